This design comes from an exercise in tuning for small area and a short achievable clock period on the open sky130 flow, not from production work. The RTL was checked by simulation tests, not by an equivalence proof against the original design. Order is by start time. A run may have started before the one above it ended, and the first run may already hold edits. Not every run is shown, and edits may drop behaviour that the tests do not exercise. In runs 6 to 19 the design's own scripts or RTL, not TritonCTS, make the clock network. No driver is modelled on the clock port, so clock power and skew are understated where the tree is cut down; a real chip needs a root buffer or a tree. Power is estimated from default activity; no workload was simulated.

==> flow/design.v <==
module HW(clk, rst, din, do0, do1, do2, count, di0, mo);
    input clk ;
    input rst ;
    localparam  dSize = 10;
    input [dSize*5-1:0] din ;
    output [dSize*3*3-1:0] mo ;
    output [dSize*3-1:0] di0 ;
    output reg [6:0] count ;
    always @(posedge clk, posedge rst) begin
        if (rst)
            count <= 0;
        else if (count == 10)
            count <= 0;
        else
            count <= count + 6'd1;
    end
    output [dSize-1:0] do0;
    output [dSize-1:0] do1;
    output [dSize-1:0] do2;
    reg [dSize-1:0] d0[0:2];
    reg [dSize-1:0] d1[0:2];
    reg [dSize-1:0] d2[0:2];
    assign di0 = { d0[2],d0[1],d0[0] };
    matrix #(.lSize(3), .dSize(dSize)) ma0(clk, rst, { d0[0],d0[1],d0[2] }, do0, mo);
    matrix #(.lSize(3), .dSize(dSize)) ma1(clk, rst, { d1[0],d1[1],d1[2] }, do1);
    matrix #(.lSize(3), .dSize(dSize)) ma2(clk, rst, { d2[0],d2[1],d2[2] }, do2);
    wire [dSize-1:0] data[0:4];
    generate
        genvar  i6 ;
        for ( i6 = 0; i6 < 5 ; i6 = i6 + 1) begin :rows
            assign data[i6] = din[dSize*i6 +: dSize];
        end
    endgenerate
    always @(posedge clk, posedge rst) begin
        if (rst) begin
            d0[0] <= 0;
            d0[1] <= 0;
            d0[2] <= 0;
            d1[0] <= 0;
            d1[1] <= 0;
            d1[2] <= 0;
            d2[0] <= 0;
            d2[1] <= 0;
            d2[2] <= 0;
        end else     begin
            d0[0] <= data[0];
            d0[1] <= data[1];
            d0[2] <= data[2];
            d1[0] <= data[1];
            d1[1] <= data[2];
            d1[2] <= data[3];
            d2[0] <= data[2];
            d2[1] <= data[3];
            d2[2] <= data[4];
        end
    end
endmodule
module matrix  ( clk, rst, ds, dOut, mo);
    parameter lSize = 3;
    parameter dSize = 3;
    input clk;
    input rst;
    input [0:dSize*lSize-1] ds;
    output [dSize-1:0] dOut ;
    reg [dSize-1:0] m[0:(lSize*lSize)-1];
    wire [dSize-1:0] a[0:(lSize*lSize)-1];
    output [dSize*lSize*lSize-1:0] mo ;
    assign mo = {m[8], m[7], m[6], m[5], m[4], m[3], m[2],m[1], m[0]};
    unit #(.dSize(dSize), .h(10'd4)) u0(m[0], 10'd0,a[0]);
    unit #(.dSize(dSize), .h(10'd4)) u1(m[1], a[0] ,a[1]);
    unit #(.dSize(dSize), .h(10'd4)) u2(m[2], a[1] ,a[2]);
    unit #(.dSize(dSize), .h(10'd3)) u3(m[3], a[2] ,a[3]);
    unit #(.dSize(dSize), .h(10'd3)) u4(m[4], a[3] ,a[4]);
    unit #(.dSize(dSize), .h(10'd3)) u5(m[5], a[4] ,a[5]);
    unit #(.dSize(dSize), .h(10'd2)) u6(m[6], a[5] ,a[6]);
    unit #(.dSize(dSize), .h(10'd2)) u7(m[7], a[6] ,a[7]);
    unit #(.dSize(dSize), .h(10'd2)) u8(m[8], a[7] ,a[8]);
    wire [dSize-1:0] d[0:lSize-1];
    generate
        genvar  i0 ;
        for ( i0 = 0; i0 < lSize; i0 = i0 + 1) begin :N
            assign d[i0] = ds[dSize*i0 : dSize*(i0+1)-1];
        end
    endgenerate
    integer i2;
    integer i3;
    integer i4;
    always @(posedge clk, posedge rst) begin
        if (rst) begin
            for ( i2 = 0; i2 < (lSize*lSize) ; i2 = i2 + 1)
                m[i2] <= 0;
        end else begin
            for ( i3 = 0; i3 < lSize ; i3 = i3 + 1)
            m[i3] <= d[i3];
            for ( i4 = lSize; i4 < (lSize*lSize) ; i4 = i4 + 1)
            m[i4] <= m[i4-lSize];
        end
    end
    assign dOut = a[(lSize*lSize)-1];
endmodule
module unit (dIn, aIn, aOut);
    parameter dSize = 3;
    parameter h = 1;
    input [dSize-1 :0] dIn;
    input [dSize-1 :0] aIn;
    output [dSize-1 :0] aOut;
    wire [dSize-1:0] snap;
    assign snap = dIn * h;
    assign aOut = aIn + snap;
endmodule
==> flow/run.sh <==
#!/bin/bash
# synth_recipe.tcl (not shown) runs the flow's synth.tcl, then flattens the netlist and writes it again
# the make line also repeats each setting of config.mk as NAME=value (left out here)
make -C /OpenROAD-flow-scripts/flow DESIGN_CONFIG=/design/flow/config.mk WORK_HOME=/design/flow/orfs CLKGATE_MAP_FILE= SYNTH_SCRIPT=/design/flow/synth_recipe.tcl finish
==> flow/config.mk <==
export PLATFORM = sky130hd
export DESIGN_NAME = HW
export DESIGN_NICKNAME = HW
export VERILOG_FILES = /design/flow/design.v
export SDC_FILE = /design/flow/constraint.sdc
export NUM_CORES = 4
export LEC_CHECK = 0
export CAP_MARGIN = 20
export CORE_MARGIN = 2
export CORE_UTILIZATION = 40
export SLEW_MARGIN = 20
==> flow/constraint.sdc <==
create_clock -name core_clock -period 9.0 [get_ports {clk}]
set_input_delay 1.8000 -clock core_clock [delete_from_list [all_inputs] [get_ports {clk}]]
set_output_delay 1.8000 -clock core_clock [all_outputs]
set_load 0.01 [all_outputs]
==> run notes, run 1 <==
outcome finished clean; share of layout cells above drive strength 1 0.0405; Fin Setup TNS 0 ns; Post-Synthesis Cells 835; count of unique library cells instantiated by Yosys 29; row count 61; final setup violating endpoints 0; DIE HEIGHT 173 um; RSZ-0062 raised after global routing false; commonest non-fill, non-tap cell in the layout clkdlybuf4s50_1; TritonCTS clock tree done; period utilization 0.956; clock root buffer clkbuf_16; clk slew on worst S/H paths 0.06 ns; TritonCTS Sinks 205; Worst EP required 7.20 ns; # port buffers 208; Synth Cell Area 0.0114 sq mm; Initial DRC Count 183; initial antenna violation count 0; final net count 1346; Max Slew Vio Count 0; Post-DP HPWL 18900 um; WP data arrival 6.80 ns; via count 6429; #FFs+latches synth 205; final instance area 0.0149 sq mm; Post-Route WL 23700 um; I/O pin cnt 209; final core occ 0.532; Cell Area, Placed 0.0140 sq mm; Area Growth Syn to Fin 30.1%; ANT nets after route 0; htree depth 1; Num CTS Buffers 25; crit end category output pin; hold path startpoint d2[2][2]$_DFF_PP0_; hold endpoint ma2.m[2][2]$_DFF_PP0_; hold bufs inserted after CTS 0; Die W 173 um; GPL Wtd Cong 0.822; Startpoint Class flop; DRC violations left 0; max cap viols 0; Hold Path Depth 0; Seq/Total Area, Yosys 0.449; most frequent cells in the layout clkdlybuf4s50_1, dfrtp_1, inv_1; fin crit period 8.60 ns; DR WL/cell 16.1 um; critical path fanouts, max 5; die area 0.0299 sq mm; worst r2r dst count[2]$_DFF_PP0_; Avg Synthesized Cell Area 13.7 sq um; pin count of the biggest net entering global routing 126; Fmax 0.116 GHz; Core Box Area 0.0279 sq mm; Fin. Hold Viols 0; Worst Setup Path Type flop to output pin; FF-to-FF setup slack 7.85 ns; YS warnings 7; Clock Latency Late Sink 0.53 ns; routed vias/inst 4.39; Slew @ Worst Pin 0.890 ns; Rel. slew slack 0.407; layout filler cell count 2458; Register-to-Register Path Depth 3; R2R Path Start count[2]$_DFF_PP0_; Initial Util 0.409; hold crit path type flop to flop; worst hold margin 0.342 ns; TritonRoute pass-1 iters 4; vias in the first global route 7074; first-pass GRT wire length 39400 um; CTS max path bufs 3; final setup skew 0.0185 ns; Antenna diodes 0; total grt overflow 0; total track usage 0.167
worst max-delay path: stages (launching register included):
cell and delay, ns:
dfrtp_1 0.42, ha_1 0.30, a21o_1 0.18, a21oi_1 0.30, o21bai_1 0.11, a21oi_1 0.21, xor2_1 0.36, fa_1 0.48
inv_1 0.08, fa_1 0.44, fa_1 0.52, fa_1 0.54, inv_1 0.05, fa_1 0.49, inv_1 0.04, ha_1 0.32
o21ai_1 0.13, a21boi_0 0.16, o21a_1 0.19, nor2_1 0.20, xnor3_1 0.25, clkdlybuf4s50_1 0.50
final cells by class:
cell class / instances / area [sq um] / area share
repair buffers: 210 / 2100 / 0.142
inverters: 195 / 739 / 0.0498
clock buffers: 35 / 703 / 0.0473
clock inverters: 7 / 143 / 0.00960
well taps: 378 / 473 / 0.0318
flip-flops and latches: 205 / 5130 / 0.345
multi-input cells: 435 / 5560 / 0.374
flip-flops by register name, summed over array words and instances (netlist names):
| register | cells |
|---|---|
| count | 7 |
| d0 | 10 |
| d1 | 30 |
| d2 | 10 |
| ma0.m | 30 |
| ma1.m | 79 |
| ma2.m | 39 |
cell usage after synthesis:
cell      number  area, sq um
maj3_1         2         20.0
ha_1          66          826
nor3_1         2         10.0
nand3_1        4         20.0
xnor3_1        4         90.1
a31oi_1        2         12.5
fa_1         156         3120
nor4_1         1         6.26
o21a_1         4         30.0
a21boi_0       1         7.51
o211ai_1       1         7.51
dfrtp_1      205         5130
nand2b_1       2         12.5
a21o_1        18          135
inv_1        195          732
o31ai_1        1         7.51
a41oi_1        1         8.76
nand2_1        2         7.51
a21oi_1       30          150
a41oi_2        1         16.3
o21ai_0       11         55.1
nor3b_1        1         7.51
nor2_1        18         67.6
xor2_1        25          219
o21bai_1       6         45.0
and3_1         3         18.8
xnor2_1       69          604
nor2b_1        3         18.8
xnor3_4        1         26.3
routing by layer:
layer | vias to the layer above | share of wire | GRT usage
met5 | - | 0 | 0
met1 | 3207 | 0.41 | 0.218
met2 | 178 | 0.50 | 0.281
li1 | 3009 | - | -
met4 | 0 | 0.022 | 0.0364
met3 | 35 | 0.070 | 0.0462
kinds of logic after synthesis:
| group | Yosys count | synth area share |
|---|---|---|
| adder cells (fa/ha/maj) | 224 | 0.348 |
| AO/OA/AOI/OAI | 76 | 0.0417 |
| buffers and inverters | 195 | 0.0641 |
| XOR/XNOR | 99 | 0.0823 |
| flip-flops | 205 | 0.449 |
| AND/OR/NAND/NOR | 36 | 0.0148 |
through the flow:
step / instances / setup slack, ns
after floorplan: 835 / 1.55
after global placement: 1423 / 0.733
after detailed placement: 1423 / 0.646
after CTS: 1465 / 0.0488
after global routing: 1465 / 0.0438
final: 1465 / 0.397
what timing repair did:
item | 4_1_cts | 5_1_grt
setup endpoints to repair | 0 | 2
setup buffers | 0 | 0
resized for setup | 0 | 5
worst max-delay path by stage:
stage / from / endpoint / cells past startpoint
6_report: ma1.m[3][1]$_DFF_PP0_ / do0[9] / 21
5_1_grt: ma1.m[3][0]$_DFF_PP0_ / do0[9] / 20
4_1_cts: ma2.m[3][1]$_DFF_PP0_ / do2[9] / 21
3_5_place_dp: ma2.m[3][0]$_DFF_PP0_ / do2[9] / 21
3_3_place_gp: ma2.m[3][0]$_DFF_PP0_ / do2[9] / 21
2_1_floorplan: ma2.m[3][0]$_DFF_PP0_ / do2[9] / 19
Power of run 1 is not shown: the default activity estimate is doubtful for this run.
==> run 2, diff against run 1 <==
==> flow/design.v (replaced) <==
module HW(clk, rst, din, do0, do1, do2, count, di0, mo);
    input clk;
    input rst;
    input [49:0] din;
    output reg [9:0] do0;
    output reg [9:0] do1;
    output reg [9:0] do2;
    output [6:0] count;
    output [29:0] di0;
    output [89:0] mo;
    reg [3:0] cnt;
    assign count = {3'b000, cnt};
    reg [29:0] x012;      
    reg [19:0] x34;       
    reg [89:0] hist;      
    reg [9:0] b0, b1, b2;
    reg [8:0] c0, c1, c2;
    assign di0 = x012;
    assign mo = hist;
    wire [9:0] x0 = x012[9:0];
    wire [9:0] x1 = x012[19:10];
    wire [9:0] x2 = x012[29:20];
    wire [9:0] x3 = x34[9:0];
    wire [9:0] x4 = x34[19:10];
    wire [9:0] p12 = x1 + x2;
    wire [9:0] s0 = x0 + p12;
    wire [9:0] s1 = p12 + x3;
    wire [9:0] s2 = x2 + x3 + x4;
    always @(posedge clk, posedge rst) begin
        if (rst) begin
            cnt <= 4'd0;
            x012 <= 30'd0;
            x34 <= 20'd0;
            hist <= 90'd0;
            do0 <= 10'd0; do1 <= 10'd0; do2 <= 10'd0;
            b0 <= 10'd0; b1 <= 10'd0; b2 <= 10'd0;
            c0 <= 9'd0; c1 <= 9'd0; c2 <= 9'd0;
        end else begin
            cnt <= (cnt == 4'd10) ? 4'd0 : cnt + 4'd1;
            x012 <= din[29:0];
            x34 <= din[49:30];
            hist <= {hist[59:0], x012};
            do0 <= {s0[7:0], 2'b00} + b0;
            do1 <= {s1[7:0], 2'b00} + b1;
            do2 <= {s2[7:0], 2'b00} + b2;
            b0 <= s0 + {s0[8:0], 1'b0} + {c0, 1'b0};
            b1 <= s1 + {s1[8:0], 1'b0} + {c1, 1'b0};
            b2 <= s2 + {s2[8:0], 1'b0} + {c2, 1'b0};
            c0 <= s0[8:0];
            c1 <= s1[8:0];
            c2 <= s2[8:0];
        end
    end
endmodule
==> run 2 against run 1 <==
Highest routed layer unchanged. Synthesized cell count fell by 15%. Die area fell by 14%. Via count decreased by 10%. Utilization increased by 0.84 points. Sequential share of layout area is 9.2 points higher. Clock-buffer cell count is 7 higher. Maximum frequency up 67%.
==> run notes, run 2 <==
Slew @ Worst Pin 0.920 ns (was 0.890 ns); # port buffers 205 (was 208); total track usage 0.160 (was 0.167); commonest non-fill, non-tap cell in the layout dfrtp_1 (was clkdlybuf4s50_1); Num CTS Buffers 25 (unchanged); hold path startpoint b1[1]$_DFF_PP0_ (was d2[2][2]$_DFF_PP0_); hold bufs inserted after CTS 0 (unchanged); worst r2r dst b1[9]$_DFF_PP0_ (was count[2]$_DFF_PP0_); Placed Instances 1236 (was 1423); EDFF count, synth 0 (unchanged); via count 5779 (was 6429); Antenna diodes 0 (unchanged); WP data arrival 5.54 ns (was 6.80 ns); count of unique library cells instantiated by Yosys 41 (was 29); hold endpoint do1[1]$_DFF_PP0_ (was ma2.m[2][2]$_DFF_PP0_); row count 57 (was 61); Max Slew Vio Count 0 (unchanged); Fin. Hold Viols 0 (unchanged); DR WL/cell 15.4 um (was 16.1 um); Worst VDD drop 0.237 mV; Largest Register hist (was ma1.m); dominant synthesized flop cell dfrtp_1 (unchanged); WL met2 9460 um (was 11800 um); Clock Latency Late Sink 0.52 ns (was 0.53 ns); final setup skew 0.0125 ns (was 0.0185 ns); # resized after CTS 0 (unchanged); pin count of the biggest net entering global routing 103 (was 126); DRC violations left 0 (unchanged); Fin Setup TNS 0 ns (unchanged); Commonest cells post-synth dfrtp_1, ha_1, inv_1, xnor2_1, a21oi_1 (was dfrtp_1, inv_1, fa_1, xnor2_1, ha_1); Rel. slew slack 0.387 (was 0.407); DIE HEIGHT 160 um (was 173 um); period utilization 0.572 (was 0.956); Worst EP required 9.40 ns (was 7.20 ns); wire length on met1 9040 um (was 9720 um); total grt overflow 0 (unchanged); #FFs+latches synth 228 (was 205); max cap viols 0 (unchanged); max layer used met4 (unchanged); Power Dens Cells 371 mW/mm^2; ranking of synthesized cells by area dfrtp_1, ha_1, fa_1 (was dfrtp_1, fa_1, ha_1); max reg flops 90 (was 79); RSZ-0062 raised after global routing false (unchanged); Initial Util 0.405 (was 0.409); most frequent cells in the layout dfrtp_1, clkdlybuf4s50_1, ha_1 (was clkdlybuf4s50_1, dfrtp_1, inv_1); total power 4.84 mW; Core Box Area 0.0242 sq mm (was 0.0279 sq mm); TritonRoute pass-1 iters 4 (unchanged); Post-Synthesis Cells 709 (was 835); FF-to-FF setup slack 3.85 ns (was 7.85 ns); crit end category flop (was output pin); hold crit path type flop to flop (unchanged); R2R Path Start x012[20]$_DFF_PP0_ (was count[2]$_DFF_PP0_); non-filler cells, final 1282 (was 1465); Initial DRC Count 270 (was 183); final setup violating endpoints 0 (unchanged); YS warnings 1 (was 7); Seq/Total Area, Yosys 0.583 (was 0.449); share of layout cells above drive strength 1 0.0532 (was 0.0405); fin crit period 5.15 ns (was 8.60 ns); GPL Wtd Cong 0.766 (was 0.822); asr flop ratio synth 1.00 (unchanged); Post-Route WL 19800 um (was 23700 um); Synth Cell Area 0.00979 sq mm (was 0.0114 sq mm); Startpoint Class flop (unchanged); TritonCTS Sinks 228 (was 205); htree depth 1 (unchanged); Setup Buffers After CTS 0 (unchanged); TritonCTS clock tree done (unchanged); CTS max path bufs 3 (unchanged); final net count 1112 (was 1346); worst hold margin 0.348 ns (was 0.342 ns); Worst Setup Path Type flop to flop (was flop to output pin); routed vias/inst 4.51 (was 4.39); Largest regs hist x90, x012 x30, x34 x20 (was ma1.m x79, ma2.m x39); Post-DP HPWL 15100 um (was 18900 um); first-pass GRT wire length 32800 um (was 39400 um); LEAKAGE 5.92 nW; Die W 160 um (was 173 um); Area Growth Syn to Fin 33.4% (was 30.1%); ANT nets after route 0 (unchanged); vias in the first global route 6104 (was 7074); most numerous cell in the Yosys netlist dfrtp_1 (unchanged); Avg Synthesized Cell Area 13.8 sq um (was 13.7 sq um); Hold Path Depth 0 (unchanged); critical path fanouts, max 7 (was 5); initial antenna violation count 0 (unchanged); Yosys top cell by area dfrtp_1 (unchanged); Register-to-Register Path Depth 21 (was 3); Fmax 0.194 GHz (was 0.116 GHz); routed wl met3 877 um (was 1650 um); I/O pin cnt 209 (unchanged); outcome finished clean (unchanged); die area 0.0257 sq mm (was 0.0299 sq mm); clk slew on worst S/H paths 0.06 ns (about the same); clock root buffer clkbuf_16 (unchanged); top-area cell type share of the netlist area 0.583 (was 0.449)
[run 2: worst max-delay path by stage]
stage	slack, ns	startpoint	cells after the start	endpoint
after floorplan	0.95	rst	1	b0[1]$_DFF_PP0_
after global placement	3.92	x012[20]$_DFF_PP0_	21	b1[9]$_DFF_PP0_
after detailed placement	3.81	x012[20]$_DFF_PP0_	21	b1[9]$_DFF_PP0_
after CTS	3.79	x012[20]$_DFF_PP0_	21	b1[9]$_DFF_PP0_
after global routing	3.35	x012[20]$_DFF_PP0_	21	b1[9]$_DFF_PP0_
final	3.85	x012[20]$_DFF_PP0_	21	b1[9]$_DFF_PP0_
[run 2: cell families (layout without fill, tap and decap cells)]
| group | count (synthesis) | after routing | synth area share |
|---|---|---|---|
| buffers and inverters | 73 | 320 | 0.0302 |
| flip-flops | 228 | 228 | 0.583 |
| XOR/XNOR | 89 | 89 | 0.0839 |
| multiplexers | 1 | 1 | 0.00115 |
| other | 1 | 3 | 0.000383 |
| AND/OR/NAND/NOR | 80 | 80 | 0.0386 |
| AO/OA/AOI/OAI | 116 | 116 | 0.0798 |
| adder cells (fa/ha/maj) | 121 | 121 | 0.183 |
[run 2: critical path: stages (launching register included)]
cell and delay (ns):
dfrtp_1 0.42, ha_1 0.24, fa_1 0.40, a21o_1 0.19, a21oi_1 0.22, o21bai_1 0.11, a21oi_1 0.21, xnor2_1 0.13
ha_1 0.43, nand3_1 0.10, nor3_1 0.29, o21ai_1 0.18, and2b_1 0.26, xor2_1 0.17, ha_1 0.28, ha_1 0.31
o21a_1 0.13, nor2_1 0.04, a21oi_1 0.15, xnor3_1 0.25, xnor2_1 0.19, xnor3_1 0.33
[run 2: per-stage QoR]
stage	setup slack (ns)	util	instance area (sq um)
6_report	3.85	0.540	13100
5_1_grt	3.35	0.540	13100
4_1_cts	3.79	0.540	13100
3_5_place_dp	3.81	0.506	12200
3_3_place_gp	3.92	0.506	12200
2_1_floorplan	0.952	-	9790
[run 2: metal layers]
metal,vias to the layer above,track usage
met5,-,0
li1,2804,-
met2,129,0.264
met3,27,0.0279
met4,0,0.0410
met1,2819,0.222
[run 2: cell type report]
cell class / instances / area (sq um)
Sequential cell: 228 / 5710
Tap cell: 324 / 405
Clock inverter: 4 / 48.8
Timing Repair Buffer: 207 / 2070
Inverter: 67 / 259
Clock buffer: 42 / 779
Fill cell: 2010 / 11100
Multi-Input combinational cell: 410 / 3790
[run 2: power breakdown]
part	total, mW	switching [mW]	internal [mW]	leakage, nW
sequential	1.38	0.0900	1.29	2.66
combinational	2.45	1.19	1.26	2.86
clock	1.01	0.392	0.615	0.409
==> run 3, diff against run 2 <==
==> flow/design.v (replaced) <==
module HW(clk, rst, din, do0, do1, do2, count, di0, mo);
    input clk;
    input rst;
    input [49:0] din;
    output reg [9:0] do0;
    output reg [9:0] do1;
    output reg [9:0] do2;
    output [6:0] count;
    output [29:0] di0;
    output [89:0] mo;
    reg [3:0] cnt;
    assign count = {3'b000, cnt};
    reg [29:0] x012;      
    reg [19:0] x34;       
    reg [89:0] hist;      
    reg [9:0] d0, d1, d2;
    reg [8:0] e0, e1, e2;
    assign di0 = x012;
    assign mo = hist;
    wire [9:0] x0 = x012[9:0];
    wire [9:0] x1 = x012[19:10];
    wire [9:0] x2 = x012[29:20];
    wire [9:0] x3 = x34[9:0];
    wire [9:0] x4 = x34[19:10];
    always @(posedge clk, posedge rst) begin
        if (rst) begin
            cnt <= 4'd0;
            x012 <= 30'd0;
            x34 <= 20'd0;
            hist <= 90'd0;
            do0 <= 10'd0; do1 <= 10'd0; do2 <= 10'd0;
            d0 <= 10'd0; d1 <= 10'd0; d2 <= 10'd0;
            e0 <= 9'd0; e1 <= 9'd0; e2 <= 9'd0;
        end else begin
            cnt <= (cnt == 4'd10) ? 4'd0 : cnt + 4'd1;
            x012 <= din[29:0];
            x34 <= din[49:30];
            hist <= {hist[59:0], x012};
            do0 <= {x0[7:0], 2'b00} + {x1[7:0], 2'b00} + {x2[7:0], 2'b00} + d0 + {d0[8:0], 1'b0} + {e0, 1'b0};
            do1 <= {x1[7:0], 2'b00} + {x2[7:0], 2'b00} + {x3[7:0], 2'b00} + d1 + {d1[8:0], 1'b0} + {e1, 1'b0};
            do2 <= {x2[7:0], 2'b00} + {x3[7:0], 2'b00} + {x4[7:0], 2'b00} + d2 + {d2[8:0], 1'b0} + {e2, 1'b0};
            d0 <= x0 + x1 + x2;
            d1 <= x1 + x2 + x3;
            d2 <= x2 + x3 + x4;
            e0 <= d0[8:0];
            e1 <= d1[8:0];
            e2 <= d2[8:0];
        end
    end
endmodule
==> flow/flow/run.sh (new file) <==
#!/bin/bash
# Layout flow: the standard ORFS flow, with extra ORFS settings from flow/extra.mk
# appended to config.mk (smaller port buffers, repair targets). Each tool's output goes
# to a log file in this folder.
set -euo pipefail
here=$(pwd)
cat "$here/flow/extra.mk" >> "$here/config.mk"
bash "$here/standard.sh" > "$here/orfs_make.log" 2>&1
==> flow/flow/extra.mk (new file) <==
export BUFFER_PORTS_ARGS = -buffer_cell sky130_fd_sc_hd__buf_1
==> flow/standard.sh (new file) <==
#!/bin/bash
# synth_recipe.tcl (not shown) runs the flow's synth.tcl, then flattens the netlist and writes it again
# the make line also repeats each setting of config.mk as NAME=value (left out here)
make -C /OpenROAD-flow-scripts/flow DESIGN_CONFIG=/design/flow/config.mk WORK_HOME=/design/flow/orfs CLKGATE_MAP_FILE= SYNTH_SCRIPT=/design/flow/synth_recipe.tcl "${@:-finish}"
--- a/flow/config.mk
+++ b/flow/config.mk
@@ -9,3 +9,4 @@
 export CORE_MARGIN = 2
 export CORE_UTILIZATION = 40
 export SLEW_MARGIN = 20
+export BUFFER_PORTS_ARGS = -buffer_cell sky130_fd_sc_hd__buf_1
removed: flow/run.sh
==> run 3 against run 2 <==
Still clean. Clock skew is 0.0031 ns lower. Sequential share of layout area increased by 4.5 points. Register-to-register slack better by 1.7 ns. Worst hold slack improved by 0.016 ns. Via count down 7.3%. Synthesized cell count fell by 5.8%. Critical path depth decreased by 8. Area after synthesis down 0.17%. Global-route usage down 0.95 points.
==> run notes, run 3 <==
outcome finished clean (unchanged); Fmax 0.288 GHz (was 0.194 GHz); TritonCTS Sinks 228 (unchanged); asr flop ratio synth 1.00 (unchanged); final setup skew 0.00944 ns (was 0.0125 ns); clock root buffer clkbuf_16 (unchanged); layout filler cell count 2177 (was 2010); total track usage 0.151 (was 0.160); worst hold margin 0.364 ns (was 0.348 ns); initial antenna violation count 2 (was 0); RSZ-0062 raised after global routing false (unchanged); row count 57 (unchanged); max cap viols 0 (unchanged); Area Growth Syn to Fin 21.3% (was 33.4%); Slew @ Worst Pin 0.798 ns (was 0.920 ns); Seq/Total Area, Yosys 0.584 (was 0.583); Post-Synthesis Cells 668 (was 709); htree depth 1 (unchanged); count of unique library cells instantiated by Yosys 29 (was 41); Core Box Area 0.0242 sq mm (unchanged); share of layout cells above drive strength 1 0.0566 (was 0.0532); TritonRoute pass-1 iters 4 (unchanged); # port buffers 205 (unchanged); Post-Route WL 18400 um (was 19800 um); start point of the critical path x012[23]$_DFF_PP0_ (was x012[20]$_DFF_PP0_); Post-DP HPWL 14100 um (was 15100 um); hold path startpoint hist[3]$_DFF_PP0_ (was b1[1]$_DFF_PP0_); crit end category flop (unchanged); commonest non-fill, non-tap cell in the layout dfrtp_1 (unchanged); Setup Buffers After CTS 0 (unchanged); WP data arrival 3.92 ns (was 5.54 ns); top-area cell type share of the netlist area 0.584 (was 0.583); hold endpoint hist[33]$_DFF_PP0_ (was do1[1]$_DFF_PP0_); final net count 1086 (was 1112); total grt overflow 0 (unchanged); first-pass GRT wire length 30300 um (was 32800 um); Rel. slew slack 0.468 (was 0.387); final setup violating endpoints 0 (unchanged); DRC violations left 0 (unchanged); Worst EP required 9.45 ns (was 9.40 ns); #FFs+latches synth 228 (unchanged); Max Slew Vio Count 0 (unchanged); critical path fanouts, max 5 (was 7); Place WS 5.50 ns (was 3.81 ns); Commonest cells post-synth dfrtp_1, inv_1, fa_1, xnor2_1, ha_1 (was dfrtp_1, ha_1, inv_1, xnor2_1, a21oi_1); DIE HEIGHT 160 um (about the same); FF-to-FF setup slack 5.53 ns (was 3.85 ns); CTS max path bufs 3 (unchanged); Initial Util 0.404 (was 0.405); most frequent cells in the layout dfrtp_1, buf_1, inv_1 (was dfrtp_1, clkdlybuf4s50_1, ha_1); hold crit path type flop to flop (unchanged); Synth Cell Area 0.00977 sq mm (was 0.00979 sq mm); max reg flops 90 (unchanged); clk slew on worst S/H paths 0.06 ns (about the same); Fin Setup TNS 0 ns (unchanged); Num CTS Buffers 26 (was 25); simple-gate share of the synthesized area 0.0110 (was 0.0386); Initial DRC Count 239 (was 270); R2R Path Start x012[23]$_DFF_PP0_ (was x012[20]$_DFF_PP0_); GPL Wtd Cong 0.730 (was 0.766); DR WL/cell 14.8 um (was 15.4 um); multiplexer area fraction after synthesis 0.00102 (was 0.00115); Adder-Cell Fraction of Synth Area 0.247 (was 0.183); Startpoint Class flop (unchanged); ANT nets after route 0 (unchanged); TritonCTS clock tree done (unchanged); final instance area 0.0118 sq mm (was 0.0131 sq mm); vias in the first global route 5764 (was 6104); Setup WS post-layout 5.53 ns (was 3.85 ns); via count 5359 (was 5779); Largest regs hist x90, x012 x30, x34 x20 (unchanged); Yosys top cell by area dfrtp_1 (unchanged); Clock Latency Late Sink 0.53 ns (was 0.52 ns); Compound-Gate Fraction of Synth Area 0.0416 (was 0.0798); largest family of logic cells by synthesized area adder cells (unchanged); Cell Area, Placed 0.0109 sq mm (was 0.0122 sq mm); hold bufs inserted after CTS 0 (unchanged); EDFF count, synth 0 (unchanged); most numerous cell in the Yosys netlist dfrtp_1 (unchanged); Largest Register hist (unchanged); period utilization 0.385 (was 0.572); Die W 160 um (about the same); pin count of the biggest net entering global routing 107 (was 103); fin crit period 3.47 ns (was 5.15 ns); worst r2r dst do0[9]$_DFF_PP0_ (was b1[9]$_DFF_PP0_); Hold Path Depth 0 (unchanged); Fin. Hold Viols 0 (unchanged); Avg Synthesized Cell Area 14.6 sq um (was 13.8 sq um); Worst Setup Path Type flop to flop (unchanged); routed vias/inst 4.31 (was 4.51); I/O pin cnt 209 (unchanged); Post-Synth XOR/XNOR Area 0.0520 (was 0.0839); die area 0.0257 sq mm (about the same); ranking of synthesized cells by area dfrtp_1, fa_1, inv_1 (was dfrtp_1, ha_1, fa_1); # resized after CTS 0 (unchanged); YS warnings 1 (unchanged); Register-to-Register Path Depth 13 (was 21); dominant synthesized flop cell dfrtp_1 (unchanged)
run 3: cell types whose count changed after synthesis, sizes merged, moves of 9 or more:
cell | previous run | this run
inv | 67 | 153
fa | 37 | 96
ha | 84 | 39
a21oi | 44 | 17
nor2 | 28 | 7
xnor2 | 62 | 43
nor2b | 16 | 1
nand2 | 15 | 5
a21o | 21 | 12
xor2 | 24 | 15
run 3: stage by stage:
stage           util  std cells
6_report       0.490       1244
5_1_grt        0.490       1242
4_1_cts        0.490       1242
3_5_place_dp   0.452       1195
3_3_place_gp   0.452       1195
2_1_floorplan      -        670
run 3: how the worst max path moves through the flow:
stage | endpoint | slack (ns) | cells past startpoint
global placement | do0[9]$_DFF_PP0_ | 5.59 | 13
detailed placement | do0[9]$_DFF_PP0_ | 5.50 | 13
finish | do0[9]$_DFF_PP0_ | 5.53 | 13
global route | do0[9]$_DFF_PP0_ | 5.31 | 13
CTS | do0[9]$_DFF_PP0_ | 5.50 | 13
floorplan | cnt[0]$_DFF_PP0_ | 0.95 | 1
run 3: cell families (layout without fill, tap and decap cells):
kind of cell | after synthesis | in the layout
DFF | 228 | 228
buffers and inverters | 159 | 407
muxes | 1 | 1
other | 1 | 5
xor gates and xnor gates | 58 | 58
and+or+nand+nor | 22 | 22
adders and majority gates | 135 | 135
AOI/OAI and AO/OA | 64 | 64
run 3: area by class of cell:
cell class	instances	area, sq um	share of cell area
antenna	2	5.00	0.000422
timing repair buffer	207	785	0.0662
clock buffer	34	762	0.0643
clock inverter	13	151	0.0128
multi-input combinational	283	3450	0.291
tap	324	405	0.0342
inverter	153	582	0.0491
sequential	228	5710	0.482
run 3: metal layers:
layer | track usage | up-vias | part of all wire
li1 | - | 2493 | -
met1 | 0.195 | 2642 | 0.42
met2 | 0.247 | 192 | 0.48
met3 | 0.0483 | 32 | 0.082
met4 | 0.0405 | 0 | 0.026
met5 | 0 | - | 0
run 3: critical path, stage by stage (launching register included):
cell	delay, ns
dfrtp_1	0.48
inv_1	0.09
fa_1	0.48
inv_1	0.07
fa_1	0.53
inv_1	0.05
fa_1	0.53
inv_1	0.07
ha_1	0.29
a21o_1	0.15
a21oi_1	0.24
o21bai_1	0.10
a21oi_1	0.19
xnor2_1	0.13
Power of run 3 is not shown: the default activity estimate is doubtful for this run.
==> run 4, diff against run 3 <==
==> flow/flow/extra.mk (replaced) <==
export BUFFER_PORTS_ARGS = -buffer_cell sky130_fd_sc_hd__buf_1
export SYNTH_ARGS = -noabc
--- a/flow/config.mk
+++ b/flow/config.mk
@@ -10,3 +10,4 @@
 export CORE_UTILIZATION = 40
 export SLEW_MARGIN = 20
 export BUFFER_PORTS_ARGS = -buffer_cell sky130_fd_sc_hd__buf_1
+export SYNTH_ARGS = -noabc
==> run 4 against run 3 <==
Sequential cell count unchanged. Critical path depth decreased by 4. Worst hold slack improved by 0.0073 ns. Maximum frequency increased by 3.6%. Largest cell class unchanged. Utilization increased by 0.60 points. Still clean. Non-clock buffer count decreased by 1. Critical endpoint is now do2[8]$_DFF_PP0_. Via count decreased by 9.2%. Sequential share of layout area increased by 2.6 points. Design area decreased by 5.2%. Highest routed layer unchanged. Synthesized cell count decreased by 22%. Critical path type unchanged.
==> run notes, run 4 <==
most frequent cells in the layout dfrtp_1, buf_1, fa_1 (was dfrtp_1, buf_1, inv_1); CTS max path bufs 3 (unchanged); die area 0.0243 sq mm (was 0.0257 sq mm); Clock Latency Late Sink 0.51 ns (was 0.53 ns); DIE HEIGHT 156 um (was 160 um); Avg Synthesized Cell Area 17.6 sq um (was 14.6 sq um); RSZ-0062 raised after global routing false (unchanged); #FFs+latches synth 228 (unchanged); period utilization 0.372 (was 0.385); clk slew on worst S/H paths 0.06 ns (about the same); Power Dens Cells 448 mW/mm^2; Setup Buffers After CTS 0 (unchanged); Fmax 0.299 GHz (was 0.288 GHz); via count 4864 (was 5359); hold bufs inserted after CTS 0 (unchanged); fin crit period 3.35 ns (was 3.47 ns); DRC violations left 0 (unchanged); LEAKAGE 4.79 nW; ranking of synthesized cells by area dfrtp_1, fa_1, ha_1 (was dfrtp_1, fa_1, inv_1); TritonCTS clock tree done (unchanged); dominant synthesized flop cell dfrtp_1 (unchanged); Worst VDD drop 0.265 mV; pin count of the biggest net entering global routing 156 (was 107); Initial DRC Count 228 (was 239); Internal Power 3.24 mW; Register-to-Register Path Depth 9 (was 13); combinational power share 0.499; Largest Register hist (unchanged); worst hold margin 0.371 ns (was 0.364 ns); P_sw 1.80 mW; Fin Setup TNS 0 ns (unchanged); Worst Setup Path Type flop to flop (unchanged); Initial Util 0.408 (was 0.404); Reg power frac 0.285; max reg flops 90 (unchanged); vias in the first global route 5302 (was 5764); Cell Area, Placed 0.0103 sq mm (was 0.0109 sq mm); Worst EP required 9.43 ns (was 9.45 ns); ANT nets after route 0 (unchanged); Post-DP HPWL 12900 um (was 14100 um); Slew @ Worst Pin 0.878 ns (was 0.798 ns); YS warnings 1 (unchanged); first-pass GRT wire length 27900 um (was 30300 um); I/O pin cnt 209 (unchanged); critical path fanouts, max 5 (unchanged); initial antenna violation count 1 (was 2); GPL Wtd Cong 0.760 (was 0.730); switching share of total power 0.357; crit end category flop (unchanged); Post-Route WL 17300 um (was 18400 um); Area Growth Syn to Fin 21.6% (was 21.3%); total track usage 0.146 (was 0.151); total grt overflow 0 (unchanged); # port buffers 205 (unchanged); most numerous cell in the Yosys netlist dfrtp_1 (unchanged); Post-Synthesis Cells 524 (was 668); routed vias/inst 4.60 (was 4.31); Rel. slew slack 0.415 (was 0.468); htree depth 1 (unchanged); commonest non-fill, non-tap cell in the layout dfrtp_1 (unchanged); asr flop ratio synth 1.00 (unchanged); hold crit path type flop to flop (unchanged); Seq/Total Area, Yosys 0.618 (was 0.584); final setup skew 0.0104 ns (was 0.00944 ns); DR WL/cell 16.3 um (was 14.8 um); TritonRoute pass-1 iters 4 (unchanged); Fin. Hold Viols 0 (unchanged); Synth Cell Area 0.00924 sq mm (was 0.00977 sq mm); Yosys top cell by area dfrtp_1 (unchanged); Hold Path Depth 0 (unchanged); layout filler cell count 1953 (was 2177); Setup WS post-layout 5.65 ns (was 5.53 ns); Num CTS Buffers 25 (was 26); row count 55 (was 57); Largest regs hist x90, x012 x30, x34 x20 (unchanged); # resized after CTS 0 (unchanged); final instance area 0.0112 sq mm (was 0.0118 sq mm); Max Slew Vio Count 0 (unchanged); TritonCTS Sinks 228 (unchanged); top-area cell type share of the netlist area 0.618 (was 0.584); max cap viols 0 (unchanged); Startpoint Class flop (unchanged); final net count 942 (was 1086); final setup violating endpoints 0 (unchanged); count of unique library cells instantiated by Yosys 29 (unchanged); Commonest cells post-synth dfrtp_1, fa_1, ha_1, xnor2_1 (was dfrtp_1, inv_1, fa_1, xnor2_1, ha_1); WP data arrival 3.77 ns (was 3.92 ns); Core Box Area 0.0226 sq mm (was 0.0242 sq mm); Clock power frac 0.216; Die W 156 um (was 160 um); EDFF count, synth 0 (unchanged); Place WS 5.26 ns (was 5.50 ns); share of layout cells above drive strength 1 0.0584 (was 0.0566); outcome finished clean (unchanged); clock root buffer clkbuf_16 (unchanged)
-- run 4: cell count changes in the layout (fill, tap and decap cells not counted), moves of 3 or more --
cell	delta
clkinv_2	+4
xor2_1	+3
nor2_1	+4
clkinvlp_4	-3
xnor2_1	-3
nor2b_1	+3
clkbuf_8	-6
clkbuf_1	+3
inv_1	-147
bufinv_16	+4
-- run 4: final timing paths --
check	from	end	slack [ns]
hold reg to reg	hist[34]$_DFF_PP0_	hist[64]$_DFF_PP0_	0.37
min in group asynchronous	rst	hist[63]$_DFF_PP0_	1.45
setup / recovery	x012[22]$_DFF_PP0_	do2[8]$_DFF_PP0_	5.65
hold / removal	hist[34]$_DFF_PP0_	hist[64]$_DFF_PP0_	0.37
max in group asynchronous	rst	e0[2]$_DFF_PP0_	6.13
setup reg to reg	x012[22]$_DFF_PP0_	do2[8]$_DFF_PP0_	5.65
-- run 4: metrics by stage --
step	total power, mW	std cells	util
final	5.03	1057	0.496
after global routing	5.54	1057	0.496
after CTS	5.16	1056	0.496
after detailed placement	4.02	1011	0.457
after global placement	3.95	1011	0.457
after floorplan	3.48	526	-
-- run 4: routing by layer --
metal,wire (um),GRT usage
met1,7330,0.196
met3,1200,0.0322
met4,402,0.0406
met5,0,0
met2,8330,0.243
-- run 4: critical path: stages, from the launching register on --
cell	delay (ns)
dfrtp_1	0.50
fa_1	0.68
fa_1	0.47
fa_1	0.48
ha_1	0.25
fa_1	0.42
a21oi_1	0.18
nor2_1	0.06
nor2_1	0.11
xnor2_1	0.12
-- run 4: area by class of cell --
class	instances	area, sq um	area share
Timing Repair Buffer	206	777	0.0692
Inverter	6	35.0	0.00312
Clock inverter	16	244	0.0217
Multi-Input combinational cell	286	3470	0.309
Tap cell	285	357	0.0317
Clock buffer	29	641	0.0570
Antenna cell	1	2.50	0.000223
Sequential cell	228	5710	0.508
-- run 4: power by group through the flow --
stage / Sequential [mW] / Combinational (mW) / Clock, mW
after CTS: 1.44 / 2.60 / 1.12
after floorplan: 1.47 / 2.01 / 0
final: 1.43 / 2.51 / 1.09
after global placement: 1.45 / 2.50 / 0
after global routing: 1.46 / 2.91 / 1.16
after detailed placement: 1.46 / 2.56 / 0
-- run 4: logic make-up after synthesis --
kind of cell | count (synthesis) | share of synthesized area
adders and majority gates | 137 | 0.264
buffers and inverters | 12 | 0.00731
xor gates and xnor gates | 58 | 0.0550
AOI/OAI and AO/OA | 61 | 0.0421
other | 1 | 0.000406
DFF | 228 | 0.618
and+or+nand+nor | 27 | 0.0138
==> run 5, diff against run 4 <==
==> flow/flow/extra.mk (replaced) <==
export BUFFER_PORTS_ARGS = -buffer_cell sky130_fd_sc_hd__buf_1
export SYNTH_ARGS = -noabc
export SETUP_SLACK_MARGIN = 6.0
--- a/flow/config.mk
+++ b/flow/config.mk
@@ -11,3 +11,4 @@
 export SLEW_MARGIN = 20
 export BUFFER_PORTS_ARGS = -buffer_cell sky130_fd_sc_hd__buf_1
 export SYNTH_ARGS = -noabc
+export SETUP_SLACK_MARGIN = 6.0
==> run 5 against run 4 <==
Synthesized cell count stayed put. Cell count rose by 2.0%. Maximum frequency increased by 8.8%. Critical path depth decreased by 7. First-iteration DRC count is 26% lower. Still clean. Largest cell class unchanged. Non-clock buffer count grew 24. Sequential cell count unchanged. Via count rose by 1.8%. Routed wire length up 4.7%.
==> run notes, run 5 <==
I/O pin cnt 209 (unchanged); die area 0.0243 sq mm (unchanged); Fin Setup TNS 0 ns (unchanged); Largest regs hist x90, x012 x30, x34 x20 (unchanged); Post-Route WL 18100 um (was 17300 um); max reg flops 90 (unchanged); Area Growth Syn to Fin 25.2% (was 21.6%); Slew @ Worst Pin 0.740 ns (was 0.878 ns); WP data arrival 1.28 ns (was 3.77 ns); period utilization 0.342 (was 0.372); Worst EP required 7.20 ns (was 9.43 ns); crit path capture di0[23] (was do2[8]$_DFF_PP0_); total track usage 0.148 (was 0.146); clk slew on worst S/H paths 0.06 ns (about the same); CTS max path bufs 3 (unchanged); fin crit period 3.08 ns (was 3.35 ns); WP depth 2 (was 9); Initial Util 0.408 (unchanged); Num CTS Buffers 24 (was 25); YS warnings 1 (unchanged); initial antenna violation count 0 (was 1); DR WL/cell 16.8 um (was 16.3 um); final net count 965 (was 942); Max Slew Vio Count 0 (unchanged); routed vias/inst 4.59 (was 4.60); R2R Path Start x012[13]$_DFF_PP0_ (was x012[22]$_DFF_PP0_); Post-Synthesis Cells 524 (unchanged); pin count of the biggest net entering global routing 174 (was 156); DRC violations left 0 (unchanged); max cap viols 0 (unchanged); row count 55 (unchanged); most numerous cell in the Yosys netlist dfrtp_1 (unchanged); most frequent cells in the layout dfrtp_1, buf_1, fa_1 (unchanged); Clock Latency Late Sink 0.52 ns (was 0.51 ns); via count 4950 (was 4864); EDFF count, synth 0 (unchanged); count of unique library cells instantiated by Yosys 29 (unchanged); Core Box Area 0.0226 sq mm (unchanged); crit-path cells buf_4 > buf_2 (was fa_1 > fa_1 > fa_1 > ha_1 > fa_1 > a21oi_1 > nor2_1 > nor2_1 > xnor2_1); DIE HEIGHT 156 um (unchanged); CP max stage cell dfrtp_2 (was fa_1); critical path fanouts, max 4 (was 5); outcome finished clean (unchanged); Post-DP HPWL 13100 um (was 12900 um); Die W 156 um (unchanged); TritonCTS clock tree done (unchanged); total grt overflow 0 (unchanged); Antenna diodes 0 (was 1); ranking of synthesized cells by area dfrtp_1, fa_1, ha_1 (unchanged); htree depth 1 (unchanged); final setup violating endpoints 0 (unchanged); ANT nets after route 0 (unchanged); Fin. Hold Viols 0 (unchanged); delay-heaviest family, CP flip-flops (was adder cells); TritonRoute pass-1 iters 4 (unchanged); Startpoint Class flop (unchanged); TritonCTS Sinks 228 (unchanged); asr flop ratio synth 1.00 (unchanged); Rel. slew slack 0.507 (was 0.415); FF-to-FF setup slack 5.93 ns (was 5.65 ns); Avg Synthesized Cell Area 17.6 sq um (unchanged); GPL Wtd Cong 0.720 (was 0.760); Yosys top cell by area dfrtp_1 (unchanged); Buffers & Inverters on Critical Path 2 (was 0); clock root buffer clkbuf_16 (unchanged); Largest Register hist (unchanged); dominant synthesized flop cell dfrtp_1 (unchanged); commonest non-fill, non-tap cell in the layout dfrtp_1 (unchanged); hold crit path type flop to flop (unchanged); vias in the first global route 5388 (was 5302); Initial DRC Count 169 (was 228); #FFs+latches synth 228 (unchanged); RSZ-0062 raised after global routing true (was false); Worst Setup Path Type flop to output pin (was flop to flop); crit end category output pin (was flop); Synth Cell Area 0.00924 sq mm (unchanged); hold path startpoint hist[14]$_DFF_PP0_ (was hist[34]$_DFF_PP0_); Seq/Total Area, Yosys 0.618 (unchanged); worst r2r dst do0[8]$_DFF_PP0_ (was do2[8]$_DFF_PP0_); # port buffers 205 (unchanged); Fmax 0.325 GHz (was 0.299 GHz); start point of the critical path x012[23]$_DFF_PP0_ (was x012[22]$_DFF_PP0_); first-pass GRT wire length 28300 um (was 27900 um); max incr delay on CP 0.46 ns (was 0.68 ns); Commonest cells post-synth dfrtp_1, fa_1, ha_1, xnor2_1 (unchanged); final setup skew 0.0193 ns (was 0.0104 ns); Register-to-Register Path Depth 8 (was 9); share of layout cells above drive strength 1 0.153 (was 0.0584); top-area cell type share of the netlist area 0.618 (unchanged)
run 5: cell counts after synthesis:
Identical to the previous run, type by type.
run 5: repair_timing:
action	in CTS	in global routing
setup endpoints to repair	27	184
pin swaps	39	8
buffers inserted	16	6
resized for setup	53	10
hold buffers	0	0
gates cloned	0	1
run 5: cells by family after synthesis:
family | after synthesis | synth area share
adders and majority gates | 137 | 0.264
xor gates and xnor gates | 58 | 0.0550
AOI/OAI and AO/OA | 61 | 0.0421
buffers and inverters | 12 | 0.00731
and+or+nand+nor | 27 | 0.0138
other | 1 | 0.000406
DFF | 228 | 0.618
run 5: routing by layer:
| layer | up-vias | track usage | wire (um) |
|---|---|---|---|
| met5 | - | 0 | 0 |
| met4 | 0 | 0.0406 | 367 |
| met3 | 26 | 0.0400 | 1290 |
| met2 | 172 | 0.248 | 8860 |
| met1 | 2523 | 0.193 | 7570 |
| li1 | 2229 | - | - |
run 5: worst min path at each step:
stage               slack (ns)  cells past startpoint                 end
floorplan                 0.39                      0     e0[0]$_DFF_PP0_
global placement          0.36                      0  hist[65]$_DFF_PP0_
detailed placement        0.36                      0  hist[83]$_DFF_PP0_
CTS                       0.37                      0  hist[44]$_DFF_PP0_
global route              0.38                      0  hist[60]$_DFF_PP0_
finish                    0.37                      0  hist[44]$_DFF_PP0_
run 5: layout make-up:
| cell class | instances | area [sq um] |
|---|---|---|
| clock buffer | 32 | 691 |
| clock inverter | 11 | 150 |
| multi-input combinational | 286 | 3560 |
| timing repair buffer | 230 | 1040 |
| tap | 285 | 357 |
| sequential | 228 | 5730 |
| fill | 1935 | 11100 |
| inverter | 6 | 26.3 |
run 5: metrics by stage:
stage          utilization  setup slack [ns]  instance area, sq um  hold WS [ns]  instances
5_1_grt              0.511              5.83                 11600         0.376       1078
2_1_floorplan            -              4.22                  9250         0.386        526
3_3_place_gp         0.458              5.61                 10400         0.358       1012
4_1_cts              0.506              5.92                 11400         0.367       1071
3_5_place_dp         0.458              5.55                 10400         0.360       1012
6_report             0.511              5.92                 11600         0.370       1078
Power of run 5 is not shown: the default activity estimate is doubtful for this run.
==> run 6, diff against run 5 <==
==> flow/flow/run.sh (replaced) <==
#!/bin/bash
# Layout flow: the standard ORFS flow, with extra ORFS settings from flow/extra.mk
# appended to config.mk (smaller port buffers, repair targets) and a flat two-level
# clock tree built by flow/mycts.tcl in place of TritonCTS (flow/pre_cts.tcl).
# Each tool's output goes to a log file in this folder.
set -euo pipefail
here=$(pwd)
cat "$here/flow/extra.mk" >> "$here/config.mk"
echo "export PRE_CTS_TCL = $here/flow/pre_cts.tcl" >> "$here/config.mk"
bash "$here/standard.sh" > "$here/orfs_make.log" 2>&1
==> flow/flow/extra.mk (replaced) <==
export BUFFER_PORTS_ARGS = -buffer_cell sky130_fd_sc_hd__buf_1
export SYNTH_ARGS = -noabc
export SETUP_SLACK_MARGIN = 6.4
export MYCTS_N = 12
export MYCTS_ROOTS = 4
export MYCTS_CELL = sky130_fd_sc_hd__clkbuf_16
export MYCTS_ROOTCELL = sky130_fd_sc_hd__clkbuf_8
==> flow/flow/mycts.tcl (new file) <==
# Flat clock tree: the clock port drives NCTS clkbuf cells, each of which drives the clock
# pins of one cluster of flip-flops (k-means on placed locations). Balanced by construction.
set nbuf [expr {[info exists ::env(MYCTS_N)] ? $::env(MYCTS_N) : 4}]
set bufcell [expr {[info exists ::env(MYCTS_CELL)] ? $::env(MYCTS_CELL) : "sky130_fd_sc_hd__clkbuf_16"}]
set block [ord::get_db_block]
set clknet [$block findNet clk]
set sinks {}
foreach it [$clknet getITerms] {
  set inst [$it getInst]
  set bb [$inst getBBox]
  lappend sinks [list [$inst getName] [$it getMTerm] [expr {([$bb xMin] + [$bb xMax]) / 2.0}] [expr {([$bb yMin] + [$bb yMax]) / 2.0}]]
}
set n [llength $sinks]
puts "MYCTS sinks $n buffers $nbuf"
# k-means, seeded by sorting on angle around the centroid
set cx 0; set cy 0
foreach s $sinks { set cx [expr {$cx + [lindex $s 2]}]; set cy [expr {$cy + [lindex $s 3]}] }
set cx [expr {$cx / $n}]; set cy [expr {$cy / $n}]
set ang {}
foreach s $sinks { lappend ang [list [expr {atan2([lindex $s 3] - $cy, [lindex $s 2] - $cx)}] $s] }
set ang [lsort -real -index 0 $ang]
set cent {}
for {set k 0} {$k < $nbuf} {incr k} {
  set s [lindex [lindex $ang [expr {int(($k + 0.5) * $n / $nbuf)}]] 1]
  lappend cent [list [expr {($cx + [lindex $s 2]) / 2.0}] [expr {($cy + [lindex $s 3]) / 2.0}]]
}
set cap [expr {int(ceil(1.0 * $n / $nbuf)) + 2}]
for {set iter 0} {$iter < 30} {incr iter} {
  # balanced assignment: sinks sorted by best-cluster distance, capacity-limited
  set cnt [lrepeat $nbuf 0]
  set assign {}
  set pairs {}
  set i 0
  foreach s $sinks {
    for {set k 0} {$k < $nbuf} {incr k} {
      set c [lindex $cent $k]
      lappend pairs [list [expr {abs([lindex $s 2] - [lindex $c 0]) + abs([lindex $s 3] - [lindex $c 1])}] $i $k]
    }
    incr i
  }
  set pairs [lsort -real -index 0 $pairs]
  array unset asg
  foreach p $pairs {
    lassign $p d i k
    if {[info exists asg($i)]} continue
    if {[lindex $cnt $k] >= $cap} continue
    set asg($i) $k
    lset cnt $k [expr {[lindex $cnt $k] + 1}]
  }
  set newc {}
  for {set k 0} {$k < $nbuf} {incr k} { lappend newc {0 0 0} }
  for {set i 0} {$i < $n} {incr i} {
    set k $asg($i); set s [lindex $sinks $i]
    lassign [lindex $newc $k] a b m
    lset newc $k [list [expr {$a + [lindex $s 2]}] [expr {$b + [lindex $s 3]}] [expr {$m + 1}]]
  }
  set cent {}
  foreach c $newc { lassign $c a b m; lappend cent [list [expr {$a / max($m,1)}] [expr {$b / max($m,1)}]] }
}
for {set k 0} {$k < $nbuf} {incr k} {
  set pins {}
  for {set i 0} {$i < $n} {incr i} {
    if {$asg($i) == $k} {
      set s [lindex $sinks $i]
      lappend pins [get_pins "[lindex $s 0]/[[lindex $s 1] getName]"]
    }
  }
  set c [lindex $cent $k]
  set dbu [$block getDbUnitsPerMicron]
  puts "MYCTS cluster $k: [llength $pins] sinks at [expr {[lindex $c 0] / $dbu}] [expr {[lindex $c 1] / $dbu}]"
  insert_buffer -buffer_cell $bufcell -net clk -load_pins $pins \
    -location [list [expr {[lindex $c 0] / $dbu}] [expr {[lindex $c 1] / $dbu}]] \
    -buffer_name myclkbuf_$k -net_name myclknet_$k
  set s0 [lindex $sinks [lsearch -exact -integer -index 0 [lmap i [lsort -integer [array names asg]] {list $asg($i)}] $k]]
  set lnet [[[$block findInst [lindex $s0 0]] findITerm [[lindex $s0 1] getName]] getNet]
  $lnet setSigType CLOCK
  puts "MYCTS net [$lnet getName] driver of [llength [$lnet getITerms]] pins"
}
# second level: the clock port drives NROOT buffers, each feeding a share of the leaf buffers
set nroot [expr {[info exists ::env(MYCTS_ROOTS)] ? $::env(MYCTS_ROOTS) : 1}]
set rootcell [expr {[info exists ::env(MYCTS_ROOTCELL)] ? $::env(MYCTS_ROOTCELL) : $bufcell}]
if {$nroot > 0} {
  set leaves {}
  foreach it [$clknet getITerms] {
    set inst [$it getInst]
    set bb [$inst getBBox]
    lappend leaves [list [$inst getName] [[$it getMTerm] getName] [expr {([$bb xMin] + [$bb xMax]) / 2.0}] [expr {([$bb yMin] + [$bb yMax]) / 2.0}]]
  }
  # split leaves into nroot groups by angle around their centroid
  set lx 0; set ly 0
  foreach l $leaves { set lx [expr {$lx + [lindex $l 2]}]; set ly [expr {$ly + [lindex $l 3]}] }
  set lx [expr {$lx / [llength $leaves]}]; set ly [expr {$ly / [llength $leaves]}]
  set la {}
  foreach l $leaves { lappend la [list [expr {atan2([lindex $l 3] - $ly, [lindex $l 2] - $lx)}] $l] }
  set la [lsort -real -index 0 $la]
  set nl [llength $la]
  for {set r 0} {$r < $nroot} {incr r} {
    set pins {}; set gx 0; set gy 0; set gm 0
    for {set i [expr {$r * $nl / $nroot}]} {$i < ($r + 1) * $nl / $nroot} {incr i} {
      set l [lindex [lindex $la $i] 1]
      lappend pins [get_pins "[lindex $l 0]/[lindex $l 1]"]
      set gx [expr {$gx + [lindex $l 2]}]; set gy [expr {$gy + [lindex $l 3]}]; incr gm
    }
    set dbu [$block getDbUnitsPerMicron]
    puts "MYCTS root $r: $gm leaf buffers"
    insert_buffer -buffer_cell $rootcell -net clk -load_pins $pins \
      -location [list [expr {$gx / $gm / $dbu}] [expr {$gy / $gm / $dbu}]] \
      -buffer_name myclkroot_$r -net_name myclkrootnet_$r
    set l [lindex [lindex $la [expr {$r * $nl / $nroot}]] 1]
    [[[$block findInst [lindex $l 0]] findITerm [lindex $l 1]] getNet] setSigType CLOCK
  }
}
$clknet setSigType CLOCK
global_connect
set_propagated_clock [all_clocks]
==> flow/flow/pre_cts.tcl (new file) <==
# PRE_CTS hook: build the clock tree with mycts.tcl and skip TritonCTS.
source [file join [file dirname [info script]] mycts.tcl]
rename clock_tree_synthesis {}
proc clock_tree_synthesis {args} { puts "clock tree built by mycts.tcl; TritonCTS skipped" }
--- a/flow/config.mk
+++ b/flow/config.mk
@@ -11,4 +11,9 @@
 export SLEW_MARGIN = 20
 export BUFFER_PORTS_ARGS = -buffer_cell sky130_fd_sc_hd__buf_1
 export SYNTH_ARGS = -noabc
-export SETUP_SLACK_MARGIN = 6.0
+export SETUP_SLACK_MARGIN = 6.4
+export MYCTS_N = 12
+export MYCTS_ROOTS = 4
+export MYCTS_CELL = sky130_fd_sc_hd__clkbuf_16
+export MYCTS_ROOTCELL = sky130_fd_sc_hd__clkbuf_8
+export PRE_CTS_TCL = /design/flow/flow/pre_cts.tcl
==> run 6 against run 5 <==
Via count rose by 2.3%. Area after synthesis stayed put. Critical endpoint is now di0[11]. Critical path depth grew 2. Sequential share of layout area fell by 1.1 points. Setup slack improved by 0.0012 ns.
==> run notes, run 6 <==
ranking of synthesized cells by area dfrtp_1, fa_1, ha_1 (unchanged); final net count 998 (was 965); I/O pin cnt 209 (unchanged); DIE HEIGHT 156 um (unchanged); Fin Setup TNS 0 ns (unchanged); Max Slew Vio Count 0 (unchanged); Initial DRC Count 197 (was 169); Setup WS post-layout 5.93 ns (was 5.92 ns); Post-DP HPWL 13000 um (was 13100 um); total grt overflow 0 (unchanged); Commonest cells post-synth dfrtp_1, fa_1, ha_1, xnor2_1 (unchanged); WP data arrival 1.27 ns (was 1.28 ns); Clock Latency Late Sink 0.32 ns (was 0.52 ns); row count 55 (unchanged); non-filler cells, final 1092 (was 1078); # port buffers 205 (unchanged); first-pass GRT wire length 29100 um (was 28300 um); dominant synthesized flop cell dfrtp_1 (unchanged); pin count of the biggest net entering global routing 97 (was 174); count of unique library cells instantiated by Yosys 29 (unchanged); Largest Register hist (unchanged); critical path fanouts, max 4 (unchanged); GPL Wtd Cong 0.728 (was 0.720); Synth Cell Area 0.00924 sq mm (unchanged); DRC violations left 0 (unchanged); routed vias/inst 4.64 (was 4.59); total track usage 0.150 (was 0.148); period utilization 0.342 (about the same); via count 5064 (was 4950); Placed Instances 1011 (was 1012); Post-Route WL 18200 um (was 18100 um); final setup violating endpoints 0 (unchanged); hold bufs inserted after CTS 0 (unchanged); Die W 156 um (unchanged); ANT nets after route 0 (unchanged); initial antenna violation count 0 (unchanged); fin crit period 3.07 ns (was 3.08 ns); Rel. slew slack 0.432 (was 0.507); Area Growth Syn to Fin 28.1% (was 25.2%); Fin. Hold Viols 0 (unchanged); #FFs+latches synth 228 (unchanged); max reg flops 90 (unchanged); final setup skew 0.0186 ns (was 0.0193 ns); Place WS 5.53 ns (was 5.55 ns); Post-Synthesis Cells 524 (unchanged); Worst EP required 7.20 ns (about the same); Core Box Area 0.0226 sq mm (unchanged); die area 0.0243 sq mm (unchanged); vias in the first global route 5475 (was 5388); asr flop ratio synth 1.00 (unchanged); Largest regs hist x90, x012 x30, x34 x20 (unchanged); Worst Setup Path Type flop to output pin (unchanged); TritonRoute pass-1 iters 4 (unchanged); DR WL/cell 16.7 um (was 16.8 um); layout filler cell count 1921 (was 1935); commonest non-fill, non-tap cell in the layout dfrtp_1 (unchanged); clk slew on worst S/H paths 0.08 ns (was 0.06 ns); most numerous cell in the Yosys netlist dfrtp_1 (unchanged); RSZ-0062 raised after global routing true (unchanged); Avg Synthesized Cell Area 17.6 sq um (unchanged); max cap viols 0 (unchanged); EDFF count, synth 0 (unchanged); Initial Util 0.408 (unchanged); most frequent cells in the layout dfrtp_1, clkbuf_2, fa_1 (was dfrtp_1, buf_1, fa_1); hold crit path type flop to flop (unchanged); top-area cell type share of the netlist area 0.618 (unchanged); crit end category output pin (unchanged); Startpoint Class flop (unchanged); Fmax 0.325 GHz (about the same); Yosys top cell by area dfrtp_1 (unchanged); outcome finished clean (unchanged); Slew @ Worst Pin 0.847 ns (was 0.740 ns); YS warnings 1 (unchanged); share of layout cells above drive strength 1 0.352 (was 0.153); Antenna diodes 0 (unchanged); Seq/Total Area, Yosys 0.618 (unchanged)
run 6: critical path, cell delays in order (launching register included):
cell and delay [ns]:
dfrtp_2 0.47, buf_4 0.16, buf_6 0.10, buf_6 0.10, buf_2 0.13
run 6: repair_timing:
| action | CTS | global route |
|---|---|---|
| endpoints found under the setup margin | 364 | 278 |
| gates resized for setup | 107 | 161 |
| gates cloned | 2 | 0 |
| setup buffers | 42 | 21 |
| endpoints found under the hold margin | 0 | 0 |
| pin swaps | 39 | 19 |
run 6: stage by stage:
stage               instance area [sq um]   util  hold slack [ns]
floorplan                            9250      -            0.386
global placement                    10400  0.457            0.355
detailed placement                  10400  0.457            0.359
CTS                                 11400  0.502            0.373
global route                        11800  0.523            0.382
finish                              11800  0.523            0.376
run 6: final cells by class, clock buffers not listed:
type                       count  area [sq um]  share of cell area
inverter                       6          26.3             0.00222
multi-input combinational    286          3640               0.308
sequential                   228          5730               0.485
tap                          285           357              0.0301
timing repair buffer         270          1720               0.145
timing repair inverter         1          5.00            0.000423
run 6: cells by family (layout without fill, tap and decap cells):
kind of cell	Yosys count	in the layout	share of synthesized area
compound gates	61	61	0.0421
xor+xnor	58	58	0.0550
fa+ha+maj	137	137	0.264
buf+inv	12	293	0.00731
flops	228	228	0.618
other cells	1	3	0.000406
simple gates	27	27	0.0138
run 6: path summary, 6_finish.rpt:
check,from,to,slack (ns),depth (start not counted)
max in group asynchronous,rst,x012[28]$_DFF_PP0_,6.79,3
setup / recovery,x012[11]$_DFF_PP0_,di0[11],5.93,4
setup reg to reg,x012[13]$_DFF_PP0_,do1[9]$_DFF_PP0_,5.93,9
hold reg to reg,hist[40]$_DFF_PP0_,hist[70]$_DFF_PP0_,0.38,0
min in group asynchronous,rst,do0[4]$_DFF_PP0_,1.64,3
hold / removal,hist[40]$_DFF_PP0_,hist[70]$_DFF_PP0_,0.38,0
run 6: per-layer routing:
layer | track usage | share of wire | vias up
met1 | 0.200 | 0.41 | 2597
met2 | 0.263 | 0.51 | 168
met3 | 0.0283 | 0.072 | 24
met4 | 0.0210 | 0.016 | 0
met5 | 0 | 0 | -
li1 | - | - | 2275
Power of run 6 is not shown: the default activity estimate is doubtful for this run.
==> run 7, diff against run 6 <==
==> flow/flow/extra.mk (replaced) <==
export BUFFER_PORTS_ARGS = -buffer_cell sky130_fd_sc_hd__buf_1
export SYNTH_ARGS = -noabc
export SETUP_SLACK_MARGIN = 6.2
export MYCTS_N = 12
export MYCTS_ROOTS = 4
export MYCTS_CELL = sky130_fd_sc_hd__clkbuf_16
export MYCTS_ROOTCELL = sky130_fd_sc_hd__clkbuf_8
--- a/flow/config.mk
+++ b/flow/config.mk
@@ -11,7 +11,7 @@
 export SLEW_MARGIN = 20
 export BUFFER_PORTS_ARGS = -buffer_cell sky130_fd_sc_hd__buf_1
 export SYNTH_ARGS = -noabc
-export SETUP_SLACK_MARGIN = 6.4
+export SETUP_SLACK_MARGIN = 6.2
 export MYCTS_N = 12
 export MYCTS_ROOTS = 4
 export MYCTS_CELL = sky130_fd_sc_hd__clkbuf_16
==> run 7 against run 6 <==
Routed wire length decreased by 2.0%. Register-to-register slack got worse by 0.03 ns. First-iteration DRC count shrank 48%. Setup slack got worse by 0.033 ns. Critical path type is now flop to flop. Cell count is 3.6% lower. Utilization is 3.0 points lower. Global-route usage decreased by 0.068 points. Highest routed layer unchanged. Still clean. Critical path depth grew 4. Die area unchanged.
==> run notes, run 7 <==
hold endpoint hist[72]$_DFF_PP0_ (was hist[70]$_DFF_PP0_); ANT nets after route 0 (unchanged); met3 Resource Use GR 0.0322 (was 0.0283); Commonest cells post-synth dfrtp_1, fa_1, ha_1, xnor2_1 (unchanged); Largest regs hist x90, x012 x30, x34 x20 (unchanged); layout filler cell count 2000 (was 1921); DRC violations left 0 (unchanged); Hold Path Depth 0 (unchanged); # port buffers 205 (unchanged); crit end category flop (was output pin); hold path startpoint hist[42]$_DFF_PP0_ (was hist[40]$_DFF_PP0_); Buffers & Inverters on Critical Path 0 (was 4); I/O pin cnt 209 (unchanged); Core Box Area 0.0226 sq mm (unchanged); max incr delay on CP 0.56 ns (was 0.47 ns); GPL Wtd Cong 0.711 (was 0.728); via count 4895 (was 5064); delay-heaviest family, CP adder cells (was buffers and inverters); final setup violating endpoints 0 (unchanged); Fmax 0.322 GHz (was 0.325 GHz); met1 Use GR 0.206 (was 0.200); routed vias/inst 4.65 (was 4.64); max reg flops 90 (unchanged); DIE HEIGHT 156 um (unchanged); outcome finished clean (unchanged); TritonRoute pass-1 iters 4 (unchanged); FF-to-FF setup slack 5.89 ns (was 5.93 ns); Synth Cell Area 0.00924 sq mm (unchanged); share of layout cells above drive strength 1 0.137 (was 0.352); Die W 156 um (unchanged); total track usage 0.149 (was 0.150); die area 0.0243 sq mm (unchanged); Antenna diodes 0 (unchanged); Post-DP HPWL 13300 um (was 13000 um); Largest Register hist (unchanged); Placed Instances 1012 (was 1011); Initial DRC Count 103 (was 197); most numerous cell in the Yosys netlist dfrtp_1 (unchanged); CP max stage cell fa_1 (was dfrtp_2); Clock Latency Late Sink 0.32 ns (about the same); Post-Synthesis Cells 524 (unchanged); max cap viols 0 (unchanged); #FFs+latches synth 228 (unchanged); Fin. Hold Viols 0 (unchanged); Post-Route WL 17900 um (was 18200 um); Fin Setup TNS 0 ns (unchanged); Slew @ Worst Pin 0.540 ns (was 0.847 ns); dominant synthesized flop cell dfrtp_1 (unchanged); most frequent cells in the layout dfrtp_1, buf_1, fa_1 (was dfrtp_1, clkbuf_2, fa_1); initial antenna violation count 0 (unchanged); count of unique library cells instantiated by Yosys 29 (unchanged); Worst Setup Path Type flop to flop (was flop to output pin); total grt overflow 0 (unchanged); met2 usage 0.251 (was 0.263); non-filler cells, final 1053 (was 1092); DR WL/cell 17.0 um (was 16.7 um); hold crit path type flop to flop (unchanged); R2R Path Start x012[12]$_DFF_PP0_ (was x012[13]$_DFF_PP0_); Avg Synthesized Cell Area 17.6 sq um (unchanged); Worst EP required 9.24 ns (was 7.20 ns); Initial Util 0.408 (unchanged); ranking of synthesized cells by area dfrtp_1, fa_1, ha_1 (unchanged); pin count of the biggest net entering global routing 80 (was 97); row count 55 (unchanged); asr flop ratio synth 1.00 (unchanged); Seq/Total Area, Yosys 0.618 (unchanged); Rel. slew slack 0.640 (was 0.432); YS warnings 1 (unchanged); RSZ-0062 raised after global routing true (unchanged); period utilization 0.345 (was 0.342); EDFF count, synth 0 (unchanged); fin crit period 3.11 ns (was 3.07 ns); crit-path cells fa_2 > fa_1 > fa_1 > ha_4 > fa_2 > a21o_1 > a21oi_2 > xnor2_1 (was buf_4 > buf_6 > buf_6 > buf_2); critical path fanouts, max 4 (unchanged); final setup skew 0.0165 ns (was 0.0186 ns); GRT Max-Usage Layer met2 (unchanged); vias in the first global route 5425 (was 5475); commonest non-fill, non-tap cell in the layout dfrtp_1 (unchanged); Yosys top cell by area dfrtp_1 (unchanged); final net count 959 (was 998); clk slew on worst S/H paths 0.08 ns (about the same); Register-to-Register Path Depth 8 (was 9); first-pass GRT wire length 29100 um (about the same); top-area cell type share of the netlist area 0.618 (unchanged); Max Slew Vio Count 0 (unchanged); WP data arrival 3.34 ns (was 1.27 ns); worst r2r dst do1[8]$_DFF_PP0_ (was do1[9]$_DFF_PP0_); Startpoint Class flop (unchanged); Area Growth Syn to Fin 20.7% (was 28.1%)
run 7: cell counts after synthesis:
Identical to the previous run, type by type.
run 7: stage by stage:
step / worst slack, ns / cell area [sq um] / util / hold slack [ns]
6_report: 5.89 / 11200 / 0.493 / 0.366
5_1_grt: 5.82 / 11200 / 0.493 / 0.380
4_1_cts: 5.95 / 11000 / 0.485 / 0.365
3_5_place_dp: 5.47 / 10400 / 0.458 / 0.358
3_3_place_gp: 5.54 / 10400 / 0.458 / 0.358
2_1_floorplan: 4.22 / 9250 / - / 0.386
run 7: routing by layer:
layer	wire (um)	part of all wire	vias to the layer above
li1	-	-	2200
met1	7430	0.42	2502
met2	8830	0.49	173
met3	1350	0.076	20
met4	261	0.015	0
met5	0	0	-
run 7: area by class of cell, clock buffers not listed:
| class | count | area (sq um) | area share |
|---|---|---|---|
| flip-flops and latches | 228 | 5730 | 0.514 |
| multi-input cells | 286 | 3610 | 0.323 |
| repair buffers | 232 | 1070 | 0.0963 |
| well taps | 285 | 357 | 0.0320 |
| inverters | 6 | 26.3 | 0.00236 |
run 7: repair_timing:
item,CTS,global route
buffers inserted,15,9
cloned,1,0
hold buffers,0,0
endpoints found under the setup margin,195,109
pin swaps,39,18
resized for setup,48,26
run 7: cell families after synthesis:
| kind of cell | synth area share |
|---|---|
| xor gates and xnor gates | 0.0550 |
| and+or+nand+nor | 0.0138 |
| adders and majority gates | 0.264 |
| other | 0.000406 |
| buffers and inverters | 0.00731 |
| AOI/OAI and AO/OA | 0.0421 |
| DFF | 0.618 |
run 7: worst max path at each step:
stage / start / end / slack (ns) / depth (start not counted)
after floorplan: rst / cnt[0]$_DFF_PP0_ / 4.22 / 1
after CTS: x012[23]$_DFF_PP0_ / do1[8]$_DFF_PP0_ / 5.95 / 8
after global placement: rst / hist[60]$_DFF_PP0_ / 5.54 / 4
after detailed placement: rst / cnt[2]$_DFF_PP0_ / 5.47 / 4
final: x012[12]$_DFF_PP0_ / do1[8]$_DFF_PP0_ / 5.89 / 8
after global routing: x012[12]$_DFF_PP0_ / do1[8]$_DFF_PP0_ / 5.82 / 8
run 7: worst register-to-register path: stages, from the launching register on:
cell and delay [ns]:
dfrtp_2 0.46, fa_2 0.51, fa_1 0.56, fa_1 0.46, ha_4 0.20, fa_2 0.39, a21o_1 0.20, a21oi_2 0.13
xnor2_1 0.13
Power of run 7 is not shown: the default activity estimate is doubtful for this run.
==> run 8, diff against run 7 <==
==> flow/flow/extra.mk (replaced) <==
export BUFFER_PORTS_ARGS = -buffer_cell sky130_fd_sc_hd__buf_1
export SYNTH_ARGS = -noabc
export SETUP_SLACK_MARGIN = 6.0
export MYCTS_N = 12
export MYCTS_ROOTS = 4
export MYCTS_CELL = sky130_fd_sc_hd__clkbuf_16
export MYCTS_ROOTCELL = sky130_fd_sc_hd__clkbuf_8
--- a/flow/config.mk
+++ b/flow/config.mk
@@ -11,7 +11,7 @@
 export SLEW_MARGIN = 20
 export BUFFER_PORTS_ARGS = -buffer_cell sky130_fd_sc_hd__buf_1
 export SYNTH_ARGS = -noabc
-export SETUP_SLACK_MARGIN = 6.2
+export SETUP_SLACK_MARGIN = 6.0
 export MYCTS_N = 12
 export MYCTS_ROOTS = 4
 export MYCTS_CELL = sky130_fd_sc_hd__clkbuf_16
==> run 8 against run 7 <==
Utilization shrank 0.69 points. Die area is the same. Via count shrank 0.57%. Worst hold slack gained 0.0049 ns. Cell count shrank 0.85%. Area after synthesis is the same. Critical path type unchanged. Critical endpoint unchanged. Largest cell class unchanged. Highest routed layer unchanged.
==> run notes, run 8 <==
period utilization 0.337 (was 0.345); FF-to-FF setup slack 5.97 ns (was 5.89 ns); Initial Util 0.408 (unchanged); critical path fanouts, max 3 (was 4); Fin. Hold Viols 0 (unchanged); Area Growth Syn to Fin 19.0% (was 20.7%); Largest regs hist x90, x012 x30, x34 x20 (unchanged); ranking of synthesized cells by area dfrtp_1, fa_1, ha_1 (unchanged); Post-Synth XOR/XNOR Area 0.0550 (unchanged); initial antenna violation count 0 (unchanged); Worst EP required 9.24 ns (about the same); max cap viols 0 (unchanged); Startpoint Class flop (unchanged); outcome finished clean (unchanged); dominant synthesized flop cell dfrtp_1 (unchanged); Post-Synthesis Cells 524 (unchanged); count of unique library cells instantiated by Yosys 29 (unchanged); WP data arrival 3.27 ns (was 3.34 ns); R2R Path Start x012[12]$_DFF_PP0_ (unchanged); Antenna diodes 0 (unchanged); hold path startpoint hist[30]$_DFF_PP0_ (was hist[42]$_DFF_PP0_); Initial DRC Count 164 (was 103); Rel. slew slack 0.511 (was 0.640); total grt overflow 0 (unchanged); asr flop ratio synth 1.00 (unchanged); Clock Latency Late Sink 0.32 ns (about the same); final net count 950 (was 959); Multi-input gate area 0.00358 sq mm (was 0.00361 sq mm); Core Box Area 0.0226 sq mm (unchanged); final instance area 0.0110 sq mm (was 0.0112 sq mm); YS warnings 1 (unchanged); Fin Setup TNS 0 ns (unchanged); Compound-Gate Fraction of Synth Area 0.0421 (unchanged); most numerous cell in the Yosys netlist dfrtp_1 (unchanged); Post-DP HPWL 13100 um (was 13300 um); DR WL/cell 16.9 um (was 17.0 um); EDFF count, synth 0 (unchanged); #FFs+latches synth 228 (unchanged); RSZ-0062 raised after global routing true (unchanged); max reg flops 90 (unchanged); Max Slew Vio Count 0 (unchanged); row count 55 (unchanged); Hold Path Depth 0 (unchanged); hold crit path type flop to flop (unchanged); via count 4867 (was 4895); top-area cell type share of the netlist area 0.618 (unchanged); vias in the first global route 5258 (was 5425); Adder-Cell Fraction of Synth Area 0.264 (unchanged); Post-Route WL 17600 um (was 17900 um); largest family of logic cells by synthesized area adder cells (unchanged); share of layout cells above drive strength 1 0.100 (was 0.137); commonest non-fill, non-tap cell in the layout dfrtp_1 (unchanged); worst hold margin 0.371 ns (was 0.366 ns); pin count of the biggest net entering global routing 88 (was 80); Cell Area, Placed 0.0104 sq mm (unchanged); fin crit period 3.03 ns (was 3.11 ns); Avg Synthesized Cell Area 17.6 sq um (unchanged); hold bufs inserted after CTS 0 (unchanged); DIE HEIGHT 156 um (unchanged); I/O pin cnt 209 (unchanged); total track usage 0.145 (was 0.149); DRC violations left 0 (unchanged); Register-to-Register Path Depth 8 (unchanged); final setup violating endpoints 0 (unchanged); multiplexer area fraction after synthesis 0 (unchanged); most frequent cells in the layout dfrtp_1, buf_1, fa_1 (unchanged); ANT nets after route 0 (unchanged); Largest Register hist (unchanged); routed vias/inst 4.66 (was 4.65); die area 0.0243 sq mm (unchanged); Slew @ Worst Pin 0.733 ns (was 0.540 ns); Die W 156 um (unchanged); final setup skew 0.0182 ns (was 0.0165 ns); Commonest cells post-synth dfrtp_1, fa_1, ha_1, xnor2_1 (unchanged); TritonRoute pass-1 iters 4 (unchanged); register area 0.00572 sq mm (was 0.00573 sq mm); crit end category flop (unchanged); simple-gate share of the synthesized area 0.0138 (unchanged); first-pass GRT wire length 28100 um (was 29100 um); Fmax 0.330 GHz (was 0.322 GHz); layout filler cell count 1982 (was 2000); # port buffers 205 (unchanged); Seq/Total Area, Yosys 0.618 (unchanged); worst r2r dst do1[8]$_DFF_PP0_ (unchanged); clk slew on worst S/H paths 0.08 ns (about the same); hold endpoint hist[60]$_DFF_PP0_ (was hist[72]$_DFF_PP0_); Worst Setup Path Type flop to flop (unchanged); GPL Wtd Cong 0.720 (was 0.711); Synth Cell Area 0.00924 sq mm (unchanged); Yosys top cell by area dfrtp_1 (unchanged)
==> run 8: through the flow <==
stage / std cells / util / worst slack, ns
final: 1044 / 0.486 / 5.97
after global routing: 1044 / 0.486 / 5.83
after CTS: 1043 / 0.483 / 5.94
after detailed placement: 1012 / 0.458 / 5.55
after global placement: 1012 / 0.458 / 5.61
after floorplan: 526 / - / 4.22
==> run 8: critical path, cell delays in order, from the launching register on <==
cell and delay (ns):
dfrtp_2 0.45, fa_2 0.51, fa_1 0.57, fa_2 0.46
ha_4 0.19, fa_2 0.34, a21o_1 0.17, a21oi_2 0.14
xnor2_1 0.13
==> run 8: cells by family (layout without fill, tap and decap cells) <==
family	after synthesis	count (layout)
flip-flops	228	228
adder cells (fa/ha/maj)	137	137
AO/OA/AOI/OAI	61	61
XOR/XNOR	58	58
AND/OR/NAND/NOR	27	27
buffers and inverters	12	245
other	1	3
==> run 8: layer usage <==
metal	vias to the layer above	GRT usage	share of wire
li1	2180	-	-
met1	2487	0.196	0.41
met2	179	0.248	0.49
met3	21	0.0300	0.077
met4	0	0.0249	0.018
met5	-	0	0
==> run 8: timing repair <==
| action | in CTS | in global routing |
|---|---|---|
| pin swaps | 39 | 12 |
| setup buffers | 14 | 1 |
| setup endpoints to repair | 183 | 8 |
| resized for setup | 32 | 9 |
| gates cloned | 1 | 0 |
==> run 8: worst max path at each step <==
stage	startpoint	endpoint	slack, ns	cells past startpoint
5_1_grt	x012[13]$_DFF_PP0_	do1[9]$_DFF_PP0_	5.83	9
3_5_place_dp	rst	hist[58]$_DFF_PP0_	5.55	4
4_1_cts	d1[4]$_DFF_PP0_	do1[8]$_DFF_PP0_	5.94	8
6_report	x012[12]$_DFF_PP0_	do1[8]$_DFF_PP0_	5.97	8
3_3_place_gp	rst	x012[18]$_DFF_PP0_	5.61	4
2_1_floorplan	rst	cnt[0]$_DFF_PP0_	4.22	1
==> run 8: layout make-up, clock buffers not listed <==
cell class / instances / share of cell area
Sequential cell: 228 / 0.520
Multi-Input combinational cell: 286 / 0.326
Inverter: 6 / 0.00239
Timing Repair Buffer: 223 / 0.0867
Tap cell: 285 / 0.0324
Power of run 8 is not shown: the default activity estimate is doubtful for this run.
==> run 9, diff against run 8 <==
--- a/flow/config.mk
+++ b/flow/config.mk
@@ -7,7 +7,7 @@
 export LEC_CHECK = 0
 export CAP_MARGIN = 20
 export CORE_MARGIN = 2
-export CORE_UTILIZATION = 40
+export CORE_UTILIZATION = 60
 export SLEW_MARGIN = 20
 export BUFFER_PORTS_ARGS = -buffer_cell sky130_fd_sc_hd__buf_1
 export SYNTH_ARGS = -noabc
==> run 9 against run 8 <==
Sequential share of layout area is 0.83 points higher. Clock skew rose by 0.0063 ns. Register-to-register slack barely moved. Worst hold slack improved by 0.0024 ns. Design area shrank 1.6%. Routed wire length down 3.0%. Critical path type unchanged. Critical endpoint is now do2[8]$_DFF_PP0_.
==> run notes, run 9 <==
outcome finished clean (unchanged); Post-Synthesis Cells 524 (unchanged); period utilization 0.337 (about the same); first-pass GRT wire length 27900 um (was 28100 um); Slew @ Worst Pin 0.907 ns (was 0.733 ns); worst r2r dst do2[8]$_DFF_PP0_ (was do1[8]$_DFF_PP0_); # port buffers 205 (unchanged); total track usage 0.218 (was 0.145); #FFs+latches synth 228 (unchanged); FF-to-FF setup slack 5.97 ns (about the same); max reg flops 90 (unchanged); fin crit period 3.03 ns (about the same); Fin. Hold Viols 0 (unchanged); ANT nets after route 0 (unchanged); final setup skew 0.0245 ns (was 0.0182 ns); Cell Area, Placed 0.0102 sq mm (was 0.0104 sq mm); Register-to-Register Path Depth 9 (was 8); Clock Latency Late Sink 0.31 ns (was 0.32 ns); WL met2 8780 um (was 8630 um); wire length on met1 6990 um (was 7290 um); Max Slew Vio Count 0 (unchanged); Initial DRC Count 161 (was 164); final instance area 0.0108 sq mm (was 0.0110 sq mm); dominant synthesized flop cell dfrtp_1 (unchanged); WP data arrival 3.27 ns (about the same); hold crit path type flop to flop (unchanged); worst hold margin 0.373 ns (was 0.371 ns); Area Growth Syn to Fin 17.1% (was 19.0%); YS warnings 1 (unchanged); TritonRoute pass-1 iters 4 (unchanged); max layer used met4 (unchanged); commonest non-fill, non-tap cell in the layout dfrtp_1 (unchanged); start point of the critical path d2[3]$_DFF_PP0_ (was x012[12]$_DFF_PP0_); Initial Util 0.610 (was 0.408); routed vias/inst 5.13 (was 4.66); Die W 128 um (was 156 um); pin count of the biggest net entering global routing 140 (was 88); DIE HEIGHT 128 um (was 156 um); GPL Wtd Cong 0.792 (was 0.720); R2R Path Start d2[3]$_DFF_PP0_ (was x012[12]$_DFF_PP0_); EDFF count, synth 0 (unchanged); Synth Cell Area 0.00924 sq mm (unchanged); non-filler cells, final 947 (was 1044); layout filler cell count 1047 (was 1982); total grt overflow 0 (unchanged); Placed Instances 915 (was 1012); Worst Setup Path Type flop to flop (unchanged); top-area cell type share of the netlist area 0.618 (unchanged); crit end category flop (unchanged); share of layout cells above drive strength 1 0.0922 (was 0.100); Startpoint Class flop (unchanged); Rel. slew slack 0.392 (was 0.511); DRC violations left 0 (unchanged); clk slew on worst S/H paths 0.08 ns (about the same); Fin Setup TNS 0 ns (unchanged); Core Box Area 0.0151 sq mm (was 0.0226 sq mm); Commonest cells post-synth dfrtp_1, fa_1, ha_1, xnor2_1 (unchanged); final net count 950 (unchanged); most numerous cell in the Yosys netlist dfrtp_1 (unchanged); most frequent cells in the layout dfrtp_1, buf_1, fa_1 (unchanged); hold bufs inserted after CTS 0 (unchanged); I/O pin cnt 209 (unchanged); Multi-input gate area 0.00355 sq mm (was 0.00358 sq mm); row count 45 (was 55); via count 4857 (was 4867); Post-Route WL 17100 um (was 17600 um); die area 0.0164 sq mm (was 0.0243 sq mm); Worst EP required 9.24 ns (about the same); asr flop ratio synth 1.00 (unchanged); ranking of synthesized cells by area dfrtp_1, fa_1, ha_1 (unchanged); Post-DP HPWL 13000 um (was 13100 um); Avg Synthesized Cell Area 17.6 sq um (unchanged); max cap viols 0 (unchanged); Fmax 0.330 GHz (about the same); routed wl met3 1020 um (was 1360 um); Largest regs hist x90, x012 x30, x34 x20 (unchanged); register area 0.00572 sq mm (about the same); count of unique library cells instantiated by Yosys 29 (unchanged); Largest Register hist (unchanged); crit path capture do2[8]$_DFF_PP0_ (was do1[8]$_DFF_PP0_); Antenna diodes 0 (unchanged); critical path fanouts, max 3 (unchanged); Yosys top cell by area dfrtp_1 (unchanged); final setup violating endpoints 0 (unchanged); Seq/Total Area, Yosys 0.618 (unchanged); initial antenna violation count 0 (unchanged); vias in the first global route 5450 (was 5258); RSZ-0062 raised after global routing true (unchanged); DR WL/cell 18.0 um (was 16.9 um)
run 9: cell counts after synthesis:
Identical to the previous run, type by type.
run 9: per-stage QoR:
stage	worst slack (ns)	utilization
6_report	5.97	0.714
5_1_grt	5.81	0.714
4_1_cts	5.93	0.711
3_5_place_dp	5.70	0.676
3_3_place_gp	5.78	0.676
2_1_floorplan	4.22	-
run 9: logic make-up after synthesis:
group / share of synthesized area
flops: 0.618
fa+ha+maj: 0.264
compound gates: 0.0421
xor+xnor: 0.0550
simple gates: 0.0138
buf+inv: 0.00731
other cells: 0.000406
run 9: worst max-delay path, stage by stage (launching register included):
cell	delay (ns)
dfrtp_1	0.41
fa_1	0.53
fa_1	0.58
fa_2	0.47
ha_4	0.18
fa_2	0.36
a21oi_2	0.14
nor2_1	0.05
nor2_1	0.12
xnor2_1	0.12
run 9: timing repair:
item | 4_1_cts | 5_1_grt
gates resized for setup | 24 | 12
setup buffers | 14 | 1
endpoints found under the setup margin | 10 | 188
pin swaps | 38 | 5
cloned | 0 | 1
run 9: worst min-delay path by stage:
stage | startpoint | end | slack [ns] | depth (start not counted)
after CTS | hist[8]$_DFF_PP0_ | hist[38]$_DFF_PP0_ | 0.37 | 0
after global placement | hist[36]$_DFF_PP0_ | hist[66]$_DFF_PP0_ | 0.35 | 0
after detailed placement | hist[8]$_DFF_PP0_ | hist[38]$_DFF_PP0_ | 0.36 | 0
final | hist[5]$_DFF_PP0_ | hist[35]$_DFF_PP0_ | 0.37 | 0
after global routing | hist[4]$_DFF_PP0_ | hist[34]$_DFF_PP0_ | 0.38 | 0
after floorplan | d0[0]$_DFF_PP0_ | e0[0]$_DFF_PP0_ | 0.39 | 0
run 9: layout make-up, clock buffers not listed:
type | instances | area share
sequential | 228 | 0.529
timing repair buffer | 222 | 0.0855
multi-input combinational | 286 | 0.328
timing repair inverter | 1 | 0.000463
inverter | 6 | 0.00243
tap | 188 | 0.0217
run 9: per-layer routing:
| metal | up-vias | global-route usage |
|---|---|---|
| met5 | - | 0 |
| met2 | 167 | 0.389 |
| met3 | 18 | 0.0351 |
| met1 | 2493 | 0.296 |
| li1 | 2179 | - |
| met4 | 0 | 0.0323 |
Power of run 9 is not shown: the default activity estimate is doubtful for this run.
==> run 10, diff against run 9 <==
--- a/flow/config.mk
+++ b/flow/config.mk
@@ -7,7 +7,7 @@
 export LEC_CHECK = 0
 export CAP_MARGIN = 20
 export CORE_MARGIN = 2
-export CORE_UTILIZATION = 60
+export CORE_UTILIZATION = 75
 export SLEW_MARGIN = 20
 export BUFFER_PORTS_ARGS = -buffer_cell sky130_fd_sc_hd__buf_1
 export SYNTH_ARGS = -noabc
==> run 10 against run 9 <==
Synthesized cell count unchanged. Via count up 6.9%. Sequential cell count unchanged. Register-to-register slack worse by 0.12 ns. Critical path depth unchanged. Largest cell class unchanged.
==> run notes, run 10 <==
outcome finished clean (unchanged); routed vias/inst 5.68 (was 5.13); most numerous cell in the Yosys netlist dfrtp_1 (unchanged); ANT nets after route 0 (unchanged); Largest Register hist (unchanged); Worst Setup Path Type flop to flop (unchanged); Post-DP HPWL 13000 um (about the same); DRC violations left 0 (unchanged); crit end category flop (unchanged); commonest non-fill, non-tap cell in the layout dfrtp_1 (unchanged); Initial Util 0.769 (was 0.610); hold crit path type flop to flop (unchanged); # port buffers 205 (unchanged); non-filler cells, final 913 (was 947); Slew @ Worst Pin 0.637 ns (was 0.907 ns); Rel. slew slack 0.575 (was 0.392); Fin. Hold Viols 0 (unchanged); GPL Wtd Cong 0.799 (was 0.792); I/O pin cnt 209 (unchanged); initial antenna violation count 0 (unchanged); DR WL/cell 22.0 um (was 18.0 um); CP max stage cell fa_2 (was fa_1); Initial DRC Count 323 (was 161); layout filler cell count 437 (was 1047); Startpoint Class flop (unchanged); final net count 957 (was 950); Buffers & Inverters on Critical Path 0 (unchanged); worst hold margin 0.377 ns (was 0.373 ns); period utilization 0.350 (was 0.337); row count 40 (was 45); fin crit period 3.15 ns (was 3.03 ns); count of unique library cells instantiated by Yosys 29 (unchanged); Die W 115 um (was 128 um); top-area cell type share of the netlist area 0.618 (unchanged); ranking of synthesized cells by area dfrtp_1, fa_1, ha_1 (unchanged); Core Box Area 0.0120 sq mm (was 0.0151 sq mm); #FFs+latches synth 228 (unchanged); Post-Synthesis Cells 524 (unchanged); final setup skew 0.0246 ns (was 0.0245 ns); critical path fanouts, max 5 (was 3); hold bufs inserted after CTS 0 (unchanged); Max Slew Vio Count 0 (unchanged); Synth Cell Area 0.00924 sq mm (unchanged); share of layout cells above drive strength 1 0.110 (was 0.0922); Setup WS post-layout 5.85 ns (was 5.97 ns); Post-Route WL 20100 um (was 17100 um); Clock Latency Late Sink 0.32 ns (was 0.31 ns); asr flop ratio synth 1.00 (unchanged); max cap viols 0 (unchanged); Antenna diodes 0 (unchanged); crit-path cells fa_2 > fa_1 > fa_1 > ha_1 > a21o_1 > a21oi_2 > o21bai_1 > a21oi_2 > xnor2_1 (was fa_1 > fa_1 > fa_2 > ha_4 > fa_2 > a21oi_2 > nor2_1 > nor2_1 > xnor2_1); max incr delay on CP 0.53 ns (was 0.58 ns); via count 5190 (was 4857); dominant synthesized flop cell dfrtp_1 (unchanged); Largest regs hist x90, x012 x30, x34 x20 (unchanged); EDFF count, synth 0 (unchanged); Placed Instances 875 (was 915); clk slew on worst S/H paths 0.08 ns (about the same); vias in the first global route 5724 (was 5450); WP data arrival 3.38 ns (was 3.27 ns); Fin Setup TNS 0 ns (unchanged); Fmax 0.318 GHz (was 0.330 GHz); Seq/Total Area, Yosys 0.618 (unchanged); Area Growth Syn to Fin 17.9% (was 17.1%); most frequent cells in the layout dfrtp_1, buf_1, fa_1 (unchanged); Commonest cells post-synth dfrtp_1, fa_1, ha_1, xnor2_1 (unchanged); Worst EP required 9.23 ns (was 9.24 ns); total grt overflow 0 (unchanged); Yosys top cell by area dfrtp_1 (unchanged); TritonRoute pass-1 iters 4 (unchanged); Place WS 5.25 ns (was 5.70 ns); final setup violating endpoints 0 (unchanged); YS warnings 1 (unchanged); delay-heaviest family, CP adder cells (unchanged); DIE HEIGHT 115 um (was 128 um); total track usage 0.291 (was 0.218); first-pass GRT wire length 29400 um (was 27900 um); RSZ-0062 raised after global routing true (unchanged); die area 0.0132 sq mm (was 0.0164 sq mm); max reg flops 90 (unchanged); Avg Synthesized Cell Area 17.6 sq um (unchanged); pin count of the biggest net entering global routing 83 (was 140)
==> run 10: cell counts after synthesis <==
Identical to the previous run, type by type.
==> run 10: kinds of logic (layout without fill, tap and decap cells) <==
group	count (synthesis)	after routing	synth area share
AO/OA/AOI/OAI	61	61	0.0421
XOR/XNOR	58	58	0.0550
adder cells (fa/ha/maj)	137	137	0.264
buffers and inverters	12	252	0.00731
flip-flops	228	228	0.618
other	1	3	0.000406
AND/OR/NAND/NOR	27	27	0.0138
==> run 10: path summary, 6_finish.rpt <==
kind,startpoint,to,slack (ns),depth (start not counted)
min in group asynchronous,rst,do0[3]$_DFF_PP0_,1.70,3
min,hist[24]$_DFF_PP0_,hist[54]$_DFF_PP0_,0.38,0
max,x012[22]$_DFF_PP0_,do2[9]$_DFF_PP0_,5.85,9
max reg2reg,x012[22]$_DFF_PP0_,do2[9]$_DFF_PP0_,5.85,9
max in group asynchronous,rst,x012[23]$_DFF_PP0_,6.26,4
min reg2reg,hist[24]$_DFF_PP0_,hist[54]$_DFF_PP0_,0.38,0
==> run 10: routing by layer <==
layer  wire length, um  vias to the layer above  GRT usage  part of all wire
li1                  -                     2189          -                 -
met1              7040                     2699      0.366              0.35
met2             11000                      240      0.535              0.55
met3              1260                       62     0.0416             0.062
met4               809                        0     0.0876             0.040
met5                 0                        -          0                 0
==> run 10: repair_timing <==
item	in CTS	in global routing
endpoints found under the setup margin	171	90
buffers inserted	17	5
gates resized for setup	31	20
pin swaps	37	16
==> run 10: cell type report, clock buffers not listed <==
type                            instances  area, sq um  area share
Inverter                                6         26.3     0.00241
Sequential cell                       228         5720       0.525
Tap cell                              147          184      0.0169
Multi-Input combinational cell        286         3630       0.333
Timing Repair Buffer                  230          987      0.0906
==> run 10: through the flow <==
stage	util	cell area (sq um)
after CTS	0.896	10800
after global placement	0.848	10200
after floorplan	-	9250
after detailed placement	0.848	10200
after global routing	0.907	10900
final	0.907	10900
==> run 10: worst register-to-register path: cells and delay by family (launching register included) <==
family | cells | cell delay [ns]
AOI/OAI and AO/OA | 4 | 0.63
xor gates and xnor gates | 1 | 0.13
adders and majority gates | 4 | 1.82
DFF | 1 | 0.48
Power of run 10 is not shown: the default activity estimate is doubtful for this run.
==> run 11, diff against run 10 <==
==> flow/flow/extra.mk (replaced) <==
export BUFFER_PORTS_ARGS = -buffer_cell sky130_fd_sc_hd__buf_1
export SYNTH_ARGS = -noabc
export SETUP_SLACK_MARGIN = 6.0
export MYCTS_N = 16
export MYCTS_ROOTS = 4
export MYCTS_CELL = sky130_fd_sc_hd__clkbuf_8
export MYCTS_ROOTCELL = sky130_fd_sc_hd__clkbuf_8
--- a/flow/config.mk
+++ b/flow/config.mk
@@ -7,13 +7,13 @@
 export LEC_CHECK = 0
 export CAP_MARGIN = 20
 export CORE_MARGIN = 2
-export CORE_UTILIZATION = 75
+export CORE_UTILIZATION = 40
 export SLEW_MARGIN = 20
 export BUFFER_PORTS_ARGS = -buffer_cell sky130_fd_sc_hd__buf_1
 export SYNTH_ARGS = -noabc
 export SETUP_SLACK_MARGIN = 6.0
-export MYCTS_N = 12
+export MYCTS_N = 16
 export MYCTS_ROOTS = 4
-export MYCTS_CELL = sky130_fd_sc_hd__clkbuf_16
+export MYCTS_CELL = sky130_fd_sc_hd__clkbuf_8
 export MYCTS_ROOTCELL = sky130_fd_sc_hd__clkbuf_8
 export PRE_CTS_TCL = /design/flow/flow/pre_cts.tcl
==> run 11 against run 10 <==
Critical path type unchanged. Critical path depth did not move. Setup slack gained 0.092 ns. Worst hold slack got worse by 0.033 ns.
==> run notes, run 11 <==
I/O pin cnt 209 (unchanged); pin count of the biggest net entering global routing 88 (was 83); Slew @ Worst Pin 0.740 ns (was 0.637 ns); max cap viols 0 (unchanged); Buffers & Inverters on Critical Path 0 (unchanged); Largest regs hist x90, x012 x30, x34 x20 (unchanged); ranking of synthesized cells by area dfrtp_1, fa_1, ha_1 (unchanged); Largest Register hist (unchanged); WP data arrival 3.30 ns (was 3.38 ns); crit end category flop (unchanged); max incr delay on CP 0.57 ns (was 0.53 ns); Yosys top cell by area dfrtp_1 (unchanged); DRC violations left 0 (unchanged); Post-Synth XOR/XNOR Area 0.0550 (unchanged); largest family of logic cells by synthesized area adder cells (unchanged); commonest non-fill, non-tap cell in the layout dfrtp_1 (unchanged); GPL Wtd Cong 0.720 (was 0.799); via count 4857 (was 5190); Post-Route WL 17700 um (was 20100 um); share of layout cells above drive strength 1 0.103 (was 0.110); #FFs+latches synth 228 (unchanged); EDFF count, synth 0 (unchanged); ANT nets after route 0 (unchanged); layout filler cell count 1986 (was 437); final setup violating endpoints 0 (unchanged); DIE HEIGHT 156 um (was 115 um); fin crit period 3.06 ns (was 3.15 ns); # port buffers 205 (unchanged); RSZ-0062 raised after global routing true (unchanged); Seq/Total Area, Yosys 0.618 (unchanged); crit-path cells fa_1 > fa_1 > fa_1 > ha_1 > a21o_1 > a21oi_2 > o21bai_1 > a21oi_1 > xnor2_1 (was fa_2 > fa_1 > fa_1 > ha_1 > a21o_1 > a21oi_2 > o21bai_1 > a21oi_2 > xnor2_1); Adder-Cell Fraction of Synth Area 0.264 (unchanged); row count 55 (was 40); Fin Setup TNS 0 ns (unchanged); Antenna diodes 0 (unchanged); Commonest cells post-synth dfrtp_1, fa_1, ha_1, xnor2_1 (unchanged); total grt overflow 0 (unchanged); FF-to-FF setup slack 5.94 ns (was 5.85 ns); initial antenna violation count 0 (unchanged); Worst EP required 9.24 ns (was 9.23 ns); CP max stage cell fa_1 (was fa_2); WP depth 9 (unchanged); Worst Setup Path Type flop to flop (unchanged); hold crit path type flop to flop (unchanged); Initial Util 0.408 (was 0.769); DR WL/cell 16.8 um (was 22.0 um); start point of the critical path x012[23]$_DFF_PP0_ (was x012[22]$_DFF_PP0_); Post-DP HPWL 13100 um (was 13000 um); Core Box Area 0.0226 sq mm (was 0.0120 sq mm); multiplexer area fraction after synthesis 0 (unchanged); count of unique library cells instantiated by Yosys 29 (unchanged); dominant synthesized flop cell dfrtp_1 (unchanged); Fmax 0.327 GHz (was 0.318 GHz); total track usage 0.146 (was 0.291); most numerous cell in the Yosys netlist dfrtp_1 (unchanged); Rel. slew slack 0.506 (was 0.575); vias in the first global route 5311 (was 5724); Register-to-Register Path Depth 9 (unchanged); max reg flops 90 (unchanged); worst r2r dst do2[9]$_DFF_PP0_ (unchanged); Worst path most repeated cell fa_1; Max Slew Vio Count 0 (unchanged); final net count 956 (was 957); Clock Latency Late Sink 0.33 ns (was 0.32 ns); YS warnings 1 (unchanged); Die W 156 um (was 115 um); critical path fanouts, max 4 (was 5); Synth Cell Area 0.00924 sq mm (unchanged); simple-gate share of the synthesized area 0.0138 (unchanged); routed vias/inst 4.63 (was 5.68); top-area cell type share of the netlist area 0.618 (unchanged); asr flop ratio synth 1.00 (unchanged); first-pass GRT wire length 28400 um (was 29400 um); Initial DRC Count 160 (was 323); Post-Synthesis Cells 524 (unchanged); Avg Synthesized Cell Area 17.6 sq um (unchanged); outcome finished clean (unchanged); Compound-Gate Fraction of Synth Area 0.0421 (unchanged); die area 0.0243 sq mm (was 0.0132 sq mm); R2R Path Start x012[23]$_DFF_PP0_ (was x012[22]$_DFF_PP0_); TritonRoute pass-1 iters 4 (unchanged); most frequent cells in the layout dfrtp_1, buf_1, fa_1 (unchanged); Fin. Hold Viols 0 (unchanged); final setup skew 0.0418 ns (was 0.0246 ns); period utilization 0.340 (was 0.350); Area Growth Syn to Fin 18.3% (was 17.9%); crit path capture do2[9]$_DFF_PP0_ (unchanged); clk slew on worst S/H paths 0.11 ns (was 0.08 ns); Startpoint Class flop (unchanged); delay-heaviest family, CP adder cells (unchanged)
==> run 11: cell count changes in the layout (fill, tap and decap cells not counted), moves of 2 or more <==
| cell | previous run | this run |
|---|---|---|
| a21oi_1 | 9 | 12 |
| a21oi_2 | 9 | 6 |
| buf_4 | 19 | 17 |
| buf_6 | 4 | 0 |
| buf_8 | 2 | 0 |
| clkbuf_16 | 12 | 0 |
| clkbuf_8 | 4 | 20 |
| dfrtp_1 | 220 | 217 |
| dfrtp_2 | 8 | 11 |
| ha_2 | 0 | 3 |
| ha_4 | 4 | 2 |
| xnor2_1 | 37 | 39 |
| xnor2_2 | 3 | 1 |
==> run 11: what timing repair did <==
action	4_1_cts	5_1_grt
setup endpoints to repair	185	8
buffers inserted	15	2
hold buffers	0	0
gates cloned	1	0
gates resized for setup	26	10
pin swaps	38	12
==> run 11: final cells by class, clock buffers not listed <==
type,instances,area [sq um],share of cell area
Inverter,6,26.3,0.00241
Multi-Input combinational cell,286,3570,0.327
Sequential cell,228,5720,0.524
Tap cell,285,357,0.0326
Timing Repair Buffer,225,977,0.0895
==> run 11: metal layers <==
| metal | GRT usage | share of wire |
|---|---|---|
| met5 | 0 | 0 |
| met4 | 0.0240 | 0.017 |
| met3 | 0.0325 | 0.077 |
| met2 | 0.247 | 0.49 |
| met1 | 0.198 | 0.42 |
==> run 11: logic make-up after synthesis <==
family	Yosys count
xor gates and xnor gates	58
other	1
buffers and inverters	12
adders and majority gates	137
DFF	228
and+or+nand+nor	27
AOI/OAI and AO/OA	61
==> run 11: worst min-delay path by stage <==
stage / start / to / cells after the start
after floorplan: d0[0]$_DFF_PP0_ / e0[0]$_DFF_PP0_ / 0
after global placement: hist[35]$_DFF_PP0_ / hist[65]$_DFF_PP0_ / 0
after detailed placement: hist[53]$_DFF_PP0_ / hist[83]$_DFF_PP0_ / 0
after CTS: hist[6]$_DFF_PP0_ / hist[36]$_DFF_PP0_ / 0
after global routing: hist[6]$_DFF_PP0_ / hist[36]$_DFF_PP0_ / 0
final: hist[6]$_DFF_PP0_ / hist[36]$_DFF_PP0_ / 0
==> run 11: stage by stage <==
step                utilization  cell area (sq um)  hold slack, ns  instances  setup WS (ns)
global placement          0.458              10400           0.358       1012           5.61
floorplan                     -               9250           0.386        526           4.22
finish                    0.482              10900           0.343       1050           5.94
global route              0.482              10900           0.367       1050           5.80
CTS                       0.479              10900           0.356       1048           5.93
detailed placement        0.458              10400           0.360       1012           5.55
==> run 11: worst register-to-register path, delay by kind of cell, from the launching register on <==
family                     cells  cell delay [ns]
adders and majority gates      4             1.80
AOI/OAI and AO/OA              4             0.57
DFF                            1             0.47
xor gates and xnor gates       1             0.13
Power of run 11 is not shown: the default activity estimate is doubtful for this run.
==> run 12, diff against run 11 <==
==> flow/flow/extra.mk (replaced) <==
export BUFFER_PORTS_ARGS = -buffer_cell sky130_fd_sc_hd__buf_1
export SYNTH_ARGS = -noabc
export SETUP_SLACK_MARGIN = 5.9
export MYCTS_N = 12
export MYCTS_ROOTS = 4
export MYCTS_CELL = sky130_fd_sc_hd__clkbuf_16
export MYCTS_ROOTCELL = sky130_fd_sc_hd__clkbuf_8
--- a/flow/config.mk
+++ b/flow/config.mk
@@ -11,9 +11,9 @@
 export SLEW_MARGIN = 20
 export BUFFER_PORTS_ARGS = -buffer_cell sky130_fd_sc_hd__buf_1
 export SYNTH_ARGS = -noabc
-export SETUP_SLACK_MARGIN = 6.0
-export MYCTS_N = 16
+export SETUP_SLACK_MARGIN = 5.9
+export MYCTS_N = 12
 export MYCTS_ROOTS = 4
-export MYCTS_CELL = sky130_fd_sc_hd__clkbuf_8
+export MYCTS_CELL = sky130_fd_sc_hd__clkbuf_16
 export MYCTS_ROOTCELL = sky130_fd_sc_hd__clkbuf_8
 export PRE_CTS_TCL = /design/flow/flow/pre_cts.tcl
==> run 12 against run 11 <==
Critical endpoint is now do1[9]$_DFF_PP0_. First-iteration DRC count up 18%. Area after synthesis unchanged. Worst hold slack gained 0.032 ns. Routed wire length is 3.3% lower. Maximum frequency shrank 0.83%. Still clean on timing, DRC and antenna. Largest cell class unchanged. Via count shrank 0.76%. Sequential cell count did not move. Design area shrank 0.22%. Synthesized cell count unchanged.
==> run notes, run 12 <==
Seq/Total Area, Yosys 0.618 (unchanged); total grt overflow 0 (unchanged); crit end category flop (unchanged); vias in the first global route 5256 (was 5311); Die W 156 um (unchanged); hold bufs inserted after CTS 0 (unchanged); final net count 948 (was 956); Area Growth Syn to Fin 18.0% (was 18.3%); Max Slew Vio Count 0 (unchanged); critical path fanouts, max 3 (was 4); Fin Setup TNS 0 ns (unchanged); # port buffers 205 (unchanged); Setup WS post-layout 5.92 ns (was 5.94 ns); most frequent cells in the layout dfrtp_1, buf_1, fa_1 (unchanged); Slew @ Worst Pin 0.787 ns (was 0.740 ns); #FFs+latches synth 228 (unchanged); final setup violating endpoints 0 (unchanged); fin crit period 3.08 ns (was 3.06 ns); die area 0.0243 sq mm (unchanged); Adder-Cell Fraction of Synth Area 0.264 (unchanged); met1 Use GR 0.194 (was 0.198); commonest non-fill, non-tap cell in the layout dfrtp_1 (unchanged); ANT nets after route 0 (unchanged); Worst Setup Path Type flop to flop (unchanged); Rel. slew slack 0.476 (was 0.506); register area 0.00572 sq mm (about the same); Place WS 4.90 ns (was 5.55 ns); initial antenna violation count 0 (unchanged); share of layout cells above drive strength 1 0.0911 (was 0.103); Largest Register hist (unchanged); Post-Synthesis Cells 524 (unchanged); Antenna diodes 0 (unchanged); total track usage 0.142 (was 0.146); EDFF count, synth 0 (unchanged); simple-gate share of the synthesized area 0.0138 (unchanged); FF-to-FF setup slack 5.92 ns (was 5.94 ns); final setup skew 0.0153 ns (was 0.0418 ns); YS warnings 1 (unchanged); hold endpoint hist[63]$_DFF_PP0_ (was hist[36]$_DFF_PP0_); GPL Wtd Cong 0.769 (was 0.720); Commonest cells post-synth dfrtp_1, fa_1, ha_1, xnor2_1 (unchanged); dominant synthesized flop cell dfrtp_1 (unchanged); multiplexer area fraction after synthesis 0 (unchanged); met2 usage 0.244 (was 0.247); DIE HEIGHT 156 um (unchanged); Fmax 0.324 GHz (was 0.327 GHz); Post-DP HPWL 13100 um (about the same); RSZ-0062 raised after global routing true (unchanged); DR WL/cell 16.4 um (was 16.8 um); period utilization 0.342 (was 0.340); worst r2r dst do1[9]$_DFF_PP0_ (was do2[9]$_DFF_PP0_); asr flop ratio synth 1.00 (unchanged); ranking of synthesized cells by area dfrtp_1, fa_1, ha_1 (unchanged); Compound-Gate Fraction of Synth Area 0.0421 (unchanged); hold path startpoint hist[33]$_DFF_PP0_ (was hist[6]$_DFF_PP0_); Initial Util 0.408 (unchanged); TritonRoute pass-1 iters 4 (unchanged); max reg flops 90 (unchanged); Synth Cell Area 0.00924 sq mm (unchanged); first-pass GRT wire length 27800 um (was 28400 um); Multi-input gate area 0.00353 sq mm (was 0.00357 sq mm); most numerous cell in the Yosys netlist dfrtp_1 (unchanged); Core Box Area 0.0226 sq mm (unchanged); Register-to-Register Path Depth 9 (unchanged); Worst EP required 9.23 ns (was 9.24 ns); R2R Path Start d1[4]$_DFF_PP0_ (was x012[23]$_DFF_PP0_); Largest regs hist x90, x012 x30, x34 x20 (unchanged); met3 Resource Use GR 0.0306 (was 0.0325); via count 4820 (was 4857); Clock Latency Late Sink 0.31 ns (was 0.33 ns); Fin. Hold Viols 0 (unchanged); DRC violations left 0 (unchanged); row count 55 (unchanged); GRT Max-Usage Layer met2 (unchanged); routed vias/inst 4.63 (about the same); hold crit path type flop to flop (unchanged); I/O pin cnt 209 (unchanged); Yosys top cell by area dfrtp_1 (unchanged); non-filler cells, final 1042 (was 1050); count of unique library cells instantiated by Yosys 29 (unchanged); clk slew on worst S/H paths 0.08 ns (was 0.11 ns); Avg Synthesized Cell Area 17.6 sq um (unchanged); largest family of logic cells by synthesized area adder cells (unchanged); WP data arrival 3.32 ns (was 3.30 ns); Initial DRC Count 188 (was 160); layout filler cell count 2051 (was 1986); Placed Instances 1013 (was 1012); Hold Path Depth 0 (unchanged); Post-Synth XOR/XNOR Area 0.0550 (unchanged); Startpoint Class flop (unchanged); outcome finished clean (unchanged); Post-Route WL 17100 um (was 17700 um); pin count of the biggest net entering global routing 78 (was 88); top-area cell type share of the netlist area 0.618 (unchanged); max cap viols 0 (unchanged)
-- run 12: cell counts after synthesis --
No cell type changed its count.
-- run 12: routing by layer --
layer / routed length [um] / up-vias
met2: 8340 / 173
met1: 7140 / 2456
met5: 0 / -
met3: 1380 / 19
li1: - / 2172
met4: 242 / 0
-- run 12: worst max-delay path, stage by stage, from the launching register on --
cell      delay [ns]
dfrtp_2         0.45
fa_1            0.51
fa_1            0.57
fa_1            0.46
ha_1            0.29
a21o_1          0.18
a21oi_2         0.15
o21bai_1        0.09
a21oi_1         0.17
xnor2_1         0.13
-- run 12: kinds of logic (layout without fill, tap and decap cells) --
logic type | after synthesis | after routing
AO/OA/AOI/OAI | 61 | 61
AND/OR/NAND/NOR | 27 | 27
flip-flops | 228 | 228
other | 1 | 3
XOR/XNOR | 58 | 58
buffers and inverters | 12 | 243
adder cells (fa/ha/maj) | 137 | 137
-- run 12: through the flow --
stage | util | hold WS, ns | area, sq um
after detailed placement | 0.457 | 0.362 | 10400
after CTS | 0.479 | 0.378 | 10800
after floorplan | - | 0.386 | 9250
after global routing | 0.481 | 0.390 | 10900
final | 0.481 | 0.376 | 10900
after global placement | 0.457 | 0.358 | 10400
-- run 12: worst max path at each step --
stage	start	to	slack, ns	cells past startpoint
final	d1[4]$_DFF_PP0_	do1[9]$_DFF_PP0_	5.92	9
after CTS	d1[4]$_DFF_PP0_	do1[9]$_DFF_PP0_	5.91	9
after floorplan	rst	cnt[0]$_DFF_PP0_	4.22	1
after global routing	d1[4]$_DFF_PP0_	do1[9]$_DFF_PP0_	5.75	9
after detailed placement	rst	do2[1]$_DFF_PP0_	4.90	4
after global placement	rst	do2[1]$_DFF_PP0_	5.02	4
-- run 12: timing repair --
item,CTS,global route
endpoints found under the hold margin,0,0
setup endpoints to repair,83,85
gates resized for setup,25,13
setup buffers,10,3
pin swaps,21,21
-- run 12: cell type report, clock buffers not listed --
cell class | count | area share
inverter | 6 | 0.00241
multi-input combinational | 286 | 0.324
sequential | 228 | 0.525
tap | 285 | 0.0327
timing repair buffer | 221 | 0.0835
Power of run 12 is not shown: the default activity estimate is doubtful for this run.
==> run 13, diff against run 12 <==
==> flow/flow/extra.mk (replaced) <==
export BUFFER_PORTS_ARGS = -buffer_cell sky130_fd_sc_hd__buf_1
export SYNTH_ARGS = -noabc
export SETUP_SLACK_MARGIN = 6.1
export MYCTS_N = 12
export MYCTS_ROOTS = 4
export MYCTS_CELL = sky130_fd_sc_hd__clkbuf_16
export MYCTS_ROOTCELL = sky130_fd_sc_hd__clkbuf_8
--- a/flow/config.mk
+++ b/flow/config.mk
@@ -11,7 +11,7 @@
 export SLEW_MARGIN = 20
 export BUFFER_PORTS_ARGS = -buffer_cell sky130_fd_sc_hd__buf_1
 export SYNTH_ARGS = -noabc
-export SETUP_SLACK_MARGIN = 5.9
+export SETUP_SLACK_MARGIN = 6.1
 export MYCTS_N = 12
 export MYCTS_ROOTS = 4
 export MYCTS_CELL = sky130_fd_sc_hd__clkbuf_16
==> run 13 against run 12 <==
Still clean on timing, DRC and antenna. Setup slack improved by 0.013 ns. Routed wire length is 1.1% higher. Utilization grew 1.1 points. Maximum frequency increased by 0.43%. Sequential cell count did not move. Critical path type unchanged. Highest routed layer unchanged.
==> run notes, run 13 <==
outcome finished clean (unchanged); DR WL/cell 16.3 um (was 16.4 um); WL met2 8380 um (was 8340 um); Initial Util 0.408 (unchanged); first-pass GRT wire length 27900 um (was 27800 um); Avg Synthesized Cell Area 17.6 sq um (unchanged); FF-to-FF setup slack 5.93 ns (was 5.92 ns); CP max stage cell fa_2 (was fa_1); most frequent cells in the layout dfrtp_1, buf_1, fa_1 (unchanged); WP data arrival 3.30 ns (was 3.32 ns); Commonest cells post-synth dfrtp_1, fa_1, ha_1, xnor2_1 (unchanged); final setup violating endpoints 0 (unchanged); critical path fanouts, max 3 (unchanged); Post-Synthesis Cells 524 (unchanged); routed vias/inst 4.59 (was 4.63); GPL Wtd Cong 0.727 (was 0.769); Post-DP HPWL 13200 um (was 13100 um); crit end category flop (unchanged); R2R Path Start x012[22]$_DFF_PP0_ (was d1[4]$_DFF_PP0_); Core Box Area 0.0226 sq mm (unchanged); row count 55 (unchanged); crit path capture do1[9]$_DFF_PP0_ (unchanged); ranking of synthesized cells by area dfrtp_1, fa_1, ha_1 (unchanged); Fin Setup TNS 0 ns (unchanged); Max Slew Vio Count 0 (unchanged); most numerous cell in the Yosys netlist dfrtp_1 (unchanged); top-area cell type share of the netlist area 0.618 (unchanged); Post-Route WL 17300 um (was 17100 um); I/O pin cnt 209 (unchanged); Clock Latency Late Sink 0.32 ns (was 0.31 ns); ANT nets after route 0 (unchanged); TritonRoute pass-1 iters 4 (unchanged); Fin. Hold Viols 0 (unchanged); final setup skew 0.0233 ns (was 0.0153 ns); initial antenna violation count 0 (unchanged); #FFs+latches synth 228 (unchanged); Worst EP required 9.23 ns (about the same); asr flop ratio synth 1.00 (unchanged); hold crit path type flop to flop (unchanged); worst r2r dst do1[9]$_DFF_PP0_ (unchanged); # port buffers 205 (unchanged); max incr delay on CP 0.54 ns (was 0.57 ns); register area 0.00573 sq mm (was 0.00572 sq mm); layout filler cell count 1967 (was 2051); RSZ-0062 raised after global routing true (unchanged); Slew @ Worst Pin 0.614 ns (was 0.787 ns); die area 0.0243 sq mm (unchanged); hold bufs inserted after CTS 0 (unchanged); dominant synthesized flop cell dfrtp_1 (unchanged); clk slew on worst S/H paths 0.08 ns (about the same); vias in the first global route 5269 (was 5256); EDFF count, synth 0 (unchanged); routed wl met3 1270 um (was 1380 um); share of layout cells above drive strength 1 0.133 (was 0.0911); Multi-input gate area 0.00362 sq mm (was 0.00353 sq mm); Largest Register hist (unchanged); Antenna diodes 0 (unchanged); Seq/Total Area, Yosys 0.618 (unchanged); Rel. slew slack 0.591 (was 0.476); crit-path cells buf_12 > fa_2 > fa_1 > fa_2 > ha_1 > a21o_1 > a21oi_2 > o21bai_1 > a21oi_2 > xnor2_1 (was fa_1 > fa_1 > fa_1 > ha_1 > a21o_1 > a21oi_2 > o21bai_1 > a21oi_1 > xnor2_1); Register-to-Register Path Depth 10 (was 9); max cap viols 0 (unchanged); count of unique library cells instantiated by Yosys 29 (unchanged); start point of the critical path x012[22]$_DFF_PP0_ (was d1[4]$_DFF_PP0_); commonest non-fill, non-tap cell in the layout dfrtp_1 (unchanged); DRC violations left 0 (unchanged); Largest regs hist x90, x012 x30, x34 x20 (unchanged); final net count 964 (was 948); max layer used met4 (unchanged); Worst Setup Path Type flop to flop (unchanged); DIE HEIGHT 156 um (unchanged); Startpoint Class flop (unchanged); total grt overflow 0 (unchanged); Yosys top cell by area dfrtp_1 (unchanged); Die W 156 um (unchanged); fin crit period 3.07 ns (was 3.08 ns); pin count of the biggest net entering global routing 93 (was 78); period utilization 0.341 (was 0.342); YS warnings 1 (unchanged); Initial DRC Count 167 (was 188); Synth Cell Area 0.00924 sq mm (unchanged); max reg flops 90 (unchanged); Fmax 0.326 GHz (was 0.324 GHz); Area Growth Syn to Fin 20.6% (was 18.0%); via count 4857 (was 4820); wire length on met1 7360 um (was 7140 um); total track usage 0.143 (was 0.142)
==> run 13: what timing repair did <==
item                       CTS  global route
buffers inserted            19            10
setup endpoints to repair  174           161
pin swaps                   41            16
gates resized for setup     41            22
==> run 13: worst max-delay path, delay by kind of cell, from the launching register on <==
family / cells / cell delay, ns
XOR/XNOR: 1 / 0.14
buffers and inverters: 1 / 0.14
flip-flops: 1 / 0.44
AO/OA/AOI/OAI: 4 / 0.59
adder cells (fa/ha/maj): 4 / 1.67
==> run 13: kinds of logic (layout without fill, tap and decap cells) <==
group	after synthesis	in the layout	share of synthesized area
adder cells (fa/ha/maj)	137	137	0.264
XOR/XNOR	58	58	0.0550
AO/OA/AOI/OAI	61	61	0.0421
flip-flops	228	228	0.618
other	1	3	0.000406
AND/OR/NAND/NOR	27	27	0.0138
buffers and inverters	12	259	0.00731
==> run 13: how the worst min path moves through the flow <==
stage	cells after the start	slack, ns	endpoint	startpoint
2_1_floorplan	0	0.39	e0[0]$_DFF_PP0_	d0[0]$_DFF_PP0_
3_3_place_gp	0	0.36	hist[63]$_DFF_PP0_	hist[33]$_DFF_PP0_
3_5_place_dp	0	0.36	hist[71]$_DFF_PP0_	hist[41]$_DFF_PP0_
4_1_cts	0	0.37	hist[81]$_DFF_PP0_	hist[51]$_DFF_PP0_
5_1_grt	0	0.38	hist[81]$_DFF_PP0_	hist[51]$_DFF_PP0_
6_report	0	0.37	hist[81]$_DFF_PP0_	hist[51]$_DFF_PP0_
==> run 13: cell type report, clock buffers not listed <==
class                           count  share of cell area
Tap cell                          285              0.0320
Multi-Input combinational cell    286               0.325
Sequential cell                   228               0.514
Inverter                            6             0.00236
Timing Repair Buffer              237              0.0953
==> run 13: metal layers <==
metal / up-vias / track usage
met2: 173 / 0.245
met1: 2468 / 0.196
met4: 0 / 0.0210
li1: 2199 / -
met5: - / 0
met3: 17 / 0.0286
==> run 13: stage by stage <==
| step | instances | hold slack (ns) | util | setup slack [ns] | cell area (sq um) |
|---|---|---|---|---|---|
| 6_report | 1058 | 0.368 | 0.492 | 5.93 | 11100 |
| 5_1_grt | 1058 | 0.384 | 0.492 | 5.80 | 11100 |
| 4_1_cts | 1048 | 0.365 | 0.485 | 5.87 | 11000 |
| 3_5_place_dp | 1013 | 0.358 | 0.457 | 5.06 | 10400 |
| 3_3_place_gp | 1013 | 0.358 | 0.457 | 5.14 | 10400 |
| 2_1_floorplan | 526 | 0.386 | - | 4.22 | 9250 |
Power of run 13 is not shown: the default activity estimate is doubtful for this run.
==> run 14, diff against run 13 <==
==> flow/flow/extra.mk (replaced) <==
export BUFFER_PORTS_ARGS = -buffer_cell sky130_fd_sc_hd__buf_1
export SYNTH_ARGS = -noabc
export SETUP_SLACK_MARGIN = 6.0
export MYCTS_N = 12
export MYCTS_ROOTS = 4
export MYCTS_CELL = sky130_fd_sc_hd__clkbuf_16
export MYCTS_ROOTCELL = sky130_fd_sc_hd__clkbuf_8
export MYCTS_NLATE = 2
export MYCTS_LATE = ^do
export MYCTS_DLYCELL = sky130_fd_sc_hd__clkbuf_8
==> flow/flow/mycts.tcl (replaced) <==
# Flat clock tree in place of TritonCTS.
#  - The flip-flops are split into clusters (balanced k-means on their placed locations);
#    each cluster is driven by one leaf buffer (MYCTS_CELL).
#  - Flip-flops whose names match MYCTS_LATE (the output registers of the filter sums)
#    form their own clusters, whose leaf buffers are fed through one more buffer
#    (MYCTS_DLYCELL): useful skew for the register-to-register paths that end there.
#  - The clock port drives MYCTS_ROOTS root buffers (MYCTS_ROOTCELL), each feeding a
#    share of the leaf (and delay) buffers.
proc envor {name def} { expr {[info exists ::env($name)] ? $::env($name) : $def} }
set nbuf     [envor MYCTS_N 12]
set nlate    [envor MYCTS_NLATE 0]
set latepat  [envor MYCTS_LATE ""]
set bufcell  [envor MYCTS_CELL sky130_fd_sc_hd__clkbuf_16]
set dlycell  [envor MYCTS_DLYCELL sky130_fd_sc_hd__clkbuf_4]
set nroot    [envor MYCTS_ROOTS 4]
set rootcell [envor MYCTS_ROOTCELL sky130_fd_sc_hd__clkbuf_8]
set block [ord::get_db_block]
set dbu [$block getDbUnitsPerMicron]
set clknet [$block findNet clk]

proc center {inst} {
  set bb [$inst getBBox]
  list [expr {([$bb xMin] + [$bb xMax]) / 2.0}] [expr {([$bb yMin] + [$bb yMax]) / 2.0}]
}

# Balanced k-means: returns a list of k lists of indexes into pts ({x y} pairs).
proc kmeans {pts k} {
  set n [llength $pts]
  if {$k <= 1} { set all {}; for {set i 0} {$i < $n} {incr i} { lappend all $i }; return [list $all] }
  set cx 0; set cy 0
  foreach p $pts { set cx [expr {$cx + [lindex $p 0]}]; set cy [expr {$cy + [lindex $p 1]}] }
  set cx [expr {$cx / $n}]; set cy [expr {$cy / $n}]
  set ang {}
  set i 0
  foreach p $pts { lappend ang [list [expr {atan2([lindex $p 1] - $cy, [lindex $p 0] - $cx)}] $i]; incr i }
  set ang [lsort -real -index 0 $ang]
  set cent {}
  for {set c 0} {$c < $k} {incr c} {
    set p [lindex $pts [lindex [lindex $ang [expr {int(($c + 0.5) * $n / $k)}]] 1]]
    lappend cent [list [expr {($cx + [lindex $p 0]) / 2.0}] [expr {($cy + [lindex $p 1]) / 2.0}]]
  }
  set cap [expr {int(ceil(1.0 * $n / $k)) + 2}]
  for {set iter 0} {$iter < 30} {incr iter} {
    set pairs {}
    for {set i 0} {$i < $n} {incr i} {
      set p [lindex $pts $i]
      for {set c 0} {$c < $k} {incr c} {
        set q [lindex $cent $c]
        lappend pairs [list [expr {abs([lindex $p 0] - [lindex $q 0]) + abs([lindex $p 1] - [lindex $q 1])}] $i $c]
      }
    }
    set pairs [lsort -real -index 0 $pairs]
    set cnt [lrepeat $k 0]
    array unset asg
    foreach pr $pairs {
      lassign $pr dd i c
      if {[info exists asg($i)] || [lindex $cnt $c] >= $cap} continue
      set asg($i) $c
      lset cnt $c [expr {[lindex $cnt $c] + 1}]
    }
    set groups [lrepeat $k {}]
    for {set i 0} {$i < $n} {incr i} { lset groups $asg($i) [concat [lindex $groups $asg($i)] $i] }
    set cent {}
    foreach g $groups {
      set sx 0; set sy 0
      foreach i $g { set sx [expr {$sx + [lindex [lindex $pts $i] 0]}]; set sy [expr {$sy + [lindex [lindex $pts $i] 1]}] }
      set m [expr {max([llength $g], 1)}]
      lappend cent [list [expr {$sx / $m}] [expr {$sy / $m}]]
    }
  }
  return $groups
}

# Insert one buffer of cell on net clk driving pins (list of {inst mterm}); returns its output net.
proc drive {cell pins name} {
  set block [ord::get_db_block]
  set dbu [$block getDbUnitsPerMicron]
  set sx 0; set sy 0; set sp {}
  foreach p $pins {
    lassign $p iname mname
    set inst [$block findInst $iname]
    lassign [center $inst] x y
    set sx [expr {$sx + $x}]; set sy [expr {$sy + $y}]
    lappend sp [get_pins "$iname/$mname"]
  }
  set m [llength $pins]
  insert_buffer -buffer_cell $cell -net clk -load_pins $sp \
    -location [list [expr {$sx / $m / $dbu}] [expr {$sy / $m / $dbu}]] -buffer_name $name -net_name ${name}_net
  lassign [lindex $pins 0] iname mname
  set net [[[$block findInst $iname] findITerm $mname] getNet]
  $net setSigType CLOCK
  set drv [$net getFirstOutput]
  puts "MYCTS $name ([[[$drv getInst] getMaster] getName]) drives $m pins at [expr {$sx / $m / $dbu}] [expr {$sy / $m / $dbu}]"
  return [list [[$drv getInst] getName] A]
}

set normal {}; set late {}
foreach it [$clknet getITerms] {
  set inst [$it getInst]
  set pin [list [$inst getName] [[$it getMTerm] getName]]
  if {$latepat ne "" && $nlate > 0 && [regexp $latepat [$inst getName]]} { lappend late $pin } else { lappend normal $pin }
}
puts "MYCTS sinks: [llength $normal] normal, [llength $late] late"

set tops {}
foreach {sinks k tag} [list $normal $nbuf leaf $late $nlate late] {
  if {[llength $sinks] == 0} continue
  set pts {}
  foreach p $sinks { lappend pts [center [$block findInst [lindex $p 0]]] }
  set c 0
  set leafpins {}
  foreach g [kmeans $pts $k] {
    if {[llength $g] == 0} continue
    set pins {}
    foreach i $g { lappend pins [lindex $sinks $i] }
    lappend leafpins [drive $bufcell $pins myclk${tag}_$c]
    incr c
  }
  if {$tag eq "late"} {
    lappend tops [drive $dlycell $leafpins myclkdly]
  } else {
    set tops [concat $tops $leafpins]
  }
}

if {$nroot > 0} {
  set pts {}
  foreach p $tops { lappend pts [center [$block findInst [lindex $p 0]]] }
  set r 0
  foreach g [kmeans $pts $nroot] {
    if {[llength $g] == 0} continue
    set pins {}
    foreach i $g { lappend pins [lindex $tops $i] }
    drive $rootcell $pins myclkroot_$r
    incr r
  }
}
$clknet setSigType CLOCK
global_connect
set_propagated_clock [all_clocks]
--- a/flow/config.mk
+++ b/flow/config.mk
@@ -11,9 +11,12 @@
 export SLEW_MARGIN = 20
 export BUFFER_PORTS_ARGS = -buffer_cell sky130_fd_sc_hd__buf_1
 export SYNTH_ARGS = -noabc
-export SETUP_SLACK_MARGIN = 6.1
+export SETUP_SLACK_MARGIN = 6.0
 export MYCTS_N = 12
 export MYCTS_ROOTS = 4
 export MYCTS_CELL = sky130_fd_sc_hd__clkbuf_16
 export MYCTS_ROOTCELL = sky130_fd_sc_hd__clkbuf_8
+export MYCTS_NLATE = 2
+export MYCTS_LATE = ^do
+export MYCTS_DLYCELL = sky130_fd_sc_hd__clkbuf_8
 export PRE_CTS_TCL = /design/flow/flow/pre_cts.tcl
==> run 14 against run 13 <==
Highest routed layer unchanged. Critical endpoint is now di0[12]. Area after synthesis unchanged. Synthesized cell count stayed put. Critical path depth down 7. Sequential cell count stayed put. Clock skew grew 0.16 ns. Design area decreased by 1.4%.
==> run notes, run 14 <==
I/O pin cnt 209 (unchanged); crit end category output pin (was flop); first-pass GRT wire length 28300 um (was 27900 um); Seq/Total Area, Yosys 0.618 (unchanged); Area Growth Syn to Fin 19.0% (was 20.6%); ANT nets after route 0 (unchanged); Synth Cell Area 0.00924 sq mm (unchanged); TritonRoute pass-1 iters 4 (unchanged); final setup skew 0.184 ns (was 0.0233 ns); #FFs+latches synth 228 (unchanged); hold bufs inserted after CTS 0 (unchanged); ranking of synthesized cells by area dfrtp_1, fa_1, ha_1 (unchanged); Initial DRC Count 176 (was 167); dominant synthesized flop cell dfrtp_1 (unchanged); Hold Path Depth 0 (unchanged); Yosys top cell by area dfrtp_1 (unchanged); vias in the first global route 5330 (was 5269); DRC violations left 0 (unchanged); YS warnings 1 (unchanged); initial antenna violation count 0 (unchanged); Register-to-Register Path Depth 9 (was 10); Post-Synthesis Cells 524 (unchanged); via count 4840 (was 4857); WP data arrival 1.16 ns (was 3.30 ns); row count 55 (unchanged); count of unique library cells instantiated by Yosys 29 (unchanged); Fmax 0.338 GHz (was 0.326 GHz); Die W 156 um (unchanged); Clock Latency Late Sink 0.48 ns (was 0.32 ns); Fin. Hold Viols 0 (unchanged); total track usage 0.145 (was 0.143); fin crit period 2.96 ns (was 3.07 ns); # port buffers 205 (unchanged); most frequent cells in the layout dfrtp_1, buf_1, fa_1 (unchanged); Fin Setup TNS 0 ns (unchanged); hold crit path type flop to flop (unchanged); critical path fanouts, max 3 (unchanged); GPL Wtd Cong 0.720 (was 0.727); commonest non-fill, non-tap cell in the layout dfrtp_1 (unchanged); Worst Setup Path Type flop to output pin (was flop to flop); final setup violating endpoints 0 (unchanged); Core Box Area 0.0226 sq mm (unchanged); Slew @ Worst Pin 0.731 ns (was 0.614 ns); Largest regs hist x90, x012 x30, x34 x20 (unchanged); share of layout cells above drive strength 1 0.0882 (was 0.133); period utilization 0.329 (was 0.341); Antenna diodes 0 (unchanged); Commonest cells post-synth dfrtp_1, fa_1, ha_1, xnor2_1 (unchanged); outcome finished clean (unchanged); Rel. slew slack 0.513 (was 0.591); Max Slew Vio Count 0 (unchanged); final net count 951 (was 964); max cap viols 0 (unchanged); DIE HEIGHT 156 um (unchanged); top-area cell type share of the netlist area 0.618 (unchanged); most numerous cell in the Yosys netlist dfrtp_1 (unchanged); Largest Register hist (unchanged); Post-DP HPWL 13100 um (was 13200 um); DR WL/cell 16.9 um (was 16.3 um); max reg flops 90 (unchanged); routed vias/inst 4.63 (was 4.59); Startpoint Class flop (unchanged); asr flop ratio synth 1.00 (unchanged); Avg Synthesized Cell Area 17.6 sq um (unchanged); EDFF count, synth 0 (unchanged); Post-Route WL 17700 um (was 17300 um); total grt overflow 0 (unchanged); Worst EP required 7.20 ns (was 9.23 ns); Initial Util 0.408 (unchanged); clk slew on worst S/H paths 0.07 ns (was 0.08 ns); die area 0.0243 sq mm (unchanged); RSZ-0062 raised after global routing true (unchanged); pin count of the biggest net entering global routing 88 (was 93)
==> run 14: cell types whose count changed in the layout (fill, tap and decap cells not counted), sizes merged <==
cell    before  now
buf        234  220
bufbuf       0    1
==> run 14: cell families after synthesis <==
family | synth area share
AOI/OAI and AO/OA | 0.0421
xor gates and xnor gates | 0.0550
and+or+nand+nor | 0.0138
buffers and inverters | 0.00731
other | 0.000406
adders and majority gates | 0.264
DFF | 0.618
==> run 14: final cells by class, clock buffers not listed <==
type,instances,area (sq um)
Sequential cell,228,5720
Multi-Input combinational cell,286,3530
Tap cell,285,357
Fill cell,1977,11600
Timing Repair Buffer,221,935
Inverter,6,26.3
==> run 14: per-stage QoR <==
| stage | setup WS [ns] | cell area [sq um] | hold slack, ns | cells | util |
|---|---|---|---|---|---|
| 2_1_floorplan | 4.22 | 9250 | 0.386 | 526 | - |
| 3_3_place_gp | 5.61 | 10400 | 0.358 | 1012 | 0.458 |
| 3_5_place_dp | 5.55 | 10400 | 0.360 | 1012 | 0.458 |
| 4_1_cts | 5.93 | 10900 | 0.377 | 1036 | 0.480 |
| 5_1_grt | 5.94 | 11000 | 0.380 | 1045 | 0.485 |
| 6_report | 6.04 | 11000 | 0.369 | 1045 | 0.485 |
==> run 14: worst max-delay path: stages, from the launching register on <==
cell     delay [ns]
dfrtp_2        0.43
buf_4          0.15
buf_4          0.13
buf_1          0.14
==> run 14: final timing paths <==
| check | startpoint | end | slack [ns] |
|---|---|---|---|
| max reg2reg | x012[12]$_DFF_PP0_ | do1[8]$_DFF_PP0_ | 6.05 |
| max | x012[12]$_DFF_PP0_ | di0[12] | 6.04 |
| min in group asynchronous | rst | do0[4]$_DFF_PP0_ | 1.54 |
| max in group asynchronous | rst | hist[74]$_DFF_PP0_ | 6.23 |
| min | hist[45]$_DFF_PP0_ | hist[75]$_DFF_PP0_ | 0.37 |
| min reg2reg | hist[45]$_DFF_PP0_ | hist[75]$_DFF_PP0_ | 0.37 |
==> run 14: what timing repair did <==
action                                  CTS  global route
endpoints found under the hold margin     0             0
setup buffers                             4             9
gates resized for setup                  13            17
endpoints found under the setup margin  164             9
cloned                                    1             0
pin swaps                                 5            27
==> run 14: metal layers <==
metal	vias to the layer above	part of all wire	GRT usage	routed length, um
met2	172	0.49	0.248	8630
met5	-	0	0	0
met1	2463	0.42	0.195	7420
li1	2182	-	-	-
met3	23	0.075	0.0303	1330
met4	0	0.018	0.0258	326
Power of run 14 is not shown: the default activity estimate is doubtful for this run.
==> run 15, diff against run 14 <==
==> flow/flow/extra.mk (replaced) <==
export BUFFER_PORTS_ARGS = -buffer_cell sky130_fd_sc_hd__buf_1
export SYNTH_ARGS = -noabc
export SETUP_SLACK_MARGIN = 6.0
export MYCTS_N = 12
export MYCTS_ROOTS = 4
export MYCTS_CELL = sky130_fd_sc_hd__clkbuf_16
export MYCTS_ROOTCELL = sky130_fd_sc_hd__clkbuf_16
export MYCTS_NLATE = 2
export MYCTS_LATE = ^do
export MYCTS_DLYCELL = sky130_fd_sc_hd__clkbuf_8
--- a/flow/config.mk
+++ b/flow/config.mk
@@ -15,7 +15,7 @@
 export MYCTS_N = 12
 export MYCTS_ROOTS = 4
 export MYCTS_CELL = sky130_fd_sc_hd__clkbuf_16
-export MYCTS_ROOTCELL = sky130_fd_sc_hd__clkbuf_8
+export MYCTS_ROOTCELL = sky130_fd_sc_hd__clkbuf_16
 export MYCTS_NLATE = 2
 export MYCTS_LATE = ^do
 export MYCTS_DLYCELL = sky130_fd_sc_hd__clkbuf_8
==> run 15 against run 14 <==
Still clean on timing, DRC and antenna. First-iteration DRC count up 2.8%. Sequential share of layout area about the same. Synthesized cell count unchanged. Sequential cell count unchanged. Global-route usage up 0.092 points. Die area unchanged. Clock skew down 0.0053 ns. Maximum frequency up 0.51%. Largest cell class unchanged.
==> run notes, run 15 <==
outcome finished clean (unchanged); count of unique library cells instantiated by Yosys 29 (unchanged); total grt overflow 0 (unchanged); DR WL/cell 17.0 um (was 16.9 um); YS warnings 1 (unchanged); Clock Latency Late Sink 0.45 ns (was 0.48 ns); most frequent cells in the layout dfrtp_1, buf_1, fa_1 (unchanged); final setup violating endpoints 0 (unchanged); register area 0.00572 sq mm (about the same); most numerous cell in the Yosys netlist dfrtp_1 (unchanged); pin count of the biggest net entering global routing 88 (unchanged); Die W 156 um (unchanged); worst r2r dst do0[9]$_DFF_PP0_ (was do1[8]$_DFF_PP0_); fin crit period 2.94 ns (was 2.96 ns); FF-to-FF setup slack 6.06 ns (was 6.05 ns); initial antenna violation count 0 (unchanged); top-area cell type share of the netlist area 0.618 (unchanged); Fmax 0.340 GHz (was 0.338 GHz); ranking of synthesized cells by area dfrtp_1, fa_1, ha_1 (unchanged); crit end category flop (was output pin); Worst Setup Path Type flop to flop (was flop to output pin); share of layout cells above drive strength 1 0.0808 (was 0.0882); row count 55 (unchanged); total track usage 0.146 (was 0.145); final net count 946 (was 951); Yosys top cell by area dfrtp_1 (unchanged); Fin Setup TNS 0 ns (unchanged); I/O pin cnt 209 (unchanged); Initial Util 0.408 (unchanged); ANT nets after route 0 (unchanged); clk slew on worst S/H paths 0.07 ns (about the same); DIE HEIGHT 156 um (unchanged); R2R Path Start x012[3]$_DFF_PP0_ (was x012[12]$_DFF_PP0_); # port buffers 205 (unchanged); Seq/Total Area, Yosys 0.618 (unchanged); Post-Synthesis Cells 524 (unchanged); max reg flops 90 (unchanged); Antenna diodes 0 (unchanged); #FFs+latches synth 228 (unchanged); asr flop ratio synth 1.00 (unchanged); commonest non-fill, non-tap cell in the layout dfrtp_1 (unchanged); Post-Route WL 17600 um (was 17700 um); Slew @ Worst Pin 0.733 ns (was 0.731 ns); via count 4819 (was 4840); DRC violations left 0 (unchanged); layout filler cell count 1973 (was 1977); die area 0.0243 sq mm (unchanged); dominant synthesized flop cell dfrtp_1 (unchanged); RSZ-0062 raised after global routing true (unchanged); GPL Wtd Cong 0.720 (unchanged); first-pass GRT wire length 28400 um (was 28300 um); period utilization 0.327 (was 0.329); vias in the first global route 5309 (was 5330); routed vias/inst 4.63 (about the same); hold crit path type flop to flop (unchanged); Avg Synthesized Cell Area 17.6 sq um (unchanged); hold bufs inserted after CTS 0 (unchanged); max cap viols 0 (unchanged); Startpoint Class flop (unchanged); crit path capture do0[9]$_DFF_PP0_ (was di0[12]); Area Growth Syn to Fin 19.0% (about the same); Post-DP HPWL 13100 um (unchanged); Max Slew Vio Count 0 (unchanged); Synth Cell Area 0.00924 sq mm (unchanged); final setup skew 0.178 ns (was 0.184 ns); Largest Register hist (unchanged); Rel. slew slack 0.512 (was 0.513); WP data arrival 3.31 ns (was 1.16 ns); start point of the critical path x012[3]$_DFF_PP0_ (was x012[12]$_DFF_PP0_); EDFF count, synth 0 (unchanged); Register-to-Register Path Depth 9 (unchanged); TritonRoute pass-1 iters 4 (unchanged); Fin. Hold Viols 0 (unchanged); critical path fanouts, max 3 (unchanged); Core Box Area 0.0226 sq mm (unchanged); Initial DRC Count 181 (was 176); Multi-input gate area 0.00352 sq mm (was 0.00353 sq mm); Largest regs hist x90, x012 x30, x34 x20 (unchanged); Commonest cells post-synth dfrtp_1, fa_1, ha_1, xnor2_1 (unchanged); Worst EP required 9.37 ns (was 7.20 ns)
[run 15: changes by cell type in the layout (fill, tap and decap cells not counted), sizes merged]
cell	delta
buf	-5
[run 15: how the worst min path moves through the flow]
stage	start	end	cells after the start
2_1_floorplan	d0[0]$_DFF_PP0_	e0[0]$_DFF_PP0_	0
3_3_place_gp	hist[35]$_DFF_PP0_	hist[65]$_DFF_PP0_	0
3_5_place_dp	hist[53]$_DFF_PP0_	hist[83]$_DFF_PP0_	0
4_1_cts	hist[45]$_DFF_PP0_	hist[75]$_DFF_PP0_	0
5_1_grt	hist[30]$_DFF_PP0_	hist[60]$_DFF_PP0_	0
6_report	hist[45]$_DFF_PP0_	hist[75]$_DFF_PP0_	0
[run 15: cell families (layout without fill, tap and decap cells)]
logic type	count (synthesis)	count (layout)	synth area share
flip-flops	228	228	0.618
adder cells (fa/ha/maj)	137	137	0.264
AO/OA/AOI/OAI	61	61	0.0421
XOR/XNOR	58	58	0.0550
AND/OR/NAND/NOR	27	27	0.0138
buffers and inverters	12	241	0.00731
other	1	3	0.000406
[run 15: routing by layer]
layer / vias up / wire, um / track usage
met3: 23 / 1330 / 0.0306
met5: - / 0 / 0
met1: 2450 / 7370 / 0.196
met4: 0 / 343 / 0.0271
li1: 2172 / - / -
met2: 174 / 8600 / 0.249
[run 15: layout make-up, clock buffers not listed]
type,count,share of cell area
Tap cell,285,0.0325
Inverter,6,0.00239
Sequential cell,228,0.520
Multi-Input combinational cell,286,0.321
Timing Repair Buffer,216,0.0817
[run 15: timing repair]
item / in CTS / in global routing
pin swaps: 6 / 21
endpoints found under the setup margin: 164 / 9
cloned: 1 / 0
setup buffers: 5 / 3
gates resized for setup: 15 / 13
[run 15: stage by stage]
stage	area [sq um]	std cells	hold slack, ns	utilization	worst slack, ns
CTS	10900	1037	0.375	0.483	6.00
detailed placement	10400	1012	0.360	0.458	5.55
finish	11000	1040	0.364	0.485	6.06
floorplan	9250	526	0.386	-	4.22
global route	11000	1040	0.380	0.485	5.91
global placement	10400	1012	0.358	0.458	5.61
[run 15: critical path: stages (launching register included)]
cell	delay (ns)
dfrtp_1	0.43
fa_1	0.62
fa_1	0.45
fa_1	0.49
ha_1	0.30
a21o_1	0.16
a21oi_2	0.18
o21bai_1	0.08
a21oi_1	0.18
xnor2_1	0.14
Power of run 15 is not shown: the default activity estimate is doubtful for this run.
==> run 16, diff against run 15 <==
==> flow/flow/extra.mk (replaced) <==
export BUFFER_PORTS_ARGS = -buffer_cell sky130_fd_sc_hd__buf_1
export SYNTH_ARGS = -noabc
export SETUP_SLACK_MARGIN = 6.0
export MYCTS_N = 12
export MYCTS_ROOTS = 4
export MYCTS_CELL = sky130_fd_sc_hd__clkbuf_16
export MYCTS_ROOTCELL = sky130_fd_sc_hd__clkbuf_8
export MYCTS_NLATE = 2
export MYCTS_LATE = ^do
export MYCTS_DLYCELL = sky130_fd_sc_hd__clkbuf_4
--- a/flow/config.mk
+++ b/flow/config.mk
@@ -15,8 +15,8 @@
 export MYCTS_N = 12
 export MYCTS_ROOTS = 4
 export MYCTS_CELL = sky130_fd_sc_hd__clkbuf_16
-export MYCTS_ROOTCELL = sky130_fd_sc_hd__clkbuf_16
+export MYCTS_ROOTCELL = sky130_fd_sc_hd__clkbuf_8
 export MYCTS_NLATE = 2
 export MYCTS_LATE = ^do
-export MYCTS_DLYCELL = sky130_fd_sc_hd__clkbuf_8
+export MYCTS_DLYCELL = sky130_fd_sc_hd__clkbuf_4
 export PRE_CTS_TCL = /design/flow/flow/pre_cts.tcl
==> run 16 against run 15 <==
Synthesized cell count is the same. Routed wire length decreased by 0.17%. Setup slack worse by 0.0025 ns. Sequential cell count is the same. Worst hold slack improved by 0.00088 ns. Cell count is essentially flat. Sequential share of layout area up 0.34 points. Design area is 0.68% lower. Die area stayed put.
==> run notes, run 16 <==
initial antenna violation count 0 (unchanged); Worst Setup Path Type flop to flop (unchanged); most numerous cell in the Yosys netlist dfrtp_1 (unchanged); largest family of logic cells by synthesized area adder cells (unchanged); Core Box Area 0.0226 sq mm (unchanged); DR WL/cell 16.9 um (was 17.0 um); TritonRoute pass-1 iters 4 (unchanged); Commonest cells post-synth dfrtp_1, fa_1, ha_1, xnor2_1 (unchanged); Fmax 0.340 GHz (about the same); max reg flops 90 (unchanged); critical path fanouts, max 3 (unchanged); final setup skew 0.221 ns (was 0.178 ns); WP data arrival 3.38 ns (was 3.31 ns); final setup violating endpoints 0 (unchanged); I/O pin cnt 209 (unchanged); final net count 945 (was 946); #FFs+latches synth 228 (unchanged); routed vias/inst 4.65 (was 4.63); Largest regs hist x90, x012 x30, x34 x20 (unchanged); RSZ-0062 raised after global routing true (unchanged); DRC violations left 0 (unchanged); Synth Cell Area 0.00924 sq mm (unchanged); Initial DRC Count 168 (was 181); first-pass GRT wire length 28200 um (was 28400 um); top-area cell type share of the netlist area 0.618 (unchanged); Post-Synth XOR/XNOR Area 0.0550 (unchanged); YS warnings 1 (unchanged); crit end category flop (unchanged); Yosys top cell by area dfrtp_1 (unchanged); Slew @ Worst Pin 0.731 ns (was 0.733 ns); simple-gate share of the synthesized area 0.0138 (unchanged); pin count of the biggest net entering global routing 88 (unchanged); row count 55 (unchanged); Die W 156 um (unchanged); hold crit path type flop to flop (unchanged); Fin. Hold Viols 0 (unchanged); layout filler cell count 1987 (was 1973); via count 4832 (was 4819); max cap viols 0 (unchanged); Max Slew Vio Count 0 (unchanged); count of unique library cells instantiated by Yosys 29 (unchanged); ANT nets after route 0 (unchanged); outcome finished clean (unchanged); hold bufs inserted after CTS 0 (unchanged); Adder-Cell Fraction of Synth Area 0.264 (unchanged); Startpoint Class flop (unchanged); period utilization 0.327 (about the same); vias in the first global route 5317 (was 5309); Avg Synthesized Cell Area 17.6 sq um (unchanged); Post-DP HPWL 13100 um (unchanged); multiplexer area fraction after synthesis 0 (unchanged); final core occ 0.482 (was 0.485); Clock Latency Late Sink 0.51 ns (was 0.45 ns); fin crit period 2.95 ns (was 2.94 ns); EDFF count, synth 0 (unchanged); ranking of synthesized cells by area dfrtp_1, fa_1, ha_1 (unchanged); dominant synthesized flop cell dfrtp_1 (unchanged); Fin Setup TNS 0 ns (unchanged); total track usage 0.145 (was 0.146); Largest Register hist (unchanged); die area 0.0243 sq mm (unchanged); Compound-Gate Fraction of Synth Area 0.0421 (unchanged); Rel. slew slack 0.512 (about the same); Worst EP required 9.43 ns (was 9.37 ns); Area Growth Syn to Fin 18.1% (was 19.0%); DIE HEIGHT 156 um (unchanged); share of layout cells above drive strength 1 0.0703 (was 0.0808); clk slew on worst S/H paths 0.08 ns (was 0.07 ns); Initial Util 0.408 (unchanged); commonest non-fill, non-tap cell in the layout dfrtp_1 (unchanged); Post-Route WL 17600 um (about the same); asr flop ratio synth 1.00 (unchanged); Seq/Total Area, Yosys 0.618 (unchanged); GPL Wtd Cong 0.720 (unchanged); Post-Synthesis Cells 524 (unchanged); # port buffers 205 (unchanged); total grt overflow 0 (unchanged); most frequent cells in the layout dfrtp_1, buf_1, fa_1 (unchanged); Antenna diodes 0 (unchanged)
run 16: cell types whose count changed in the layout (fill, tap and decap cells not counted):
| cell | delta |
|---|---|
| a21oi_2 | -1 |
| buf_4 | -1 |
| fa_1 | +1 |
| clkbuf_16 | -4 |
| ha_2 | -3 |
| clkbuf_4 | +1 |
| dfrtp_1 | +2 |
| dfrtp_2 | -2 |
| ha_1 | +3 |
| a21oi_1 | +1 |
| fa_2 | -1 |
| clkbuf_8 | +3 |
run 16: stage by stage:
step | cell area [sq um] | setup WS, ns | instances | hold slack, ns
after floorplan | 9250 | 4.22 | 526 | 0.386
after global placement | 10400 | 5.61 | 1012 | 0.358
after detailed placement | 10400 | 5.55 | 1012 | 0.360
after CTS | 10800 | 6.00 | 1034 | 0.351
after global routing | 10900 | 5.93 | 1039 | 0.380
final | 10900 | 6.05 | 1039 | 0.365
run 16: critical path: stages (launching register included):
cell and delay [ns]:
dfrtp_1 0.43, fa_1 0.62, fa_1 0.45, fa_1 0.53, ha_1 0.31, a21o_1 0.16
a21oi_2 0.18, o21bai_1 0.08, a21oi_1 0.18, xnor2_1 0.14
run 16: final timing paths:
check,start,end,slack [ns],cells past startpoint
hold / removal,d2[0]$_DFF_PP0_,do2[1]$_DFF_PP0_,0.36,1
setup / recovery,x012[3]$_DFF_PP0_,do0[9]$_DFF_PP0_,6.05,9
setup reg to reg,x012[3]$_DFF_PP0_,do0[9]$_DFF_PP0_,6.05,9
min in group asynchronous,rst,do0[4]$_DFF_PP0_,1.49,3
hold reg to reg,d2[0]$_DFF_PP0_,do2[1]$_DFF_PP0_,0.36,1
max in group asynchronous,rst,hist[74]$_DFF_PP0_,6.23,4
run 16: per-layer routing:
metal / up-vias / global-route usage / share of wire
li1: 2170 / - / -
met1: 2463 / 0.194 / 0.42
met2: 176 / 0.249 / 0.49
met3: 23 / 0.0300 / 0.075
met4: 0 / 0.0258 / 0.018
met5: - / 0 / 0
run 16: area by class of cell, clock buffers not listed:
| cell class | instances | area [sq um] | share of cell area |
|---|---|---|---|
| Tap cell | 285 | 357 | 0.0327 |
| Inverter | 6 | 26.3 | 0.00241 |
| Sequential cell | 228 | 5720 | 0.524 |
| Multi-Input combinational cell | 286 | 3510 | 0.322 |
| Timing Repair Buffer | 215 | 890 | 0.0815 |
run 16: timing repair:
item                       in CTS  in global routing
resized for setup               9                 12
buffers inserted                2                  5
pin swaps                       1                 10
gates cloned                    1                  0
setup endpoints to repair     164                  8
hold endpoints to repair        0                  0
run 16: cells by family after synthesis:
group	Yosys count
AO/OA/AOI/OAI	61
XOR/XNOR	58
adder cells (fa/ha/maj)	137
buffers and inverters	12
flip-flops	228
other	1
AND/OR/NAND/NOR	27
Power of run 16 is not shown: the default activity estimate is doubtful for this run.
==> run 17, diff against run 16 <==
--- a/flow/flow/extra.mk
+++ b/flow/flow/extra.mk
@@ -1,6 +1,6 @@
 export BUFFER_PORTS_ARGS = -buffer_cell sky130_fd_sc_hd__buf_1
 export SYNTH_ARGS = -noabc
-export SETUP_SLACK_MARGIN = 6.0
+export SETUP_SLACK_MARGIN = 6.25
 export MYCTS_N = 12
 export MYCTS_ROOTS = 4
 export MYCTS_CELL = sky130_fd_sc_hd__clkbuf_16
--- a/flow/config.mk
+++ b/flow/config.mk
@@ -11,7 +11,7 @@
 export SLEW_MARGIN = 20
 export BUFFER_PORTS_ARGS = -buffer_cell sky130_fd_sc_hd__buf_1
 export SYNTH_ARGS = -noabc
-export SETUP_SLACK_MARGIN = 6.0
+export SETUP_SLACK_MARGIN = 6.25
 export MYCTS_N = 12
 export MYCTS_ROOTS = 4
 export MYCTS_CELL = sky130_fd_sc_hd__clkbuf_16
==> run 17 against run 16 <==
Still clean on timing, DRC and antenna. Utilization is 2.6 points higher. Sequential share of layout area shrank 2.6 points. Global-route usage increased by 0.66 points. Area after synthesis did not move. Via count up 2.7%. Synthesized cell count unchanged. Setup slack gained 0.0090 ns. Register-to-register slack about the same. Maximum frequency grew 0.31%. Worst hold slack got worse by 0.049 ns. Clock skew is 0.041 ns higher. Die area did not move.
==> run notes, run 17 <==
Startpoint Class flop (unchanged); Worst Setup Path Type flop to flop (unchanged); max cap viols 0 (unchanged); asr flop ratio synth 1.00 (unchanged); share of layout cells above drive strength 1 0.220 (was 0.0703); Rel. slew slack 0.431 (was 0.512); vias in the first global route 5471 (was 5317); final setup skew 0.262 ns (was 0.221 ns); first-pass GRT wire length 29300 um (was 28200 um); CP max stage cell fa_2 (was fa_1); final setup violating endpoints 0 (unchanged); Fin Setup TNS 0 ns (unchanged); most frequent cells in the layout dfrtp_1, buf_1, fa_1 (unchanged); die area 0.0243 sq mm (unchanged); TritonRoute pass-1 iters 4 (unchanged); outcome finished clean (unchanged); Compound-Gate Fraction of Synth Area 0.0421 (unchanged); Worst path most repeated cell fa_2 (was fa_1); Area Growth Syn to Fin 24.6% (was 18.1%); Initial DRC Count 153 (was 168); max reg flops 90 (unchanged); Post-DP HPWL 13000 um (was 13100 um); pin count of the biggest net entering global routing 97 (was 88); top-area cell type share of the netlist area 0.618 (unchanged); Fin. Hold Viols 0 (unchanged); total grt overflow 0 (unchanged); most numerous cell in the Yosys netlist dfrtp_1 (unchanged); Post-Synthesis Cells 524 (unchanged); DIE HEIGHT 156 um (unchanged); routed vias/inst 4.61 (was 4.65); WL met2 9030 um (was 8630 um); ANT nets after route 0 (unchanged); commonest non-fill, non-tap cell in the layout dfrtp_1 (unchanged); critical path fanouts, max 4 (was 3); crit end category flop (unchanged); Max Slew Vio Count 0 (unchanged); routed wl met3 1290 um (was 1330 um); dominant synthesized flop cell dfrtp_1 (unchanged); Adder-Cell Fraction of Synth Area 0.264 (unchanged); fin crit period 2.94 ns (was 2.95 ns); multiplexer area fraction after synthesis 0 (unchanged); Slew @ Worst Pin 0.848 ns (was 0.731 ns); Core Box Area 0.0226 sq mm (unchanged); hold bufs inserted after CTS 0 (unchanged); crit-path cells buf_4 > fa_2 > fa_2 > fa_2 > ha_4 > fa_2 > a21o_1 > a21oi_2 > xnor2_1 (was fa_1 > fa_1 > fa_1 > ha_1 > a21o_1 > a21oi_2 > o21bai_1 > a21oi_1 > xnor2_1); Commonest cells post-synth dfrtp_1, fa_1, ha_1, xnor2_1 (unchanged); Clock Latency Late Sink 0.54 ns (was 0.51 ns); row count 55 (unchanged); largest family of logic cells by synthesized area adder cells (unchanged); EDFF count, synth 0 (unchanged); simple-gate share of the synthesized area 0.0138 (unchanged); Post-Route WL 18300 um (was 17600 um); period utilization 0.326 (was 0.327); Initial Util 0.408 (unchanged); DR WL/cell 17.0 um (was 16.9 um); Largest regs hist x90, x012 x30, x34 x20 (unchanged); #FFs+latches synth 228 (unchanged); max layer used met4 (unchanged); initial antenna violation count 0 (unchanged); worst hold margin 0.315 ns (was 0.365 ns); Antenna diodes 0 (unchanged); wire length on met1 7620 um (was 7330 um); final net count 982 (was 945); final core occ 0.508 (was 0.482); ranking of synthesized cells by area dfrtp_1, fa_1, ha_1 (unchanged); Die W 156 um (unchanged); total track usage 0.151 (was 0.145); Seq/Total Area, Yosys 0.618 (unchanged); YS warnings 1 (unchanged); max incr delay on CP 0.56 ns (was 0.62 ns); Worst EP required 9.45 ns (was 9.43 ns); DRC violations left 0 (unchanged); Synth Cell Area 0.00924 sq mm (unchanged); I/O pin cnt 209 (unchanged); # port buffers 205 (unchanged); Yosys top cell by area dfrtp_1 (unchanged); hold crit path type flop to flop (unchanged); Fmax 0.341 GHz (was 0.340 GHz); Post-Synth XOR/XNOR Area 0.0550 (unchanged); Largest Register hist (unchanged); count of unique library cells instantiated by Yosys 29 (unchanged); GPL Wtd Cong 0.728 (was 0.720); RSZ-0062 raised after global routing true (unchanged); Avg Synthesized Cell Area 17.6 sq um (unchanged); WP data arrival 3.39 ns (was 3.38 ns); clk slew on worst S/H paths 0.08 ns (about the same); via count 4962 (was 4832)
[run 17: changes by cell type in the layout (fill, tap and decap cells not counted), moves of 3 or more]
cell / delta
buf_1: -46
fa_1: -10
xnor2_1: -3
ha_1: -7
dfrtp_1: -12
fa_2: +10
xnor2_2: +3
buf_6: +25
clkbuf_2: +29
a21oi_2: +4
dfrtp_2: +12
ha_2: +6
a21oi_1: -4
buf_4: +25
[run 17: layout make-up, clock buffers not listed]
cell class	instances	area [sq um]
inverters	6	26.3
repair inverters	1	5.00
flip-flops and latches	228	5730
repair buffers	251	1360
fillers	1940	11100
well taps	285	357
multi-input cells	286	3610
[run 17: path summary, 6_finish.rpt]
kind / from / to / slack, ns / depth (start not counted)
worst max-delay path: x012[21]$_DFF_PP0_ / do1[8]$_DFF_PP0_ / 6.06 / 9
worst min-delay path: d1[0]$_DFF_PP0_ / do1[1]$_DFF_PP0_ / 0.32 / 1
worst max register to register: x012[21]$_DFF_PP0_ / do1[8]$_DFF_PP0_ / 6.06 / 9
worst min register to register: d1[0]$_DFF_PP0_ / do1[1]$_DFF_PP0_ / 0.32 / 1
max in group asynchronous: rst / x012[27]$_DFF_PP0_ / 6.44 / 3
min in group asynchronous: rst / do0[6]$_DFF_PP0_ / 1.44 / 2
[run 17: cells by family after synthesis]
family          count (synthesis)
flops                         228
xor+xnor                       58
compound gates                 61
other cells                     1
simple gates                   27
buf+inv                        12
fa+ha+maj                     137
[run 17: worst max-delay path, delay by kind of cell (launching register included)]
family / cells / cell delay, ns
buf+inv: 1 / 0.15
flops: 1 / 0.44
xor+xnor: 1 / 0.14
compound gates: 2 / 0.34
fa+ha+maj: 5 / 1.97
[run 17: timing repair]
action / 4_1_cts / 5_1_grt
gates cloned: 2 / 0
pin swaps: 36 / 12
setup buffers: 35 / 9
setup endpoints to repair: 260 / 68
resized for setup: 72 / 68
[run 17: stage by stage]
step                area (sq um)  instances  setup WS [ns]
finish                     11500       1076           6.06
global route               11500       1076           5.98
CTS                        11300       1067           6.02
detailed placement         10400       1011           5.53
global placement           10400       1011           5.62
floorplan                   9250        526           4.22
[run 17: metal layers]
layer,track usage,vias up
li1,-,2238
met1,0.204,2527
met2,0.261,177
met3,0.0297,20
met4,0.0253,0
met5,0,-
Power of run 17 is not shown: the default activity estimate is doubtful for this run.
==> run 18, diff against run 17 <==
==> flow/flow/extra.mk (replaced) <==
export BUFFER_PORTS_ARGS = -buffer_cell sky130_fd_sc_hd__buf_1
export SYNTH_ARGS = -noabc
export SETUP_SLACK_MARGIN = 6.0
export MYCTS_N = 18
export MYCTS_ROOTS = 4
export MYCTS_CELL = sky130_fd_sc_hd__clkbuf_8
export MYCTS_ROOTCELL = sky130_fd_sc_hd__clkbuf_8
export MYCTS_NLATE = 3
export MYCTS_LATE = ^do
export MYCTS_DLYCELL = sky130_fd_sc_hd__clkbuf_4
--- a/flow/config.mk
+++ b/flow/config.mk
@@ -11,12 +11,12 @@
 export SLEW_MARGIN = 20
 export BUFFER_PORTS_ARGS = -buffer_cell sky130_fd_sc_hd__buf_1
 export SYNTH_ARGS = -noabc
-export SETUP_SLACK_MARGIN = 6.25
-export MYCTS_N = 12
+export SETUP_SLACK_MARGIN = 6.0
+export MYCTS_N = 18
 export MYCTS_ROOTS = 4
-export MYCTS_CELL = sky130_fd_sc_hd__clkbuf_16
+export MYCTS_CELL = sky130_fd_sc_hd__clkbuf_8
 export MYCTS_ROOTCELL = sky130_fd_sc_hd__clkbuf_8
-export MYCTS_NLATE = 2
+export MYCTS_NLATE = 3
 export MYCTS_LATE = ^do
 export MYCTS_DLYCELL = sky130_fd_sc_hd__clkbuf_4
 export PRE_CTS_TCL = /design/flow/flow/pre_cts.tcl
==> run 18 against run 17 <==
Register-to-register slack hardly changed. Utilization is 2.9 points lower. Worst hold slack better by 0.045 ns. Die area stayed put. Setup slack worse by 0.0093 ns. Global-route usage is 0.51 points lower. Sequential share of layout area is 2.8 points higher. Critical path type unchanged. Critical endpoint is now do2[9]$_DFF_PP0_. Largest cell class unchanged.
==> run notes, run 18 <==
outcome finished clean (unchanged); met1 Use GR 0.198 (was 0.204); total grt overflow 0 (unchanged); Register-to-Register Path Depth 9 (unchanged); switching share of total power 0.380; Worst VDD drop 0.253 mV; DR WL/cell 17.0 um (about the same); worst hold margin 0.360 ns (was 0.315 ns); top-area cell type share of the netlist area 0.618 (unchanged); asr flop ratio synth 1.00 (unchanged); met2 usage 0.247 (was 0.261); final net count 953 (was 982); period utilization 0.327 (was 0.326); hold path startpoint hist[47]$_DFF_PP0_ (was d1[0]$_DFF_PP0_); Fin Setup TNS 0 ns (unchanged); dominant synthesized flop cell dfrtp_1 (unchanged); Reg power frac 0.307; clk slew on worst S/H paths 0.10 ns (was 0.08 ns); first-pass GRT wire length 28400 um (was 29300 um); die area 0.0243 sq mm (unchanged); P_sw 1.77 mW; WP data arrival 3.38 ns (was 3.39 ns); ANT nets after route 0 (unchanged); most frequent cells in the layout dfrtp_1, buf_1, fa_1 (unchanged); YS warnings 1 (unchanged); GRT Max-Usage Layer met2 (unchanged); layout filler cell count 1990 (was 1940); non-filler cells, final 1047 (was 1076); Power Dens Cells 430 mW/mm^2; Post-DP HPWL 13100 um (was 13000 um); Post-Route WL 17800 um (was 18300 um); Clock Latency Late Sink 0.51 ns (was 0.54 ns); Hold Path Depth 0 (was 1); initial antenna violation count 0 (unchanged); Seq/Total Area, Yosys 0.618 (unchanged); final core occ 0.480 (was 0.508); Initial DRC Count 184 (was 153); Internal Power 2.89 mW; #FFs+latches synth 228 (unchanged); DRC violations left 0 (unchanged); Largest Register hist (unchanged); share of layout cells above drive strength 1 0.0814 (was 0.220); Die W 156 um (unchanged); Largest regs hist x90, x012 x30, x34 x20 (unchanged); Max Slew Vio Count 0 (unchanged); # port buffers 205 (unchanged); routed vias/inst 4.66 (was 4.61); TritonRoute pass-1 iters 4 (unchanged); via count 4880 (was 4962); Synth Cell Area 0.00924 sq mm (unchanged); DIE HEIGHT 156 um (unchanged); ranking of synthesized cells by area dfrtp_1, fa_1, ha_1 (unchanged); Clock power frac 0.123; R2R Path Start x012[23]$_DFF_PP0_ (was x012[21]$_DFF_PP0_); most numerous cell in the Yosys netlist dfrtp_1 (unchanged); Core Box Area 0.0226 sq mm (unchanged); final setup skew 0.245 ns (was 0.262 ns); total track usage 0.146 (was 0.151); crit end category flop (unchanged); EDFF count, synth 0 (unchanged); Area Growth Syn to Fin 17.6% (was 24.6%); RSZ-0062 raised after global routing true (unchanged); Yosys top cell by area dfrtp_1 (unchanged); vias in the first global route 5341 (was 5471); hold crit path type flop to flop (unchanged); Avg Synthesized Cell Area 17.6 sq um (unchanged); Rel. slew slack 0.512 (was 0.431); Placed Instances 1012 (was 1011); Fmax 0.339 GHz (was 0.341 GHz); GPL Wtd Cong 0.720 (was 0.728); Fin. Hold Viols 0 (unchanged); met3 Resource Use GR 0.0294 (was 0.0297); commonest non-fill, non-tap cell in the layout dfrtp_1 (unchanged); final setup violating endpoints 0 (unchanged); LEAKAGE 4.59 nW; Slew @ Worst Pin 0.732 ns (was 0.848 ns); Initial Util 0.408 (unchanged); I/O pin cnt 209 (unchanged); FF-to-FF setup slack 6.05 ns (was 6.06 ns); Antenna diodes 0 (unchanged); row count 55 (unchanged); critical path fanouts, max 4 (unchanged); Startpoint Class flop (unchanged); fin crit period 2.95 ns (was 2.94 ns); max cap viols 0 (unchanged); Commonest cells post-synth dfrtp_1, fa_1, ha_1, xnor2_1 (unchanged); count of unique library cells instantiated by Yosys 29 (unchanged); max reg flops 90 (unchanged); start point of the critical path x012[23]$_DFF_PP0_ (was x012[21]$_DFF_PP0_); Worst EP required 9.43 ns (was 9.45 ns); Worst Setup Path Type flop to flop (unchanged); Post-Synthesis Cells 524 (unchanged); pin count of the biggest net entering global routing 88 (was 97); combinational power share 0.570
-- run 18: cell families (layout without fill, tap and decap cells) --
| group | after synthesis | in the layout | synth area share |
|---|---|---|---|
| other cells | 1 | 3 | 0.000406 |
| simple gates | 27 | 27 | 0.0138 |
| xor+xnor | 58 | 58 | 0.0550 |
| flops | 228 | 228 | 0.618 |
| compound gates | 61 | 61 | 0.0421 |
| fa+ha+maj | 137 | 137 | 0.264 |
| buf+inv | 12 | 248 | 0.00731 |
-- run 18: power groups by stage --
stage / registers, mW / clock network, mW / logic (mW)
after floorplan: 1.47 / 0 / 2.01
after global placement: 1.45 / 0 / 2.51
after detailed placement: 1.46 / 0 / 2.56
after CTS: 1.44 / 0.602 / 2.63
after global routing: 1.47 / 0.639 / 3.08
final: 1.43 / 0.574 / 2.66
-- run 18: final timing paths --
| check | end |
|---|---|
| worst min-delay path | hist[77]$_DFF_PP0_ |
| worst min register to register | hist[77]$_DFF_PP0_ |
| max in group asynchronous | x012[21]$_DFF_PP0_ |
| worst max register to register | do2[9]$_DFF_PP0_ |
| min in group asynchronous | do0[4]$_DFF_PP0_ |
| worst max-delay path | do2[9]$_DFF_PP0_ |
-- run 18: cell type report, clock buffers not listed --
| type | instances | area [sq um] | share of cell area |
|---|---|---|---|
| sequential | 228 | 5720 | 0.526 |
| multi-input combinational | 286 | 3510 | 0.323 |
| timing repair buffer | 216 | 897 | 0.0826 |
| tap | 285 | 357 | 0.0328 |
| inverter | 6 | 26.3 | 0.00242 |
-- run 18: through the flow --
| step | area [sq um] | total power [mW] | setup slack [ns] |
|---|---|---|---|
| 5_1_grt | 10900 | 5.18 | 5.92 |
| 4_1_cts | 10800 | 4.67 | 6.00 |
| 3_3_place_gp | 10400 | 3.97 | 5.61 |
| 2_1_floorplan | 9250 | 3.48 | 4.22 |
| 3_5_place_dp | 10400 | 4.02 | 5.55 |
| 6_report | 10900 | 4.67 | 6.05 |
-- run 18: critical path, cell delays in order (launching register included) --
cell,delay [ns]
dfrtp_2,0.47
fa_1,0.60
fa_1,0.44
fa_1,0.48
ha_1,0.31
a21o_1,0.19
a21oi_2,0.17
o21bai_1,0.08
a21oi_1,0.17
xnor2_1,0.13
-- run 18: timing repair --
item,in CTS,in global routing
pin swaps,0,15
buffers inserted,0,8
gates cloned,1,0
gates resized for setup,9,13
hold buffers,0,0
endpoints found under the setup margin,164,9
-- run 18: per-layer routing --
metal | vias up | wire length [um]
met4 | 0 | 404
li1 | 2185 | -
met3 | 28 | 1270
met5 | - | 0
met1 | 2490 | 7560
met2 | 177 | 8590
==> run 19, diff against run 18 <==
--- a/flow/design.v
+++ b/flow/design.v
@@ -22,6 +22,16 @@
     wire [9:0] x2 = x012[29:20];
     wire [9:0] x3 = x34[9:0];
     wire [9:0] x4 = x34[19:10];
+    wire [9:0] s0 = x0 ^ x1 ^ x2;
+    wire [9:0] s1 = x1 ^ x2 ^ x3;
+    wire [9:0] s2 = x2 ^ x3 ^ x4;
+    wire [8:0] c0 = (x0[8:0] & x1[8:0]) | (x0[8:0] & x2[8:0]) | (x1[8:0] & x2[8:0]);
+    wire [8:0] c1 = (x1[8:0] & x2[8:0]) | (x1[8:0] & x3[8:0]) | (x2[8:0] & x3[8:0]);
+    wire [8:0] c2 = (x2[8:0] & x3[8:0]) | (x2[8:0] & x4[8:0]) | (x3[8:0] & x4[8:0]);
+    wire [9:0] t0, t1, t2;
+    bkadd a0(s0, {c0, 1'b0}, t0);
+    bkadd a1(s1, {c1, 1'b0}, t1);
+    bkadd a2(s2, {c2, 1'b0}, t2);
     always @(posedge clk, posedge rst) begin
         if (rst) begin
             cnt <= 4'd0;
@@ -36,15 +46,35 @@
             x012 <= din[29:0];
             x34 <= din[49:30];
             hist <= {hist[59:0], x012};
-            do0 <= {x0[7:0], 2'b00} + {x1[7:0], 2'b00} + {x2[7:0], 2'b00} + d0 + {d0[8:0], 1'b0} + {e0, 1'b0};
-            do1 <= {x1[7:0], 2'b00} + {x2[7:0], 2'b00} + {x3[7:0], 2'b00} + d1 + {d1[8:0], 1'b0} + {e1, 1'b0};
-            do2 <= {x2[7:0], 2'b00} + {x3[7:0], 2'b00} + {x4[7:0], 2'b00} + d2 + {d2[8:0], 1'b0} + {e2, 1'b0};
-            d0 <= x0 + x1 + x2;
-            d1 <= x1 + x2 + x3;
-            d2 <= x2 + x3 + x4;
+            do0 <= {s0[7:0], 2'b00} + {c0[6:0], 3'b000} + d0 + {d0[8:0], 1'b0} + {e0, 1'b0};
+            do1 <= {s1[7:0], 2'b00} + {c1[6:0], 3'b000} + d1 + {d1[8:0], 1'b0} + {e1, 1'b0};
+            do2 <= {s2[7:0], 2'b00} + {c2[6:0], 3'b000} + d2 + {d2[8:0], 1'b0} + {e2, 1'b0};
+            d0 <= t0;
+            d1 <= t1;
+            d2 <= t2;
             e0 <= d0[8:0];
             e1 <= d1[8:0];
             e2 <= d2[8:0];
         end
     end
 endmodule
+module bkadd(a, b, y);
+    input [9:0] a, b;
+    output [9:0] y;
+    wire [9:0] p = a ^ b;
+    wire [9:0] g = a & b;
+    wire g10 = g[1] | (p[1] & g[0]);
+    wire g32 = g[3] | (p[3] & g[2]);  wire p32 = p[3] & p[2];
+    wire g54 = g[5] | (p[5] & g[4]);  wire p54 = p[5] & p[4];
+    wire g76 = g[7] | (p[7] & g[6]);  wire p76 = p[7] & p[6];
+    wire g30 = g32 | (p32 & g10);
+    wire g74 = g76 | (p76 & g54);     wire p74 = p76 & p54;
+    wire g70 = g74 | (p74 & g30);
+    wire g50 = g54 | (p54 & g30);
+    wire g20 = g[2] | (p[2] & g10);
+    wire g40 = g[4] | (p[4] & g30);
+    wire g60 = g[6] | (p[6] & g50);
+    wire g80 = g[8] | (p[8] & g70);
+    wire [9:0] cin = {g80, g70, g60, g50, g40, g30, g20, g10, g[0], 1'b0};
+    assign y = p ^ cin;
+endmodule
==> run 19 against run 18 <==
Still clean. Cell count decreased by 2.1%. Routed wire length down 1.8%. Critical path depth grew 1. Area after synthesis decreased by 0.38%. Utilization grew 0.083 points. Clock skew fell by 0.019 ns. Via count is 2.6% lower. Sequential cell count did not move. Design area rose by 0.17%. Maximum frequency grew 0.31%. Register-to-register slack hardly changed.
==> run notes, run 19 <==
outcome finished clean (unchanged); Placed Instances 987 (was 1012); YS warnings 1 (unchanged); dominant synthesized flop cell dfrtp_1 (unchanged); Post-Route WL 17500 um (was 17800 um); fin crit period 2.94 ns (was 2.95 ns); vias in the first global route 5534 (was 5341); final setup violating endpoints 0 (unchanged); TritonRoute pass-1 iters 4 (unchanged); Largest regs hist x90, x012 x30, x34 x20 (unchanged); Post-Synthesis Cells 498 (was 524); Post-DP HPWL 13000 um (was 13100 um); RSZ-0062 raised after global routing true (unchanged); pin count of the biggest net entering global routing 71 (was 88); critical path fanouts, max 4 (unchanged); CP max stage cell fa_2 (was fa_1); Synth Cell Area 0.00920 sq mm (was 0.00924 sq mm); clk slew on worst S/H paths 0.09 ns (was 0.10 ns); first-pass GRT wire length 28900 um (was 28400 um); Fin. Hold Viols 0 (unchanged); share of layout cells above drive strength 1 0.107 (was 0.0814); Seq/Total Area, Yosys 0.620 (was 0.618); commonest non-fill, non-tap cell in the layout dfrtp_1 (unchanged); ranking of synthesized cells by area dfrtp_1, fa_1, ha_1 (unchanged); Core Box Area 0.0226 sq mm (unchanged); Worst EP required 9.21 ns (was 9.43 ns); met2 usage 0.255 (was 0.247); routed vias/inst 4.64 (was 4.66); GRT Max-Usage Layer met2 (unchanged); final core occ 0.480 (about the same); #FFs+latches synth 228 (unchanged); max cap viols 0 (unchanged); max reg flops 90 (unchanged); Clock Latency Late Sink 0.51 ns (about the same); Slew @ Worst Pin 0.614 ns (was 0.732 ns); Antenna diodes 0 (unchanged); Fin Setup TNS 0 ns (unchanged); max incr delay on CP 0.57 ns (was 0.60 ns); DRC violations left 0 (unchanged); die area 0.0242 sq mm (was 0.0243 sq mm); ANT nets after route 0 (unchanged); Fmax 0.341 GHz (was 0.339 GHz); total grt overflow 0 (unchanged); # port buffers 205 (unchanged); Die W 156 um (about the same); crit end category flop (unchanged); worst hold margin 0.349 ns (was 0.360 ns); I/O pin cnt 209 (unchanged); hold crit path type flop to flop (unchanged); Worst Setup Path Type flop to flop (unchanged); WP data arrival 3.14 ns (was 3.38 ns); hold bufs inserted after CTS 0 (unchanged); final net count 937 (was 953); count of unique library cells instantiated by Yosys 20 (was 29); DR WL/cell 17.1 um (was 17.0 um); Commonest cells post-synth dfrtp_1, fa_1, xnor2_1, ha_1, a21o_1 (was dfrtp_1, fa_1, ha_1, xnor2_1); Largest Register hist (unchanged); EDFF count, synth 0 (unchanged); top-area cell type share of the netlist area 0.620 (was 0.618); non-filler cells, final 1025 (was 1047); most numerous cell in the Yosys netlist dfrtp_1 (unchanged); Yosys top cell by area dfrtp_1 (unchanged); via count 4755 (was 4880); Startpoint Class flop (unchanged); total track usage 0.149 (was 0.146); crit-path cells fa_2 > ha_1 > a21o_1 > a21o_1 > a21o_1 > o21a_1 > fa_2 > xnor2_2 > xnor2_1 > xnor2_1 (was fa_1 > fa_1 > fa_1 > ha_1 > a21o_1 > a21oi_2 > o21bai_1 > a21oi_1 > xnor2_1); Initial Util 0.406 (was 0.408); DIE HEIGHT 156 um (about the same); initial antenna violation count 0 (unchanged); Area Growth Syn to Fin 18.2% (was 17.6%); final setup skew 0.227 ns (was 0.245 ns); Initial DRC Count 137 (was 184); Worst path most repeated cell a21o_1 (was fa_1); met1 Use GR 0.197 (was 0.198); period utilization 0.326 (was 0.327); GPL Wtd Cong 0.739 (was 0.720); most frequent cells in the layout dfrtp_1, buf_1, fa_1 (unchanged); Rel. slew slack 0.591 (was 0.512); row count 55 (unchanged); asr flop ratio synth 1.00 (unchanged); met3 Resource Use GR 0.0347 (was 0.0294); Avg Synthesized Cell Area 18.5 sq um (was 17.6 sq um); Max Slew Vio Count 0 (unchanged)
-- run 19: cell types whose count changed in the layout (fill, tap and decap cells not counted), moves of 5 or more --
cell	before	now
ha_1	40	35
fa_2	7	13
nor2_1	11	3
o21ai_0	12	7
a21oi_1	14	8
a21o_1	10	18
-- run 19: kinds of logic (layout without fill, tap and decap cells) --
group           Yosys count  in the layout  synth area share
flops                   228            228             0.620
fa+ha+maj               143            143             0.280
xor+xnor                 54             54            0.0514
compound gates           46             46            0.0324
simple gates             14             14           0.00762
buf+inv                  11            251           0.00693
other cells               1              3          0.000408
mux                       1              1           0.00109
-- run 19: layout make-up, clock buffers not listed --
cell class / count / area, sq um
fillers: 1963 / 11800
flip-flops and latches: 228 / 5720
multi-input cells: 261 / 3520
repair buffers: 218 / 891
well taps: 285 / 357
inverters: 5 / 22.5
repair inverters: 2 / 12.5
-- run 19: what timing repair did --
action | CTS | global route
setup buffers | 8 | 2
cloned | 1 | 1
endpoints found under the hold margin | 0 | 0
endpoints found under the setup margin | 134 | 121
resized for setup | 17 | 24
pin swaps | 18 | 14
-- run 19: worst paths after layout --
kind | slack, ns | cells after the start | end | startpoint
max | 6.06 | 10 | d1[9]$_DFF_PP0_ | x012[22]$_DFF_PP0_
min | 0.35 | 1 | do0[1]$_DFF_PP0_ | d0[0]$_DFF_PP0_
max reg2reg | 6.06 | 10 | d1[9]$_DFF_PP0_ | x012[22]$_DFF_PP0_
min reg2reg | 0.35 | 1 | do0[1]$_DFF_PP0_ | d0[0]$_DFF_PP0_
max in group asynchronous | 6.29 | 4 | d1[5]$_DFF_PP0_ | rst
min in group asynchronous | 1.50 | 2 | do0[8]$_DFF_PP0_ | rst
-- run 19: worst max-delay path: cells and delay by family (launching register included) --
family	cells	cell delay, ns
DFF	1	0.49
AOI/OAI and AO/OA	4	0.75
adders and majority gates	3	1.15
xor gates and xnor gates	3	0.42
-- run 19: per-layer routing --
metal / wire [um] / vias to the layer above / share of wire
met2: 8440 / 185 / 0.48
met5: 0 / - / 0
met3: 1350 / 27 / 0.077
li1: - / 2091 / -
met1: 7340 / 2452 / 0.42
met4: 378 / 0 / 0.022
-- run 19: stage by stage --
step,instance area [sq um],setup slack (ns)
after floorplan,9220,4.22
after global placement,10300,5.00
after detailed placement,10300,4.92
after CTS,10800,6.01
after global routing,10900,5.89
final,10900,6.06
Power of run 19 is not shown: the default activity estimate is doubtful for this run.

-- what the ideal ports hide --
The results above use ideal ports. As a check the final layouts listed here were re-extracted and re-timed, cells and wires unchanged.
Step 1: set_driving_cell puts a clkbuf_16 on clk and a buf_2 on each other input, an assumption about the parent block.
Step 2 times the ports against the registers' clock, not the clock port: input delays grow and output delays shrink by t, the midpoint of the rising clock arrivals with the driver on.
Slacks: ideal / step 1 / step 2; pairs: ideal / step 1.
run	shift t [ns]	setup slack, ns	hold slack, ns	worst data-port slew with drivers (ns)	pins driven straight from the clock port
run 1	0.565	0.397 / 0.352 / 0.916	0.342 / 0.342 / 0.342	0.04	1
run 2	0.554	3.854 / 3.854 / 3.854	0.348 / 0.348 / 0.348	0.07	1
run 3	0.561	5.533 / 5.533 / 5.533	0.364 / 0.364 / 0.364	0.07	1
run 4	0.546	5.653 / 5.653 / 5.601	0.371 / 0.371 / 0.371	0.07	1
run 5	0.556	5.925 / 5.880 / 5.927	0.370 / 0.370 / 0.370	0.04	1
run 6	0.387	5.926 / 5.851 / 5.928	0.376 / 0.376 / 0.376	0.05	4
run 7	0.389	5.893 / 5.893 / 5.893	0.366 / 0.366 / 0.366	0.04	4
run 8	0.381	5.965 / 5.965 / 5.880	0.371 / 0.371 / 0.371	0.04	4
run 9	0.379	5.969 / 5.969 / 5.969	0.373 / 0.373 / 0.373	0.05	4
run 10	0.374	5.851 / 5.852 / 5.852	0.377 / 0.377 / 0.377	0.05	4
run 11	0.380	5.944 / 5.944 / 5.891	0.343 / 0.343 / 0.343	0.04	4
run 12	0.387	5.918 / 5.918 / 5.876	0.376 / 0.376 / 0.376	0.04	4
run 13	0.386	5.931 / 5.931 / 5.931	0.368 / 0.368 / 0.368	0.05	4
run 14	0.461	6.042 / 5.965 / 5.821	0.369 / 0.369 / 0.369	0.04	4
run 15	0.455	6.057 / 6.043 / 5.810	0.364 / 0.364 / 0.364	0.04	4
run 16	0.479	6.055 / 6.048 / 5.805	0.365 / 0.365 / 0.365	0.04	4
run 17	0.491	6.064 / 6.030 / 6.011	0.315 / 0.316 / 0.316	0.05	4
run 18	0.468	6.054 / 6.007 / 5.816	0.360 / 0.360 / 0.360	0.04	4
run 19	0.488	6.064 / 6.006 / 5.862	0.349 / 0.349 / 0.349	0.04	4
After both steps every run listed still meets setup and hold. For run 16, which loses most, drivers alone change the setup slack by -0.007 ns; drivers and shift together by -0.250 ns. The worst setup slack also covers recovery checks on asynchronous resets.
